From an optimization exercise on the open Yosys and OpenROAD flow, aimed at small area, a short achievable clock period and few clock cycles per item; shortcuts taken in it are not production practice. Function was checked by simulation only, so behaviour that the tests miss may differ from the original. Runs are listed by start time; runs that overlapped did not see each other's results, and the first one shown may already differ from the original design. The series may have gaps, and a smaller design here may also do less where the tests do not look. Power is estimated from default activity; no workload was simulated.

[flow/design.v]
module fir (
	input clock,
	input aclr,
	input load,
	input [31:0] dataa,
	output [31:0] result
);
	reg [31:0] xr;
	reg [31:0] s2;
	reg [3:1] cy2;
	reg [31:0] s3;
	reg [3:1] cy3;
	reg [31:0] s4;
	reg [3:1] cy4;
	reg [31:0] s5;
	reg [3:1] cy5;
	reg [31:0] s6;
	reg [3:1] cy6;
	reg [31:0] s7;
	reg [3:1] cy7;
	reg [31:0] s8;
	reg [3:1] cy8;
	reg [31:0] s9;
	reg [3:1] cy9;
	reg [31:0] s10;
	reg [3:1] cy10;
	reg [31:0] s11;
	reg [3:1] cy11;
	reg [31:0] s12;
	reg [3:1] cy12;
	reg [31:0] s13;
	reg [3:1] cy13;
	reg [31:0] s14;
	reg [3:1] cy14;
	reg [31:0] s15;
	reg [3:1] cy15;
	reg [31:0] s16;
	reg [3:1] cy16;
	reg [31:0] s17;
	reg [3:1] cy17;
	reg [31:0] s18;
	reg [3:1] cy18;
	reg [31:0] s19;
	reg [3:1] cy19;
	reg [31:0] s20;
	reg [3:1] cy20;
	reg [31:0] s21;
	reg [3:1] cy21;
	reg [31:0] s22;
	reg [3:1] cy22;
	reg [31:0] s23;
	reg [3:1] cy23;
	reg [31:0] s24;
	reg [3:1] cy24;
	reg [31:0] s25;
	reg [3:1] cy25;
	reg [31:0] s26;
	reg [3:1] cy26;
	reg [31:0] s27;
	reg [3:1] cy27;
	reg [31:0] s28;
	reg [3:1] cy28;
	reg [31:0] s29;
	reg [3:1] cy29;
	reg [31:0] s30;
	reg [3:1] cy30;
	reg [31:0] s31;
	reg [3:1] cy31;
	reg [31:0] s32;
	reg [3:1] cy32;
	reg [31:0] s33;
	reg [3:1] cy33;
	reg [31:0] s34;
	reg [3:1] cy34;
	reg [31:0] s35;
	reg [3:1] cy35;
	reg [31:0] s36;
	reg [3:1] cy36;
	reg [31:0] s37;
	reg [3:1] cy37;
	reg [31:0] s38;
	reg [3:1] cy38;
	reg [31:0] s39;
	reg [3:1] cy39;
	reg [31:0] s40;
	reg [3:1] cy40;
	reg [31:0] s41;
	reg [3:1] cy41;
	reg [31:0] s42;
	reg [3:1] cy42;
	reg [31:0] s43;
	reg [3:1] cy43;
	reg [31:0] s44;
	reg [3:1] cy44;
	reg [31:0] s45;
	reg [3:1] cy45;
	reg [31:0] s46;
	reg [3:1] cy46;
	reg [31:0] s47;
	reg [3:1] cy47;
	reg [31:0] s48;
	reg [3:1] cy48;
	reg [31:0] s49;
	wire [31:0] p3 = xr + {xr[30:0],1'b0};
	wire [31:0] p5 = xr + {xr[29:0],2'b0};
	wire [31:0] m7 = xr - {xr[28:0],3'b0};
	wire [31:0] p9 = xr + {xr[28:0],3'b0};
	wire [31:0] m31 = xr - {xr[26:0],5'b0};
	wire [31:0] a2 = ~xr;
	wire [31:0] b2 = s3;
	wire [31:0] n2;
	wire [3:1] ncy2;
	rca #(8) u2_0 (.a(a2[7:0]), .b(b2[7:0]), .ci(1'b1), .s(n2[7:0]), .co(ncy2[1]));
	rca #(8) u2_1 (.a(a2[15:8]), .b(b2[15:8]), .ci(cy3[1]), .s(n2[15:8]), .co(ncy2[2]));
	rca #(8) u2_2 (.a(a2[23:16]), .b(b2[23:16]), .ci(cy3[2]), .s(n2[23:16]), .co(ncy2[3]));
	rca #(8) u2_3 (.a(a2[31:24]), .b(b2[31:24]), .ci(cy3[3]), .s(n2[31:24]), .co());
	wire [31:0] a3 = ~{xr[30:0],1'b0};
	wire [31:0] b3 = s4;
	wire [31:0] n3;
	wire [3:1] ncy3;
	rca #(8) u3_0 (.a(a3[7:0]), .b(b3[7:0]), .ci(1'b1), .s(n3[7:0]), .co(ncy3[1]));
	rca #(8) u3_1 (.a(a3[15:8]), .b(b3[15:8]), .ci(cy4[1]), .s(n3[15:8]), .co(ncy3[2]));
	rca #(8) u3_2 (.a(a3[23:16]), .b(b3[23:16]), .ci(cy4[2]), .s(n3[23:16]), .co(ncy3[3]));
	rca #(8) u3_3 (.a(a3[31:24]), .b(b3[31:24]), .ci(cy4[3]), .s(n3[31:24]), .co());
	wire [31:0] a4 = xr;
	wire [31:0] b4 = s5;
	wire [31:0] n4;
	wire [3:1] ncy4;
	rca #(8) u4_0 (.a(a4[7:0]), .b(b4[7:0]), .ci(1'b0), .s(n4[7:0]), .co(ncy4[1]));
	rca #(8) u4_1 (.a(a4[15:8]), .b(b4[15:8]), .ci(cy5[1]), .s(n4[15:8]), .co(ncy4[2]));
	rca #(8) u4_2 (.a(a4[23:16]), .b(b4[23:16]), .ci(cy5[2]), .s(n4[23:16]), .co(ncy4[3]));
	rca #(8) u4_3 (.a(a4[31:24]), .b(b4[31:24]), .ci(cy5[3]), .s(n4[31:24]), .co());
	wire [31:0] n5 = s6;
	wire [3:1] ncy5 = cy6;
	wire [31:0] a6 = ~{xr[30:0],1'b0};
	wire [31:0] b6 = s7;
	wire [31:0] n6;
	wire [3:1] ncy6;
	rca #(8) u6_0 (.a(a6[7:0]), .b(b6[7:0]), .ci(1'b1), .s(n6[7:0]), .co(ncy6[1]));
	rca #(8) u6_1 (.a(a6[15:8]), .b(b6[15:8]), .ci(cy7[1]), .s(n6[15:8]), .co(ncy6[2]));
	rca #(8) u6_2 (.a(a6[23:16]), .b(b6[23:16]), .ci(cy7[2]), .s(n6[23:16]), .co(ncy6[3]));
	rca #(8) u6_3 (.a(a6[31:24]), .b(b6[31:24]), .ci(cy7[3]), .s(n6[31:24]), .co());
	wire [31:0] a7 = xr;
	wire [31:0] b7 = s8;
	wire [31:0] n7;
	wire [3:1] ncy7;
	rca #(8) u7_0 (.a(a7[7:0]), .b(b7[7:0]), .ci(1'b0), .s(n7[7:0]), .co(ncy7[1]));
	rca #(8) u7_1 (.a(a7[15:8]), .b(b7[15:8]), .ci(cy8[1]), .s(n7[15:8]), .co(ncy7[2]));
	rca #(8) u7_2 (.a(a7[23:16]), .b(b7[23:16]), .ci(cy8[2]), .s(n7[23:16]), .co(ncy7[3]));
	rca #(8) u7_3 (.a(a7[31:24]), .b(b7[31:24]), .ci(cy8[3]), .s(n7[31:24]), .co());
	wire [31:0] a8 = xr;
	wire [31:0] b8 = s9;
	wire [31:0] n8;
	wire [3:1] ncy8;
	rca #(8) u8_0 (.a(a8[7:0]), .b(b8[7:0]), .ci(1'b0), .s(n8[7:0]), .co(ncy8[1]));
	rca #(8) u8_1 (.a(a8[15:8]), .b(b8[15:8]), .ci(cy9[1]), .s(n8[15:8]), .co(ncy8[2]));
	rca #(8) u8_2 (.a(a8[23:16]), .b(b8[23:16]), .ci(cy9[2]), .s(n8[23:16]), .co(ncy8[3]));
	rca #(8) u8_3 (.a(a8[31:24]), .b(b8[31:24]), .ci(cy9[3]), .s(n8[31:24]), .co());
	wire [31:0] a9 = ~p3;
	wire [31:0] b9 = s10;
	wire [31:0] n9;
	wire [3:1] ncy9;
	rca #(8) u9_0 (.a(a9[7:0]), .b(b9[7:0]), .ci(1'b1), .s(n9[7:0]), .co(ncy9[1]));
	rca #(8) u9_1 (.a(a9[15:8]), .b(b9[15:8]), .ci(cy10[1]), .s(n9[15:8]), .co(ncy9[2]));
	rca #(8) u9_2 (.a(a9[23:16]), .b(b9[23:16]), .ci(cy10[2]), .s(n9[23:16]), .co(ncy9[3]));
	rca #(8) u9_3 (.a(a9[31:24]), .b(b9[31:24]), .ci(cy10[3]), .s(n9[31:24]), .co());
	wire [31:0] a10 = xr;
	wire [31:0] b10 = s11;
	wire [31:0] n10;
	wire [3:1] ncy10;
	rca #(8) u10_0 (.a(a10[7:0]), .b(b10[7:0]), .ci(1'b0), .s(n10[7:0]), .co(ncy10[1]));
	rca #(8) u10_1 (.a(a10[15:8]), .b(b10[15:8]), .ci(cy11[1]), .s(n10[15:8]), .co(ncy10[2]));
	rca #(8) u10_2 (.a(a10[23:16]), .b(b10[23:16]), .ci(cy11[2]), .s(n10[23:16]), .co(ncy10[3]));
	rca #(8) u10_3 (.a(a10[31:24]), .b(b10[31:24]), .ci(cy11[3]), .s(n10[31:24]), .co());
	wire [31:0] a11 = p3;
	wire [31:0] b11 = s12;
	wire [31:0] n11;
	wire [3:1] ncy11;
	rca #(8) u11_0 (.a(a11[7:0]), .b(b11[7:0]), .ci(1'b0), .s(n11[7:0]), .co(ncy11[1]));
	rca #(8) u11_1 (.a(a11[15:8]), .b(b11[15:8]), .ci(cy12[1]), .s(n11[15:8]), .co(ncy11[2]));
	rca #(8) u11_2 (.a(a11[23:16]), .b(b11[23:16]), .ci(cy12[2]), .s(n11[23:16]), .co(ncy11[3]));
	rca #(8) u11_3 (.a(a11[31:24]), .b(b11[31:24]), .ci(cy12[3]), .s(n11[31:24]), .co());
	wire [31:0] a12 = ~p5;
	wire [31:0] b12 = s13;
	wire [31:0] n12;
	wire [3:1] ncy12;
	rca #(8) u12_0 (.a(a12[7:0]), .b(b12[7:0]), .ci(1'b1), .s(n12[7:0]), .co(ncy12[1]));
	rca #(8) u12_1 (.a(a12[15:8]), .b(b12[15:8]), .ci(cy13[1]), .s(n12[15:8]), .co(ncy12[2]));
	rca #(8) u12_2 (.a(a12[23:16]), .b(b12[23:16]), .ci(cy13[2]), .s(n12[23:16]), .co(ncy12[3]));
	rca #(8) u12_3 (.a(a12[31:24]), .b(b12[31:24]), .ci(cy13[3]), .s(n12[31:24]), .co());
	wire [31:0] n13 = s14;
	wire [3:1] ncy13 = cy14;
	wire [31:0] a14 = {p3[30:0],1'b0};
	wire [31:0] b14 = s15;
	wire [31:0] n14;
	wire [3:1] ncy14;
	rca #(8) u14_0 (.a(a14[7:0]), .b(b14[7:0]), .ci(1'b0), .s(n14[7:0]), .co(ncy14[1]));
	rca #(8) u14_1 (.a(a14[15:8]), .b(b14[15:8]), .ci(cy15[1]), .s(n14[15:8]), .co(ncy14[2]));
	rca #(8) u14_2 (.a(a14[23:16]), .b(b14[23:16]), .ci(cy15[2]), .s(n14[23:16]), .co(ncy14[3]));
	rca #(8) u14_3 (.a(a14[31:24]), .b(b14[31:24]), .ci(cy15[3]), .s(n14[31:24]), .co());
	wire [31:0] a15 = ~{p3[30:0],1'b0};
	wire [31:0] b15 = s16;
	wire [31:0] n15;
	wire [3:1] ncy15;
	rca #(8) u15_0 (.a(a15[7:0]), .b(b15[7:0]), .ci(1'b1), .s(n15[7:0]), .co(ncy15[1]));
	rca #(8) u15_1 (.a(a15[15:8]), .b(b15[15:8]), .ci(cy16[1]), .s(n15[15:8]), .co(ncy15[2]));
	rca #(8) u15_2 (.a(a15[23:16]), .b(b15[23:16]), .ci(cy16[2]), .s(n15[23:16]), .co(ncy15[3]));
	rca #(8) u15_3 (.a(a15[31:24]), .b(b15[31:24]), .ci(cy16[3]), .s(n15[31:24]), .co());
	wire [31:0] a16 = ~p3;
	wire [31:0] b16 = s17;
	wire [31:0] n16;
	wire [3:1] ncy16;
	rca #(8) u16_0 (.a(a16[7:0]), .b(b16[7:0]), .ci(1'b1), .s(n16[7:0]), .co(ncy16[1]));
	rca #(8) u16_1 (.a(a16[15:8]), .b(b16[15:8]), .ci(cy17[1]), .s(n16[15:8]), .co(ncy16[2]));
	rca #(8) u16_2 (.a(a16[23:16]), .b(b16[23:16]), .ci(cy17[2]), .s(n16[23:16]), .co(ncy16[3]));
	rca #(8) u16_3 (.a(a16[31:24]), .b(b16[31:24]), .ci(cy17[3]), .s(n16[31:24]), .co());
	wire [31:0] a17 = {p5[30:0],1'b0};
	wire [31:0] b17 = s18;
	wire [31:0] n17;
	wire [3:1] ncy17;
	rca #(8) u17_0 (.a(a17[7:0]), .b(b17[7:0]), .ci(1'b0), .s(n17[7:0]), .co(ncy17[1]));
	rca #(8) u17_1 (.a(a17[15:8]), .b(b17[15:8]), .ci(cy18[1]), .s(n17[15:8]), .co(ncy17[2]));
	rca #(8) u17_2 (.a(a17[23:16]), .b(b17[23:16]), .ci(cy18[2]), .s(n17[23:16]), .co(ncy17[3]));
	rca #(8) u17_3 (.a(a17[31:24]), .b(b17[31:24]), .ci(cy18[3]), .s(n17[31:24]), .co());
	wire [31:0] a18 = m7;
	wire [31:0] b18 = s19;
	wire [31:0] n18;
	wire [3:1] ncy18;
	rca #(8) u18_0 (.a(a18[7:0]), .b(b18[7:0]), .ci(1'b0), .s(n18[7:0]), .co(ncy18[1]));
	rca #(8) u18_1 (.a(a18[15:8]), .b(b18[15:8]), .ci(cy19[1]), .s(n18[15:8]), .co(ncy18[2]));
	rca #(8) u18_2 (.a(a18[23:16]), .b(b18[23:16]), .ci(cy19[2]), .s(n18[23:16]), .co(ncy18[3]));
	rca #(8) u18_3 (.a(a18[31:24]), .b(b18[31:24]), .ci(cy19[3]), .s(n18[31:24]), .co());
	wire [31:0] a19 = ~p9;
	wire [31:0] b19 = s20;
	wire [31:0] n19;
	wire [3:1] ncy19;
	rca #(8) u19_0 (.a(a19[7:0]), .b(b19[7:0]), .ci(1'b1), .s(n19[7:0]), .co(ncy19[1]));
	rca #(8) u19_1 (.a(a19[15:8]), .b(b19[15:8]), .ci(cy20[1]), .s(n19[15:8]), .co(ncy19[2]));
	rca #(8) u19_2 (.a(a19[23:16]), .b(b19[23:16]), .ci(cy20[2]), .s(n19[23:16]), .co(ncy19[3]));
	rca #(8) u19_3 (.a(a19[31:24]), .b(b19[31:24]), .ci(cy20[3]), .s(n19[31:24]), .co());
	wire [31:0] o1_20 = {xr[27:0],4'b0};
	wire [31:0] o2_20 = p3;
	wire [31:0] a20 = o1_20 ^ o2_20 ^ s21;
	wire [31:0] m20 = (o1_20 & o2_20) | (o1_20 & s21) | (o2_20 & s21);
	wire [31:0] b20 = {m20[30:0], 1'b0};
	wire [31:0] n20;
	wire [3:1] ncy20;
	rca #(8) u20_0 (.a(a20[7:0]), .b(b20[7:0]), .ci(1'b0), .s(n20[7:0]), .co(ncy20[1]));
	rca #(8) u20_1 (.a(a20[15:8]), .b(b20[15:8]), .ci(cy21[1]), .s(n20[15:8]), .co(ncy20[2]));
	rca #(8) u20_2 (.a(a20[23:16]), .b(b20[23:16]), .ci(cy21[2]), .s(n20[23:16]), .co(ncy20[3]));
	rca #(8) u20_3 (.a(a20[31:24]), .b(b20[31:24]), .ci(cy21[3]), .s(n20[31:24]), .co());
	wire [31:0] a21 = m7;
	wire [31:0] b21 = s22;
	wire [31:0] n21;
	wire [3:1] ncy21;
	rca #(8) u21_0 (.a(a21[7:0]), .b(b21[7:0]), .ci(1'b0), .s(n21[7:0]), .co(ncy21[1]));
	rca #(8) u21_1 (.a(a21[15:8]), .b(b21[15:8]), .ci(cy22[1]), .s(n21[15:8]), .co(ncy21[2]));
	rca #(8) u21_2 (.a(a21[23:16]), .b(b21[23:16]), .ci(cy22[2]), .s(n21[23:16]), .co(ncy21[3]));
	rca #(8) u21_3 (.a(a21[31:24]), .b(b21[31:24]), .ci(cy22[3]), .s(n21[31:24]), .co());
	wire [31:0] a22 = m31;
	wire [31:0] b22 = s23;
	wire [31:0] n22;
	wire [3:1] ncy22;
	rca #(8) u22_0 (.a(a22[7:0]), .b(b22[7:0]), .ci(1'b0), .s(n22[7:0]), .co(ncy22[1]));
	rca #(8) u22_1 (.a(a22[15:8]), .b(b22[15:8]), .ci(cy23[1]), .s(n22[15:8]), .co(ncy22[2]));
	rca #(8) u22_2 (.a(a22[23:16]), .b(b22[23:16]), .ci(cy23[2]), .s(n22[23:16]), .co(ncy22[3]));
	rca #(8) u22_3 (.a(a22[31:24]), .b(b22[31:24]), .ci(cy23[3]), .s(n22[31:24]), .co());
	wire [31:0] o1_23 = {xr[25:0],6'b0};
	wire [31:0] o2_23 = {p5[30:0],1'b0};
	wire [31:0] a23 = o1_23 ^ o2_23 ^ s24;
	wire [31:0] m23 = (o1_23 & o2_23) | (o1_23 & s24) | (o2_23 & s24);
	wire [31:0] b23 = {m23[30:0], 1'b0};
	wire [31:0] n23;
	wire [3:1] ncy23;
	rca #(8) u23_0 (.a(a23[7:0]), .b(b23[7:0]), .ci(1'b0), .s(n23[7:0]), .co(ncy23[1]));
	rca #(8) u23_1 (.a(a23[15:8]), .b(b23[15:8]), .ci(cy24[1]), .s(n23[15:8]), .co(ncy23[2]));
	rca #(8) u23_2 (.a(a23[23:16]), .b(b23[23:16]), .ci(cy24[2]), .s(n23[23:16]), .co(ncy23[3]));
	rca #(8) u23_3 (.a(a23[31:24]), .b(b23[31:24]), .ci(cy24[3]), .s(n23[31:24]), .co());
	wire [31:0] o1_24 = {p5[26:0],5'b0};
	wire [31:0] o2_24 = p3;
	wire [31:0] a24 = o1_24 ^ o2_24 ^ s25;
	wire [31:0] m24 = (o1_24 & o2_24) | (o1_24 & s25) | (o2_24 & s25);
	wire [31:0] b24 = {m24[30:0], 1'b0};
	wire [31:0] n24;
	wire [3:1] ncy24;
	rca #(8) u24_0 (.a(a24[7:0]), .b(b24[7:0]), .ci(1'b0), .s(n24[7:0]), .co(ncy24[1]));
	rca #(8) u24_1 (.a(a24[15:8]), .b(b24[15:8]), .ci(cy25[1]), .s(n24[15:8]), .co(ncy24[2]));
	rca #(8) u24_2 (.a(a24[23:16]), .b(b24[23:16]), .ci(cy25[2]), .s(n24[23:16]), .co(ncy24[3]));
	rca #(8) u24_3 (.a(a24[31:24]), .b(b24[31:24]), .ci(cy25[3]), .s(n24[31:24]), .co());
	wire [31:0] o1_25 = {xr[25:0],6'b0};
	wire [31:0] o2_25 = {p5[30:0],1'b0};
	wire [31:0] a25 = o1_25 ^ o2_25 ^ s26;
	wire [31:0] m25 = (o1_25 & o2_25) | (o1_25 & s26) | (o2_25 & s26);
	wire [31:0] b25 = {m25[30:0], 1'b0};
	wire [31:0] n25;
	wire [3:1] ncy25;
	rca #(8) u25_0 (.a(a25[7:0]), .b(b25[7:0]), .ci(1'b0), .s(n25[7:0]), .co(ncy25[1]));
	rca #(8) u25_1 (.a(a25[15:8]), .b(b25[15:8]), .ci(cy26[1]), .s(n25[15:8]), .co(ncy25[2]));
	rca #(8) u25_2 (.a(a25[23:16]), .b(b25[23:16]), .ci(cy26[2]), .s(n25[23:16]), .co(ncy25[3]));
	rca #(8) u25_3 (.a(a25[31:24]), .b(b25[31:24]), .ci(cy26[3]), .s(n25[31:24]), .co());
	wire [31:0] a26 = m31;
	wire [31:0] b26 = s27;
	wire [31:0] n26;
	wire [3:1] ncy26;
	rca #(8) u26_0 (.a(a26[7:0]), .b(b26[7:0]), .ci(1'b0), .s(n26[7:0]), .co(ncy26[1]));
	rca #(8) u26_1 (.a(a26[15:8]), .b(b26[15:8]), .ci(cy27[1]), .s(n26[15:8]), .co(ncy26[2]));
	rca #(8) u26_2 (.a(a26[23:16]), .b(b26[23:16]), .ci(cy27[2]), .s(n26[23:16]), .co(ncy26[3]));
	rca #(8) u26_3 (.a(a26[31:24]), .b(b26[31:24]), .ci(cy27[3]), .s(n26[31:24]), .co());
	wire [31:0] a27 = m7;
	wire [31:0] b27 = s28;
	wire [31:0] n27;
	wire [3:1] ncy27;
	rca #(8) u27_0 (.a(a27[7:0]), .b(b27[7:0]), .ci(1'b0), .s(n27[7:0]), .co(ncy27[1]));
	rca #(8) u27_1 (.a(a27[15:8]), .b(b27[15:8]), .ci(cy28[1]), .s(n27[15:8]), .co(ncy27[2]));
	rca #(8) u27_2 (.a(a27[23:16]), .b(b27[23:16]), .ci(cy28[2]), .s(n27[23:16]), .co(ncy27[3]));
	rca #(8) u27_3 (.a(a27[31:24]), .b(b27[31:24]), .ci(cy28[3]), .s(n27[31:24]), .co());
	wire [31:0] o1_28 = {xr[27:0],4'b0};
	wire [31:0] o2_28 = p3;
	wire [31:0] a28 = o1_28 ^ o2_28 ^ s29;
	wire [31:0] m28 = (o1_28 & o2_28) | (o1_28 & s29) | (o2_28 & s29);
	wire [31:0] b28 = {m28[30:0], 1'b0};
	wire [31:0] n28;
	wire [3:1] ncy28;
	rca #(8) u28_0 (.a(a28[7:0]), .b(b28[7:0]), .ci(1'b0), .s(n28[7:0]), .co(ncy28[1]));
	rca #(8) u28_1 (.a(a28[15:8]), .b(b28[15:8]), .ci(cy29[1]), .s(n28[15:8]), .co(ncy28[2]));
	rca #(8) u28_2 (.a(a28[23:16]), .b(b28[23:16]), .ci(cy29[2]), .s(n28[23:16]), .co(ncy28[3]));
	rca #(8) u28_3 (.a(a28[31:24]), .b(b28[31:24]), .ci(cy29[3]), .s(n28[31:24]), .co());
	wire [31:0] a29 = ~p9;
	wire [31:0] b29 = s30;
	wire [31:0] n29;
	wire [3:1] ncy29;
	rca #(8) u29_0 (.a(a29[7:0]), .b(b29[7:0]), .ci(1'b1), .s(n29[7:0]), .co(ncy29[1]));
	rca #(8) u29_1 (.a(a29[15:8]), .b(b29[15:8]), .ci(cy30[1]), .s(n29[15:8]), .co(ncy29[2]));
	rca #(8) u29_2 (.a(a29[23:16]), .b(b29[23:16]), .ci(cy30[2]), .s(n29[23:16]), .co(ncy29[3]));
	rca #(8) u29_3 (.a(a29[31:24]), .b(b29[31:24]), .ci(cy30[3]), .s(n29[31:24]), .co());
	wire [31:0] a30 = m7;
	wire [31:0] b30 = s31;
	wire [31:0] n30;
	wire [3:1] ncy30;
	rca #(8) u30_0 (.a(a30[7:0]), .b(b30[7:0]), .ci(1'b0), .s(n30[7:0]), .co(ncy30[1]));
	rca #(8) u30_1 (.a(a30[15:8]), .b(b30[15:8]), .ci(cy31[1]), .s(n30[15:8]), .co(ncy30[2]));
	rca #(8) u30_2 (.a(a30[23:16]), .b(b30[23:16]), .ci(cy31[2]), .s(n30[23:16]), .co(ncy30[3]));
	rca #(8) u30_3 (.a(a30[31:24]), .b(b30[31:24]), .ci(cy31[3]), .s(n30[31:24]), .co());
	wire [31:0] a31 = {p5[30:0],1'b0};
	wire [31:0] b31 = s32;
	wire [31:0] n31;
	wire [3:1] ncy31;
	rca #(8) u31_0 (.a(a31[7:0]), .b(b31[7:0]), .ci(1'b0), .s(n31[7:0]), .co(ncy31[1]));
	rca #(8) u31_1 (.a(a31[15:8]), .b(b31[15:8]), .ci(cy32[1]), .s(n31[15:8]), .co(ncy31[2]));
	rca #(8) u31_2 (.a(a31[23:16]), .b(b31[23:16]), .ci(cy32[2]), .s(n31[23:16]), .co(ncy31[3]));
	rca #(8) u31_3 (.a(a31[31:24]), .b(b31[31:24]), .ci(cy32[3]), .s(n31[31:24]), .co());
	wire [31:0] a32 = ~p3;
	wire [31:0] b32 = s33;
	wire [31:0] n32;
	wire [3:1] ncy32;
	rca #(8) u32_0 (.a(a32[7:0]), .b(b32[7:0]), .ci(1'b1), .s(n32[7:0]), .co(ncy32[1]));
	rca #(8) u32_1 (.a(a32[15:8]), .b(b32[15:8]), .ci(cy33[1]), .s(n32[15:8]), .co(ncy32[2]));
	rca #(8) u32_2 (.a(a32[23:16]), .b(b32[23:16]), .ci(cy33[2]), .s(n32[23:16]), .co(ncy32[3]));
	rca #(8) u32_3 (.a(a32[31:24]), .b(b32[31:24]), .ci(cy33[3]), .s(n32[31:24]), .co());
	wire [31:0] a33 = ~{p3[30:0],1'b0};
	wire [31:0] b33 = s34;
	wire [31:0] n33;
	wire [3:1] ncy33;
	rca #(8) u33_0 (.a(a33[7:0]), .b(b33[7:0]), .ci(1'b1), .s(n33[7:0]), .co(ncy33[1]));
	rca #(8) u33_1 (.a(a33[15:8]), .b(b33[15:8]), .ci(cy34[1]), .s(n33[15:8]), .co(ncy33[2]));
	rca #(8) u33_2 (.a(a33[23:16]), .b(b33[23:16]), .ci(cy34[2]), .s(n33[23:16]), .co(ncy33[3]));
	rca #(8) u33_3 (.a(a33[31:24]), .b(b33[31:24]), .ci(cy34[3]), .s(n33[31:24]), .co());
	wire [31:0] a34 = {p3[30:0],1'b0};
	wire [31:0] b34 = s35;
	wire [31:0] n34;
	wire [3:1] ncy34;
	rca #(8) u34_0 (.a(a34[7:0]), .b(b34[7:0]), .ci(1'b0), .s(n34[7:0]), .co(ncy34[1]));
	rca #(8) u34_1 (.a(a34[15:8]), .b(b34[15:8]), .ci(cy35[1]), .s(n34[15:8]), .co(ncy34[2]));
	rca #(8) u34_2 (.a(a34[23:16]), .b(b34[23:16]), .ci(cy35[2]), .s(n34[23:16]), .co(ncy34[3]));
	rca #(8) u34_3 (.a(a34[31:24]), .b(b34[31:24]), .ci(cy35[3]), .s(n34[31:24]), .co());
	wire [31:0] n35 = s36;
	wire [3:1] ncy35 = cy36;
	wire [31:0] a36 = ~p5;
	wire [31:0] b36 = s37;
	wire [31:0] n36;
	wire [3:1] ncy36;
	rca #(8) u36_0 (.a(a36[7:0]), .b(b36[7:0]), .ci(1'b1), .s(n36[7:0]), .co(ncy36[1]));
	rca #(8) u36_1 (.a(a36[15:8]), .b(b36[15:8]), .ci(cy37[1]), .s(n36[15:8]), .co(ncy36[2]));
	rca #(8) u36_2 (.a(a36[23:16]), .b(b36[23:16]), .ci(cy37[2]), .s(n36[23:16]), .co(ncy36[3]));
	rca #(8) u36_3 (.a(a36[31:24]), .b(b36[31:24]), .ci(cy37[3]), .s(n36[31:24]), .co());
	wire [31:0] a37 = p3;
	wire [31:0] b37 = s38;
	wire [31:0] n37;
	wire [3:1] ncy37;
	rca #(8) u37_0 (.a(a37[7:0]), .b(b37[7:0]), .ci(1'b0), .s(n37[7:0]), .co(ncy37[1]));
	rca #(8) u37_1 (.a(a37[15:8]), .b(b37[15:8]), .ci(cy38[1]), .s(n37[15:8]), .co(ncy37[2]));
	rca #(8) u37_2 (.a(a37[23:16]), .b(b37[23:16]), .ci(cy38[2]), .s(n37[23:16]), .co(ncy37[3]));
	rca #(8) u37_3 (.a(a37[31:24]), .b(b37[31:24]), .ci(cy38[3]), .s(n37[31:24]), .co());
	wire [31:0] a38 = xr;
	wire [31:0] b38 = s39;
	wire [31:0] n38;
	wire [3:1] ncy38;
	rca #(8) u38_0 (.a(a38[7:0]), .b(b38[7:0]), .ci(1'b0), .s(n38[7:0]), .co(ncy38[1]));
	rca #(8) u38_1 (.a(a38[15:8]), .b(b38[15:8]), .ci(cy39[1]), .s(n38[15:8]), .co(ncy38[2]));
	rca #(8) u38_2 (.a(a38[23:16]), .b(b38[23:16]), .ci(cy39[2]), .s(n38[23:16]), .co(ncy38[3]));
	rca #(8) u38_3 (.a(a38[31:24]), .b(b38[31:24]), .ci(cy39[3]), .s(n38[31:24]), .co());
	wire [31:0] a39 = ~p3;
	wire [31:0] b39 = s40;
	wire [31:0] n39;
	wire [3:1] ncy39;
	rca #(8) u39_0 (.a(a39[7:0]), .b(b39[7:0]), .ci(1'b1), .s(n39[7:0]), .co(ncy39[1]));
	rca #(8) u39_1 (.a(a39[15:8]), .b(b39[15:8]), .ci(cy40[1]), .s(n39[15:8]), .co(ncy39[2]));
	rca #(8) u39_2 (.a(a39[23:16]), .b(b39[23:16]), .ci(cy40[2]), .s(n39[23:16]), .co(ncy39[3]));
	rca #(8) u39_3 (.a(a39[31:24]), .b(b39[31:24]), .ci(cy40[3]), .s(n39[31:24]), .co());
	wire [31:0] a40 = xr;
	wire [31:0] b40 = s41;
	wire [31:0] n40;
	wire [3:1] ncy40;
	rca #(8) u40_0 (.a(a40[7:0]), .b(b40[7:0]), .ci(1'b0), .s(n40[7:0]), .co(ncy40[1]));
	rca #(8) u40_1 (.a(a40[15:8]), .b(b40[15:8]), .ci(cy41[1]), .s(n40[15:8]), .co(ncy40[2]));
	rca #(8) u40_2 (.a(a40[23:16]), .b(b40[23:16]), .ci(cy41[2]), .s(n40[23:16]), .co(ncy40[3]));
	rca #(8) u40_3 (.a(a40[31:24]), .b(b40[31:24]), .ci(cy41[3]), .s(n40[31:24]), .co());
	wire [31:0] a41 = xr;
	wire [31:0] b41 = s42;
	wire [31:0] n41;
	wire [3:1] ncy41;
	rca #(8) u41_0 (.a(a41[7:0]), .b(b41[7:0]), .ci(1'b0), .s(n41[7:0]), .co(ncy41[1]));
	rca #(8) u41_1 (.a(a41[15:8]), .b(b41[15:8]), .ci(cy42[1]), .s(n41[15:8]), .co(ncy41[2]));
	rca #(8) u41_2 (.a(a41[23:16]), .b(b41[23:16]), .ci(cy42[2]), .s(n41[23:16]), .co(ncy41[3]));
	rca #(8) u41_3 (.a(a41[31:24]), .b(b41[31:24]), .ci(cy42[3]), .s(n41[31:24]), .co());
	wire [31:0] a42 = ~{xr[30:0],1'b0};
	wire [31:0] b42 = s43;
	wire [31:0] n42;
	wire [3:1] ncy42;
	rca #(8) u42_0 (.a(a42[7:0]), .b(b42[7:0]), .ci(1'b1), .s(n42[7:0]), .co(ncy42[1]));
	rca #(8) u42_1 (.a(a42[15:8]), .b(b42[15:8]), .ci(cy43[1]), .s(n42[15:8]), .co(ncy42[2]));
	rca #(8) u42_2 (.a(a42[23:16]), .b(b42[23:16]), .ci(cy43[2]), .s(n42[23:16]), .co(ncy42[3]));
	rca #(8) u42_3 (.a(a42[31:24]), .b(b42[31:24]), .ci(cy43[3]), .s(n42[31:24]), .co());
	wire [31:0] n43 = s44;
	wire [3:1] ncy43 = cy44;
	wire [31:0] a44 = xr;
	wire [31:0] b44 = s45;
	wire [31:0] n44;
	wire [3:1] ncy44;
	rca #(8) u44_0 (.a(a44[7:0]), .b(b44[7:0]), .ci(1'b0), .s(n44[7:0]), .co(ncy44[1]));
	rca #(8) u44_1 (.a(a44[15:8]), .b(b44[15:8]), .ci(cy45[1]), .s(n44[15:8]), .co(ncy44[2]));
	rca #(8) u44_2 (.a(a44[23:16]), .b(b44[23:16]), .ci(cy45[2]), .s(n44[23:16]), .co(ncy44[3]));
	rca #(8) u44_3 (.a(a44[31:24]), .b(b44[31:24]), .ci(cy45[3]), .s(n44[31:24]), .co());
	wire [31:0] a45 = ~{xr[30:0],1'b0};
	wire [31:0] b45 = s46;
	wire [31:0] n45;
	wire [3:1] ncy45;
	rca #(8) u45_0 (.a(a45[7:0]), .b(b45[7:0]), .ci(1'b1), .s(n45[7:0]), .co(ncy45[1]));
	rca #(8) u45_1 (.a(a45[15:8]), .b(b45[15:8]), .ci(cy46[1]), .s(n45[15:8]), .co(ncy45[2]));
	rca #(8) u45_2 (.a(a45[23:16]), .b(b45[23:16]), .ci(cy46[2]), .s(n45[23:16]), .co(ncy45[3]));
	rca #(8) u45_3 (.a(a45[31:24]), .b(b45[31:24]), .ci(cy46[3]), .s(n45[31:24]), .co());
	wire [31:0] a46 = ~xr;
	wire [31:0] b46 = s47;
	wire [31:0] n46;
	wire [3:1] ncy46;
	rca #(8) u46_0 (.a(a46[7:0]), .b(b46[7:0]), .ci(1'b1), .s(n46[7:0]), .co(ncy46[1]));
	rca #(8) u46_1 (.a(a46[15:8]), .b(b46[15:8]), .ci(cy47[1]), .s(n46[15:8]), .co(ncy46[2]));
	rca #(8) u46_2 (.a(a46[23:16]), .b(b46[23:16]), .ci(cy47[2]), .s(n46[23:16]), .co(ncy46[3]));
	rca #(8) u46_3 (.a(a46[31:24]), .b(b46[31:24]), .ci(cy47[3]), .s(n46[31:24]), .co());
	wire [31:0] a47 = {xr[30:0],1'b0};
	wire [31:0] b47 = s48;
	wire [31:0] n47;
	wire [3:1] ncy47;
	rca #(8) u47_0 (.a(a47[7:0]), .b(b47[7:0]), .ci(1'b0), .s(n47[7:0]), .co(ncy47[1]));
	rca #(8) u47_1 (.a(a47[15:8]), .b(b47[15:8]), .ci(cy48[1]), .s(n47[15:8]), .co(ncy47[2]));
	rca #(8) u47_2 (.a(a47[23:16]), .b(b47[23:16]), .ci(cy48[2]), .s(n47[23:16]), .co(ncy47[3]));
	rca #(8) u47_3 (.a(a47[31:24]), .b(b47[31:24]), .ci(cy48[3]), .s(n47[31:24]), .co());
	wire [31:0] a48 = xr;
	wire [31:0] b48 = s49;
	wire [31:0] n48;
	wire [3:1] ncy48;
	rca #(8) u48_0 (.a(a48[7:0]), .b(b48[7:0]), .ci(1'b0), .s(n48[7:0]), .co(ncy48[1]));
	rca #(8) u48_1 (.a(a48[15:8]), .b(b48[15:8]), .ci(1'b0), .s(n48[15:8]), .co(ncy48[2]));
	rca #(8) u48_2 (.a(a48[23:16]), .b(b48[23:16]), .ci(1'b0), .s(n48[23:16]), .co(ncy48[3]));
	rca #(8) u48_3 (.a(a48[31:24]), .b(b48[31:24]), .ci(1'b0), .s(n48[31:24]), .co());
	wire [31:0] n49 = xr;
	wire [31:0] cv2 = {1'b0,1'b0,1'b0,1'b0,1'b0,1'b0,1'b0,cy2[3],1'b0,1'b0,1'b0,1'b0,1'b0,1'b0,1'b0,cy2[2],1'b0,1'b0,1'b0,1'b0,1'b0,1'b0,1'b0,cy2[1],1'b0,1'b0,1'b0,1'b0,1'b0,1'b0,1'b0,1'b0};
	wire [31:0] S = {xr[30:0],1'b0} + s2 + cv2;
	wire [16:0] ylo = {1'b0, dataa[15:0]} + {1'b0, S[15:0]};
	wire [15:0] yhi = dataa[31:16] + S[31:16];
	reg [7:0] rlo;
	reg rc;
	reg [15:0] rhi;
	assign result = {8'b0, rhi + {15'b0, rc}, rlo};
	always @(posedge clock) begin
		if (load) begin
			rlo <= ylo[15:8];
			rc <= ylo[16];
			rhi <= yhi;
		end
	end
	always @(posedge clock) begin
		if (aclr) begin
			xr <= 32'd0;
			s2 <= 32'd0;
			cy2 <= 3'd0;
			s3 <= 32'd0;
			cy3 <= 3'd0;
			s4 <= 32'd0;
			cy4 <= 3'd0;
			s5 <= 32'd0;
			cy5 <= 3'd0;
			s6 <= 32'd0;
			cy6 <= 3'd0;
			s7 <= 32'd0;
			cy7 <= 3'd0;
			s8 <= 32'd0;
			cy8 <= 3'd0;
			s9 <= 32'd0;
			cy9 <= 3'd0;
			s10 <= 32'd0;
			cy10 <= 3'd0;
			s11 <= 32'd0;
			cy11 <= 3'd0;
			s12 <= 32'd0;
			cy12 <= 3'd0;
			s13 <= 32'd0;
			cy13 <= 3'd0;
			s14 <= 32'd0;
			cy14 <= 3'd0;
			s15 <= 32'd0;
			cy15 <= 3'd0;
			s16 <= 32'd0;
			cy16 <= 3'd0;
			s17 <= 32'd0;
			cy17 <= 3'd0;
			s18 <= 32'd0;
			cy18 <= 3'd0;
			s19 <= 32'd0;
			cy19 <= 3'd0;
			s20 <= 32'd0;
			cy20 <= 3'd0;
			s21 <= 32'd0;
			cy21 <= 3'd0;
			s22 <= 32'd0;
			cy22 <= 3'd0;
			s23 <= 32'd0;
			cy23 <= 3'd0;
			s24 <= 32'd0;
			cy24 <= 3'd0;
			s25 <= 32'd0;
			cy25 <= 3'd0;
			s26 <= 32'd0;
			cy26 <= 3'd0;
			s27 <= 32'd0;
			cy27 <= 3'd0;
			s28 <= 32'd0;
			cy28 <= 3'd0;
			s29 <= 32'd0;
			cy29 <= 3'd0;
			s30 <= 32'd0;
			cy30 <= 3'd0;
			s31 <= 32'd0;
			cy31 <= 3'd0;
			s32 <= 32'd0;
			cy32 <= 3'd0;
			s33 <= 32'd0;
			cy33 <= 3'd0;
			s34 <= 32'd0;
			cy34 <= 3'd0;
			s35 <= 32'd0;
			cy35 <= 3'd0;
			s36 <= 32'd0;
			cy36 <= 3'd0;
			s37 <= 32'd0;
			cy37 <= 3'd0;
			s38 <= 32'd0;
			cy38 <= 3'd0;
			s39 <= 32'd0;
			cy39 <= 3'd0;
			s40 <= 32'd0;
			cy40 <= 3'd0;
			s41 <= 32'd0;
			cy41 <= 3'd0;
			s42 <= 32'd0;
			cy42 <= 3'd0;
			s43 <= 32'd0;
			cy43 <= 3'd0;
			s44 <= 32'd0;
			cy44 <= 3'd0;
			s45 <= 32'd0;
			cy45 <= 3'd0;
			s46 <= 32'd0;
			cy46 <= 3'd0;
			s47 <= 32'd0;
			cy47 <= 3'd0;
			s48 <= 32'd0;
			cy48 <= 3'd0;
			s49 <= 32'd0;
		end else if (load) begin
			xr <= dataa;
			s2 <= n2;
			cy2 <= ncy2;
			s3 <= n3;
			cy3 <= ncy3;
			s4 <= n4;
			cy4 <= ncy4;
			s5 <= n5;
			cy5 <= ncy5;
			s6 <= n6;
			cy6 <= ncy6;
			s7 <= n7;
			cy7 <= ncy7;
			s8 <= n8;
			cy8 <= ncy8;
			s9 <= n9;
			cy9 <= ncy9;
			s10 <= n10;
			cy10 <= ncy10;
			s11 <= n11;
			cy11 <= ncy11;
			s12 <= n12;
			cy12 <= ncy12;
			s13 <= n13;
			cy13 <= ncy13;
			s14 <= n14;
			cy14 <= ncy14;
			s15 <= n15;
			cy15 <= ncy15;
			s16 <= n16;
			cy16 <= ncy16;
			s17 <= n17;
			cy17 <= ncy17;
			s18 <= n18;
			cy18 <= ncy18;
			s19 <= n19;
			cy19 <= ncy19;
			s20 <= n20;
			cy20 <= ncy20;
			s21 <= n21;
			cy21 <= ncy21;
			s22 <= n22;
			cy22 <= ncy22;
			s23 <= n23;
			cy23 <= ncy23;
			s24 <= n24;
			cy24 <= ncy24;
			s25 <= n25;
			cy25 <= ncy25;
			s26 <= n26;
			cy26 <= ncy26;
			s27 <= n27;
			cy27 <= ncy27;
			s28 <= n28;
			cy28 <= ncy28;
			s29 <= n29;
			cy29 <= ncy29;
			s30 <= n30;
			cy30 <= ncy30;
			s31 <= n31;
			cy31 <= ncy31;
			s32 <= n32;
			cy32 <= ncy32;
			s33 <= n33;
			cy33 <= ncy33;
			s34 <= n34;
			cy34 <= ncy34;
			s35 <= n35;
			cy35 <= ncy35;
			s36 <= n36;
			cy36 <= ncy36;
			s37 <= n37;
			cy37 <= ncy37;
			s38 <= n38;
			cy38 <= ncy38;
			s39 <= n39;
			cy39 <= ncy39;
			s40 <= n40;
			cy40 <= ncy40;
			s41 <= n41;
			cy41 <= ncy41;
			s42 <= n42;
			cy42 <= ncy42;
			s43 <= n43;
			cy43 <= ncy43;
			s44 <= n44;
			cy44 <= ncy44;
			s45 <= n45;
			cy45 <= ncy45;
			s46 <= n46;
			cy46 <= ncy46;
			s47 <= n47;
			cy47 <= ncy47;
			s48 <= n48;
			cy48 <= ncy48;
			s49 <= n49;
		end
	end
endmodule
module rca #(parameter N = 8) (
	input [N-1:0] a,
	input [N-1:0] b,
	input ci,
	output [N-1:0] s,
	output co
);
	wire [N:0] c;
	assign c[0] = ci;
	genvar i;
	generate
		for (i = 0; i < N; i = i + 1) begin : g
			assign s[i] = a[i] ^ b[i] ^ c[i];
			assign c[i+1] = (a[i] & b[i]) | (c[i] & (a[i] ^ b[i]));
		end
	endgenerate
	assign co = c[N];
endmodule
module CI_fir
	(
		input 		reset,
		input		clk,
		input		clk_en,
		input	[31:0]	dataa,
		input	[31:0]	datab,
		input		start,
		output	[31:0]	result,
		output		done
	);
	wire        load = start & clk_en & ~reset;
	fir Inst_fir(
		.clock	(clk),
		.aclr	(reset),
		.load	(load),
		.dataa	(dataa),
		.result	(result)
	);
	reg done_reg;
	always @ (posedge clk) begin
		if (reset) begin
			done_reg <= 1'b0;
		end else if (clk_en) begin
			done_reg <= start;
		end
	end
	assign done = done_reg & clk_en;
endmodule
[flow/run.sh]
#!/bin/bash
# synth_recipe.tcl (not shown) runs the flow's synth.tcl, then flattens the netlist and writes it again
# the make line also repeats each setting of config.mk as NAME=value (left out here)
make -C /OpenROAD-flow-scripts/flow DESIGN_CONFIG=/design/flow/config.mk WORK_HOME=/design/flow/orfs CLKGATE_MAP_FILE= SYNTH_SCRIPT=/design/flow/synth_recipe.tcl finish
[flow/config.mk]
export PLATFORM = sky130hd
export DESIGN_NAME = CI_fir
export DESIGN_NICKNAME = CI_fir
export VERILOG_FILES = /design/flow/design.v
export SDC_FILE = /design/flow/constraint.sdc
export NUM_CORES = 4
export LEC_CHECK = 0
export CAP_MARGIN = 20
export CORE_MARGIN = 2
export CORE_UTILIZATION = 45
export SLEW_MARGIN = 20
[flow/constraint.sdc]
create_clock -name core_clock -period 17.0 [get_ports {clk}]
set_input_delay 3.4000 -clock core_clock [delete_from_list [all_inputs] [get_ports {clk}]]
set_output_delay 3.4000 -clock core_clock [all_outputs]
set_load 0.01 [all_outputs]
==> insert_results.sql, run 1 <==
INSERT INTO impl_metrics (metric_group, metric, value, unit) VALUES
('run_status', 'outcome', 'no timing/DRC/antenna violations', ''),
('clock_tree', 'clock_tree_root_buffer_cell', 'clkbuf_16', ''),
('synth', 'syn_avg_cell_area', '9.34', 'um^2'),
('sta', 'worst_hold_slack', '0.437', 'ns'),
('setup_path', 'worst-endpoint-required', '17.74', 'ns'),
('sta', 'hold_violations', '0', ''),
('sta', 'post-route-period-util', '51.2', '%'),
('floorplan', 'rows', '175', ''),
('sta', 'final.min_clock_period', '8.70', 'ns'),
('clock_tree', 'clk_pin_slew', '0.06', 'ns'),
('setup_path', 'cp_slowest_cell', 'o41ai_1', ''),
('placement', 'hpwlAfterDp', '175000', 'um'),
('clock_tree', 'post_cts_resized', '0', ''),
('synth', 'synth_warnings', '2', ''),
('detailed_routing', 'antenna_violating_nets_post_route', '0', ''),
('setup_path', 'worst-r2r-setup-slack', '8.30', 'ns'),
('synth', 'combined_area_of_all_synthesized_cells', '103000', 'um^2'),
('detailed_routing', 'drt_iter0_drc', '5367', ''),
('min_path', 'hold_path_class', 'register to register', ''),
('sta', 'finalSetupTns', '0', 'ns'),
('sta', 'worst_slew_pin_slew', '1.17', 'ns'),
('setup_path', 'critical_path.endpoint_type', 'register', ''),
('final_layout', 'nFillCells', '21000', ''),
('setup_path', 'critical-path-max-stage-delay', '1.01', 'ns'),
('floorplan', 'floorplan.initialDensity', '45.2', '%'),
('synth', 'synth_sequential_area_ratio', '34.0', '%'),
('clock_tree', 'cts.repair_timing.setup_buffer_count', '0', ''),
('global_route', 'grt_pass1_wl', '408000', 'um'),
('pwr', 'power_density', '103', 'nW/um^2'),
('detailed_routing', 'drt-vias-per-instance', '5.15', ''),
('floorplan', 'design.portCount', '101', ''),
('final_layout', 'areaGrowthSynthToFinish', '9.90', '%'),
('synth', 'number_of_synthesized_flops_with_an_enable_pin', '25', ''),
('sta', 'timing.max_slew.rel_slack', '22.3', '%'),
('sta', 'max_clock_freq', '115', 'MHz'),
('detailed_routing', 'remaining_drc_errors', '0', ''),
('floorplan', 'y_dimension_of_the_die', '482', 'um'),
('sta', 'worst_clock_skew', '0.0475', 'ns'),
('placement', 'place_worst_setup_slack', '8.46', 'ns'),
('detailed_routing', 'vias', '71900', ''),
('clock_tree', 'cts_tree', 'yes', ''),
('clock_tree', 'clock-sinks', '1735', ''),
('pwr', 'worst_ir_drop_vdd', '0.109', 'mV'),
('synth', 'synth_cell_types', '91', ''),
('setup_path', 'timing_worst_setup_path_type', 'register to register', ''),
('setup_path', 'worstPathMaxFanout', '30', ''),
('synth', 'ys.flop_type', 'dfxtp_1', ''),
('floorplan', 'design.die.area', '232000', 'um^2'),
('clock_tree', 'cts_inserted_buffers', '192', ''),
('final_layout', 'final_cell_mix', '2114 x nand2_1, 1688 x dfxtp_1, 1398 x fa_1', ''),
('global_route', 'antenna_found_initial', '6', ''),
('floorplan', 'dieWidth', '482', 'um'),
('placement', 'post-place-cells', '13600', ''),
('detailed_routing', 'total_wire_length_after_detailed_routing', '253000', 'um'),
('floorplan', 'fp.coreArea', '227000', 'um^2'),
('global_route', 'grt.total_usage', '22.1', '%'),
('final_layout', 'most_common_library_cell_in_the_layout_ignoring_fill_and_taps', 'nand2_1', ''),
('placement', 'globalplace.congestion', '0.921', ''),
('synth', 'synth_seq_cells', '1735', ''),
('pwr', 'reported_leakage_power', '0.0436', 'uW'),
('clock_tree', 'htreeDepth', '4', ''),
('global_route', 'pin_count_of_the_biggest_net_entering_global_routing', '248', ''),
('detailed_routing', 'routedWlPerCell', '18.1', 'um'),
('sta', 'total_count_of_max_transition_violations_in_the_final_report', '0', ''),
('global_route', 'grt_pass1_vias', '73100', ''),
('sta', 'grt_setup_unrepaired', 'no', ''),
('clock_tree', 'worst_skew_late_latency', '0.86', 'ns'),
('setup_path', 'library_cell_appearing_most_often_on_the_critical_path', 'fa_1', ''),
('sta', 'final_setup_fails', '0', ''),
('synth', 'ys_async_sr_fraction', '0', '%'),
('final_layout', 'post_route_cells_drive_above_1_share', '4.79', '%'),
('final_layout', 'fin_cells', '14000', ''),
('flow_run', 'drv.max_cap_violation_count', '0', ''),
('sta', 'worst_slack', '8.30', 'ns'),
('global_route', 'grt-ovfl-total', '0', ''),
('final_layout', 'final_net_count', '12600', ''),
('clock_tree', 'clk_path_buf_depth', '3', ''),
('setup_path', 'startpoint_type', 'register', ''),
('clock_tree', 'cts_hold_repair.buffers', '0', ''),
('detailed_routing', 'drtPass1Iterations', '6', ''),
('synth', 'synthCells', '11000', ''),
('setup_path', 'cp_data_arrival_time', '9.44', 'ns'),
('placement', 'port_buffers', '60', '');
[worst paths after layout]
check / startpoint / end / cells past startpoint
setup / recovery: Inst_fir.xr[3]$_SDFFE_PP0P_ / Inst_fir.s29[31]$_SDFFE_PP0P_ / 25
hold / removal: Inst_fir.s44[22]$_SDFFE_PP0P_ / Inst_fir.s43[22]$_SDFFE_PP0P_ / 2
setup reg to reg: Inst_fir.xr[3]$_SDFFE_PP0P_ / Inst_fir.s29[31]$_SDFFE_PP0P_ / 25
hold reg to reg: Inst_fir.s44[22]$_SDFFE_PP0P_ / Inst_fir.s43[22]$_SDFFE_PP0P_ / 2
[cell type report]
type                    instances  area [um^2]  area share, %
well taps                    3009         3760           3.33
flip-flops and latches       1735        35000           31.0
repair buffers                185         1780           1.58
multi-input cells            7353        60700           53.7
clock inverters                74         1160           1.02
inverters                    1322         4960           4.39
diodes                          3         7.51        0.00665
clock buffers                 281         5630           4.98
[critical path: cells and delay by family (launching register included)]
family / cells / cell delay, ns
compound gates: 8 / 2.81
buf+inv: 4 / 1.15
simple gates: 1 / 0.07
flops: 1 / 0.31
xor+xnor: 4 / 0.76
fa+ha+maj: 8 / 3.45
[synthesized netlist by cell type, drive strengths merged, types with 6 or more instances]
master | instances | area share (%)
nand2 | 2115 | 7.7
dfxtp | 1710 | 33
fa | 1398 | 27
inv | 1320 | 4.8
a21oi | 1182 | 5.8
nor2 | 802 | 2.9
a211oi | 701 | 5.1
clkbuf | 577 | 2.1
ha | 308 | 3.7
xnor2 | 206 | 1.8
o21ai | 81 | 0.41
xor2 | 74 | 0.65
a21o | 71 | 0.52
nor3 | 43 | 0.21
nand3 | 42 | 0.20
o21bai | 35 | 0.26
buf | 31 | 0.16
nand2b | 29 | 0.18
nor2b | 28 | 0.17
edfxtp | 25 | 0.73
and3 | 15 | 0.091
nand4 | 15 | 0.10
o21a | 15 | 0.11
a31oi | 14 | 0.097
o211ai | 14 | 0.12
xnor3 | 10 | 0.22
and2 | 9 | 0.055
nand3b | 9 | 0.066
o311ai | 9 | 0.094
a211o | 8 | 0.068
a21boi | 8 | 0.058
or2 | 8 | 0.049
o31ai | 7 | 0.065
nor3b | 6 | 0.044
nor4 | 6 | 0.057
o41ai | 6 | 0.069
or3 | 6 | 0.037
[metal layers]
| metal | share of wire, % | vias up | global-route usage (%) |
|---|---|---|---|
| li1 | - | 34600 | - |
| met1 | 49 | 35500 | 33.5 |
| met2 | 44 | 1501 | 33.3 |
| met3 | 5.0 | 346 | 3.05 |
| met4 | 2.0 | 2 | 5.32 |
| met5 | 0.0051 | - | 0 |
[stage by stage]
step	utilization [%]	instance area [um^2]	total power, uW
2_1_floorplan	-	103000	6440
3_3_place_gp	46.7	106000	7170
3_5_place_dp	46.7	106000	7220
4_1_cts	49.7	113000	11700
5_1_grt	49.7	113000	12300
6_report	49.7	113000	11600
[cells by family (layout without fill, tap and decap cells)]
family	Yosys count	in the layout	share of synthesized area [%]
and+or+nand+nor	3149	3149	12.1
AOI/OAI and AO/OA	2194	2194	13.2
buffers and inverters	1930	1862	7.09
DFF	1735	1735	34.0
adders and majority gates	1707	1707	31.0
xor gates and xnor gates	290	290	2.63
muxes	5	5	0.0487
other	1	11	0.00365
[where the power goes]
part	internal (uW)	total (uW)	switching, uW
sequential	4370	4550	182
combinational	1010	2590	1580
clock	2670	4470	1810
total	8050	11600	3570
Testbench counts, summed over its fixed seeds: cycles 9,608, items 9,600.
==> run 2: changes to the inputs <==
==> flow/design.v (replaced) <==
module rca #(parameter N = 8) (
	input [N-1:0] a,
	input [N-1:0] b,
	input ci,
	output [N-1:0] s,
	output co
);
	wire [N:0] c;
	assign c[0] = ci;
	genvar i;
	generate
		for (i = 0; i < N; i = i + 1) begin : g
			assign s[i] = a[i] ^ b[i] ^ c[i];
			assign c[i+1] = (a[i] & b[i]) | (c[i] & (a[i] ^ b[i]));
		end
	endgenerate
	assign co = c[N];
endmodule
module CI_fir
	(
		input 		reset,
		input		clk,
		input		clk_en,
		input	[31:0]	dataa,
		input	[31:0]	datab,
		input		start,
		output	[31:0]	result,
		output		done
	);
	wire load = start & clk_en & ~reset;
	reg [31:0] xr1;    
	reg [31:0] xr2;    
	reg [31:1] p3;    
	wire [31:0] p3_n = xr1 + {xr1[30:0],1'b0};
	wire [31:0] p3_f = {p3, xr2[0:0]};
	reg [31:2] p5;    
	wire [31:0] p5_n = xr1 + {xr1[29:0],2'b0};
	wire [31:0] p5_f = {p5, xr2[1:0]};
	reg [31:3] m7;    
	wire [31:0] m7_n = xr1 - {xr1[28:0],3'b0};
	wire [31:0] m7_f = {m7, xr2[2:0]};
	reg [31:3] p9;    
	wire [31:0] p9_n = xr1 + {xr1[28:0],3'b0};
	wire [31:0] p9_f = {p9, xr2[2:0]};
	reg [31:5] m31;    
	wire [31:0] m31_n = xr1 - {xr1[26:0],5'b0};
	wire [31:0] m31_f = {m31, xr2[4:0]};
	reg [31:0] t4;
	reg [3:1] cy4;
	reg [31:0] t5;
	reg [3:1] cy5;
	reg [31:0] t6;
	reg [3:1] cy6;
	reg [31:0] t7;
	reg [3:1] cy7;
	reg [31:0] t8;
	reg [3:1] cy8;
	reg [31:0] t9;
	reg [3:1] cy9;
	reg [31:0] t10;
	reg [3:1] cy10;
	reg [31:0] t11;
	reg [3:1] cy11;
	reg [31:0] t12;
	reg [3:1] cy12;
	reg [31:0] t13;
	reg [3:1] cy13;
	reg [31:0] t14;
	reg [3:1] cy14;
	reg [31:0] t15;
	reg [3:1] cy15;
	reg [31:0] t16;
	reg [3:1] cy16;
	reg [31:0] t17;
	reg [3:1] cy17;
	reg [31:0] t18;
	reg [3:1] cy18;
	reg [31:0] t19;
	reg [3:1] cy19;
	reg [31:0] t20;
	reg [3:1] cy20;
	reg [31:0] t21;
	reg [3:1] cy21;
	reg [31:0] t22;
	reg [3:1] cy22;
	reg [31:0] t23;
	reg [3:1] cy23;
	reg [31:0] t24;
	reg [3:1] cy24;
	reg [31:0] t25;
	reg [3:1] cy25;
	reg [31:0] t26;
	reg [3:1] cy26;
	reg [31:0] t27;
	reg [3:1] cy27;
	reg [31:0] t28;
	reg [3:1] cy28;
	reg [31:0] t29;
	reg [3:1] cy29;
	reg [31:0] t30;
	reg [3:1] cy30;
	reg [31:0] t31;
	reg [3:1] cy31;
	reg [31:0] t32;
	reg [3:1] cy32;
	reg [31:0] t33;
	reg [3:1] cy33;
	reg [31:0] t34;
	reg [3:1] cy34;
	reg [31:0] t35;
	reg [3:1] cy35;
	reg [31:0] t36;
	reg [3:1] cy36;
	reg [31:0] t37;
	reg [3:1] cy37;
	reg [31:0] t38;
	reg [3:1] cy38;
	reg [31:0] t39;
	reg [3:1] cy39;
	reg [31:0] t40;
	reg [3:1] cy40;
	reg [31:0] t41;
	reg [3:1] cy41;
	reg [31:0] t42;
	reg [3:1] cy42;
	reg [31:0] t43;
	reg [3:1] cy43;
	reg [31:0] t44;
	reg [3:1] cy44;
	reg [31:0] t45;
	reg [3:1] cy45;
	reg [31:0] t46;
	reg [3:1] cy46;
	reg [31:0] t47;
	reg [3:1] cy47;
	reg [31:0] t48;
	reg [3:1] cy48;
	reg [31:0] t49;
	wire [31:0] a4 = xr2;
	wire [31:0] b4 = t5;
	wire [31:0] n4;
	wire [3:1] ncy4;
	rca #(8) u4_0 (.a(a4[7:0]), .b(b4[7:0]), .ci(1'b0), .s(n4[7:0]), .co(ncy4[1]));
	rca #(8) u4_1 (.a(a4[15:8]), .b(b4[15:8]), .ci(cy5[1]), .s(n4[15:8]), .co(ncy4[2]));
	rca #(8) u4_2 (.a(a4[23:16]), .b(b4[23:16]), .ci(cy5[2]), .s(n4[23:16]), .co(ncy4[3]));
	rca #(8) u4_3 (.a(a4[31:24]), .b(b4[31:24]), .ci(cy5[3]), .s(n4[31:24]), .co());
	wire [31:0] a6 = ~{xr2[30:0],1'b0};
	wire [31:0] b6 = t7;
	wire [31:0] n6;
	wire [3:1] ncy6;
	rca #(8) u6_0 (.a(a6[7:0]), .b(b6[7:0]), .ci(1'b1), .s(n6[7:0]), .co(ncy6[1]));
	rca #(8) u6_1 (.a(a6[15:8]), .b(b6[15:8]), .ci(cy7[1]), .s(n6[15:8]), .co(ncy6[2]));
	rca #(8) u6_2 (.a(a6[23:16]), .b(b6[23:16]), .ci(cy7[2]), .s(n6[23:16]), .co(ncy6[3]));
	rca #(8) u6_3 (.a(a6[31:24]), .b(b6[31:24]), .ci(cy7[3]), .s(n6[31:24]), .co());
	wire [31:0] a7 = xr2;
	wire [31:0] b7 = t8;
	wire [31:0] n7;
	wire [3:1] ncy7;
	rca #(8) u7_0 (.a(a7[7:0]), .b(b7[7:0]), .ci(1'b0), .s(n7[7:0]), .co(ncy7[1]));
	rca #(8) u7_1 (.a(a7[15:8]), .b(b7[15:8]), .ci(cy8[1]), .s(n7[15:8]), .co(ncy7[2]));
	rca #(8) u7_2 (.a(a7[23:16]), .b(b7[23:16]), .ci(cy8[2]), .s(n7[23:16]), .co(ncy7[3]));
	rca #(8) u7_3 (.a(a7[31:24]), .b(b7[31:24]), .ci(cy8[3]), .s(n7[31:24]), .co());
	wire [31:0] a8 = xr2;
	wire [31:0] b8 = t9;
	wire [31:0] n8;
	wire [3:1] ncy8;
	rca #(8) u8_0 (.a(a8[7:0]), .b(b8[7:0]), .ci(1'b0), .s(n8[7:0]), .co(ncy8[1]));
	rca #(8) u8_1 (.a(a8[15:8]), .b(b8[15:8]), .ci(cy9[1]), .s(n8[15:8]), .co(ncy8[2]));
	rca #(8) u8_2 (.a(a8[23:16]), .b(b8[23:16]), .ci(cy9[2]), .s(n8[23:16]), .co(ncy8[3]));
	rca #(8) u8_3 (.a(a8[31:24]), .b(b8[31:24]), .ci(cy9[3]), .s(n8[31:24]), .co());
	wire [31:0] a9 = ~p3_f;
	wire [31:0] b9 = t10;
	wire [31:0] n9;
	wire [3:1] ncy9;
	rca #(8) u9_0 (.a(a9[7:0]), .b(b9[7:0]), .ci(1'b1), .s(n9[7:0]), .co(ncy9[1]));
	rca #(8) u9_1 (.a(a9[15:8]), .b(b9[15:8]), .ci(cy10[1]), .s(n9[15:8]), .co(ncy9[2]));
	rca #(8) u9_2 (.a(a9[23:16]), .b(b9[23:16]), .ci(cy10[2]), .s(n9[23:16]), .co(ncy9[3]));
	rca #(8) u9_3 (.a(a9[31:24]), .b(b9[31:24]), .ci(cy10[3]), .s(n9[31:24]), .co());
	wire [31:0] a10 = xr2;
	wire [31:0] b10 = t11;
	wire [31:0] n10;
	wire [3:1] ncy10;
	rca #(8) u10_0 (.a(a10[7:0]), .b(b10[7:0]), .ci(1'b0), .s(n10[7:0]), .co(ncy10[1]));
	rca #(8) u10_1 (.a(a10[15:8]), .b(b10[15:8]), .ci(cy11[1]), .s(n10[15:8]), .co(ncy10[2]));
	rca #(8) u10_2 (.a(a10[23:16]), .b(b10[23:16]), .ci(cy11[2]), .s(n10[23:16]), .co(ncy10[3]));
	rca #(8) u10_3 (.a(a10[31:24]), .b(b10[31:24]), .ci(cy11[3]), .s(n10[31:24]), .co());
	wire [31:0] a11 = p3_f;
	wire [31:0] b11 = t12;
	wire [31:0] n11;
	wire [3:1] ncy11;
	rca #(8) u11_0 (.a(a11[7:0]), .b(b11[7:0]), .ci(1'b0), .s(n11[7:0]), .co(ncy11[1]));
	rca #(8) u11_1 (.a(a11[15:8]), .b(b11[15:8]), .ci(cy12[1]), .s(n11[15:8]), .co(ncy11[2]));
	rca #(8) u11_2 (.a(a11[23:16]), .b(b11[23:16]), .ci(cy12[2]), .s(n11[23:16]), .co(ncy11[3]));
	rca #(8) u11_3 (.a(a11[31:24]), .b(b11[31:24]), .ci(cy12[3]), .s(n11[31:24]), .co());
	wire [31:0] a12 = ~p5_f;
	wire [31:0] b12 = t13;
	wire [31:0] n12;
	wire [3:1] ncy12;
	rca #(8) u12_0 (.a(a12[7:0]), .b(b12[7:0]), .ci(1'b1), .s(n12[7:0]), .co(ncy12[1]));
	rca #(8) u12_1 (.a(a12[15:8]), .b(b12[15:8]), .ci(cy13[1]), .s(n12[15:8]), .co(ncy12[2]));
	rca #(8) u12_2 (.a(a12[23:16]), .b(b12[23:16]), .ci(cy13[2]), .s(n12[23:16]), .co(ncy12[3]));
	rca #(8) u12_3 (.a(a12[31:24]), .b(b12[31:24]), .ci(cy13[3]), .s(n12[31:24]), .co());
	wire [31:0] a14 = {p3_f[30:0],1'b0};
	wire [31:0] b14 = t15;
	wire [31:0] n14;
	wire [3:1] ncy14;
	rca #(8) u14_0 (.a(a14[7:0]), .b(b14[7:0]), .ci(1'b0), .s(n14[7:0]), .co(ncy14[1]));
	rca #(8) u14_1 (.a(a14[15:8]), .b(b14[15:8]), .ci(cy15[1]), .s(n14[15:8]), .co(ncy14[2]));
	rca #(8) u14_2 (.a(a14[23:16]), .b(b14[23:16]), .ci(cy15[2]), .s(n14[23:16]), .co(ncy14[3]));
	rca #(8) u14_3 (.a(a14[31:24]), .b(b14[31:24]), .ci(cy15[3]), .s(n14[31:24]), .co());
	wire [31:0] a15 = ~{p3_f[30:0],1'b0};
	wire [31:0] b15 = t16;
	wire [31:0] n15;
	wire [3:1] ncy15;
	rca #(8) u15_0 (.a(a15[7:0]), .b(b15[7:0]), .ci(1'b1), .s(n15[7:0]), .co(ncy15[1]));
	rca #(8) u15_1 (.a(a15[15:8]), .b(b15[15:8]), .ci(cy16[1]), .s(n15[15:8]), .co(ncy15[2]));
	rca #(8) u15_2 (.a(a15[23:16]), .b(b15[23:16]), .ci(cy16[2]), .s(n15[23:16]), .co(ncy15[3]));
	rca #(8) u15_3 (.a(a15[31:24]), .b(b15[31:24]), .ci(cy16[3]), .s(n15[31:24]), .co());
	wire [31:0] a16 = ~p3_f;
	wire [31:0] b16 = t17;
	wire [31:0] n16;
	wire [3:1] ncy16;
	rca #(8) u16_0 (.a(a16[7:0]), .b(b16[7:0]), .ci(1'b1), .s(n16[7:0]), .co(ncy16[1]));
	rca #(8) u16_1 (.a(a16[15:8]), .b(b16[15:8]), .ci(cy17[1]), .s(n16[15:8]), .co(ncy16[2]));
	rca #(8) u16_2 (.a(a16[23:16]), .b(b16[23:16]), .ci(cy17[2]), .s(n16[23:16]), .co(ncy16[3]));
	rca #(8) u16_3 (.a(a16[31:24]), .b(b16[31:24]), .ci(cy17[3]), .s(n16[31:24]), .co());
	wire [31:0] a17 = {p5_f[30:0],1'b0};
	wire [31:0] b17 = t18;
	wire [31:0] n17;
	wire [3:1] ncy17;
	rca #(8) u17_0 (.a(a17[7:0]), .b(b17[7:0]), .ci(1'b0), .s(n17[7:0]), .co(ncy17[1]));
	rca #(8) u17_1 (.a(a17[15:8]), .b(b17[15:8]), .ci(cy18[1]), .s(n17[15:8]), .co(ncy17[2]));
	rca #(8) u17_2 (.a(a17[23:16]), .b(b17[23:16]), .ci(cy18[2]), .s(n17[23:16]), .co(ncy17[3]));
	rca #(8) u17_3 (.a(a17[31:24]), .b(b17[31:24]), .ci(cy18[3]), .s(n17[31:24]), .co());
	wire [31:0] a18 = m7_f;
	wire [31:0] b18 = t19;
	wire [31:0] n18;
	wire [3:1] ncy18;
	rca #(8) u18_0 (.a(a18[7:0]), .b(b18[7:0]), .ci(1'b0), .s(n18[7:0]), .co(ncy18[1]));
	rca #(8) u18_1 (.a(a18[15:8]), .b(b18[15:8]), .ci(cy19[1]), .s(n18[15:8]), .co(ncy18[2]));
	rca #(8) u18_2 (.a(a18[23:16]), .b(b18[23:16]), .ci(cy19[2]), .s(n18[23:16]), .co(ncy18[3]));
	rca #(8) u18_3 (.a(a18[31:24]), .b(b18[31:24]), .ci(cy19[3]), .s(n18[31:24]), .co());
	wire [31:0] a19 = ~p9_f;
	wire [31:0] b19 = t20;
	wire [31:0] n19;
	wire [3:1] ncy19;
	rca #(8) u19_0 (.a(a19[7:0]), .b(b19[7:0]), .ci(1'b1), .s(n19[7:0]), .co(ncy19[1]));
	rca #(8) u19_1 (.a(a19[15:8]), .b(b19[15:8]), .ci(cy20[1]), .s(n19[15:8]), .co(ncy19[2]));
	rca #(8) u19_2 (.a(a19[23:16]), .b(b19[23:16]), .ci(cy20[2]), .s(n19[23:16]), .co(ncy19[3]));
	rca #(8) u19_3 (.a(a19[31:24]), .b(b19[31:24]), .ci(cy20[3]), .s(n19[31:24]), .co());
	wire [31:0] o1_20 = {xr2[27:0],4'b0};
	wire [31:0] o2_20 = p3_f;
	wire [31:0] a20 = o1_20 ^ o2_20 ^ t21;
	wire [31:0] m20 = (o1_20 & o2_20) | (o1_20 & t21) | (o2_20 & t21);
	wire [31:0] b20 = {m20[30:0], 1'b0};
	wire [31:0] n20;
	wire [3:1] ncy20;
	rca #(8) u20_0 (.a(a20[7:0]), .b(b20[7:0]), .ci(1'b0), .s(n20[7:0]), .co(ncy20[1]));
	rca #(8) u20_1 (.a(a20[15:8]), .b(b20[15:8]), .ci(cy21[1]), .s(n20[15:8]), .co(ncy20[2]));
	rca #(8) u20_2 (.a(a20[23:16]), .b(b20[23:16]), .ci(cy21[2]), .s(n20[23:16]), .co(ncy20[3]));
	rca #(8) u20_3 (.a(a20[31:24]), .b(b20[31:24]), .ci(cy21[3]), .s(n20[31:24]), .co());
	wire [31:0] a21 = m7_f;
	wire [31:0] b21 = t22;
	wire [31:0] n21;
	wire [3:1] ncy21;
	rca #(8) u21_0 (.a(a21[7:0]), .b(b21[7:0]), .ci(1'b0), .s(n21[7:0]), .co(ncy21[1]));
	rca #(8) u21_1 (.a(a21[15:8]), .b(b21[15:8]), .ci(cy22[1]), .s(n21[15:8]), .co(ncy21[2]));
	rca #(8) u21_2 (.a(a21[23:16]), .b(b21[23:16]), .ci(cy22[2]), .s(n21[23:16]), .co(ncy21[3]));
	rca #(8) u21_3 (.a(a21[31:24]), .b(b21[31:24]), .ci(cy22[3]), .s(n21[31:24]), .co());
	wire [31:0] a22 = m31_f;
	wire [31:0] b22 = t23;
	wire [31:0] n22;
	wire [3:1] ncy22;
	rca #(8) u22_0 (.a(a22[7:0]), .b(b22[7:0]), .ci(1'b0), .s(n22[7:0]), .co(ncy22[1]));
	rca #(8) u22_1 (.a(a22[15:8]), .b(b22[15:8]), .ci(cy23[1]), .s(n22[15:8]), .co(ncy22[2]));
	rca #(8) u22_2 (.a(a22[23:16]), .b(b22[23:16]), .ci(cy23[2]), .s(n22[23:16]), .co(ncy22[3]));
	rca #(8) u22_3 (.a(a22[31:24]), .b(b22[31:24]), .ci(cy23[3]), .s(n22[31:24]), .co());
	wire [31:0] o1_23 = {xr2[25:0],6'b0};
	wire [31:0] o2_23 = {p5_f[30:0],1'b0};
	wire [31:0] a23 = o1_23 ^ o2_23 ^ t24;
	wire [31:0] m23 = (o1_23 & o2_23) | (o1_23 & t24) | (o2_23 & t24);
	wire [31:0] b23 = {m23[30:0], 1'b0};
	wire [31:0] n23;
	wire [3:1] ncy23;
	rca #(8) u23_0 (.a(a23[7:0]), .b(b23[7:0]), .ci(1'b0), .s(n23[7:0]), .co(ncy23[1]));
	rca #(8) u23_1 (.a(a23[15:8]), .b(b23[15:8]), .ci(cy24[1]), .s(n23[15:8]), .co(ncy23[2]));
	rca #(8) u23_2 (.a(a23[23:16]), .b(b23[23:16]), .ci(cy24[2]), .s(n23[23:16]), .co(ncy23[3]));
	rca #(8) u23_3 (.a(a23[31:24]), .b(b23[31:24]), .ci(cy24[3]), .s(n23[31:24]), .co());
	wire [31:0] o1_24 = {p5_f[26:0],5'b0};
	wire [31:0] o2_24 = p3_f;
	wire [31:0] a24 = o1_24 ^ o2_24 ^ t25;
	wire [31:0] m24 = (o1_24 & o2_24) | (o1_24 & t25) | (o2_24 & t25);
	wire [31:0] b24 = {m24[30:0], 1'b0};
	wire [31:0] n24;
	wire [3:1] ncy24;
	rca #(8) u24_0 (.a(a24[7:0]), .b(b24[7:0]), .ci(1'b0), .s(n24[7:0]), .co(ncy24[1]));
	rca #(8) u24_1 (.a(a24[15:8]), .b(b24[15:8]), .ci(cy25[1]), .s(n24[15:8]), .co(ncy24[2]));
	rca #(8) u24_2 (.a(a24[23:16]), .b(b24[23:16]), .ci(cy25[2]), .s(n24[23:16]), .co(ncy24[3]));
	rca #(8) u24_3 (.a(a24[31:24]), .b(b24[31:24]), .ci(cy25[3]), .s(n24[31:24]), .co());
	wire [31:0] o1_25 = {xr2[25:0],6'b0};
	wire [31:0] o2_25 = {p5_f[30:0],1'b0};
	wire [31:0] a25 = o1_25 ^ o2_25 ^ t26;
	wire [31:0] m25 = (o1_25 & o2_25) | (o1_25 & t26) | (o2_25 & t26);
	wire [31:0] b25 = {m25[30:0], 1'b0};
	wire [31:0] n25;
	wire [3:1] ncy25;
	rca #(8) u25_0 (.a(a25[7:0]), .b(b25[7:0]), .ci(1'b0), .s(n25[7:0]), .co(ncy25[1]));
	rca #(8) u25_1 (.a(a25[15:8]), .b(b25[15:8]), .ci(cy26[1]), .s(n25[15:8]), .co(ncy25[2]));
	rca #(8) u25_2 (.a(a25[23:16]), .b(b25[23:16]), .ci(cy26[2]), .s(n25[23:16]), .co(ncy25[3]));
	rca #(8) u25_3 (.a(a25[31:24]), .b(b25[31:24]), .ci(cy26[3]), .s(n25[31:24]), .co());
	wire [31:0] a26 = m31_f;
	wire [31:0] b26 = t27;
	wire [31:0] n26;
	wire [3:1] ncy26;
	rca #(8) u26_0 (.a(a26[7:0]), .b(b26[7:0]), .ci(1'b0), .s(n26[7:0]), .co(ncy26[1]));
	rca #(8) u26_1 (.a(a26[15:8]), .b(b26[15:8]), .ci(cy27[1]), .s(n26[15:8]), .co(ncy26[2]));
	rca #(8) u26_2 (.a(a26[23:16]), .b(b26[23:16]), .ci(cy27[2]), .s(n26[23:16]), .co(ncy26[3]));
	rca #(8) u26_3 (.a(a26[31:24]), .b(b26[31:24]), .ci(cy27[3]), .s(n26[31:24]), .co());
	wire [31:0] a27 = m7_f;
	wire [31:0] b27 = t28;
	wire [31:0] n27;
	wire [3:1] ncy27;
	rca #(8) u27_0 (.a(a27[7:0]), .b(b27[7:0]), .ci(1'b0), .s(n27[7:0]), .co(ncy27[1]));
	rca #(8) u27_1 (.a(a27[15:8]), .b(b27[15:8]), .ci(cy28[1]), .s(n27[15:8]), .co(ncy27[2]));
	rca #(8) u27_2 (.a(a27[23:16]), .b(b27[23:16]), .ci(cy28[2]), .s(n27[23:16]), .co(ncy27[3]));
	rca #(8) u27_3 (.a(a27[31:24]), .b(b27[31:24]), .ci(cy28[3]), .s(n27[31:24]), .co());
	wire [31:0] o1_28 = {xr2[27:0],4'b0};
	wire [31:0] o2_28 = p3_f;
	wire [31:0] a28 = o1_28 ^ o2_28 ^ t29;
	wire [31:0] m28 = (o1_28 & o2_28) | (o1_28 & t29) | (o2_28 & t29);
	wire [31:0] b28 = {m28[30:0], 1'b0};
	wire [31:0] n28;
	wire [3:1] ncy28;
	rca #(8) u28_0 (.a(a28[7:0]), .b(b28[7:0]), .ci(1'b0), .s(n28[7:0]), .co(ncy28[1]));
	rca #(8) u28_1 (.a(a28[15:8]), .b(b28[15:8]), .ci(cy29[1]), .s(n28[15:8]), .co(ncy28[2]));
	rca #(8) u28_2 (.a(a28[23:16]), .b(b28[23:16]), .ci(cy29[2]), .s(n28[23:16]), .co(ncy28[3]));
	rca #(8) u28_3 (.a(a28[31:24]), .b(b28[31:24]), .ci(cy29[3]), .s(n28[31:24]), .co());
	wire [31:0] a29 = ~p9_f;
	wire [31:0] b29 = t30;
	wire [31:0] n29;
	wire [3:1] ncy29;
	rca #(8) u29_0 (.a(a29[7:0]), .b(b29[7:0]), .ci(1'b1), .s(n29[7:0]), .co(ncy29[1]));
	rca #(8) u29_1 (.a(a29[15:8]), .b(b29[15:8]), .ci(cy30[1]), .s(n29[15:8]), .co(ncy29[2]));
	rca #(8) u29_2 (.a(a29[23:16]), .b(b29[23:16]), .ci(cy30[2]), .s(n29[23:16]), .co(ncy29[3]));
	rca #(8) u29_3 (.a(a29[31:24]), .b(b29[31:24]), .ci(cy30[3]), .s(n29[31:24]), .co());
	wire [31:0] a30 = m7_f;
	wire [31:0] b30 = t31;
	wire [31:0] n30;
	wire [3:1] ncy30;
	rca #(8) u30_0 (.a(a30[7:0]), .b(b30[7:0]), .ci(1'b0), .s(n30[7:0]), .co(ncy30[1]));
	rca #(8) u30_1 (.a(a30[15:8]), .b(b30[15:8]), .ci(cy31[1]), .s(n30[15:8]), .co(ncy30[2]));
	rca #(8) u30_2 (.a(a30[23:16]), .b(b30[23:16]), .ci(cy31[2]), .s(n30[23:16]), .co(ncy30[3]));
	rca #(8) u30_3 (.a(a30[31:24]), .b(b30[31:24]), .ci(cy31[3]), .s(n30[31:24]), .co());
	wire [31:0] a31 = {p5_f[30:0],1'b0};
	wire [31:0] b31 = t32;
	wire [31:0] n31;
	wire [3:1] ncy31;
	rca #(8) u31_0 (.a(a31[7:0]), .b(b31[7:0]), .ci(1'b0), .s(n31[7:0]), .co(ncy31[1]));
	rca #(8) u31_1 (.a(a31[15:8]), .b(b31[15:8]), .ci(cy32[1]), .s(n31[15:8]), .co(ncy31[2]));
	rca #(8) u31_2 (.a(a31[23:16]), .b(b31[23:16]), .ci(cy32[2]), .s(n31[23:16]), .co(ncy31[3]));
	rca #(8) u31_3 (.a(a31[31:24]), .b(b31[31:24]), .ci(cy32[3]), .s(n31[31:24]), .co());
	wire [31:0] a32 = ~p3_f;
	wire [31:0] b32 = t33;
	wire [31:0] n32;
	wire [3:1] ncy32;
	rca #(8) u32_0 (.a(a32[7:0]), .b(b32[7:0]), .ci(1'b1), .s(n32[7:0]), .co(ncy32[1]));
	rca #(8) u32_1 (.a(a32[15:8]), .b(b32[15:8]), .ci(cy33[1]), .s(n32[15:8]), .co(ncy32[2]));
	rca #(8) u32_2 (.a(a32[23:16]), .b(b32[23:16]), .ci(cy33[2]), .s(n32[23:16]), .co(ncy32[3]));
	rca #(8) u32_3 (.a(a32[31:24]), .b(b32[31:24]), .ci(cy33[3]), .s(n32[31:24]), .co());
	wire [31:0] a33 = ~{p3_f[30:0],1'b0};
	wire [31:0] b33 = t34;
	wire [31:0] n33;
	wire [3:1] ncy33;
	rca #(8) u33_0 (.a(a33[7:0]), .b(b33[7:0]), .ci(1'b1), .s(n33[7:0]), .co(ncy33[1]));
	rca #(8) u33_1 (.a(a33[15:8]), .b(b33[15:8]), .ci(cy34[1]), .s(n33[15:8]), .co(ncy33[2]));
	rca #(8) u33_2 (.a(a33[23:16]), .b(b33[23:16]), .ci(cy34[2]), .s(n33[23:16]), .co(ncy33[3]));
	rca #(8) u33_3 (.a(a33[31:24]), .b(b33[31:24]), .ci(cy34[3]), .s(n33[31:24]), .co());
	wire [31:0] a34 = {p3_f[30:0],1'b0};
	wire [31:0] b34 = t35;
	wire [31:0] n34;
	wire [3:1] ncy34;
	rca #(8) u34_0 (.a(a34[7:0]), .b(b34[7:0]), .ci(1'b0), .s(n34[7:0]), .co(ncy34[1]));
	rca #(8) u34_1 (.a(a34[15:8]), .b(b34[15:8]), .ci(cy35[1]), .s(n34[15:8]), .co(ncy34[2]));
	rca #(8) u34_2 (.a(a34[23:16]), .b(b34[23:16]), .ci(cy35[2]), .s(n34[23:16]), .co(ncy34[3]));
	rca #(8) u34_3 (.a(a34[31:24]), .b(b34[31:24]), .ci(cy35[3]), .s(n34[31:24]), .co());
	wire [31:0] a36 = ~p5_f;
	wire [31:0] b36 = t37;
	wire [31:0] n36;
	wire [3:1] ncy36;
	rca #(8) u36_0 (.a(a36[7:0]), .b(b36[7:0]), .ci(1'b1), .s(n36[7:0]), .co(ncy36[1]));
	rca #(8) u36_1 (.a(a36[15:8]), .b(b36[15:8]), .ci(cy37[1]), .s(n36[15:8]), .co(ncy36[2]));
	rca #(8) u36_2 (.a(a36[23:16]), .b(b36[23:16]), .ci(cy37[2]), .s(n36[23:16]), .co(ncy36[3]));
	rca #(8) u36_3 (.a(a36[31:24]), .b(b36[31:24]), .ci(cy37[3]), .s(n36[31:24]), .co());
	wire [31:0] a37 = p3_f;
	wire [31:0] b37 = t38;
	wire [31:0] n37;
	wire [3:1] ncy37;
	rca #(8) u37_0 (.a(a37[7:0]), .b(b37[7:0]), .ci(1'b0), .s(n37[7:0]), .co(ncy37[1]));
	rca #(8) u37_1 (.a(a37[15:8]), .b(b37[15:8]), .ci(cy38[1]), .s(n37[15:8]), .co(ncy37[2]));
	rca #(8) u37_2 (.a(a37[23:16]), .b(b37[23:16]), .ci(cy38[2]), .s(n37[23:16]), .co(ncy37[3]));
	rca #(8) u37_3 (.a(a37[31:24]), .b(b37[31:24]), .ci(cy38[3]), .s(n37[31:24]), .co());
	wire [31:0] a38 = xr2;
	wire [31:0] b38 = t39;
	wire [31:0] n38;
	wire [3:1] ncy38;
	rca #(8) u38_0 (.a(a38[7:0]), .b(b38[7:0]), .ci(1'b0), .s(n38[7:0]), .co(ncy38[1]));
	rca #(8) u38_1 (.a(a38[15:8]), .b(b38[15:8]), .ci(cy39[1]), .s(n38[15:8]), .co(ncy38[2]));
	rca #(8) u38_2 (.a(a38[23:16]), .b(b38[23:16]), .ci(cy39[2]), .s(n38[23:16]), .co(ncy38[3]));
	rca #(8) u38_3 (.a(a38[31:24]), .b(b38[31:24]), .ci(cy39[3]), .s(n38[31:24]), .co());
	wire [31:0] a39 = ~p3_f;
	wire [31:0] b39 = t40;
	wire [31:0] n39;
	wire [3:1] ncy39;
	rca #(8) u39_0 (.a(a39[7:0]), .b(b39[7:0]), .ci(1'b1), .s(n39[7:0]), .co(ncy39[1]));
	rca #(8) u39_1 (.a(a39[15:8]), .b(b39[15:8]), .ci(cy40[1]), .s(n39[15:8]), .co(ncy39[2]));
	rca #(8) u39_2 (.a(a39[23:16]), .b(b39[23:16]), .ci(cy40[2]), .s(n39[23:16]), .co(ncy39[3]));
	rca #(8) u39_3 (.a(a39[31:24]), .b(b39[31:24]), .ci(cy40[3]), .s(n39[31:24]), .co());
	wire [31:0] a40 = xr2;
	wire [31:0] b40 = t41;
	wire [31:0] n40;
	wire [3:1] ncy40;
	rca #(8) u40_0 (.a(a40[7:0]), .b(b40[7:0]), .ci(1'b0), .s(n40[7:0]), .co(ncy40[1]));
	rca #(8) u40_1 (.a(a40[15:8]), .b(b40[15:8]), .ci(cy41[1]), .s(n40[15:8]), .co(ncy40[2]));
	rca #(8) u40_2 (.a(a40[23:16]), .b(b40[23:16]), .ci(cy41[2]), .s(n40[23:16]), .co(ncy40[3]));
	rca #(8) u40_3 (.a(a40[31:24]), .b(b40[31:24]), .ci(cy41[3]), .s(n40[31:24]), .co());
	wire [31:0] a41 = xr2;
	wire [31:0] b41 = t42;
	wire [31:0] n41;
	wire [3:1] ncy41;
	rca #(8) u41_0 (.a(a41[7:0]), .b(b41[7:0]), .ci(1'b0), .s(n41[7:0]), .co(ncy41[1]));
	rca #(8) u41_1 (.a(a41[15:8]), .b(b41[15:8]), .ci(cy42[1]), .s(n41[15:8]), .co(ncy41[2]));
	rca #(8) u41_2 (.a(a41[23:16]), .b(b41[23:16]), .ci(cy42[2]), .s(n41[23:16]), .co(ncy41[3]));
	rca #(8) u41_3 (.a(a41[31:24]), .b(b41[31:24]), .ci(cy42[3]), .s(n41[31:24]), .co());
	wire [31:0] a42 = ~{xr2[30:0],1'b0};
	wire [31:0] b42 = t43;
	wire [31:0] n42;
	wire [3:1] ncy42;
	rca #(8) u42_0 (.a(a42[7:0]), .b(b42[7:0]), .ci(1'b1), .s(n42[7:0]), .co(ncy42[1]));
	rca #(8) u42_1 (.a(a42[15:8]), .b(b42[15:8]), .ci(cy43[1]), .s(n42[15:8]), .co(ncy42[2]));
	rca #(8) u42_2 (.a(a42[23:16]), .b(b42[23:16]), .ci(cy43[2]), .s(n42[23:16]), .co(ncy42[3]));
	rca #(8) u42_3 (.a(a42[31:24]), .b(b42[31:24]), .ci(cy43[3]), .s(n42[31:24]), .co());
	wire [31:0] a44 = xr2;
	wire [31:0] b44 = t45;
	wire [31:0] n44;
	wire [3:1] ncy44;
	rca #(8) u44_0 (.a(a44[7:0]), .b(b44[7:0]), .ci(1'b0), .s(n44[7:0]), .co(ncy44[1]));
	rca #(8) u44_1 (.a(a44[15:8]), .b(b44[15:8]), .ci(cy45[1]), .s(n44[15:8]), .co(ncy44[2]));
	rca #(8) u44_2 (.a(a44[23:16]), .b(b44[23:16]), .ci(cy45[2]), .s(n44[23:16]), .co(ncy44[3]));
	rca #(8) u44_3 (.a(a44[31:24]), .b(b44[31:24]), .ci(cy45[3]), .s(n44[31:24]), .co());
	wire [31:0] a45 = ~{xr2[30:0],1'b0};
	wire [31:0] b45 = t46;
	wire [31:0] n45;
	wire [3:1] ncy45;
	rca #(8) u45_0 (.a(a45[7:0]), .b(b45[7:0]), .ci(1'b1), .s(n45[7:0]), .co(ncy45[1]));
	rca #(8) u45_1 (.a(a45[15:8]), .b(b45[15:8]), .ci(cy46[1]), .s(n45[15:8]), .co(ncy45[2]));
	rca #(8) u45_2 (.a(a45[23:16]), .b(b45[23:16]), .ci(cy46[2]), .s(n45[23:16]), .co(ncy45[3]));
	rca #(8) u45_3 (.a(a45[31:24]), .b(b45[31:24]), .ci(cy46[3]), .s(n45[31:24]), .co());
	wire [31:0] a46 = ~xr2;
	wire [31:0] b46 = t47;
	wire [31:0] n46;
	wire [3:1] ncy46;
	rca #(8) u46_0 (.a(a46[7:0]), .b(b46[7:0]), .ci(1'b1), .s(n46[7:0]), .co(ncy46[1]));
	rca #(8) u46_1 (.a(a46[15:8]), .b(b46[15:8]), .ci(cy47[1]), .s(n46[15:8]), .co(ncy46[2]));
	rca #(8) u46_2 (.a(a46[23:16]), .b(b46[23:16]), .ci(cy47[2]), .s(n46[23:16]), .co(ncy46[3]));
	rca #(8) u46_3 (.a(a46[31:24]), .b(b46[31:24]), .ci(cy47[3]), .s(n46[31:24]), .co());
	wire [31:0] a47 = {xr2[30:0],1'b0};
	wire [31:0] b47 = t48;
	wire [31:0] n47;
	wire [3:1] ncy47;
	rca #(8) u47_0 (.a(a47[7:0]), .b(b47[7:0]), .ci(1'b0), .s(n47[7:0]), .co(ncy47[1]));
	rca #(8) u47_1 (.a(a47[15:8]), .b(b47[15:8]), .ci(cy48[1]), .s(n47[15:8]), .co(ncy47[2]));
	rca #(8) u47_2 (.a(a47[23:16]), .b(b47[23:16]), .ci(cy48[2]), .s(n47[23:16]), .co(ncy47[3]));
	rca #(8) u47_3 (.a(a47[31:24]), .b(b47[31:24]), .ci(cy48[3]), .s(n47[31:24]), .co());
	wire [31:0] a48 = xr2;
	wire [31:0] b48 = t49;
	wire [31:0] n48;
	wire [3:1] ncy48;
	rca #(8) u48_0 (.a(a48[7:0]), .b(b48[7:0]), .ci(1'b0), .s(n48[7:0]), .co(ncy48[1]));
	rca #(8) u48_1 (.a(a48[15:8]), .b(b48[15:8]), .ci(1'b0), .s(n48[15:8]), .co(ncy48[2]));
	rca #(8) u48_2 (.a(a48[23:16]), .b(b48[23:16]), .ci(1'b0), .s(n48[23:16]), .co(ncy48[3]));
	rca #(8) u48_3 (.a(a48[31:24]), .b(b48[31:24]), .ci(1'b0), .s(n48[31:24]), .co());
	reg [31:0] u;     
	wire [31:0] cv = {1'b0,1'b0,1'b0,1'b0,1'b0,1'b0,1'b0,cy4[3],1'b0,1'b0,1'b0,1'b0,1'b0,1'b0,1'b0,cy4[2],1'b0,1'b0,1'b0,1'b0,1'b0,1'b0,1'b0,cy4[1],1'b0,1'b0,1'b0,1'b0,1'b0,1'b0,1'b0,1'b0};
	wire [31:0] u_n = t4 + cv + ~xr1 + ~{xr2[30:0],1'b0} + 32'd2;
	wire [31:0] S = {xr1[30:0],1'b0} + u;
	wire [31:0] y = dataa + S;
	reg [23:0] rres;
	assign result = {8'b0, rres};
	always @(posedge clk) begin
		if (load) begin
			rres <= y[31:8];
		end
	end
	reg done_reg;
	always @(posedge clk) begin
		if (reset) begin
			done_reg <= 1'b0;
		end else if (clk_en) begin
			done_reg <= start;
		end
	end
	assign done = done_reg;
	always @(posedge clk) begin
		if (reset) begin
			xr1 <= 32'd0;
			xr2 <= 32'd0;
			p3 <= 31'd0;
			p5 <= 30'd0;
			m7 <= 29'd0;
			p9 <= 29'd0;
			m31 <= 27'd0;
			t4 <= 32'd0;
			cy4 <= 3'd0;
			t5 <= 32'd0;
			cy5 <= 3'd0;
			t6 <= 32'd0;
			cy6 <= 3'd0;
			t7 <= 32'd0;
			cy7 <= 3'd0;
			t8 <= 32'd0;
			cy8 <= 3'd0;
			t9 <= 32'd0;
			cy9 <= 3'd0;
			t10 <= 32'd0;
			cy10 <= 3'd0;
			t11 <= 32'd0;
			cy11 <= 3'd0;
			t12 <= 32'd0;
			cy12 <= 3'd0;
			t13 <= 32'd0;
			cy13 <= 3'd0;
			t14 <= 32'd0;
			cy14 <= 3'd0;
			t15 <= 32'd0;
			cy15 <= 3'd0;
			t16 <= 32'd0;
			cy16 <= 3'd0;
			t17 <= 32'd0;
			cy17 <= 3'd0;
			t18 <= 32'd0;
			cy18 <= 3'd0;
			t19 <= 32'd0;
			cy19 <= 3'd0;
			t20 <= 32'd0;
			cy20 <= 3'd0;
			t21 <= 32'd0;
			cy21 <= 3'd0;
			t22 <= 32'd0;
			cy22 <= 3'd0;
			t23 <= 32'd0;
			cy23 <= 3'd0;
			t24 <= 32'd0;
			cy24 <= 3'd0;
			t25 <= 32'd0;
			cy25 <= 3'd0;
			t26 <= 32'd0;
			cy26 <= 3'd0;
			t27 <= 32'd0;
			cy27 <= 3'd0;
			t28 <= 32'd0;
			cy28 <= 3'd0;
			t29 <= 32'd0;
			cy29 <= 3'd0;
			t30 <= 32'd0;
			cy30 <= 3'd0;
			t31 <= 32'd0;
			cy31 <= 3'd0;
			t32 <= 32'd0;
			cy32 <= 3'd0;
			t33 <= 32'd0;
			cy33 <= 3'd0;
			t34 <= 32'd0;
			cy34 <= 3'd0;
			t35 <= 32'd0;
			cy35 <= 3'd0;
			t36 <= 32'd0;
			cy36 <= 3'd0;
			t37 <= 32'd0;
			cy37 <= 3'd0;
			t38 <= 32'd0;
			cy38 <= 3'd0;
			t39 <= 32'd0;
			cy39 <= 3'd0;
			t40 <= 32'd0;
			cy40 <= 3'd0;
			t41 <= 32'd0;
			cy41 <= 3'd0;
			t42 <= 32'd0;
			cy42 <= 3'd0;
			t43 <= 32'd0;
			cy43 <= 3'd0;
			t44 <= 32'd0;
			cy44 <= 3'd0;
			t45 <= 32'd0;
			cy45 <= 3'd0;
			t46 <= 32'd0;
			cy46 <= 3'd0;
			t47 <= 32'd0;
			cy47 <= 3'd0;
			t48 <= 32'd0;
			cy48 <= 3'd0;
			t49 <= 32'd0;
			u <= 32'd0;
		end else if (load) begin
			xr1 <= dataa;
			xr2 <= xr1;
			p3 <= p3_n[31:1];
			p5 <= p5_n[31:2];
			m7 <= m7_n[31:3];
			p9 <= p9_n[31:3];
			m31 <= m31_n[31:5];
			t4 <= n4;
			cy4 <= ncy4;
			t5 <= t6;
			cy5 <= cy6;
			t6 <= n6;
			cy6 <= ncy6;
			t7 <= n7;
			cy7 <= ncy7;
			t8 <= n8;
			cy8 <= ncy8;
			t9 <= n9;
			cy9 <= ncy9;
			t10 <= n10;
			cy10 <= ncy10;
			t11 <= n11;
			cy11 <= ncy11;
			t12 <= n12;
			cy12 <= ncy12;
			t13 <= t14;
			cy13 <= cy14;
			t14 <= n14;
			cy14 <= ncy14;
			t15 <= n15;
			cy15 <= ncy15;
			t16 <= n16;
			cy16 <= ncy16;
			t17 <= n17;
			cy17 <= ncy17;
			t18 <= n18;
			cy18 <= ncy18;
			t19 <= n19;
			cy19 <= ncy19;
			t20 <= n20;
			cy20 <= ncy20;
			t21 <= n21;
			cy21 <= ncy21;
			t22 <= n22;
			cy22 <= ncy22;
			t23 <= n23;
			cy23 <= ncy23;
			t24 <= n24;
			cy24 <= ncy24;
			t25 <= n25;
			cy25 <= ncy25;
			t26 <= n26;
			cy26 <= ncy26;
			t27 <= n27;
			cy27 <= ncy27;
			t28 <= n28;
			cy28 <= ncy28;
			t29 <= n29;
			cy29 <= ncy29;
			t30 <= n30;
			cy30 <= ncy30;
			t31 <= n31;
			cy31 <= ncy31;
			t32 <= n32;
			cy32 <= ncy32;
			t33 <= n33;
			cy33 <= ncy33;
			t34 <= n34;
			cy34 <= ncy34;
			t35 <= t36;
			cy35 <= cy36;
			t36 <= n36;
			cy36 <= ncy36;
			t37 <= n37;
			cy37 <= ncy37;
			t38 <= n38;
			cy38 <= ncy38;
			t39 <= n39;
			cy39 <= ncy39;
			t40 <= n40;
			cy40 <= ncy40;
			t41 <= n41;
			cy41 <= ncy41;
			t42 <= n42;
			cy42 <= ncy42;
			t43 <= t44;
			cy43 <= cy44;
			t44 <= n44;
			cy44 <= ncy44;
			t45 <= n45;
			cy45 <= ncy45;
			t46 <= n46;
			cy46 <= ncy46;
			t47 <= n47;
			cy47 <= ncy47;
			t48 <= n48;
			cy48 <= ncy48;
			t49 <= xr2;
			u <= u_n;
		end
	end
endmodule
==> flow/flow/run.sh (new file) <==
#!/bin/bash
# Layout flow: the standard layout (standard.sh, unchanged synthesis and steps), with the
# resizer's setup repair told to keep MARGIN ns of slack against the 17 ns clock, so that it
# sizes and buffers the logic for the period the design can reach instead of stopping at 17 ns.
# make's full output goes to flow.log here; ORFS writes each step's log under orfs/logs/.
set -euo pipefail
MARGIN=12
bash standard.sh SETUP_SLACK_MARGIN=$MARGIN finish > flow.log 2>&1
==> flow/standard.sh (new file) <==
#!/bin/bash
# synth_recipe.tcl (not shown) runs the flow's synth.tcl, then flattens the netlist and writes it again
# the make line also repeats each setting of config.mk as NAME=value (left out here)
make -C /OpenROAD-flow-scripts/flow DESIGN_CONFIG=/design/flow/config.mk WORK_HOME=/design/flow/orfs CLKGATE_MAP_FILE= SYNTH_SCRIPT=/design/flow/synth_recipe.tcl "${@:-finish}"
removed: flow/run.sh
==> insert_results.sql, run 2 <==
INSERT INTO impl_metrics (metric_group, metric, value, unit) VALUES
('final_layout', 'most_common_library_cell_in_the_layout_ignoring_fill_and_taps', 'nand2_1', ''),
('final_layout', 'post_route_cells_drive_above_1_share', '5.79', '%'),
('sta', 'total_count_of_max_transition_violations_in_the_final_report', '0', ''),
('setup_path', 'critical_path.endpoint_type', 'register', ''),
('clock_tree', 'clk_pin_slew', '0.06', 'ns'),
('setup_path', 'worstPathMaxFanout', '3', ''),
('sta', 'final.min_clock_period', '5.63', 'ns'),
('min_path', 'hold_path_class', 'register to register', ''),
('placement', 'hpwlAfterDp', '188000', 'um'),
('final_layout', 'nFillCells', '21400', ''),
('min_path', 'min-delay-start', 't6[16]$_SDFFE_PP0P_', ''),
('placement', 'post-place-cells', '13900', ''),
('placement', 'globalplace.congestion', '0.899', ''),
('placement', 'placedInstanceArea', '109000', 'um^2'),
('synth', 'synth_seq_cells', '1873', ''),
('final_layout', 'fin_cells', '14400', ''),
('floorplan', 'dieWidth', '488', 'um'),
('pwr', 'reported_leakage_power', '0.0451', 'uW'),
('sta', 'grt_setup_unrepaired', 'yes', ''),
('final_layout', 'design_area', '118000', 'um^2'),
('flow_run', 'drv.max_cap_violation_count', '0', ''),
('synth', 'combined_area_of_all_synthesized_cells', '106000', 'um^2'),
('synth', 'number_of_synthesized_flops_with_an_enable_pin', '24', ''),
('synth', 'synth_top_cells_by_count', '2370 x nand2_1, 1849 x dfxtp_1, 1409 x fa_1', ''),
('synth', 'ys_async_sr_fraction', '0', '%'),
('detailed_routing', 'drt_iter0_drc', '5773', ''),
('floorplan', 'y_dimension_of_the_die', '488', 'um'),
('floorplan', 'floorplan.initialDensity', '45.3', '%'),
('synth', 'synth_top_area_share', '35.1', '%'),
('sta', 'timing.max_slew.rel_slack', '24.9', '%'),
('global_route', 'grt_pass1_wl', '444000', 'um'),
('setup_path', 'cp_data_arrival_time', '6.23', 'ns'),
('global_route', 'grt.total_usage', '23.6', '%'),
('sta', 'post-route-period-util', '33.1', '%'),
('sta', 'worst_slew_pin_slew', '1.13', 'ns'),
('setup_path', 'critical_path_origin', 'dataa[14]', ''),
('synth', 'post-synth-top-count-cell', 'nand2_1', ''),
('global_route', 'grt-ovfl-total', '0', ''),
('setup_path', 'startpoint_type', 'input pin', ''),
('clock_tree', 'clock_tree_root_buffer_cell', 'clkbuf_16', ''),
('detailed_routing', 'antenna_violating_nets_post_route', '0', ''),
('floorplan', 'design.die.area', '238000', 'um^2'),
('setup_path', 'timing_worst_setup_path_type', 'input pin to register', ''),
('clock_tree', 'cts_inserted_buffers', '207', ''),
('synth', 'synth_cell_types', '76', ''),
('detailed_routing', 'drt-vias-per-instance', '5.28', ''),
('detailed_routing', 'remaining_drc_errors', '0', ''),
('synth', 'synth_area_leaders', 'dfxtp_1 35%, fa_1 27%, nand2_1 8.4%', ''),
('clock_tree', 'cts_tree', 'yes', ''),
('detailed_routing', 'drtPass1Iterations', '6', ''),
('global_route', 'antenna_found_initial', '3', ''),
('floorplan', 'fp.coreArea', '233000', 'um^2'),
('synth', 'ys.flop_type', 'dfxtp_1', ''),
('synth', 'yosys.area.top_type', 'dfxtp_1', ''),
('detailed_routing', 'routedWlPerCell', '19.5', 'um'),
('placement', 'port_buffers', '60', ''),
('global_route', 'grt_pass1_vias', '77700', ''),
('final_layout', 'areaGrowthSynthToFinish', '11.5', '%'),
('clock_tree', 'worst_skew_late_latency', '0.89', 'ns'),
('sta', 'max_clock_freq', '178', 'MHz'),
('sta', 'final_setup_fails', '0', ''),
('detailed_routing', 'vias', '75900', ''),
('final_layout', 'final_net_count', '12800', ''),
('clock_tree', 'clock-sinks', '1873', ''),
('synth', 'synth_warnings', '1', ''),
('sta', 'worst_hold_slack', '0.415', 'ns'),
('floorplan', 'design.portCount', '101', ''),
('setup_path', 'crit-reg2reg-launch', 'p3[24]$_SDFFE_PP0P_', ''),
('sta', 'hold_violations', '0', ''),
('synth', 'syn_avg_cell_area', '9.38', 'um^2'),
('synth', 'synth_sequential_area_ratio', '35.8', '%'),
('sta', 'finalSetupTns', '0', 'ns'),
('detailed_routing', 'total_wire_length_after_detailed_routing', '280000', 'um'),
('sta', 'worst_clock_skew', '0.0992', 'ns'),
('pwr', 'power_density', '95.0', 'nW/um^2'),
('pwr', 'worst_ir_drop_vdd', '0.101', 'mV'),
('synth', 'synthCells', '11300', ''),
('run_status', 'outcome', 'no timing/DRC/antenna violations', ''),
('floorplan', 'rows', '177', ''),
('clock_tree', 'htreeDepth', '4', ''),
('final_layout', 'final_cell_mix', '2367 x nand2_1, 1821 x dfxtp_1, 1393 x fa_1', ''),
('pwr', 'post-layout-total-power', '11200', 'uW'),
('setup_path', 'worst-endpoint-required', '17.60', 'ns'),
('clock_tree', 'clk_path_buf_depth', '3', ''),
('global_route', 'pin_count_of_the_biggest_net_entering_global_routing', '204', '');
run 2: cell types whose count changed in the layout (fill, tap and decap cells not counted), moves of 17 or more:
| cell | previous run | this run |
|---|---|---|
| nand2_1 | 2114 | 2367 |
| buf_6 | 1 | 22 |
| clkdlybuf4s50_1 | 59 | 12 |
| dlygate4sd2_1 | 0 | 28 |
| o21ai_0 | 70 | 100 |
| inv_1 | 1315 | 1078 |
| a211oi_1 | 696 | 662 |
| dfxtp_1 | 1688 | 1821 |
| nor2_1 | 800 | 749 |
| ha_1 | 308 | 281 |
| a21oi_1 | 1179 | 1285 |
| buf_16 | 3 | 20 |
| clkbuf_16 | 194 | 215 |
run 2: cell families after synthesis:
family	after synthesis	share of synthesized area [%]
multiplexers	1	0.00948
AO/OA/AOI/OAI	2327	13.3
buffers and inverters	1743	6.23
other	1	0.00355
flip-flops	1873	35.8
AND/OR/NAND/NOR	3344	12.4
adder cells (fa/ha/maj)	1703	30.2
XOR/XNOR	258	2.14
run 2: worst max-delay path, stage by stage:
cell and delay [ns]:
buf_8 0.10, fa_1 0.52, ha_4 0.22, a21o_1 0.18
a21oi_2 0.22, o211ai_1 0.16, a221oi_4 0.28, nand2_2 0.11
a21o_1 0.24, a221o_1 0.41, a21oi_2 0.16, o21bai_1 0.09
xnor2_1 0.13
run 2: per-stage QoR:
step                      worst slack [ns]  utilization, %
final                                11.37            50.5
after CTS                            11.42            50.2
after detailed placement              9.54            46.7
after floorplan                      10.90               -
after global placement                9.61            46.7
after global routing                 11.28            50.5
run 2: cell type report:
class                   count  area, um^2  share of cell area [%]
inverters                1089        4120                    3.50
clock inverters            43         748                   0.636
multi-input cells        7644       61800                    52.5
well taps                3132        3920                    3.33
repair buffers            260        3140                    2.67
flip-flops and latches   1873       37800                    32.1
clock buffers             317        6170                    5.25
diodes                      1        2.50                 0.00213
run 2: power by group:
group,leakage (uW),internal [uW],switching [uW]
registers,0.0153,4630,207
logic,0.0264,713,1060
clock network,0.00337,2620,1940
total,0.0451,7970,3200
run 2: per-layer routing:
metal,global-route usage (%),wire [um],vias up,part of all wire (%)
met2,35.4,123000,1744,44
met5,0,0,-,0
met3,3.66,16100,368,5.8
met1,35.7,135000,38100,48
li1,-,-,35700,-
met4,5.33,5410,0,1.9
run 2: timing repair:
item | CTS | global route
hold buffers | 0 | 0
resized for setup | 198 | 103
gates cloned | 14 | 8
endpoints found under the setup margin | 1714 | 1061
endpoints found under the hold margin | 0 | 0
buffers inserted | 34 | 24
pin swaps | 45 | 45
run 2: worst paths after layout:
kind                           to  slack, ns  cells after the start
max            rres[23]$_DFFE_PP_      11.37                     13
max reg2reg  t24[31]$_SDFFE_PP0P_      12.16                     15
min reg2reg   t5[16]$_SDFFE_PP0P_       0.42                      2
min           t5[16]$_SDFFE_PP0P_       0.42                      2
Testbench counts for the RTL of run 2, summed over its fixed seeds: cycles 9,608, items 9,600.
==> run 3: changes to the inputs <==
--- a/flow/design.v
+++ b/flow/design.v
@@ -16,6 +16,15 @@
 	endgenerate
 	assign co = c[N];
 endmodule
+module gmux #(parameter W = 32) (
+	input [W-1:0] n,
+	input [W-1:0] q,
+	input ln,
+	input lq,
+	output [W-1:0] d
+);
+	assign d = ({W{ln}} & n) | ({W{lq}} & q);
+endmodule
 module CI_fir
 	(
 		input 		reset,
@@ -31,19 +40,611 @@
 	reg [31:0] xr1;    
 	reg [31:0] xr2;    
 	reg [31:1] p3;    
-	wire [31:0] p3_n = xr1 + {xr1[30:0],1'b0};
+	wire [31:0] p3_n_a = xr1;
+	wire [31:0] p3_n_b = {xr1[30:0],1'b0};
+	wire [31:0] p3_n_p = p3_n_a ^ p3_n_b;
+	wire [31:0] p3_n_g = p3_n_a & p3_n_b;
+	wire p3_n_G1 = p3_n_g[1] | (p3_n_p[1] & p3_n_g[0]);
+	wire p3_n_P1 = p3_n_p[1] & p3_n_p[0];
+	wire p3_n_G2 = p3_n_g[3] | (p3_n_p[3] & p3_n_g[2]);
+	wire p3_n_P2 = p3_n_p[3] & p3_n_p[2];
+	wire p3_n_G3 = p3_n_g[5] | (p3_n_p[5] & p3_n_g[4]);
+	wire p3_n_P3 = p3_n_p[5] & p3_n_p[4];
+	wire p3_n_G4 = p3_n_g[7] | (p3_n_p[7] & p3_n_g[6]);
+	wire p3_n_P4 = p3_n_p[7] & p3_n_p[6];
+	wire p3_n_G5 = p3_n_g[9] | (p3_n_p[9] & p3_n_g[8]);
+	wire p3_n_P5 = p3_n_p[9] & p3_n_p[8];
+	wire p3_n_G6 = p3_n_g[11] | (p3_n_p[11] & p3_n_g[10]);
+	wire p3_n_P6 = p3_n_p[11] & p3_n_p[10];
+	wire p3_n_G7 = p3_n_g[13] | (p3_n_p[13] & p3_n_g[12]);
+	wire p3_n_P7 = p3_n_p[13] & p3_n_p[12];
+	wire p3_n_G8 = p3_n_g[15] | (p3_n_p[15] & p3_n_g[14]);
+	wire p3_n_P8 = p3_n_p[15] & p3_n_p[14];
+	wire p3_n_G9 = p3_n_g[17] | (p3_n_p[17] & p3_n_g[16]);
+	wire p3_n_P9 = p3_n_p[17] & p3_n_p[16];
+	wire p3_n_G10 = p3_n_g[19] | (p3_n_p[19] & p3_n_g[18]);
+	wire p3_n_P10 = p3_n_p[19] & p3_n_p[18];
+	wire p3_n_G11 = p3_n_g[21] | (p3_n_p[21] & p3_n_g[20]);
+	wire p3_n_P11 = p3_n_p[21] & p3_n_p[20];
+	wire p3_n_G12 = p3_n_g[23] | (p3_n_p[23] & p3_n_g[22]);
+	wire p3_n_P12 = p3_n_p[23] & p3_n_p[22];
+	wire p3_n_G13 = p3_n_g[25] | (p3_n_p[25] & p3_n_g[24]);
+	wire p3_n_P13 = p3_n_p[25] & p3_n_p[24];
+	wire p3_n_G14 = p3_n_g[27] | (p3_n_p[27] & p3_n_g[26]);
+	wire p3_n_P14 = p3_n_p[27] & p3_n_p[26];
+	wire p3_n_G15 = p3_n_g[29] | (p3_n_p[29] & p3_n_g[28]);
+	wire p3_n_P15 = p3_n_p[29] & p3_n_p[28];
+	wire p3_n_G16 = p3_n_g[31] | (p3_n_p[31] & p3_n_g[30]);
+	wire p3_n_P16 = p3_n_p[31] & p3_n_p[30];
+	wire p3_n_G17 = p3_n_G2 | (p3_n_P2 & p3_n_G1);
+	wire p3_n_P17 = p3_n_P2 & p3_n_P1;
+	wire p3_n_G18 = p3_n_G4 | (p3_n_P4 & p3_n_G3);
+	wire p3_n_P18 = p3_n_P4 & p3_n_P3;
+	wire p3_n_G19 = p3_n_G6 | (p3_n_P6 & p3_n_G5);
+	wire p3_n_P19 = p3_n_P6 & p3_n_P5;
+	wire p3_n_G20 = p3_n_G8 | (p3_n_P8 & p3_n_G7);
+	wire p3_n_P20 = p3_n_P8 & p3_n_P7;
+	wire p3_n_G21 = p3_n_G10 | (p3_n_P10 & p3_n_G9);
+	wire p3_n_P21 = p3_n_P10 & p3_n_P9;
+	wire p3_n_G22 = p3_n_G12 | (p3_n_P12 & p3_n_G11);
+	wire p3_n_P22 = p3_n_P12 & p3_n_P11;
+	wire p3_n_G23 = p3_n_G14 | (p3_n_P14 & p3_n_G13);
+	wire p3_n_P23 = p3_n_P14 & p3_n_P13;
+	wire p3_n_G24 = p3_n_G16 | (p3_n_P16 & p3_n_G15);
+	wire p3_n_P24 = p3_n_P16 & p3_n_P15;
+	wire p3_n_G25 = p3_n_G18 | (p3_n_P18 & p3_n_G17);
+	wire p3_n_P25 = p3_n_P18 & p3_n_P17;
+	wire p3_n_G26 = p3_n_G20 | (p3_n_P20 & p3_n_G19);
+	wire p3_n_P26 = p3_n_P20 & p3_n_P19;
+	wire p3_n_G27 = p3_n_G22 | (p3_n_P22 & p3_n_G21);
+	wire p3_n_P27 = p3_n_P22 & p3_n_P21;
+	wire p3_n_G28 = p3_n_G24 | (p3_n_P24 & p3_n_G23);
+	wire p3_n_P28 = p3_n_P24 & p3_n_P23;
+	wire p3_n_G29 = p3_n_G26 | (p3_n_P26 & p3_n_G25);
+	wire p3_n_P29 = p3_n_P26 & p3_n_P25;
+	wire p3_n_G30 = p3_n_G28 | (p3_n_P28 & p3_n_G27);
+	wire p3_n_P30 = p3_n_P28 & p3_n_P27;
+	wire p3_n_G31 = p3_n_G30 | (p3_n_P30 & p3_n_G29);
+	wire p3_n_P31 = p3_n_P30 & p3_n_P29;
+	wire p3_n_G32 = p3_n_G27 | (p3_n_P27 & p3_n_G29);
+	wire p3_n_P32 = p3_n_P27 & p3_n_P29;
+	wire p3_n_G33 = p3_n_G19 | (p3_n_P19 & p3_n_G25);
+	wire p3_n_P33 = p3_n_P19 & p3_n_P25;
+	wire p3_n_G34 = p3_n_G21 | (p3_n_P21 & p3_n_G29);
+	wire p3_n_P34 = p3_n_P21 & p3_n_P29;
+	wire p3_n_G35 = p3_n_G23 | (p3_n_P23 & p3_n_G32);
+	wire p3_n_P35 = p3_n_P23 & p3_n_P32;
+	wire p3_n_G36 = p3_n_G3 | (p3_n_P3 & p3_n_G17);
+	wire p3_n_P36 = p3_n_P3 & p3_n_P17;
+	wire p3_n_G37 = p3_n_G5 | (p3_n_P5 & p3_n_G25);
+	wire p3_n_P37 = p3_n_P5 & p3_n_P25;
+	wire p3_n_G38 = p3_n_G7 | (p3_n_P7 & p3_n_G33);
+	wire p3_n_P38 = p3_n_P7 & p3_n_P33;
+	wire p3_n_G39 = p3_n_G9 | (p3_n_P9 & p3_n_G29);
+	wire p3_n_P39 = p3_n_P9 & p3_n_P29;
+	wire p3_n_G40 = p3_n_G11 | (p3_n_P11 & p3_n_G34);
+	wire p3_n_P40 = p3_n_P11 & p3_n_P34;
+	wire p3_n_G41 = p3_n_G13 | (p3_n_P13 & p3_n_G32);
+	wire p3_n_P41 = p3_n_P13 & p3_n_P32;
+	wire p3_n_G42 = p3_n_G15 | (p3_n_P15 & p3_n_G35);
+	wire p3_n_P42 = p3_n_P15 & p3_n_P35;
+	wire p3_n_G43 = p3_n_g[2] | (p3_n_p[2] & p3_n_G1);
+	wire p3_n_P43 = p3_n_p[2] & p3_n_P1;
+	wire p3_n_G44 = p3_n_g[4] | (p3_n_p[4] & p3_n_G17);
+	wire p3_n_P44 = p3_n_p[4] & p3_n_P17;
+	wire p3_n_G45 = p3_n_g[6] | (p3_n_p[6] & p3_n_G36);
+	wire p3_n_P45 = p3_n_p[6] & p3_n_P36;
+	wire p3_n_G46 = p3_n_g[8] | (p3_n_p[8] & p3_n_G25);
+	wire p3_n_P46 = p3_n_p[8] & p3_n_P25;
+	wire p3_n_G47 = p3_n_g[10] | (p3_n_p[10] & p3_n_G37);
+	wire p3_n_P47 = p3_n_p[10] & p3_n_P37;
+	wire p3_n_G48 = p3_n_g[12] | (p3_n_p[12] & p3_n_G33);
+	wire p3_n_P48 = p3_n_p[12] & p3_n_P33;
+	wire p3_n_G49 = p3_n_g[14] | (p3_n_p[14] & p3_n_G38);
+	wire p3_n_P49 = p3_n_p[14] & p3_n_P38;
+	wire p3_n_G50 = p3_n_g[16] | (p3_n_p[16] & p3_n_G29);
+	wire p3_n_P50 = p3_n_p[16] & p3_n_P29;
+	wire p3_n_G51 = p3_n_g[18] | (p3_n_p[18] & p3_n_G39);
+	wire p3_n_P51 = p3_n_p[18] & p3_n_P39;
+	wire p3_n_G52 = p3_n_g[20] | (p3_n_p[20] & p3_n_G34);
+	wire p3_n_P52 = p3_n_p[20] & p3_n_P34;
+	wire p3_n_G53 = p3_n_g[22] | (p3_n_p[22] & p3_n_G40);
+	wire p3_n_P53 = p3_n_p[22] & p3_n_P40;
+	wire p3_n_G54 = p3_n_g[24] | (p3_n_p[24] & p3_n_G32);
+	wire p3_n_P54 = p3_n_p[24] & p3_n_P32;
+	wire p3_n_G55 = p3_n_g[26] | (p3_n_p[26] & p3_n_G41);
+	wire p3_n_P55 = p3_n_p[26] & p3_n_P41;
+	wire p3_n_G56 = p3_n_g[28] | (p3_n_p[28] & p3_n_G35);
+	wire p3_n_P56 = p3_n_p[28] & p3_n_P35;
+	wire p3_n_G57 = p3_n_g[30] | (p3_n_p[30] & p3_n_G42);
+	wire p3_n_P57 = p3_n_p[30] & p3_n_P42;
+	wire [31:0] p3_n = p3_n_p ^ {p3_n_G57, p3_n_G42, p3_n_G56, p3_n_G35, p3_n_G55, p3_n_G41, p3_n_G54, p3_n_G32, p3_n_G53, p3_n_G40, p3_n_G52, p3_n_G34, p3_n_G51, p3_n_G39, p3_n_G50, p3_n_G29, p3_n_G49, p3_n_G38, p3_n_G48, p3_n_G33, p3_n_G47, p3_n_G37, p3_n_G46, p3_n_G25, p3_n_G45, p3_n_G36, p3_n_G44, p3_n_G17, p3_n_G43, p3_n_G1, p3_n_g[0], 1'b0};
 	wire [31:0] p3_f = {p3, xr2[0:0]};
 	reg [31:2] p5;    
-	wire [31:0] p5_n = xr1 + {xr1[29:0],2'b0};
+	wire [31:0] p5_n_a = xr1;
+	wire [31:0] p5_n_b = {xr1[29:0],2'b0};
+	wire [31:0] p5_n_p = p5_n_a ^ p5_n_b;
+	wire [31:0] p5_n_g = p5_n_a & p5_n_b;
+	wire p5_n_G1 = p5_n_g[1] | (p5_n_p[1] & p5_n_g[0]);
+	wire p5_n_P1 = p5_n_p[1] & p5_n_p[0];
+	wire p5_n_G2 = p5_n_g[3] | (p5_n_p[3] & p5_n_g[2]);
+	wire p5_n_P2 = p5_n_p[3] & p5_n_p[2];
+	wire p5_n_G3 = p5_n_g[5] | (p5_n_p[5] & p5_n_g[4]);
+	wire p5_n_P3 = p5_n_p[5] & p5_n_p[4];
+	wire p5_n_G4 = p5_n_g[7] | (p5_n_p[7] & p5_n_g[6]);
+	wire p5_n_P4 = p5_n_p[7] & p5_n_p[6];
+	wire p5_n_G5 = p5_n_g[9] | (p5_n_p[9] & p5_n_g[8]);
+	wire p5_n_P5 = p5_n_p[9] & p5_n_p[8];
+	wire p5_n_G6 = p5_n_g[11] | (p5_n_p[11] & p5_n_g[10]);
+	wire p5_n_P6 = p5_n_p[11] & p5_n_p[10];
+	wire p5_n_G7 = p5_n_g[13] | (p5_n_p[13] & p5_n_g[12]);
+	wire p5_n_P7 = p5_n_p[13] & p5_n_p[12];
+	wire p5_n_G8 = p5_n_g[15] | (p5_n_p[15] & p5_n_g[14]);
+	wire p5_n_P8 = p5_n_p[15] & p5_n_p[14];
+	wire p5_n_G9 = p5_n_g[17] | (p5_n_p[17] & p5_n_g[16]);
+	wire p5_n_P9 = p5_n_p[17] & p5_n_p[16];
+	wire p5_n_G10 = p5_n_g[19] | (p5_n_p[19] & p5_n_g[18]);
+	wire p5_n_P10 = p5_n_p[19] & p5_n_p[18];
+	wire p5_n_G11 = p5_n_g[21] | (p5_n_p[21] & p5_n_g[20]);
+	wire p5_n_P11 = p5_n_p[21] & p5_n_p[20];
+	wire p5_n_G12 = p5_n_g[23] | (p5_n_p[23] & p5_n_g[22]);
+	wire p5_n_P12 = p5_n_p[23] & p5_n_p[22];
+	wire p5_n_G13 = p5_n_g[25] | (p5_n_p[25] & p5_n_g[24]);
+	wire p5_n_P13 = p5_n_p[25] & p5_n_p[24];
+	wire p5_n_G14 = p5_n_g[27] | (p5_n_p[27] & p5_n_g[26]);
+	wire p5_n_P14 = p5_n_p[27] & p5_n_p[26];
+	wire p5_n_G15 = p5_n_g[29] | (p5_n_p[29] & p5_n_g[28]);
+	wire p5_n_P15 = p5_n_p[29] & p5_n_p[28];
+	wire p5_n_G16 = p5_n_g[31] | (p5_n_p[31] & p5_n_g[30]);
+	wire p5_n_P16 = p5_n_p[31] & p5_n_p[30];
+	wire p5_n_G17 = p5_n_G2 | (p5_n_P2 & p5_n_G1);
+	wire p5_n_P17 = p5_n_P2 & p5_n_P1;
+	wire p5_n_G18 = p5_n_G4 | (p5_n_P4 & p5_n_G3);
+	wire p5_n_P18 = p5_n_P4 & p5_n_P3;
+	wire p5_n_G19 = p5_n_G6 | (p5_n_P6 & p5_n_G5);
+	wire p5_n_P19 = p5_n_P6 & p5_n_P5;
+	wire p5_n_G20 = p5_n_G8 | (p5_n_P8 & p5_n_G7);
+	wire p5_n_P20 = p5_n_P8 & p5_n_P7;
+	wire p5_n_G21 = p5_n_G10 | (p5_n_P10 & p5_n_G9);
+	wire p5_n_P21 = p5_n_P10 & p5_n_P9;
+	wire p5_n_G22 = p5_n_G12 | (p5_n_P12 & p5_n_G11);
+	wire p5_n_P22 = p5_n_P12 & p5_n_P11;
+	wire p5_n_G23 = p5_n_G14 | (p5_n_P14 & p5_n_G13);
+	wire p5_n_P23 = p5_n_P14 & p5_n_P13;
+	wire p5_n_G24 = p5_n_G16 | (p5_n_P16 & p5_n_G15);
+	wire p5_n_P24 = p5_n_P16 & p5_n_P15;
+	wire p5_n_G25 = p5_n_G18 | (p5_n_P18 & p5_n_G17);
+	wire p5_n_P25 = p5_n_P18 & p5_n_P17;
+	wire p5_n_G26 = p5_n_G20 | (p5_n_P20 & p5_n_G19);
+	wire p5_n_P26 = p5_n_P20 & p5_n_P19;
+	wire p5_n_G27 = p5_n_G22 | (p5_n_P22 & p5_n_G21);
+	wire p5_n_P27 = p5_n_P22 & p5_n_P21;
+	wire p5_n_G28 = p5_n_G24 | (p5_n_P24 & p5_n_G23);
+	wire p5_n_P28 = p5_n_P24 & p5_n_P23;
+	wire p5_n_G29 = p5_n_G26 | (p5_n_P26 & p5_n_G25);
+	wire p5_n_P29 = p5_n_P26 & p5_n_P25;
+	wire p5_n_G30 = p5_n_G28 | (p5_n_P28 & p5_n_G27);
+	wire p5_n_P30 = p5_n_P28 & p5_n_P27;
+	wire p5_n_G31 = p5_n_G30 | (p5_n_P30 & p5_n_G29);
+	wire p5_n_P31 = p5_n_P30 & p5_n_P29;
+	wire p5_n_G32 = p5_n_G27 | (p5_n_P27 & p5_n_G29);
+	wire p5_n_P32 = p5_n_P27 & p5_n_P29;
+	wire p5_n_G33 = p5_n_G19 | (p5_n_P19 & p5_n_G25);
+	wire p5_n_P33 = p5_n_P19 & p5_n_P25;
+	wire p5_n_G34 = p5_n_G21 | (p5_n_P21 & p5_n_G29);
+	wire p5_n_P34 = p5_n_P21 & p5_n_P29;
+	wire p5_n_G35 = p5_n_G23 | (p5_n_P23 & p5_n_G32);
+	wire p5_n_P35 = p5_n_P23 & p5_n_P32;
+	wire p5_n_G36 = p5_n_G3 | (p5_n_P3 & p5_n_G17);
+	wire p5_n_P36 = p5_n_P3 & p5_n_P17;
+	wire p5_n_G37 = p5_n_G5 | (p5_n_P5 & p5_n_G25);
+	wire p5_n_P37 = p5_n_P5 & p5_n_P25;
+	wire p5_n_G38 = p5_n_G7 | (p5_n_P7 & p5_n_G33);
+	wire p5_n_P38 = p5_n_P7 & p5_n_P33;
+	wire p5_n_G39 = p5_n_G9 | (p5_n_P9 & p5_n_G29);
+	wire p5_n_P39 = p5_n_P9 & p5_n_P29;
+	wire p5_n_G40 = p5_n_G11 | (p5_n_P11 & p5_n_G34);
+	wire p5_n_P40 = p5_n_P11 & p5_n_P34;
+	wire p5_n_G41 = p5_n_G13 | (p5_n_P13 & p5_n_G32);
+	wire p5_n_P41 = p5_n_P13 & p5_n_P32;
+	wire p5_n_G42 = p5_n_G15 | (p5_n_P15 & p5_n_G35);
+	wire p5_n_P42 = p5_n_P15 & p5_n_P35;
+	wire p5_n_G43 = p5_n_g[2] | (p5_n_p[2] & p5_n_G1);
+	wire p5_n_P43 = p5_n_p[2] & p5_n_P1;
+	wire p5_n_G44 = p5_n_g[4] | (p5_n_p[4] & p5_n_G17);
+	wire p5_n_P44 = p5_n_p[4] & p5_n_P17;
+	wire p5_n_G45 = p5_n_g[6] | (p5_n_p[6] & p5_n_G36);
+	wire p5_n_P45 = p5_n_p[6] & p5_n_P36;
+	wire p5_n_G46 = p5_n_g[8] | (p5_n_p[8] & p5_n_G25);
+	wire p5_n_P46 = p5_n_p[8] & p5_n_P25;
+	wire p5_n_G47 = p5_n_g[10] | (p5_n_p[10] & p5_n_G37);
+	wire p5_n_P47 = p5_n_p[10] & p5_n_P37;
+	wire p5_n_G48 = p5_n_g[12] | (p5_n_p[12] & p5_n_G33);
+	wire p5_n_P48 = p5_n_p[12] & p5_n_P33;
+	wire p5_n_G49 = p5_n_g[14] | (p5_n_p[14] & p5_n_G38);
+	wire p5_n_P49 = p5_n_p[14] & p5_n_P38;
+	wire p5_n_G50 = p5_n_g[16] | (p5_n_p[16] & p5_n_G29);
+	wire p5_n_P50 = p5_n_p[16] & p5_n_P29;
+	wire p5_n_G51 = p5_n_g[18] | (p5_n_p[18] & p5_n_G39);
+	wire p5_n_P51 = p5_n_p[18] & p5_n_P39;
+	wire p5_n_G52 = p5_n_g[20] | (p5_n_p[20] & p5_n_G34);
+	wire p5_n_P52 = p5_n_p[20] & p5_n_P34;
+	wire p5_n_G53 = p5_n_g[22] | (p5_n_p[22] & p5_n_G40);
+	wire p5_n_P53 = p5_n_p[22] & p5_n_P40;
+	wire p5_n_G54 = p5_n_g[24] | (p5_n_p[24] & p5_n_G32);
+	wire p5_n_P54 = p5_n_p[24] & p5_n_P32;
+	wire p5_n_G55 = p5_n_g[26] | (p5_n_p[26] & p5_n_G41);
+	wire p5_n_P55 = p5_n_p[26] & p5_n_P41;
+	wire p5_n_G56 = p5_n_g[28] | (p5_n_p[28] & p5_n_G35);
+	wire p5_n_P56 = p5_n_p[28] & p5_n_P35;
+	wire p5_n_G57 = p5_n_g[30] | (p5_n_p[30] & p5_n_G42);
+	wire p5_n_P57 = p5_n_p[30] & p5_n_P42;
+	wire [31:0] p5_n = p5_n_p ^ {p5_n_G57, p5_n_G42, p5_n_G56, p5_n_G35, p5_n_G55, p5_n_G41, p5_n_G54, p5_n_G32, p5_n_G53, p5_n_G40, p5_n_G52, p5_n_G34, p5_n_G51, p5_n_G39, p5_n_G50, p5_n_G29, p5_n_G49, p5_n_G38, p5_n_G48, p5_n_G33, p5_n_G47, p5_n_G37, p5_n_G46, p5_n_G25, p5_n_G45, p5_n_G36, p5_n_G44, p5_n_G17, p5_n_G43, p5_n_G1, p5_n_g[0], 1'b0};
 	wire [31:0] p5_f = {p5, xr2[1:0]};
 	reg [31:3] m7;    
-	wire [31:0] m7_n = xr1 - {xr1[28:0],3'b0};
+	wire [31:0] m7_n_a = xr1;
+	wire [31:0] m7_n_b = ~{xr1[28:0],3'b0};
+	wire [31:0] m7_n_p = m7_n_a ^ m7_n_b;
+	wire [31:0] m7_n_g = m7_n_a & m7_n_b;
+	wire m7_n_g0c = m7_n_g[0] | (m7_n_p[0] & 1'b1);
+	wire m7_n_G1 = m7_n_g[1] | (m7_n_p[1] & m7_n_g0c);
+	wire m7_n_P1 = m7_n_p[1] & m7_n_p[0];
+	wire m7_n_G2 = m7_n_g[3] | (m7_n_p[3] & m7_n_g[2]);
+	wire m7_n_P2 = m7_n_p[3] & m7_n_p[2];
+	wire m7_n_G3 = m7_n_g[5] | (m7_n_p[5] & m7_n_g[4]);
+	wire m7_n_P3 = m7_n_p[5] & m7_n_p[4];
+	wire m7_n_G4 = m7_n_g[7] | (m7_n_p[7] & m7_n_g[6]);
+	wire m7_n_P4 = m7_n_p[7] & m7_n_p[6];
+	wire m7_n_G5 = m7_n_g[9] | (m7_n_p[9] & m7_n_g[8]);
+	wire m7_n_P5 = m7_n_p[9] & m7_n_p[8];
+	wire m7_n_G6 = m7_n_g[11] | (m7_n_p[11] & m7_n_g[10]);
+	wire m7_n_P6 = m7_n_p[11] & m7_n_p[10];
+	wire m7_n_G7 = m7_n_g[13] | (m7_n_p[13] & m7_n_g[12]);
+	wire m7_n_P7 = m7_n_p[13] & m7_n_p[12];
+	wire m7_n_G8 = m7_n_g[15] | (m7_n_p[15] & m7_n_g[14]);
+	wire m7_n_P8 = m7_n_p[15] & m7_n_p[14];
+	wire m7_n_G9 = m7_n_g[17] | (m7_n_p[17] & m7_n_g[16]);
+	wire m7_n_P9 = m7_n_p[17] & m7_n_p[16];
+	wire m7_n_G10 = m7_n_g[19] | (m7_n_p[19] & m7_n_g[18]);
+	wire m7_n_P10 = m7_n_p[19] & m7_n_p[18];
+	wire m7_n_G11 = m7_n_g[21] | (m7_n_p[21] & m7_n_g[20]);
+	wire m7_n_P11 = m7_n_p[21] & m7_n_p[20];
+	wire m7_n_G12 = m7_n_g[23] | (m7_n_p[23] & m7_n_g[22]);
+	wire m7_n_P12 = m7_n_p[23] & m7_n_p[22];
+	wire m7_n_G13 = m7_n_g[25] | (m7_n_p[25] & m7_n_g[24]);
+	wire m7_n_P13 = m7_n_p[25] & m7_n_p[24];
+	wire m7_n_G14 = m7_n_g[27] | (m7_n_p[27] & m7_n_g[26]);
+	wire m7_n_P14 = m7_n_p[27] & m7_n_p[26];
+	wire m7_n_G15 = m7_n_g[29] | (m7_n_p[29] & m7_n_g[28]);
+	wire m7_n_P15 = m7_n_p[29] & m7_n_p[28];
+	wire m7_n_G16 = m7_n_g[31] | (m7_n_p[31] & m7_n_g[30]);
+	wire m7_n_P16 = m7_n_p[31] & m7_n_p[30];
+	wire m7_n_G17 = m7_n_G2 | (m7_n_P2 & m7_n_G1);
+	wire m7_n_P17 = m7_n_P2 & m7_n_P1;
+	wire m7_n_G18 = m7_n_G4 | (m7_n_P4 & m7_n_G3);
+	wire m7_n_P18 = m7_n_P4 & m7_n_P3;
+	wire m7_n_G19 = m7_n_G6 | (m7_n_P6 & m7_n_G5);
+	wire m7_n_P19 = m7_n_P6 & m7_n_P5;
+	wire m7_n_G20 = m7_n_G8 | (m7_n_P8 & m7_n_G7);
+	wire m7_n_P20 = m7_n_P8 & m7_n_P7;
+	wire m7_n_G21 = m7_n_G10 | (m7_n_P10 & m7_n_G9);
+	wire m7_n_P21 = m7_n_P10 & m7_n_P9;
+	wire m7_n_G22 = m7_n_G12 | (m7_n_P12 & m7_n_G11);
+	wire m7_n_P22 = m7_n_P12 & m7_n_P11;
+	wire m7_n_G23 = m7_n_G14 | (m7_n_P14 & m7_n_G13);
+	wire m7_n_P23 = m7_n_P14 & m7_n_P13;
+	wire m7_n_G24 = m7_n_G16 | (m7_n_P16 & m7_n_G15);
+	wire m7_n_P24 = m7_n_P16 & m7_n_P15;
+	wire m7_n_G25 = m7_n_G18 | (m7_n_P18 & m7_n_G17);
+	wire m7_n_P25 = m7_n_P18 & m7_n_P17;
+	wire m7_n_G26 = m7_n_G20 | (m7_n_P20 & m7_n_G19);
+	wire m7_n_P26 = m7_n_P20 & m7_n_P19;
+	wire m7_n_G27 = m7_n_G22 | (m7_n_P22 & m7_n_G21);
+	wire m7_n_P27 = m7_n_P22 & m7_n_P21;
+	wire m7_n_G28 = m7_n_G24 | (m7_n_P24 & m7_n_G23);
+	wire m7_n_P28 = m7_n_P24 & m7_n_P23;
+	wire m7_n_G29 = m7_n_G26 | (m7_n_P26 & m7_n_G25);
+	wire m7_n_P29 = m7_n_P26 & m7_n_P25;
+	wire m7_n_G30 = m7_n_G28 | (m7_n_P28 & m7_n_G27);
+	wire m7_n_P30 = m7_n_P28 & m7_n_P27;
+	wire m7_n_G31 = m7_n_G30 | (m7_n_P30 & m7_n_G29);
+	wire m7_n_P31 = m7_n_P30 & m7_n_P29;
+	wire m7_n_G32 = m7_n_G27 | (m7_n_P27 & m7_n_G29);
+	wire m7_n_P32 = m7_n_P27 & m7_n_P29;
+	wire m7_n_G33 = m7_n_G19 | (m7_n_P19 & m7_n_G25);
+	wire m7_n_P33 = m7_n_P19 & m7_n_P25;
+	wire m7_n_G34 = m7_n_G21 | (m7_n_P21 & m7_n_G29);
+	wire m7_n_P34 = m7_n_P21 & m7_n_P29;
+	wire m7_n_G35 = m7_n_G23 | (m7_n_P23 & m7_n_G32);
+	wire m7_n_P35 = m7_n_P23 & m7_n_P32;
+	wire m7_n_G36 = m7_n_G3 | (m7_n_P3 & m7_n_G17);
+	wire m7_n_P36 = m7_n_P3 & m7_n_P17;
+	wire m7_n_G37 = m7_n_G5 | (m7_n_P5 & m7_n_G25);
+	wire m7_n_P37 = m7_n_P5 & m7_n_P25;
+	wire m7_n_G38 = m7_n_G7 | (m7_n_P7 & m7_n_G33);
+	wire m7_n_P38 = m7_n_P7 & m7_n_P33;
+	wire m7_n_G39 = m7_n_G9 | (m7_n_P9 & m7_n_G29);
+	wire m7_n_P39 = m7_n_P9 & m7_n_P29;
+	wire m7_n_G40 = m7_n_G11 | (m7_n_P11 & m7_n_G34);
+	wire m7_n_P40 = m7_n_P11 & m7_n_P34;
+	wire m7_n_G41 = m7_n_G13 | (m7_n_P13 & m7_n_G32);
+	wire m7_n_P41 = m7_n_P13 & m7_n_P32;
+	wire m7_n_G42 = m7_n_G15 | (m7_n_P15 & m7_n_G35);
+	wire m7_n_P42 = m7_n_P15 & m7_n_P35;
+	wire m7_n_G43 = m7_n_g[2] | (m7_n_p[2] & m7_n_G1);
+	wire m7_n_P43 = m7_n_p[2] & m7_n_P1;
+	wire m7_n_G44 = m7_n_g[4] | (m7_n_p[4] & m7_n_G17);
+	wire m7_n_P44 = m7_n_p[4] & m7_n_P17;
+	wire m7_n_G45 = m7_n_g[6] | (m7_n_p[6] & m7_n_G36);
+	wire m7_n_P45 = m7_n_p[6] & m7_n_P36;
+	wire m7_n_G46 = m7_n_g[8] | (m7_n_p[8] & m7_n_G25);
+	wire m7_n_P46 = m7_n_p[8] & m7_n_P25;
+	wire m7_n_G47 = m7_n_g[10] | (m7_n_p[10] & m7_n_G37);
+	wire m7_n_P47 = m7_n_p[10] & m7_n_P37;
+	wire m7_n_G48 = m7_n_g[12] | (m7_n_p[12] & m7_n_G33);
+	wire m7_n_P48 = m7_n_p[12] & m7_n_P33;
+	wire m7_n_G49 = m7_n_g[14] | (m7_n_p[14] & m7_n_G38);
+	wire m7_n_P49 = m7_n_p[14] & m7_n_P38;
+	wire m7_n_G50 = m7_n_g[16] | (m7_n_p[16] & m7_n_G29);
+	wire m7_n_P50 = m7_n_p[16] & m7_n_P29;
+	wire m7_n_G51 = m7_n_g[18] | (m7_n_p[18] & m7_n_G39);
+	wire m7_n_P51 = m7_n_p[18] & m7_n_P39;
+	wire m7_n_G52 = m7_n_g[20] | (m7_n_p[20] & m7_n_G34);
+	wire m7_n_P52 = m7_n_p[20] & m7_n_P34;
+	wire m7_n_G53 = m7_n_g[22] | (m7_n_p[22] & m7_n_G40);
+	wire m7_n_P53 = m7_n_p[22] & m7_n_P40;
+	wire m7_n_G54 = m7_n_g[24] | (m7_n_p[24] & m7_n_G32);
+	wire m7_n_P54 = m7_n_p[24] & m7_n_P32;
+	wire m7_n_G55 = m7_n_g[26] | (m7_n_p[26] & m7_n_G41);
+	wire m7_n_P55 = m7_n_p[26] & m7_n_P41;
+	wire m7_n_G56 = m7_n_g[28] | (m7_n_p[28] & m7_n_G35);
+	wire m7_n_P56 = m7_n_p[28] & m7_n_P35;
+	wire m7_n_G57 = m7_n_g[30] | (m7_n_p[30] & m7_n_G42);
+	wire m7_n_P57 = m7_n_p[30] & m7_n_P42;
+	wire [31:0] m7_n = m7_n_p ^ {m7_n_G57, m7_n_G42, m7_n_G56, m7_n_G35, m7_n_G55, m7_n_G41, m7_n_G54, m7_n_G32, m7_n_G53, m7_n_G40, m7_n_G52, m7_n_G34, m7_n_G51, m7_n_G39, m7_n_G50, m7_n_G29, m7_n_G49, m7_n_G38, m7_n_G48, m7_n_G33, m7_n_G47, m7_n_G37, m7_n_G46, m7_n_G25, m7_n_G45, m7_n_G36, m7_n_G44, m7_n_G17, m7_n_G43, m7_n_G1, m7_n_g0c, 1'b1};
 	wire [31:0] m7_f = {m7, xr2[2:0]};
 	reg [31:3] p9;    
-	wire [31:0] p9_n = xr1 + {xr1[28:0],3'b0};
+	wire [31:0] p9_n_a = xr1;
+	wire [31:0] p9_n_b = {xr1[28:0],3'b0};
+	wire [31:0] p9_n_p = p9_n_a ^ p9_n_b;
+	wire [31:0] p9_n_g = p9_n_a & p9_n_b;
+	wire p9_n_G1 = p9_n_g[1] | (p9_n_p[1] & p9_n_g[0]);
+	wire p9_n_P1 = p9_n_p[1] & p9_n_p[0];
+	wire p9_n_G2 = p9_n_g[3] | (p9_n_p[3] & p9_n_g[2]);
+	wire p9_n_P2 = p9_n_p[3] & p9_n_p[2];
+	wire p9_n_G3 = p9_n_g[5] | (p9_n_p[5] & p9_n_g[4]);
+	wire p9_n_P3 = p9_n_p[5] & p9_n_p[4];
+	wire p9_n_G4 = p9_n_g[7] | (p9_n_p[7] & p9_n_g[6]);
+	wire p9_n_P4 = p9_n_p[7] & p9_n_p[6];
+	wire p9_n_G5 = p9_n_g[9] | (p9_n_p[9] & p9_n_g[8]);
+	wire p9_n_P5 = p9_n_p[9] & p9_n_p[8];
+	wire p9_n_G6 = p9_n_g[11] | (p9_n_p[11] & p9_n_g[10]);
+	wire p9_n_P6 = p9_n_p[11] & p9_n_p[10];
+	wire p9_n_G7 = p9_n_g[13] | (p9_n_p[13] & p9_n_g[12]);
+	wire p9_n_P7 = p9_n_p[13] & p9_n_p[12];
+	wire p9_n_G8 = p9_n_g[15] | (p9_n_p[15] & p9_n_g[14]);
+	wire p9_n_P8 = p9_n_p[15] & p9_n_p[14];
+	wire p9_n_G9 = p9_n_g[17] | (p9_n_p[17] & p9_n_g[16]);
+	wire p9_n_P9 = p9_n_p[17] & p9_n_p[16];
+	wire p9_n_G10 = p9_n_g[19] | (p9_n_p[19] & p9_n_g[18]);
+	wire p9_n_P10 = p9_n_p[19] & p9_n_p[18];
+	wire p9_n_G11 = p9_n_g[21] | (p9_n_p[21] & p9_n_g[20]);
+	wire p9_n_P11 = p9_n_p[21] & p9_n_p[20];
+	wire p9_n_G12 = p9_n_g[23] | (p9_n_p[23] & p9_n_g[22]);
+	wire p9_n_P12 = p9_n_p[23] & p9_n_p[22];
+	wire p9_n_G13 = p9_n_g[25] | (p9_n_p[25] & p9_n_g[24]);
+	wire p9_n_P13 = p9_n_p[25] & p9_n_p[24];
+	wire p9_n_G14 = p9_n_g[27] | (p9_n_p[27] & p9_n_g[26]);
+	wire p9_n_P14 = p9_n_p[27] & p9_n_p[26];
+	wire p9_n_G15 = p9_n_g[29] | (p9_n_p[29] & p9_n_g[28]);
+	wire p9_n_P15 = p9_n_p[29] & p9_n_p[28];
+	wire p9_n_G16 = p9_n_g[31] | (p9_n_p[31] & p9_n_g[30]);
+	wire p9_n_P16 = p9_n_p[31] & p9_n_p[30];
+	wire p9_n_G17 = p9_n_G2 | (p9_n_P2 & p9_n_G1);
+	wire p9_n_P17 = p9_n_P2 & p9_n_P1;
+	wire p9_n_G18 = p9_n_G4 | (p9_n_P4 & p9_n_G3);
+	wire p9_n_P18 = p9_n_P4 & p9_n_P3;
+	wire p9_n_G19 = p9_n_G6 | (p9_n_P6 & p9_n_G5);
+	wire p9_n_P19 = p9_n_P6 & p9_n_P5;
+	wire p9_n_G20 = p9_n_G8 | (p9_n_P8 & p9_n_G7);
+	wire p9_n_P20 = p9_n_P8 & p9_n_P7;
+	wire p9_n_G21 = p9_n_G10 | (p9_n_P10 & p9_n_G9);
+	wire p9_n_P21 = p9_n_P10 & p9_n_P9;
+	wire p9_n_G22 = p9_n_G12 | (p9_n_P12 & p9_n_G11);
+	wire p9_n_P22 = p9_n_P12 & p9_n_P11;
+	wire p9_n_G23 = p9_n_G14 | (p9_n_P14 & p9_n_G13);
+	wire p9_n_P23 = p9_n_P14 & p9_n_P13;
+	wire p9_n_G24 = p9_n_G16 | (p9_n_P16 & p9_n_G15);
+	wire p9_n_P24 = p9_n_P16 & p9_n_P15;
+	wire p9_n_G25 = p9_n_G18 | (p9_n_P18 & p9_n_G17);
+	wire p9_n_P25 = p9_n_P18 & p9_n_P17;
+	wire p9_n_G26 = p9_n_G20 | (p9_n_P20 & p9_n_G19);
+	wire p9_n_P26 = p9_n_P20 & p9_n_P19;
+	wire p9_n_G27 = p9_n_G22 | (p9_n_P22 & p9_n_G21);
+	wire p9_n_P27 = p9_n_P22 & p9_n_P21;
+	wire p9_n_G28 = p9_n_G24 | (p9_n_P24 & p9_n_G23);
+	wire p9_n_P28 = p9_n_P24 & p9_n_P23;
+	wire p9_n_G29 = p9_n_G26 | (p9_n_P26 & p9_n_G25);
+	wire p9_n_P29 = p9_n_P26 & p9_n_P25;
+	wire p9_n_G30 = p9_n_G28 | (p9_n_P28 & p9_n_G27);
+	wire p9_n_P30 = p9_n_P28 & p9_n_P27;
+	wire p9_n_G31 = p9_n_G30 | (p9_n_P30 & p9_n_G29);
+	wire p9_n_P31 = p9_n_P30 & p9_n_P29;
+	wire p9_n_G32 = p9_n_G27 | (p9_n_P27 & p9_n_G29);
+	wire p9_n_P32 = p9_n_P27 & p9_n_P29;
+	wire p9_n_G33 = p9_n_G19 | (p9_n_P19 & p9_n_G25);
+	wire p9_n_P33 = p9_n_P19 & p9_n_P25;
+	wire p9_n_G34 = p9_n_G21 | (p9_n_P21 & p9_n_G29);
+	wire p9_n_P34 = p9_n_P21 & p9_n_P29;
+	wire p9_n_G35 = p9_n_G23 | (p9_n_P23 & p9_n_G32);
+	wire p9_n_P35 = p9_n_P23 & p9_n_P32;
+	wire p9_n_G36 = p9_n_G3 | (p9_n_P3 & p9_n_G17);
+	wire p9_n_P36 = p9_n_P3 & p9_n_P17;
+	wire p9_n_G37 = p9_n_G5 | (p9_n_P5 & p9_n_G25);
+	wire p9_n_P37 = p9_n_P5 & p9_n_P25;
+	wire p9_n_G38 = p9_n_G7 | (p9_n_P7 & p9_n_G33);
+	wire p9_n_P38 = p9_n_P7 & p9_n_P33;
+	wire p9_n_G39 = p9_n_G9 | (p9_n_P9 & p9_n_G29);
+	wire p9_n_P39 = p9_n_P9 & p9_n_P29;
+	wire p9_n_G40 = p9_n_G11 | (p9_n_P11 & p9_n_G34);
+	wire p9_n_P40 = p9_n_P11 & p9_n_P34;
+	wire p9_n_G41 = p9_n_G13 | (p9_n_P13 & p9_n_G32);
+	wire p9_n_P41 = p9_n_P13 & p9_n_P32;
+	wire p9_n_G42 = p9_n_G15 | (p9_n_P15 & p9_n_G35);
+	wire p9_n_P42 = p9_n_P15 & p9_n_P35;
+	wire p9_n_G43 = p9_n_g[2] | (p9_n_p[2] & p9_n_G1);
+	wire p9_n_P43 = p9_n_p[2] & p9_n_P1;
+	wire p9_n_G44 = p9_n_g[4] | (p9_n_p[4] & p9_n_G17);
+	wire p9_n_P44 = p9_n_p[4] & p9_n_P17;
+	wire p9_n_G45 = p9_n_g[6] | (p9_n_p[6] & p9_n_G36);
+	wire p9_n_P45 = p9_n_p[6] & p9_n_P36;
+	wire p9_n_G46 = p9_n_g[8] | (p9_n_p[8] & p9_n_G25);
+	wire p9_n_P46 = p9_n_p[8] & p9_n_P25;
+	wire p9_n_G47 = p9_n_g[10] | (p9_n_p[10] & p9_n_G37);
+	wire p9_n_P47 = p9_n_p[10] & p9_n_P37;
+	wire p9_n_G48 = p9_n_g[12] | (p9_n_p[12] & p9_n_G33);
+	wire p9_n_P48 = p9_n_p[12] & p9_n_P33;
+	wire p9_n_G49 = p9_n_g[14] | (p9_n_p[14] & p9_n_G38);
+	wire p9_n_P49 = p9_n_p[14] & p9_n_P38;
+	wire p9_n_G50 = p9_n_g[16] | (p9_n_p[16] & p9_n_G29);
+	wire p9_n_P50 = p9_n_p[16] & p9_n_P29;
+	wire p9_n_G51 = p9_n_g[18] | (p9_n_p[18] & p9_n_G39);
+	wire p9_n_P51 = p9_n_p[18] & p9_n_P39;
+	wire p9_n_G52 = p9_n_g[20] | (p9_n_p[20] & p9_n_G34);
+	wire p9_n_P52 = p9_n_p[20] & p9_n_P34;
+	wire p9_n_G53 = p9_n_g[22] | (p9_n_p[22] & p9_n_G40);
+	wire p9_n_P53 = p9_n_p[22] & p9_n_P40;
+	wire p9_n_G54 = p9_n_g[24] | (p9_n_p[24] & p9_n_G32);
+	wire p9_n_P54 = p9_n_p[24] & p9_n_P32;
+	wire p9_n_G55 = p9_n_g[26] | (p9_n_p[26] & p9_n_G41);
+	wire p9_n_P55 = p9_n_p[26] & p9_n_P41;
+	wire p9_n_G56 = p9_n_g[28] | (p9_n_p[28] & p9_n_G35);
+	wire p9_n_P56 = p9_n_p[28] & p9_n_P35;
+	wire p9_n_G57 = p9_n_g[30] | (p9_n_p[30] & p9_n_G42);
+	wire p9_n_P57 = p9_n_p[30] & p9_n_P42;
+	wire [31:0] p9_n = p9_n_p ^ {p9_n_G57, p9_n_G42, p9_n_G56, p9_n_G35, p9_n_G55, p9_n_G41, p9_n_G54, p9_n_G32, p9_n_G53, p9_n_G40, p9_n_G52, p9_n_G34, p9_n_G51, p9_n_G39, p9_n_G50, p9_n_G29, p9_n_G49, p9_n_G38, p9_n_G48, p9_n_G33, p9_n_G47, p9_n_G37, p9_n_G46, p9_n_G25, p9_n_G45, p9_n_G36, p9_n_G44, p9_n_G17, p9_n_G43, p9_n_G1, p9_n_g[0], 1'b0};
 	wire [31:0] p9_f = {p9, xr2[2:0]};
 	reg [31:5] m31;    
-	wire [31:0] m31_n = xr1 - {xr1[26:0],5'b0};
+	wire [31:0] m31_n_a = xr1;
+	wire [31:0] m31_n_b = ~{xr1[26:0],5'b0};
+	wire [31:0] m31_n_p = m31_n_a ^ m31_n_b;
+	wire [31:0] m31_n_g = m31_n_a & m31_n_b;
+	wire m31_n_g0c = m31_n_g[0] | (m31_n_p[0] & 1'b1);
+	wire m31_n_G1 = m31_n_g[1] | (m31_n_p[1] & m31_n_g0c);
+	wire m31_n_P1 = m31_n_p[1] & m31_n_p[0];
+	wire m31_n_G2 = m31_n_g[3] | (m31_n_p[3] & m31_n_g[2]);
+	wire m31_n_P2 = m31_n_p[3] & m31_n_p[2];
+	wire m31_n_G3 = m31_n_g[5] | (m31_n_p[5] & m31_n_g[4]);
+	wire m31_n_P3 = m31_n_p[5] & m31_n_p[4];
+	wire m31_n_G4 = m31_n_g[7] | (m31_n_p[7] & m31_n_g[6]);
+	wire m31_n_P4 = m31_n_p[7] & m31_n_p[6];
+	wire m31_n_G5 = m31_n_g[9] | (m31_n_p[9] & m31_n_g[8]);
+	wire m31_n_P5 = m31_n_p[9] & m31_n_p[8];
+	wire m31_n_G6 = m31_n_g[11] | (m31_n_p[11] & m31_n_g[10]);
+	wire m31_n_P6 = m31_n_p[11] & m31_n_p[10];
+	wire m31_n_G7 = m31_n_g[13] | (m31_n_p[13] & m31_n_g[12]);
+	wire m31_n_P7 = m31_n_p[13] & m31_n_p[12];
+	wire m31_n_G8 = m31_n_g[15] | (m31_n_p[15] & m31_n_g[14]);
+	wire m31_n_P8 = m31_n_p[15] & m31_n_p[14];
+	wire m31_n_G9 = m31_n_g[17] | (m31_n_p[17] & m31_n_g[16]);
+	wire m31_n_P9 = m31_n_p[17] & m31_n_p[16];
+	wire m31_n_G10 = m31_n_g[19] | (m31_n_p[19] & m31_n_g[18]);
+	wire m31_n_P10 = m31_n_p[19] & m31_n_p[18];
+	wire m31_n_G11 = m31_n_g[21] | (m31_n_p[21] & m31_n_g[20]);
+	wire m31_n_P11 = m31_n_p[21] & m31_n_p[20];
+	wire m31_n_G12 = m31_n_g[23] | (m31_n_p[23] & m31_n_g[22]);
+	wire m31_n_P12 = m31_n_p[23] & m31_n_p[22];
+	wire m31_n_G13 = m31_n_g[25] | (m31_n_p[25] & m31_n_g[24]);
+	wire m31_n_P13 = m31_n_p[25] & m31_n_p[24];
+	wire m31_n_G14 = m31_n_g[27] | (m31_n_p[27] & m31_n_g[26]);
+	wire m31_n_P14 = m31_n_p[27] & m31_n_p[26];
+	wire m31_n_G15 = m31_n_g[29] | (m31_n_p[29] & m31_n_g[28]);
+	wire m31_n_P15 = m31_n_p[29] & m31_n_p[28];
+	wire m31_n_G16 = m31_n_g[31] | (m31_n_p[31] & m31_n_g[30]);
+	wire m31_n_P16 = m31_n_p[31] & m31_n_p[30];
+	wire m31_n_G17 = m31_n_G2 | (m31_n_P2 & m31_n_G1);
+	wire m31_n_P17 = m31_n_P2 & m31_n_P1;
+	wire m31_n_G18 = m31_n_G4 | (m31_n_P4 & m31_n_G3);
+	wire m31_n_P18 = m31_n_P4 & m31_n_P3;
+	wire m31_n_G19 = m31_n_G6 | (m31_n_P6 & m31_n_G5);
+	wire m31_n_P19 = m31_n_P6 & m31_n_P5;
+	wire m31_n_G20 = m31_n_G8 | (m31_n_P8 & m31_n_G7);
+	wire m31_n_P20 = m31_n_P8 & m31_n_P7;
+	wire m31_n_G21 = m31_n_G10 | (m31_n_P10 & m31_n_G9);
+	wire m31_n_P21 = m31_n_P10 & m31_n_P9;
+	wire m31_n_G22 = m31_n_G12 | (m31_n_P12 & m31_n_G11);
+	wire m31_n_P22 = m31_n_P12 & m31_n_P11;
+	wire m31_n_G23 = m31_n_G14 | (m31_n_P14 & m31_n_G13);
+	wire m31_n_P23 = m31_n_P14 & m31_n_P13;
+	wire m31_n_G24 = m31_n_G16 | (m31_n_P16 & m31_n_G15);
+	wire m31_n_P24 = m31_n_P16 & m31_n_P15;
+	wire m31_n_G25 = m31_n_G18 | (m31_n_P18 & m31_n_G17);
+	wire m31_n_P25 = m31_n_P18 & m31_n_P17;
+	wire m31_n_G26 = m31_n_G20 | (m31_n_P20 & m31_n_G19);
+	wire m31_n_P26 = m31_n_P20 & m31_n_P19;
+	wire m31_n_G27 = m31_n_G22 | (m31_n_P22 & m31_n_G21);
+	wire m31_n_P27 = m31_n_P22 & m31_n_P21;
+	wire m31_n_G28 = m31_n_G24 | (m31_n_P24 & m31_n_G23);
+	wire m31_n_P28 = m31_n_P24 & m31_n_P23;
+	wire m31_n_G29 = m31_n_G26 | (m31_n_P26 & m31_n_G25);
+	wire m31_n_P29 = m31_n_P26 & m31_n_P25;
+	wire m31_n_G30 = m31_n_G28 | (m31_n_P28 & m31_n_G27);
+	wire m31_n_P30 = m31_n_P28 & m31_n_P27;
+	wire m31_n_G31 = m31_n_G30 | (m31_n_P30 & m31_n_G29);
+	wire m31_n_P31 = m31_n_P30 & m31_n_P29;
+	wire m31_n_G32 = m31_n_G27 | (m31_n_P27 & m31_n_G29);
+	wire m31_n_P32 = m31_n_P27 & m31_n_P29;
+	wire m31_n_G33 = m31_n_G19 | (m31_n_P19 & m31_n_G25);
+	wire m31_n_P33 = m31_n_P19 & m31_n_P25;
+	wire m31_n_G34 = m31_n_G21 | (m31_n_P21 & m31_n_G29);
+	wire m31_n_P34 = m31_n_P21 & m31_n_P29;
+	wire m31_n_G35 = m31_n_G23 | (m31_n_P23 & m31_n_G32);
+	wire m31_n_P35 = m31_n_P23 & m31_n_P32;
+	wire m31_n_G36 = m31_n_G3 | (m31_n_P3 & m31_n_G17);
+	wire m31_n_P36 = m31_n_P3 & m31_n_P17;
+	wire m31_n_G37 = m31_n_G5 | (m31_n_P5 & m31_n_G25);
+	wire m31_n_P37 = m31_n_P5 & m31_n_P25;
+	wire m31_n_G38 = m31_n_G7 | (m31_n_P7 & m31_n_G33);
+	wire m31_n_P38 = m31_n_P7 & m31_n_P33;
+	wire m31_n_G39 = m31_n_G9 | (m31_n_P9 & m31_n_G29);
+	wire m31_n_P39 = m31_n_P9 & m31_n_P29;
+	wire m31_n_G40 = m31_n_G11 | (m31_n_P11 & m31_n_G34);
+	wire m31_n_P40 = m31_n_P11 & m31_n_P34;
+	wire m31_n_G41 = m31_n_G13 | (m31_n_P13 & m31_n_G32);
+	wire m31_n_P41 = m31_n_P13 & m31_n_P32;
+	wire m31_n_G42 = m31_n_G15 | (m31_n_P15 & m31_n_G35);
+	wire m31_n_P42 = m31_n_P15 & m31_n_P35;
+	wire m31_n_G43 = m31_n_g[2] | (m31_n_p[2] & m31_n_G1);
+	wire m31_n_P43 = m31_n_p[2] & m31_n_P1;
+	wire m31_n_G44 = m31_n_g[4] | (m31_n_p[4] & m31_n_G17);
+	wire m31_n_P44 = m31_n_p[4] & m31_n_P17;
+	wire m31_n_G45 = m31_n_g[6] | (m31_n_p[6] & m31_n_G36);
+	wire m31_n_P45 = m31_n_p[6] & m31_n_P36;
+	wire m31_n_G46 = m31_n_g[8] | (m31_n_p[8] & m31_n_G25);
+	wire m31_n_P46 = m31_n_p[8] & m31_n_P25;
+	wire m31_n_G47 = m31_n_g[10] | (m31_n_p[10] & m31_n_G37);
+	wire m31_n_P47 = m31_n_p[10] & m31_n_P37;
+	wire m31_n_G48 = m31_n_g[12] | (m31_n_p[12] & m31_n_G33);
+	wire m31_n_P48 = m31_n_p[12] & m31_n_P33;
+	wire m31_n_G49 = m31_n_g[14] | (m31_n_p[14] & m31_n_G38);
+	wire m31_n_P49 = m31_n_p[14] & m31_n_P38;
+	wire m31_n_G50 = m31_n_g[16] | (m31_n_p[16] & m31_n_G29);
+	wire m31_n_P50 = m31_n_p[16] & m31_n_P29;
+	wire m31_n_G51 = m31_n_g[18] | (m31_n_p[18] & m31_n_G39);
+	wire m31_n_P51 = m31_n_p[18] & m31_n_P39;
+	wire m31_n_G52 = m31_n_g[20] | (m31_n_p[20] & m31_n_G34);
+	wire m31_n_P52 = m31_n_p[20] & m31_n_P34;
+	wire m31_n_G53 = m31_n_g[22] | (m31_n_p[22] & m31_n_G40);
+	wire m31_n_P53 = m31_n_p[22] & m31_n_P40;
+	wire m31_n_G54 = m31_n_g[24] | (m31_n_p[24] & m31_n_G32);
+	wire m31_n_P54 = m31_n_p[24] & m31_n_P32;
+	wire m31_n_G55 = m31_n_g[26] | (m31_n_p[26] & m31_n_G41);
+	wire m31_n_P55 = m31_n_p[26] & m31_n_P41;
+	wire m31_n_G56 = m31_n_g[28] | (m31_n_p[28] & m31_n_G35);
+	wire m31_n_P56 = m31_n_p[28] & m31_n_P35;
+	wire m31_n_G57 = m31_n_g[30] | (m31_n_p[30] & m31_n_G42);
+	wire m31_n_P57 = m31_n_p[30] & m31_n_P42;
+	wire [31:0] m31_n = m31_n_p ^ {m31_n_G57, m31_n_G42, m31_n_G56, m31_n_G35, m31_n_G55, m31_n_G41, m31_n_G54, m31_n_G32, m31_n_G53, m31_n_G40, m31_n_G52, m31_n_G34, m31_n_G51, m31_n_G39, m31_n_G50, m31_n_G29, m31_n_G49, m31_n_G38, m31_n_G48, m31_n_G33, m31_n_G47, m31_n_G37, m31_n_G46, m31_n_G25, m31_n_G45, m31_n_G36, m31_n_G44, m31_n_G17, m31_n_G43, m31_n_G1, m31_n_g0c, 1'b1};
 	wire [31:0] m31_f = {m31, xr2[4:0]};
 	reg [31:0] t4;
 	reg [3:1] cy4;
@@ -481,8 +1082,253 @@
 	rca #(8) u48_3 (.a(a48[31:24]), .b(b48[31:24]), .ci(1'b0), .s(n48[31:24]), .co());
 	reg [31:0] u;     
 	wire [31:0] cv = {1'b0,1'b0,1'b0,1'b0,1'b0,1'b0,1'b0,cy4[3],1'b0,1'b0,1'b0,1'b0,1'b0,1'b0,1'b0,cy4[2],1'b0,1'b0,1'b0,1'b0,1'b0,1'b0,1'b0,cy4[1],1'b0,1'b0,1'b0,1'b0,1'b0,1'b0,1'b0,1'b0};
-	wire [31:0] u_n = t4 + cv + ~xr1 + ~{xr2[30:0],1'b0} + 32'd2;
-	wire [31:0] S = {xr1[30:0],1'b0} + u;
+	wire [31:0] ua = t4;
+	wire [31:0] ub = ~xr1;
+	wire [31:0] uc = {~xr2[30:0],1'b1};
+	wire [31:0] us1 = ua ^ ub ^ uc;
+	wire [31:0] uc1 = (ua & ub) | (ua & uc) | (ub & uc);
+	wire [31:0] ud = cv | 32'd2;
+	wire [31:0] ue = {uc1[30:0],1'b0};
+	wire [31:0] us2 = us1 ^ ue ^ ud;
+	wire [31:0] uc2 = (us1 & ue) | (us1 & ud) | (ue & ud);
+	wire [31:0] u_n_a = us2;
+	wire [31:0] u_n_b = {uc2[30:0],1'b0};
+	wire [31:0] u_n_p = u_n_a ^ u_n_b;
+	wire [31:0] u_n_g = u_n_a & u_n_b;
+	wire u_n_G1 = u_n_g[1] | (u_n_p[1] & u_n_g[0]);
+	wire u_n_P1 = u_n_p[1] & u_n_p[0];
+	wire u_n_G2 = u_n_g[3] | (u_n_p[3] & u_n_g[2]);
+	wire u_n_P2 = u_n_p[3] & u_n_p[2];
+	wire u_n_G3 = u_n_g[5] | (u_n_p[5] & u_n_g[4]);
+	wire u_n_P3 = u_n_p[5] & u_n_p[4];
+	wire u_n_G4 = u_n_g[7] | (u_n_p[7] & u_n_g[6]);
+	wire u_n_P4 = u_n_p[7] & u_n_p[6];
+	wire u_n_G5 = u_n_g[9] | (u_n_p[9] & u_n_g[8]);
+	wire u_n_P5 = u_n_p[9] & u_n_p[8];
+	wire u_n_G6 = u_n_g[11] | (u_n_p[11] & u_n_g[10]);
+	wire u_n_P6 = u_n_p[11] & u_n_p[10];
+	wire u_n_G7 = u_n_g[13] | (u_n_p[13] & u_n_g[12]);
+	wire u_n_P7 = u_n_p[13] & u_n_p[12];
+	wire u_n_G8 = u_n_g[15] | (u_n_p[15] & u_n_g[14]);
+	wire u_n_P8 = u_n_p[15] & u_n_p[14];
+	wire u_n_G9 = u_n_g[17] | (u_n_p[17] & u_n_g[16]);
+	wire u_n_P9 = u_n_p[17] & u_n_p[16];
+	wire u_n_G10 = u_n_g[19] | (u_n_p[19] & u_n_g[18]);
+	wire u_n_P10 = u_n_p[19] & u_n_p[18];
+	wire u_n_G11 = u_n_g[21] | (u_n_p[21] & u_n_g[20]);
+	wire u_n_P11 = u_n_p[21] & u_n_p[20];
+	wire u_n_G12 = u_n_g[23] | (u_n_p[23] & u_n_g[22]);
+	wire u_n_P12 = u_n_p[23] & u_n_p[22];
+	wire u_n_G13 = u_n_g[25] | (u_n_p[25] & u_n_g[24]);
+	wire u_n_P13 = u_n_p[25] & u_n_p[24];
+	wire u_n_G14 = u_n_g[27] | (u_n_p[27] & u_n_g[26]);
+	wire u_n_P14 = u_n_p[27] & u_n_p[26];
+	wire u_n_G15 = u_n_g[29] | (u_n_p[29] & u_n_g[28]);
+	wire u_n_P15 = u_n_p[29] & u_n_p[28];
+	wire u_n_G16 = u_n_g[31] | (u_n_p[31] & u_n_g[30]);
+	wire u_n_P16 = u_n_p[31] & u_n_p[30];
+	wire u_n_G17 = u_n_G2 | (u_n_P2 & u_n_G1);
+	wire u_n_P17 = u_n_P2 & u_n_P1;
+	wire u_n_G18 = u_n_G4 | (u_n_P4 & u_n_G3);
+	wire u_n_P18 = u_n_P4 & u_n_P3;
+	wire u_n_G19 = u_n_G6 | (u_n_P6 & u_n_G5);
+	wire u_n_P19 = u_n_P6 & u_n_P5;
+	wire u_n_G20 = u_n_G8 | (u_n_P8 & u_n_G7);
+	wire u_n_P20 = u_n_P8 & u_n_P7;
+	wire u_n_G21 = u_n_G10 | (u_n_P10 & u_n_G9);
+	wire u_n_P21 = u_n_P10 & u_n_P9;
+	wire u_n_G22 = u_n_G12 | (u_n_P12 & u_n_G11);
+	wire u_n_P22 = u_n_P12 & u_n_P11;
+	wire u_n_G23 = u_n_G14 | (u_n_P14 & u_n_G13);
+	wire u_n_P23 = u_n_P14 & u_n_P13;
+	wire u_n_G24 = u_n_G16 | (u_n_P16 & u_n_G15);
+	wire u_n_P24 = u_n_P16 & u_n_P15;
+	wire u_n_G25 = u_n_G18 | (u_n_P18 & u_n_G17);
+	wire u_n_P25 = u_n_P18 & u_n_P17;
+	wire u_n_G26 = u_n_G20 | (u_n_P20 & u_n_G19);
+	wire u_n_P26 = u_n_P20 & u_n_P19;
+	wire u_n_G27 = u_n_G22 | (u_n_P22 & u_n_G21);
+	wire u_n_P27 = u_n_P22 & u_n_P21;
+	wire u_n_G28 = u_n_G24 | (u_n_P24 & u_n_G23);
+	wire u_n_P28 = u_n_P24 & u_n_P23;
+	wire u_n_G29 = u_n_G26 | (u_n_P26 & u_n_G25);
+	wire u_n_P29 = u_n_P26 & u_n_P25;
+	wire u_n_G30 = u_n_G28 | (u_n_P28 & u_n_G27);
+	wire u_n_P30 = u_n_P28 & u_n_P27;
+	wire u_n_G31 = u_n_G30 | (u_n_P30 & u_n_G29);
+	wire u_n_P31 = u_n_P30 & u_n_P29;
+	wire u_n_G32 = u_n_G27 | (u_n_P27 & u_n_G29);
+	wire u_n_P32 = u_n_P27 & u_n_P29;
+	wire u_n_G33 = u_n_G19 | (u_n_P19 & u_n_G25);
+	wire u_n_P33 = u_n_P19 & u_n_P25;
+	wire u_n_G34 = u_n_G21 | (u_n_P21 & u_n_G29);
+	wire u_n_P34 = u_n_P21 & u_n_P29;
+	wire u_n_G35 = u_n_G23 | (u_n_P23 & u_n_G32);
+	wire u_n_P35 = u_n_P23 & u_n_P32;
+	wire u_n_G36 = u_n_G3 | (u_n_P3 & u_n_G17);
+	wire u_n_P36 = u_n_P3 & u_n_P17;
+	wire u_n_G37 = u_n_G5 | (u_n_P5 & u_n_G25);
+	wire u_n_P37 = u_n_P5 & u_n_P25;
+	wire u_n_G38 = u_n_G7 | (u_n_P7 & u_n_G33);
+	wire u_n_P38 = u_n_P7 & u_n_P33;
+	wire u_n_G39 = u_n_G9 | (u_n_P9 & u_n_G29);
+	wire u_n_P39 = u_n_P9 & u_n_P29;
+	wire u_n_G40 = u_n_G11 | (u_n_P11 & u_n_G34);
+	wire u_n_P40 = u_n_P11 & u_n_P34;
+	wire u_n_G41 = u_n_G13 | (u_n_P13 & u_n_G32);
+	wire u_n_P41 = u_n_P13 & u_n_P32;
+	wire u_n_G42 = u_n_G15 | (u_n_P15 & u_n_G35);
+	wire u_n_P42 = u_n_P15 & u_n_P35;
+	wire u_n_G43 = u_n_g[2] | (u_n_p[2] & u_n_G1);
+	wire u_n_P43 = u_n_p[2] & u_n_P1;
+	wire u_n_G44 = u_n_g[4] | (u_n_p[4] & u_n_G17);
+	wire u_n_P44 = u_n_p[4] & u_n_P17;
+	wire u_n_G45 = u_n_g[6] | (u_n_p[6] & u_n_G36);
+	wire u_n_P45 = u_n_p[6] & u_n_P36;
+	wire u_n_G46 = u_n_g[8] | (u_n_p[8] & u_n_G25);
+	wire u_n_P46 = u_n_p[8] & u_n_P25;
+	wire u_n_G47 = u_n_g[10] | (u_n_p[10] & u_n_G37);
+	wire u_n_P47 = u_n_p[10] & u_n_P37;
+	wire u_n_G48 = u_n_g[12] | (u_n_p[12] & u_n_G33);
+	wire u_n_P48 = u_n_p[12] & u_n_P33;
+	wire u_n_G49 = u_n_g[14] | (u_n_p[14] & u_n_G38);
+	wire u_n_P49 = u_n_p[14] & u_n_P38;
+	wire u_n_G50 = u_n_g[16] | (u_n_p[16] & u_n_G29);
+	wire u_n_P50 = u_n_p[16] & u_n_P29;
+	wire u_n_G51 = u_n_g[18] | (u_n_p[18] & u_n_G39);
+	wire u_n_P51 = u_n_p[18] & u_n_P39;
+	wire u_n_G52 = u_n_g[20] | (u_n_p[20] & u_n_G34);
+	wire u_n_P52 = u_n_p[20] & u_n_P34;
+	wire u_n_G53 = u_n_g[22] | (u_n_p[22] & u_n_G40);
+	wire u_n_P53 = u_n_p[22] & u_n_P40;
+	wire u_n_G54 = u_n_g[24] | (u_n_p[24] & u_n_G32);
+	wire u_n_P54 = u_n_p[24] & u_n_P32;
+	wire u_n_G55 = u_n_g[26] | (u_n_p[26] & u_n_G41);
+	wire u_n_P55 = u_n_p[26] & u_n_P41;
+	wire u_n_G56 = u_n_g[28] | (u_n_p[28] & u_n_G35);
+	wire u_n_P56 = u_n_p[28] & u_n_P35;
+	wire u_n_G57 = u_n_g[30] | (u_n_p[30] & u_n_G42);
+	wire u_n_P57 = u_n_p[30] & u_n_P42;
+	wire [31:0] u_n = u_n_p ^ {u_n_G57, u_n_G42, u_n_G56, u_n_G35, u_n_G55, u_n_G41, u_n_G54, u_n_G32, u_n_G53, u_n_G40, u_n_G52, u_n_G34, u_n_G51, u_n_G39, u_n_G50, u_n_G29, u_n_G49, u_n_G38, u_n_G48, u_n_G33, u_n_G47, u_n_G37, u_n_G46, u_n_G25, u_n_G45, u_n_G36, u_n_G44, u_n_G17, u_n_G43, u_n_G1, u_n_g[0], 1'b0};
+	wire [31:0] S_a = {xr1[30:0],1'b0};
+	wire [31:0] S_b = u;
+	wire [31:0] S_p = S_a ^ S_b;
+	wire [31:0] S_g = S_a & S_b;
+	wire S_G1 = S_g[1] | (S_p[1] & S_g[0]);
+	wire S_P1 = S_p[1] & S_p[0];
+	wire S_G2 = S_g[3] | (S_p[3] & S_g[2]);
+	wire S_P2 = S_p[3] & S_p[2];
+	wire S_G3 = S_g[5] | (S_p[5] & S_g[4]);
+	wire S_P3 = S_p[5] & S_p[4];
+	wire S_G4 = S_g[7] | (S_p[7] & S_g[6]);
+	wire S_P4 = S_p[7] & S_p[6];
+	wire S_G5 = S_g[9] | (S_p[9] & S_g[8]);
+	wire S_P5 = S_p[9] & S_p[8];
+	wire S_G6 = S_g[11] | (S_p[11] & S_g[10]);
+	wire S_P6 = S_p[11] & S_p[10];
+	wire S_G7 = S_g[13] | (S_p[13] & S_g[12]);
+	wire S_P7 = S_p[13] & S_p[12];
+	wire S_G8 = S_g[15] | (S_p[15] & S_g[14]);
+	wire S_P8 = S_p[15] & S_p[14];
+	wire S_G9 = S_g[17] | (S_p[17] & S_g[16]);
+	wire S_P9 = S_p[17] & S_p[16];
+	wire S_G10 = S_g[19] | (S_p[19] & S_g[18]);
+	wire S_P10 = S_p[19] & S_p[18];
+	wire S_G11 = S_g[21] | (S_p[21] & S_g[20]);
+	wire S_P11 = S_p[21] & S_p[20];
+	wire S_G12 = S_g[23] | (S_p[23] & S_g[22]);
+	wire S_P12 = S_p[23] & S_p[22];
+	wire S_G13 = S_g[25] | (S_p[25] & S_g[24]);
+	wire S_P13 = S_p[25] & S_p[24];
+	wire S_G14 = S_g[27] | (S_p[27] & S_g[26]);
+	wire S_P14 = S_p[27] & S_p[26];
+	wire S_G15 = S_g[29] | (S_p[29] & S_g[28]);
+	wire S_P15 = S_p[29] & S_p[28];
+	wire S_G16 = S_g[31] | (S_p[31] & S_g[30]);
+	wire S_P16 = S_p[31] & S_p[30];
+	wire S_G17 = S_G2 | (S_P2 & S_G1);
+	wire S_P17 = S_P2 & S_P1;
+	wire S_G18 = S_G4 | (S_P4 & S_G3);
+	wire S_P18 = S_P4 & S_P3;
+	wire S_G19 = S_G6 | (S_P6 & S_G5);
+	wire S_P19 = S_P6 & S_P5;
+	wire S_G20 = S_G8 | (S_P8 & S_G7);
+	wire S_P20 = S_P8 & S_P7;
+	wire S_G21 = S_G10 | (S_P10 & S_G9);
+	wire S_P21 = S_P10 & S_P9;
+	wire S_G22 = S_G12 | (S_P12 & S_G11);
+	wire S_P22 = S_P12 & S_P11;
+	wire S_G23 = S_G14 | (S_P14 & S_G13);
+	wire S_P23 = S_P14 & S_P13;
+	wire S_G24 = S_G16 | (S_P16 & S_G15);
+	wire S_P24 = S_P16 & S_P15;
+	wire S_G25 = S_G18 | (S_P18 & S_G17);
+	wire S_P25 = S_P18 & S_P17;
+	wire S_G26 = S_G20 | (S_P20 & S_G19);
+	wire S_P26 = S_P20 & S_P19;
+	wire S_G27 = S_G22 | (S_P22 & S_G21);
+	wire S_P27 = S_P22 & S_P21;
+	wire S_G28 = S_G24 | (S_P24 & S_G23);
+	wire S_P28 = S_P24 & S_P23;
+	wire S_G29 = S_G26 | (S_P26 & S_G25);
+	wire S_P29 = S_P26 & S_P25;
+	wire S_G30 = S_G28 | (S_P28 & S_G27);
+	wire S_P30 = S_P28 & S_P27;
+	wire S_G31 = S_G30 | (S_P30 & S_G29);
+	wire S_P31 = S_P30 & S_P29;
+	wire S_G32 = S_G27 | (S_P27 & S_G29);
+	wire S_P32 = S_P27 & S_P29;
+	wire S_G33 = S_G19 | (S_P19 & S_G25);
+	wire S_P33 = S_P19 & S_P25;
+	wire S_G34 = S_G21 | (S_P21 & S_G29);
+	wire S_P34 = S_P21 & S_P29;
+	wire S_G35 = S_G23 | (S_P23 & S_G32);
+	wire S_P35 = S_P23 & S_P32;
+	wire S_G36 = S_G3 | (S_P3 & S_G17);
+	wire S_P36 = S_P3 & S_P17;
+	wire S_G37 = S_G5 | (S_P5 & S_G25);
+	wire S_P37 = S_P5 & S_P25;
+	wire S_G38 = S_G7 | (S_P7 & S_G33);
+	wire S_P38 = S_P7 & S_P33;
+	wire S_G39 = S_G9 | (S_P9 & S_G29);
+	wire S_P39 = S_P9 & S_P29;
+	wire S_G40 = S_G11 | (S_P11 & S_G34);
+	wire S_P40 = S_P11 & S_P34;
+	wire S_G41 = S_G13 | (S_P13 & S_G32);
+	wire S_P41 = S_P13 & S_P32;
+	wire S_G42 = S_G15 | (S_P15 & S_G35);
+	wire S_P42 = S_P15 & S_P35;
+	wire S_G43 = S_g[2] | (S_p[2] & S_G1);
+	wire S_P43 = S_p[2] & S_P1;
+	wire S_G44 = S_g[4] | (S_p[4] & S_G17);
+	wire S_P44 = S_p[4] & S_P17;
+	wire S_G45 = S_g[6] | (S_p[6] & S_G36);
+	wire S_P45 = S_p[6] & S_P36;
+	wire S_G46 = S_g[8] | (S_p[8] & S_G25);
+	wire S_P46 = S_p[8] & S_P25;
+	wire S_G47 = S_g[10] | (S_p[10] & S_G37);
+	wire S_P47 = S_p[10] & S_P37;
+	wire S_G48 = S_g[12] | (S_p[12] & S_G33);
+	wire S_P48 = S_p[12] & S_P33;
+	wire S_G49 = S_g[14] | (S_p[14] & S_G38);
+	wire S_P49 = S_p[14] & S_P38;
+	wire S_G50 = S_g[16] | (S_p[16] & S_G29);
+	wire S_P50 = S_p[16] & S_P29;
+	wire S_G51 = S_g[18] | (S_p[18] & S_G39);
+	wire S_P51 = S_p[18] & S_P39;
+	wire S_G52 = S_g[20] | (S_p[20] & S_G34);
+	wire S_P52 = S_p[20] & S_P34;
+	wire S_G53 = S_g[22] | (S_p[22] & S_G40);
+	wire S_P53 = S_p[22] & S_P40;
+	wire S_G54 = S_g[24] | (S_p[24] & S_G32);
+	wire S_P54 = S_p[24] & S_P32;
+	wire S_G55 = S_g[26] | (S_p[26] & S_G41);
+	wire S_P55 = S_p[26] & S_P41;
+	wire S_G56 = S_g[28] | (S_p[28] & S_G35);
+	wire S_P56 = S_p[28] & S_P35;
+	wire S_G57 = S_g[30] | (S_p[30] & S_G42);
+	wire S_P57 = S_p[30] & S_P42;
+	wire [31:0] S = S_p ^ {S_G57, S_G42, S_G56, S_G35, S_G55, S_G41, S_G54, S_G32, S_G53, S_G40, S_G52, S_G34, S_G51, S_G39, S_G50, S_G29, S_G49, S_G38, S_G48, S_G33, S_G47, S_G37, S_G46, S_G25, S_G45, S_G36, S_G44, S_G17, S_G43, S_G1, S_g[0], 1'b0};
 	wire [31:0] y = dataa + S;
 	reg [23:0] rres;
 	assign result = {8'b0, rres};
@@ -500,207 +1346,112 @@
 		end
 	end
 	assign done = done_reg;
+	wire sel_new = load;             
+	wire sel_old = ~load & ~reset;
+	wire [1848:0] d_all;
+	gmux #(1849) g_all (
+		.n({dataa, xr1, p3_n[31:1], p5_n[31:2], m7_n[31:3], p9_n[31:3], m31_n[31:5], n4, ncy4, t6, cy6, n6, ncy6, n7, ncy7, n8, ncy8, n9, ncy9, n10, ncy10, n11, ncy11, n12, ncy12, t14, cy14, n14, ncy14, n15, ncy15, n16, ncy16, n17, ncy17, n18, ncy18, n19, ncy19, n20, ncy20, n21, ncy21, n22, ncy22, n23, ncy23, n24, ncy24, n25, ncy25, n26, ncy26, n27, ncy27, n28, ncy28, n29, ncy29, n30, ncy30, n31, ncy31, n32, ncy32, n33, ncy33, n34, ncy34, t36, cy36, n36, ncy36, n37, ncy37, n38, ncy38, n39, ncy39, n40, ncy40, n41, ncy41, n42, ncy42, t44, cy44, n44, ncy44, n45, ncy45, n46, ncy46, n47, ncy47, n48, ncy48, xr2, u_n}),
+		.q({xr1, xr2, p3, p5, m7, p9, m31, t4, cy4, t5, cy5, t6, cy6, t7, cy7, t8, cy8, t9, cy9, t10, cy10, t11, cy11, t12, cy12, t13, cy13, t14, cy14, t15, cy15, t16, cy16, t17, cy17, t18, cy18, t19, cy19, t20, cy20, t21, cy21, t22, cy22, t23, cy23, t24, cy24, t25, cy25, t26, cy26, t27, cy27, t28, cy28, t29, cy29, t30, cy30, t31, cy31, t32, cy32, t33, cy33, t34, cy34, t35, cy35, t36, cy36, t37, cy37, t38, cy38, t39, cy39, t40, cy40, t41, cy41, t42, cy42, t43, cy43, t44, cy44, t45, cy45, t46, cy46, t47, cy47, t48, cy48, t49, u}),
+		.ln(sel_new), .lq(sel_old), .d(d_all));
 	always @(posedge clk) begin
-		if (reset) begin
-			xr1 <= 32'd0;
-			xr2 <= 32'd0;
-			p3 <= 31'd0;
-			p5 <= 30'd0;
-			m7 <= 29'd0;
-			p9 <= 29'd0;
-			m31 <= 27'd0;
-			t4 <= 32'd0;
-			cy4 <= 3'd0;
-			t5 <= 32'd0;
-			cy5 <= 3'd0;
-			t6 <= 32'd0;
-			cy6 <= 3'd0;
-			t7 <= 32'd0;
-			cy7 <= 3'd0;
-			t8 <= 32'd0;
-			cy8 <= 3'd0;
-			t9 <= 32'd0;
-			cy9 <= 3'd0;
-			t10 <= 32'd0;
-			cy10 <= 3'd0;
-			t11 <= 32'd0;
-			cy11 <= 3'd0;
-			t12 <= 32'd0;
-			cy12 <= 3'd0;
-			t13 <= 32'd0;
-			cy13 <= 3'd0;
-			t14 <= 32'd0;
-			cy14 <= 3'd0;
-			t15 <= 32'd0;
-			cy15 <= 3'd0;
-			t16 <= 32'd0;
-			cy16 <= 3'd0;
-			t17 <= 32'd0;
-			cy17 <= 3'd0;
-			t18 <= 32'd0;
-			cy18 <= 3'd0;
-			t19 <= 32'd0;
-			cy19 <= 3'd0;
-			t20 <= 32'd0;
-			cy20 <= 3'd0;
-			t21 <= 32'd0;
-			cy21 <= 3'd0;
-			t22 <= 32'd0;
-			cy22 <= 3'd0;
-			t23 <= 32'd0;
-			cy23 <= 3'd0;
-			t24 <= 32'd0;
-			cy24 <= 3'd0;
-			t25 <= 32'd0;
-			cy25 <= 3'd0;
-			t26 <= 32'd0;
-			cy26 <= 3'd0;
-			t27 <= 32'd0;
-			cy27 <= 3'd0;
-			t28 <= 32'd0;
-			cy28 <= 3'd0;
-			t29 <= 32'd0;
-			cy29 <= 3'd0;
-			t30 <= 32'd0;
-			cy30 <= 3'd0;
-			t31 <= 32'd0;
-			cy31 <= 3'd0;
-			t32 <= 32'd0;
-			cy32 <= 3'd0;
-			t33 <= 32'd0;
-			cy33 <= 3'd0;
-			t34 <= 32'd0;
-			cy34 <= 3'd0;
-			t35 <= 32'd0;
-			cy35 <= 3'd0;
-			t36 <= 32'd0;
-			cy36 <= 3'd0;
-			t37 <= 32'd0;
-			cy37 <= 3'd0;
-			t38 <= 32'd0;
-			cy38 <= 3'd0;
-			t39 <= 32'd0;
-			cy39 <= 3'd0;
-			t40 <= 32'd0;
-			cy40 <= 3'd0;
-			t41 <= 32'd0;
-			cy41 <= 3'd0;
-			t42 <= 32'd0;
-			cy42 <= 3'd0;
-			t43 <= 32'd0;
-			cy43 <= 3'd0;
-			t44 <= 32'd0;
-			cy44 <= 3'd0;
-			t45 <= 32'd0;
-			cy45 <= 3'd0;
-			t46 <= 32'd0;
-			cy46 <= 3'd0;
-			t47 <= 32'd0;
-			cy47 <= 3'd0;
-			t48 <= 32'd0;
-			cy48 <= 3'd0;
-			t49 <= 32'd0;
-			u <= 32'd0;
-		end else if (load) begin
-			xr1 <= dataa;
-			xr2 <= xr1;
-			p3 <= p3_n[31:1];
-			p5 <= p5_n[31:2];
-			m7 <= m7_n[31:3];
-			p9 <= p9_n[31:3];
-			m31 <= m31_n[31:5];
-			t4 <= n4;
-			cy4 <= ncy4;
-			t5 <= t6;
-			cy5 <= cy6;
-			t6 <= n6;
-			cy6 <= ncy6;
-			t7 <= n7;
-			cy7 <= ncy7;
-			t8 <= n8;
-			cy8 <= ncy8;
-			t9 <= n9;
-			cy9 <= ncy9;
-			t10 <= n10;
-			cy10 <= ncy10;
-			t11 <= n11;
-			cy11 <= ncy11;
-			t12 <= n12;
-			cy12 <= ncy12;
-			t13 <= t14;
-			cy13 <= cy14;
-			t14 <= n14;
-			cy14 <= ncy14;
-			t15 <= n15;
-			cy15 <= ncy15;
-			t16 <= n16;
-			cy16 <= ncy16;
-			t17 <= n17;
-			cy17 <= ncy17;
-			t18 <= n18;
-			cy18 <= ncy18;
-			t19 <= n19;
-			cy19 <= ncy19;
-			t20 <= n20;
-			cy20 <= ncy20;
-			t21 <= n21;
-			cy21 <= ncy21;
-			t22 <= n22;
-			cy22 <= ncy22;
-			t23 <= n23;
-			cy23 <= ncy23;
-			t24 <= n24;
-			cy24 <= ncy24;
-			t25 <= n25;
-			cy25 <= ncy25;
-			t26 <= n26;
-			cy26 <= ncy26;
-			t27 <= n27;
-			cy27 <= ncy27;
-			t28 <= n28;
-			cy28 <= ncy28;
-			t29 <= n29;
-			cy29 <= ncy29;
-			t30 <= n30;
-			cy30 <= ncy30;
-			t31 <= n31;
-			cy31 <= ncy31;
-			t32 <= n32;
-			cy32 <= ncy32;
-			t33 <= n33;
-			cy33 <= ncy33;
-			t34 <= n34;
-			cy34 <= ncy34;
-			t35 <= t36;
-			cy35 <= cy36;
-			t36 <= n36;
-			cy36 <= ncy36;
-			t37 <= n37;
-			cy37 <= ncy37;
-			t38 <= n38;
-			cy38 <= ncy38;
-			t39 <= n39;
-			cy39 <= ncy39;
-			t40 <= n40;
-			cy40 <= ncy40;
-			t41 <= n41;
-			cy41 <= ncy41;
-			t42 <= n42;
-			cy42 <= ncy42;
-			t43 <= t44;
-			cy43 <= cy44;
-			t44 <= n44;
-			cy44 <= ncy44;
-			t45 <= n45;
-			cy45 <= ncy45;
-			t46 <= n46;
-			cy46 <= ncy46;
-			t47 <= n47;
-			cy47 <= ncy47;
-			t48 <= n48;
-			cy48 <= ncy48;
-			t49 <= xr2;
-			u <= u_n;
-		end
+		xr1 <= d_all[1848:1817];
+		xr2 <= d_all[1816:1785];
+		p3 <= d_all[1784:1754];
+		p5 <= d_all[1753:1724];
+		m7 <= d_all[1723:1695];
+		p9 <= d_all[1694:1666];
+		m31 <= d_all[1665:1639];
+		t4 <= d_all[1638:1607];
+		cy4 <= d_all[1606:1604];
+		t5 <= d_all[1603:1572];
+		cy5 <= d_all[1571:1569];
+		t6 <= d_all[1568:1537];
+		cy6 <= d_all[1536:1534];
+		t7 <= d_all[1533:1502];
+		cy7 <= d_all[1501:1499];
+		t8 <= d_all[1498:1467];
+		cy8 <= d_all[1466:1464];
+		t9 <= d_all[1463:1432];
+		cy9 <= d_all[1431:1429];
+		t10 <= d_all[1428:1397];
+		cy10 <= d_all[1396:1394];
+		t11 <= d_all[1393:1362];
+		cy11 <= d_all[1361:1359];
+		t12 <= d_all[1358:1327];
+		cy12 <= d_all[1326:1324];
+		t13 <= d_all[1323:1292];
+		cy13 <= d_all[1291:1289];
+		t14 <= d_all[1288:1257];
+		cy14 <= d_all[1256:1254];
+		t15 <= d_all[1253:1222];
+		cy15 <= d_all[1221:1219];
+		t16 <= d_all[1218:1187];
+		cy16 <= d_all[1186:1184];
+		t17 <= d_all[1183:1152];
+		cy17 <= d_all[1151:1149];
+		t18 <= d_all[1148:1117];
+		cy18 <= d_all[1116:1114];
+		t19 <= d_all[1113:1082];
+		cy19 <= d_all[1081:1079];
+		t20 <= d_all[1078:1047];
+		cy20 <= d_all[1046:1044];
+		t21 <= d_all[1043:1012];
+		cy21 <= d_all[1011:1009];
+		t22 <= d_all[1008:977];
+		cy22 <= d_all[976:974];
+		t23 <= d_all[973:942];
+		cy23 <= d_all[941:939];
+		t24 <= d_all[938:907];
+		cy24 <= d_all[906:904];
+		t25 <= d_all[903:872];
+		cy25 <= d_all[871:869];
+		t26 <= d_all[868:837];
+		cy26 <= d_all[836:834];
+		t27 <= d_all[833:802];
+		cy27 <= d_all[801:799];
+		t28 <= d_all[798:767];
+		cy28 <= d_all[766:764];
+		t29 <= d_all[763:732];
+		cy29 <= d_all[731:729];
+		t30 <= d_all[728:697];
+		cy30 <= d_all[696:694];
+		t31 <= d_all[693:662];
+		cy31 <= d_all[661:659];
+		t32 <= d_all[658:627];
+		cy32 <= d_all[626:624];
+		t33 <= d_all[623:592];
+		cy33 <= d_all[591:589];
+		t34 <= d_all[588:557];
+		cy34 <= d_all[556:554];
+		t35 <= d_all[553:522];
+		cy35 <= d_all[521:519];
+		t36 <= d_all[518:487];
+		cy36 <= d_all[486:484];
+		t37 <= d_all[483:452];
+		cy37 <= d_all[451:449];
+		t38 <= d_all[448:417];
+		cy38 <= d_all[416:414];
+		t39 <= d_all[413:382];
+		cy39 <= d_all[381:379];
+		t40 <= d_all[378:347];
+		cy40 <= d_all[346:344];
+		t41 <= d_all[343:312];
+		cy41 <= d_all[311:309];
+		t42 <= d_all[308:277];
+		cy42 <= d_all[276:274];
+		t43 <= d_all[273:242];
+		cy43 <= d_all[241:239];
+		t44 <= d_all[238:207];
+		cy44 <= d_all[206:204];
+		t45 <= d_all[203:172];
+		cy45 <= d_all[171:169];
+		t46 <= d_all[168:137];
+		cy46 <= d_all[136:134];
+		t47 <= d_all[133:102];
+		cy47 <= d_all[101:99];
+		t48 <= d_all[98:67];
+		cy48 <= d_all[66:64];
+		t49 <= d_all[63:32];
+		u <= d_all[31:0];
 	end
 endmodule
--- a/flow/config.mk
+++ b/flow/config.mk
@@ -8,4 +8,6 @@
 export CAP_MARGIN = 20
 export CORE_MARGIN = 2
 export CORE_UTILIZATION = 45
+export CTS_CLUSTER_DIAMETER = 80
+export CTS_CLUSTER_SIZE = 25
 export SLEW_MARGIN = 20
==> insert_results.sql, run 3 <==
INSERT INTO impl_metrics (metric_group, metric, value, unit) VALUES
('run_status', 'outcome', 'no timing/DRC/antenna violations', ''),
('synth', 'synth_sequential_area_ratio', '37.8', '%'),
('floorplan', 'dieWidth', '475', 'um'),
('synth', 'ys.flop_type', 'dfxtp_1', ''),
('synth', 'number_of_synthesized_flops_with_an_enable_pin', '24', ''),
('sta', 'worst_slack', '12.01', 'ns'),
('pwr', 'worst_ir_drop_vdd', '0.0947', 'mV'),
('global_route', 'grt.total_usage', '22.8', '%'),
('global_route', 'grt_util_met3', '3.41', '%'),
('floorplan', 'floorplan.initialDensity', '45.1', '%'),
('clock_tree', 'cts_inserted_buffers', '111', ''),
('global_route', 'pin_count_of_the_biggest_net_entering_global_routing', '176', ''),
('sta', 'timing.max_slew.rel_slack', '28.1', '%'),
('synth', 'synth_cell_types', '70', ''),
('floorplan', 'y_dimension_of_the_die', '475', 'um'),
('global_route', 'grt-ovfl-total', '0', ''),
('final_layout', 'final_net_count', '11000', ''),
('clock_tree', 'htreeDepth', '3', ''),
('synth', 'synth_area_leaders', 'dfxtp_1 37%, fa_1 30%, a22o_1 7.8%', ''),
('setup_path', 'timing_worst_setup_path_type', 'input pin to register', ''),
('synth', 'synth_top_cells_by_count', '1850 x dfxtp_1, 1608 x inv_1, 1474 x fa_1', ''),
('pwr', 'post-layout-total-power', '9430', 'uW'),
('setup_path', 'worst-endpoint-required', '17.53', 'ns'),
('final_layout', 'final_cell_mix', '1820 x dfxtp_1, 1584 x inv_1, 1401 x fa_1', ''),
('global_route', 'grt_pass1_vias', '68100', ''),
('flow_run', 'drv.max_cap_violation_count', '0', ''),
('synth', 'post-synth-top-count-cell', 'dfxtp_1', ''),
('detailed_routing', 'total_wire_length_after_detailed_routing', '250000', 'um'),
('setup_path', 'startpoint_type', 'input pin', ''),
('sta', 'final.min_clock_period', '4.99', 'ns'),
('global_route', 'antenna_found_initial', '8', ''),
('sta', 'worst_hold_slack', '0.456', 'ns'),
('synth', 'post_synthesis_xor_xnor_area_fraction', '1.94', '%'),
('sta', 'worst_clock_skew', '0.0425', 'ns'),
('synth', 'syn_avg_cell_area', '10.9', 'um^2'),
('global_route', 'grt_pass1_wl', '400000', 'um'),
('synth', 'synth_top_area_share', '37.0', '%'),
('placement', 'place_worst_setup_slack', '8.61', 'ns'),
('detailed_routing', 'drt-vias-per-instance', '5.20', ''),
('synth', 'synthCells', '9202', ''),
('synth', 'muxShareOfSynthArea', '0', '%'),
('synth', 'synth_compound_gate_area_share', '14.6', '%'),
('synth', 'synth_simple_gate_area_share', '4.47', '%'),
('clock_tree', 'clock_tree_root_buffer_cell', 'clkbuf_16', ''),
('placement', 'globalplace.congestion', '0.817', ''),
('synth', 'ys_async_sr_fraction', '0', '%'),
('clock_tree', 'clk_pin_slew', '0.10', 'ns'),
('global_route', 'grt_util_met1', '34.0', '%'),
('sta', 'grt_setup_unrepaired', 'yes', ''),
('setup_path', 'worstRegToRegCells', '14', ''),
('floorplan', 'fp.coreArea', '221000', 'um^2'),
('final_layout', 'most_common_library_cell_in_the_layout_ignoring_fill_and_taps', 'dfxtp_1', ''),
('final_layout', 'areaGrowthSynthToFinish', '10.8', '%'),
('detailed_routing', 'drtPass1Iterations', '5', ''),
('detailed_routing', 'routedWlPerCell', '20.4', 'um'),
('detailed_routing', 'antenna_violating_nets_post_route', '0', ''),
('sta', 'final_setup_fails', '0', ''),
('clock_tree', 'cts_tree', 'yes', ''),
('min_path', 'hold_path_class', 'register to register', ''),
('setup_path', 'cp_data_arrival_time', '5.52', 'ns'),
('placement', 'port_buffers', '60', ''),
('detailed_routing', 'drt_iter0_drc', '4493', ''),
('sta', 'max_clock_freq', '200', 'MHz'),
('setup_path', 'worstPathMaxFanout', '3', ''),
('synth', 'yosys.area.top_type', 'dfxtp_1', ''),
('sta', 'total_count_of_max_transition_violations_in_the_final_report', '0', ''),
('sta', 'post-route-period-util', '29.4', '%'),
('placement', 'hpwlAfterDp', '166000', 'um'),
('global_route', 'use_met2', '35.3', '%'),
('placement', 'placedInstanceArea', '104000', 'um^2'),
('final_layout', 'nFillCells', '19700', ''),
('clock_tree', 'clock-sinks', '1874', ''),
('sta', 'worst_slew_pin_slew', '1.08', 'ns'),
('synth', 'dominant_combinational_cell_family_by_area_after_synthesis', 'adder cells', ''),
('pwr', 'power_density', '85.1', 'nW/um^2'),
('final_layout', 'design_area', '111000', 'um^2'),
('sta', 'hold_violations', '0', ''),
('synth', 'synth-adder-area-share', '33.5', '%'),
('floorplan', 'design.portCount', '101', ''),
('setup_path', 'critical_path.endpoint_type', 'register', ''),
('min_path', 'timing.hold.worst_path_depth', '1', ''),
('synth', 'synth_warnings', '1', ''),
('synth', 'combined_area_of_all_synthesized_cells', '100000', 'um^2'),
('pwr', 'reported_leakage_power', '0.0422', 'uW'),
('detailed_routing', 'vias', '63700', ''),
('clock_tree', 'worst_skew_late_latency', '0.80', 'ns'),
('global_route', 'grt_busiest_layer', 'met2', ''),
('clock_tree', 'clk_path_buf_depth', '3', ''),
('synth', 'synth_seq_cells', '1874', ''),
('detailed_routing', 'remaining_drc_errors', '0', ''),
('floorplan', 'design.die.area', '226000', 'um^2'),
('sta', 'finalSetupTns', '0', 'ns'),
('final_layout', 'post_route_cells_drive_above_1_share', '6.85', '%'),
('floorplan', 'rows', '173', '');
[run 3: worst paths after layout]
kind	from	to	slack [ns]
setup / recovery	dataa[2]	rres[11]$_DFFE_PP_	12.01
hold / removal	t14[26]$_DFF_P_	t13[26]$_DFF_P_	0.46
setup reg to reg	p3[16]$_DFF_P_	t24[23]$_DFF_P_	12.10
hold reg to reg	t14[26]$_DFF_P_	t13[26]$_DFF_P_	0.46
[run 3: logic make-up (layout without fill, tap and decap cells)]
group | count (synthesis) | count (layout)
other | 1 | 12
adders and majority gates | 1791 | 1791
AOI/OAI and AO/OA | 2151 | 2151
and+or+nand+nor | 1124 | 1126
xor gates and xnor gates | 222 | 222
DFF | 1874 | 1874
buffers and inverters | 2039 | 2093
[run 3: where the power goes]
part           total [uW]  internal [uW]  switching [uW]
Combinational        1470            608             863
Sequential           4750           4600             150
Clock                3210           1450            1760
Total                9430           6660            2770
[run 3: critical path: stages]
cell and delay, ns:
clkdlybuf4s15_2 0.21, ha_4 0.22, buf_4 0.13, a21oi_4 0.18
a211oi_4 0.10, buf_4 0.16, nor4_4 0.27, o21ai_2 0.12
a21o_1 0.24, a21oi_2 0.19, o21bai_1 0.12, xor2_1 0.16
[run 3: stage by stage]
| stage | instances | util (%) |
|---|---|---|
| finish | 12200 | 50.0 |
| floorplan | 9209 | - |
| global placement | 11900 | 46.9 |
| detailed placement | 11900 | 46.9 |
| global route | 12200 | 50.0 |
| CTS | 12200 | 49.7 |
[run 3: layout make-up]
type / count / area, um^2 / area share [%]
tap: 2975 / 3720 / 3.36
timing repair buffer: 275 / 3730 / 3.37
inverter: 1608 / 6130 / 5.54
clock inverter: 85 / 1060 / 0.956
antenna: 4 / 10.0 / 0.00904
multi-input combinational: 5298 / 55300 / 49.9
sequential: 1874 / 37800 / 34.2
timing repair inverter: 2 / 17.5 / 0.0158
clock buffer: 123 / 2950 / 2.66
[run 3: what timing repair did]
action	in CTS	in global routing
gates cloned	44	3
endpoints found under the setup margin	1848	797
pin swaps	26	33
buffers inserted	40	42
hold buffers	0	0
gates resized for setup	227	83
[run 3: metal layers]
metal	vias up	wire length [um]	share of wire [%]
li1	29400	-	-
met2	1297	113000	45
met3	227	13600	5.4
met1	32800	120000	48
met4	0	3740	1.5
met5	-	0	0
Testbench counts for the RTL of run 3, summed over its fixed seeds: cycles 9,608, items 9,600.
==> run 4: changes to the inputs <==
==> flow/flow/run.sh (replaced) <==
#!/bin/bash
# Layout flow: the standard layout (standard.sh, unchanged synthesis and steps), with the
# resizer's setup repair told to keep MARGIN ns of slack against the 17 ns clock, so that it
# sizes and buffers the logic for the period the design can reach instead of stopping at 17 ns.
# Synthesis is the standard one except that SYNTH_ARGS=-noabc skips the quick ABC pass inside
# yosys synth (registers are unchanged), so extract_fa sees the adders as written and maps
# them to full-adder cells without extra inverters.
# make's full output goes to flow.log here; ORFS writes each step's log under orfs/logs/.
set -euo pipefail
MARGIN=12
bash standard.sh SYNTH_ARGS=-noabc SETUP_SLACK_MARGIN=$MARGIN finish > flow.log 2>&1
==> insert_results.sql, run 4 <==
INSERT INTO impl_metrics (metric_group, metric, value, unit) VALUES
('run_status', 'outcome', 'no timing/DRC/antenna violations', ''),
('pwr', 'reported_leakage_power', '0.0459', 'uW'),
('synth', 'synth_area_leaders', 'dfxtp_1 38%, fa_1 31%, a22o_1 11%', ''),
('synth', 'synth_sequential_area_ratio', '39.2', '%'),
('sta', 'worst_clock_skew', '0.0546', 'ns'),
('final_layout', 'final_net_count', '9739', ''),
('placement', 'port_buffers', '60', ''),
('global_route', 'antenna_found_initial', '5', ''),
('synth', 'muxShareOfSynthArea', '0', '%'),
('sta', 'worst_hold_slack', '0.461', 'ns'),
('synth', 'synth-adder-area-share', '34.9', '%'),
('synth', 'syn_avg_cell_area', '12.2', 'um^2'),
('clock_tree', 'clock-sinks', '1874', ''),
('detailed_routing', 'drt-vias-per-instance', '5.43', ''),
('global_route', 'grt_pass1_wl', '367000', 'um'),
('floorplan', 'design.portCount', '101', ''),
('synth', 'synth_warnings', '1', ''),
('pwr', 'power_density', '87.8', 'nW/um^2'),
('synth', 'synth_top_area_share', '38.4', '%'),
('synth', 'synth_simple_gate_area_share', '3.50', '%'),
('clock_tree', 'cts_tree', 'yes', ''),
('final_layout', 'nFillCells', '18600', ''),
('clock_tree', 'htreeDepth', '3', ''),
('synth', 'synthCells', '7922', ''),
('synth', 'synth_compound_gate_area_share', '16.3', '%'),
('detailed_routing', 'drt_iter0_drc', '4283', ''),
('clock_tree', 'worst_skew_late_latency', '0.80', 'ns'),
('setup_path', 'critical_path.endpoint_type', 'register', ''),
('setup_path', 'cp_data_arrival_time', '5.84', 'ns'),
('synth', 'dominant_combinational_cell_family_by_area_after_synthesis', 'adder cells', ''),
('detailed_routing', 'total_wire_length_after_detailed_routing', '229000', 'um'),
('detailed_routing', 'drtPass1Iterations', '5', ''),
('floorplan', 'y_dimension_of_the_die', '467', 'um'),
('synth', 'synth_seq_cells', '1874', ''),
('placement', 'placedInstanceArea', '100000', 'um^2'),
('global_route', 'grt_pass1_vias', '63400', ''),
('synth', 'synth_cell_types', '58', ''),
('sta', 'max_clock_freq', '189', 'MHz'),
('sta', 'final.min_clock_period', '5.28', 'ns'),
('synth', 'ys.flop_type', 'dfxtp_1', ''),
('global_route', 'grt-ovfl-total', '0', ''),
('placement', 'hpwlAfterDp', '151000', 'um'),
('global_route', 'grt.total_usage', '21.4', '%'),
('floorplan', 'design.die.area', '218000', 'um^2'),
('synth', 'combined_area_of_all_synthesized_cells', '96400', 'um^2'),
('final_layout', 'multi_input_area', '55200', 'um^2'),
('final_layout', 'final_cell_mix', '1811 x dfxtp_1, 1472 x fa_1, 1191 x a22o_1', ''),
('placement', 'globalplace.congestion', '0.796', ''),
('setup_path', 'worstPathMaxFanout', '2', ''),
('final_layout', 'post_route_cells_drive_above_1_share', '6.56', '%'),
('pwr', 'worst_ir_drop_vdd', '0.0887', 'mV'),
('detailed_routing', 'remaining_drc_errors', '0', ''),
('floorplan', 'fp.coreArea', '213000', 'um^2'),
('floorplan', 'dieWidth', '467', 'um'),
('clock_tree', 'clk_path_buf_depth', '3', ''),
('setup_path', 'timing_worst_setup_path_type', 'input pin to register', ''),
('min_path', 'hold_path_class', 'register to register', ''),
('final_layout', 'areaGrowthSynthToFinish', '10.0', '%'),
('floorplan', 'floorplan.initialDensity', '45.3', '%'),
('synth', 'post_synthesis_xor_xnor_area_fraction', '2.00', '%'),
('sta', 'total_count_of_max_transition_violations_in_the_final_report', '0', ''),
('detailed_routing', 'antenna_violating_nets_post_route', '0', ''),
('synth', 'number_of_synthesized_flops_with_an_enable_pin', '24', ''),
('synth', 'ys_async_sr_fraction', '0', '%'),
('detailed_routing', 'vias', '58600', ''),
('clock_tree', 'cts_inserted_buffers', '111', ''),
('final_layout', 'most_common_library_cell_in_the_layout_ignoring_fill_and_taps', 'dfxtp_1', ''),
('sta', 'worst_slew_pin_slew', '1.17', 'ns'),
('flow_run', 'drv.max_cap_violation_count', '0', ''),
('synth', 'post-synth-top-count-cell', 'dfxtp_1', ''),
('sta', 'hold_violations', '0', ''),
('global_route', 'pin_count_of_the_biggest_net_entering_global_routing', '225', ''),
('final_layout', 'seqCellArea', '37800', 'um^2'),
('sta', 'grt_setup_unrepaired', 'yes', ''),
('synth', 'synth_top_cells_by_count', '1850 x dfxtp_1, 1474 x fa_1, 1191 x a22o_1', ''),
('setup_path', 'startpoint_type', 'input pin', ''),
('floorplan', 'rows', '169', ''),
('sta', 'timing.max_slew.rel_slack', '22.0', '%'),
('sta', 'post-route-period-util', '31.1', '%'),
('clock_tree', 'clock_tree_root_buffer_cell', 'clkbuf_16', ''),
('synth', 'yosys.area.top_type', 'dfxtp_1', ''),
('detailed_routing', 'routedWlPerCell', '21.2', 'um'),
('sta', 'final_setup_fails', '0', ''),
('sta', 'finalSetupTns', '0', 'ns'),
('clock_tree', 'clk_pin_slew', '0.09', 'ns'),
('setup_path', 'worst-endpoint-required', '17.56', 'ns'),
('final_layout', 'design_area', '106000', 'um^2');
-- run 4: timing repair --
action	in CTS	in global routing
setup endpoints to repair	1644	691
setup buffers	33	27
cloned	19	7
gates resized for setup	230	49
hold buffers	0	0
pin swaps	39	44
-- run 4: kinds of logic (layout without fill, tap and decap cells) --
kind of cell             Yosys count  after routing
buffers and inverters           1054           1084
flip-flops                      1874           1874
adder cells (fa/ha/maj)         1805           1805
AO/OA/AOI/OAI                   2135           2136
AND/OR/NAND/NOR                  833            835
other                              1             12
XOR/XNOR                         220            220
-- run 4: cell type report --
type | count | share of cell area, %
clock buffer | 124 | 2.79
timing repair inverter | 3 | 0.0248
multi-input combinational | 5004 | 52.1
antenna | 4 | 0.00944
sequential | 1874 | 35.7
inverter | 621 | 2.21
timing repair buffer | 251 | 2.91
tap | 2821 | 3.33
clock inverter | 85 | 0.955
-- run 4: power by group --
group / internal (uW) / leakage [uW] / switching (uW)
combinational: 586 / 0.0287 / 762
sequential: 4590 / 0.0153 / 192
clock: 1430 / 0.00192 / 1740
total: 6610 / 0.0459 / 2700
-- run 4: final timing paths --
| path | from | endpoint | slack, ns | cells after the start |
|---|---|---|---|---|
| hold reg to reg | t16[17]$_DFF_P_ | t16[17]$_DFF_P_ | 0.46 | 2 |
| setup / recovery | dataa[4] | rres[17]$_DFFE_PP_ | 11.72 | 17 |
| hold / removal | t16[17]$_DFF_P_ | t16[17]$_DFF_P_ | 0.46 | 2 |
| setup reg to reg | xr1[1]$_DFF_P_ | rres[17]$_DFFE_PP_ | 11.83 | 25 |
-- run 4: routing by layer --
layer / GRT usage, % / up-vias / share of wire [%]
met5: 0 / - / 0.0057
met4: 5.03 / 2 / 2.1
li1: - / 26700 / -
met2: 32.7 / 1122 / 45
met1: 32.2 / 30500 / 48
met3: 2.99 / 253 / 4.8
-- run 4: worst max-delay path, cell delays in order --
cell and delay [ns]:
clkdlybuf4s15_1 0.20, ha_1 0.32, nand3_2 0.10, a211oi_4 0.25
a311oi_2 0.15, buf_4 0.18, a21oi_4 0.19, a311oi_4 0.05
buf_6 0.16, buf_6 0.11, buf_6 0.11, nor2_4 0.11
buf_4 0.13, buf_6 0.09, nand2_2 0.05, o21ai_2 0.15
xor2_1 0.09
-- run 4: stage by stage --
| stage | util, % | cells | worst slack [ns] | total power [uW] |
|---|---|---|---|---|
| after floorplan | - | 7929 | 11.48 | 5730 |
| after global placement | 47.1 | 10500 | 8.88 | 6100 |
| after detailed placement | 47.1 | 10500 | 8.86 | 6140 |
| after CTS | 49.6 | 10700 | 11.76 | 9380 |
| after global routing | 49.9 | 10800 | 11.65 | 9770 |
| final | 49.9 | 10800 | 11.72 | 9310 |
==> run 5: changes to the inputs <==
--- a/flow/design.v
+++ b/flow/design.v
@@ -21,9 +21,11 @@
 	input [W-1:0] q,
 	input ln,
 	input lq,
+	input [W-1:0] rv,
+	input lr,
 	output [W-1:0] d
 );
-	assign d = ({W{ln}} & n) | ({W{lq}} & q);
+	assign d = ({W{ln}} & n) | ({W{lq}} & q) | ({W{lr}} & rv);
 endmodule
 module CI_fir
 	(
@@ -745,11 +747,11 @@
 	rca #(8) u4_1 (.a(a4[15:8]), .b(b4[15:8]), .ci(cy5[1]), .s(n4[15:8]), .co(ncy4[2]));
 	rca #(8) u4_2 (.a(a4[23:16]), .b(b4[23:16]), .ci(cy5[2]), .s(n4[23:16]), .co(ncy4[3]));
 	rca #(8) u4_3 (.a(a4[31:24]), .b(b4[31:24]), .ci(cy5[3]), .s(n4[31:24]), .co());
-	wire [31:0] a6 = ~{xr2[30:0],1'b0};
+	wire [31:0] a6 = {xr2[30:0],1'b0};
 	wire [31:0] b6 = t7;
 	wire [31:0] n6;
 	wire [3:1] ncy6;
-	rca #(8) u6_0 (.a(a6[7:0]), .b(b6[7:0]), .ci(1'b1), .s(n6[7:0]), .co(ncy6[1]));
+	rca #(8) u6_0 (.a(a6[7:0]), .b(b6[7:0]), .ci(1'b0), .s(n6[7:0]), .co(ncy6[1]));
 	rca #(8) u6_1 (.a(a6[15:8]), .b(b6[15:8]), .ci(cy7[1]), .s(n6[15:8]), .co(ncy6[2]));
 	rca #(8) u6_2 (.a(a6[23:16]), .b(b6[23:16]), .ci(cy7[2]), .s(n6[23:16]), .co(ncy6[3]));
 	rca #(8) u6_3 (.a(a6[31:24]), .b(b6[31:24]), .ci(cy7[3]), .s(n6[31:24]), .co());
@@ -769,11 +771,11 @@
 	rca #(8) u8_1 (.a(a8[15:8]), .b(b8[15:8]), .ci(cy9[1]), .s(n8[15:8]), .co(ncy8[2]));
 	rca #(8) u8_2 (.a(a8[23:16]), .b(b8[23:16]), .ci(cy9[2]), .s(n8[23:16]), .co(ncy8[3]));
 	rca #(8) u8_3 (.a(a8[31:24]), .b(b8[31:24]), .ci(cy9[3]), .s(n8[31:24]), .co());
-	wire [31:0] a9 = ~p3_f;
+	wire [31:0] a9 = p3_f;
 	wire [31:0] b9 = t10;
 	wire [31:0] n9;
 	wire [3:1] ncy9;
-	rca #(8) u9_0 (.a(a9[7:0]), .b(b9[7:0]), .ci(1'b1), .s(n9[7:0]), .co(ncy9[1]));
+	rca #(8) u9_0 (.a(a9[7:0]), .b(b9[7:0]), .ci(1'b0), .s(n9[7:0]), .co(ncy9[1]));
 	rca #(8) u9_1 (.a(a9[15:8]), .b(b9[15:8]), .ci(cy10[1]), .s(n9[15:8]), .co(ncy9[2]));
 	rca #(8) u9_2 (.a(a9[23:16]), .b(b9[23:16]), .ci(cy10[2]), .s(n9[23:16]), .co(ncy9[3]));
 	rca #(8) u9_3 (.a(a9[31:24]), .b(b9[31:24]), .ci(cy10[3]), .s(n9[31:24]), .co());
@@ -793,11 +795,11 @@
 	rca #(8) u11_1 (.a(a11[15:8]), .b(b11[15:8]), .ci(cy12[1]), .s(n11[15:8]), .co(ncy11[2]));
 	rca #(8) u11_2 (.a(a11[23:16]), .b(b11[23:16]), .ci(cy12[2]), .s(n11[23:16]), .co(ncy11[3]));
 	rca #(8) u11_3 (.a(a11[31:24]), .b(b11[31:24]), .ci(cy12[3]), .s(n11[31:24]), .co());
-	wire [31:0] a12 = ~p5_f;
+	wire [31:0] a12 = p5_f;
 	wire [31:0] b12 = t13;
 	wire [31:0] n12;
 	wire [3:1] ncy12;
-	rca #(8) u12_0 (.a(a12[7:0]), .b(b12[7:0]), .ci(1'b1), .s(n12[7:0]), .co(ncy12[1]));
+	rca #(8) u12_0 (.a(a12[7:0]), .b(b12[7:0]), .ci(1'b0), .s(n12[7:0]), .co(ncy12[1]));
 	rca #(8) u12_1 (.a(a12[15:8]), .b(b12[15:8]), .ci(cy13[1]), .s(n12[15:8]), .co(ncy12[2]));
 	rca #(8) u12_2 (.a(a12[23:16]), .b(b12[23:16]), .ci(cy13[2]), .s(n12[23:16]), .co(ncy12[3]));
 	rca #(8) u12_3 (.a(a12[31:24]), .b(b12[31:24]), .ci(cy13[3]), .s(n12[31:24]), .co());
@@ -809,19 +811,19 @@
 	rca #(8) u14_1 (.a(a14[15:8]), .b(b14[15:8]), .ci(cy15[1]), .s(n14[15:8]), .co(ncy14[2]));
 	rca #(8) u14_2 (.a(a14[23:16]), .b(b14[23:16]), .ci(cy15[2]), .s(n14[23:16]), .co(ncy14[3]));
 	rca #(8) u14_3 (.a(a14[31:24]), .b(b14[31:24]), .ci(cy15[3]), .s(n14[31:24]), .co());
-	wire [31:0] a15 = ~{p3_f[30:0],1'b0};
+	wire [31:0] a15 = {p3_f[30:0],1'b0};
 	wire [31:0] b15 = t16;
 	wire [31:0] n15;
 	wire [3:1] ncy15;
-	rca #(8) u15_0 (.a(a15[7:0]), .b(b15[7:0]), .ci(1'b1), .s(n15[7:0]), .co(ncy15[1]));
+	rca #(8) u15_0 (.a(a15[7:0]), .b(b15[7:0]), .ci(1'b0), .s(n15[7:0]), .co(ncy15[1]));
 	rca #(8) u15_1 (.a(a15[15:8]), .b(b15[15:8]), .ci(cy16[1]), .s(n15[15:8]), .co(ncy15[2]));
 	rca #(8) u15_2 (.a(a15[23:16]), .b(b15[23:16]), .ci(cy16[2]), .s(n15[23:16]), .co(ncy15[3]));
 	rca #(8) u15_3 (.a(a15[31:24]), .b(b15[31:24]), .ci(cy16[3]), .s(n15[31:24]), .co());
-	wire [31:0] a16 = ~p3_f;
+	wire [31:0] a16 = p3_f;
 	wire [31:0] b16 = t17;
 	wire [31:0] n16;
 	wire [3:1] ncy16;
-	rca #(8) u16_0 (.a(a16[7:0]), .b(b16[7:0]), .ci(1'b1), .s(n16[7:0]), .co(ncy16[1]));
+	rca #(8) u16_0 (.a(a16[7:0]), .b(b16[7:0]), .ci(1'b0), .s(n16[7:0]), .co(ncy16[1]));
 	rca #(8) u16_1 (.a(a16[15:8]), .b(b16[15:8]), .ci(cy17[1]), .s(n16[15:8]), .co(ncy16[2]));
 	rca #(8) u16_2 (.a(a16[23:16]), .b(b16[23:16]), .ci(cy17[2]), .s(n16[23:16]), .co(ncy16[3]));
 	rca #(8) u16_3 (.a(a16[31:24]), .b(b16[31:24]), .ci(cy17[3]), .s(n16[31:24]), .co());
@@ -841,11 +843,11 @@
 	rca #(8) u18_1 (.a(a18[15:8]), .b(b18[15:8]), .ci(cy19[1]), .s(n18[15:8]), .co(ncy18[2]));
 	rca #(8) u18_2 (.a(a18[23:16]), .b(b18[23:16]), .ci(cy19[2]), .s(n18[23:16]), .co(ncy18[3]));
 	rca #(8) u18_3 (.a(a18[31:24]), .b(b18[31:24]), .ci(cy19[3]), .s(n18[31:24]), .co());
-	wire [31:0] a19 = ~p9_f;
+	wire [31:0] a19 = p9_f;
 	wire [31:0] b19 = t20;
 	wire [31:0] n19;
 	wire [3:1] ncy19;
-	rca #(8) u19_0 (.a(a19[7:0]), .b(b19[7:0]), .ci(1'b1), .s(n19[7:0]), .co(ncy19[1]));
+	rca #(8) u19_0 (.a(a19[7:0]), .b(b19[7:0]), .ci(1'b0), .s(n19[7:0]), .co(ncy19[1]));
 	rca #(8) u19_1 (.a(a19[15:8]), .b(b19[15:8]), .ci(cy20[1]), .s(n19[15:8]), .co(ncy19[2]));
 	rca #(8) u19_2 (.a(a19[23:16]), .b(b19[23:16]), .ci(cy20[2]), .s(n19[23:16]), .co(ncy19[3]));
 	rca #(8) u19_3 (.a(a19[31:24]), .b(b19[31:24]), .ci(cy20[3]), .s(n19[31:24]), .co());
@@ -936,11 +938,11 @@
 	rca #(8) u28_1 (.a(a28[15:8]), .b(b28[15:8]), .ci(cy29[1]), .s(n28[15:8]), .co(ncy28[2]));
 	rca #(8) u28_2 (.a(a28[23:16]), .b(b28[23:16]), .ci(cy29[2]), .s(n28[23:16]), .co(ncy28[3]));
 	rca #(8) u28_3 (.a(a28[31:24]), .b(b28[31:24]), .ci(cy29[3]), .s(n28[31:24]), .co());
-	wire [31:0] a29 = ~p9_f;
+	wire [31:0] a29 = p9_f;
 	wire [31:0] b29 = t30;
 	wire [31:0] n29;
 	wire [3:1] ncy29;
-	rca #(8) u29_0 (.a(a29[7:0]), .b(b29[7:0]), .ci(1'b1), .s(n29[7:0]), .co(ncy29[1]));
+	rca #(8) u29_0 (.a(a29[7:0]), .b(b29[7:0]), .ci(1'b0), .s(n29[7:0]), .co(ncy29[1]));
 	rca #(8) u29_1 (.a(a29[15:8]), .b(b29[15:8]), .ci(cy30[1]), .s(n29[15:8]), .co(ncy29[2]));
 	rca #(8) u29_2 (.a(a29[23:16]), .b(b29[23:16]), .ci(cy30[2]), .s(n29[23:16]), .co(ncy29[3]));
 	rca #(8) u29_3 (.a(a29[31:24]), .b(b29[31:24]), .ci(cy30[3]), .s(n29[31:24]), .co());
@@ -960,19 +962,19 @@
 	rca #(8) u31_1 (.a(a31[15:8]), .b(b31[15:8]), .ci(cy32[1]), .s(n31[15:8]), .co(ncy31[2]));
 	rca #(8) u31_2 (.a(a31[23:16]), .b(b31[23:16]), .ci(cy32[2]), .s(n31[23:16]), .co(ncy31[3]));
 	rca #(8) u31_3 (.a(a31[31:24]), .b(b31[31:24]), .ci(cy32[3]), .s(n31[31:24]), .co());
-	wire [31:0] a32 = ~p3_f;
+	wire [31:0] a32 = p3_f;
 	wire [31:0] b32 = t33;
 	wire [31:0] n32;
 	wire [3:1] ncy32;
-	rca #(8) u32_0 (.a(a32[7:0]), .b(b32[7:0]), .ci(1'b1), .s(n32[7:0]), .co(ncy32[1]));
+	rca #(8) u32_0 (.a(a32[7:0]), .b(b32[7:0]), .ci(1'b0), .s(n32[7:0]), .co(ncy32[1]));
 	rca #(8) u32_1 (.a(a32[15:8]), .b(b32[15:8]), .ci(cy33[1]), .s(n32[15:8]), .co(ncy32[2]));
 	rca #(8) u32_2 (.a(a32[23:16]), .b(b32[23:16]), .ci(cy33[2]), .s(n32[23:16]), .co(ncy32[3]));
 	rca #(8) u32_3 (.a(a32[31:24]), .b(b32[31:24]), .ci(cy33[3]), .s(n32[31:24]), .co());
-	wire [31:0] a33 = ~{p3_f[30:0],1'b0};
+	wire [31:0] a33 = {p3_f[30:0],1'b0};
 	wire [31:0] b33 = t34;
 	wire [31:0] n33;
 	wire [3:1] ncy33;
-	rca #(8) u33_0 (.a(a33[7:0]), .b(b33[7:0]), .ci(1'b1), .s(n33[7:0]), .co(ncy33[1]));
+	rca #(8) u33_0 (.a(a33[7:0]), .b(b33[7:0]), .ci(1'b0), .s(n33[7:0]), .co(ncy33[1]));
 	rca #(8) u33_1 (.a(a33[15:8]), .b(b33[15:8]), .ci(cy34[1]), .s(n33[15:8]), .co(ncy33[2]));
 	rca #(8) u33_2 (.a(a33[23:16]), .b(b33[23:16]), .ci(cy34[2]), .s(n33[23:16]), .co(ncy33[3]));
 	rca #(8) u33_3 (.a(a33[31:24]), .b(b33[31:24]), .ci(cy34[3]), .s(n33[31:24]), .co());
@@ -984,11 +986,11 @@
 	rca #(8) u34_1 (.a(a34[15:8]), .b(b34[15:8]), .ci(cy35[1]), .s(n34[15:8]), .co(ncy34[2]));
 	rca #(8) u34_2 (.a(a34[23:16]), .b(b34[23:16]), .ci(cy35[2]), .s(n34[23:16]), .co(ncy34[3]));
 	rca #(8) u34_3 (.a(a34[31:24]), .b(b34[31:24]), .ci(cy35[3]), .s(n34[31:24]), .co());
-	wire [31:0] a36 = ~p5_f;
+	wire [31:0] a36 = p5_f;
 	wire [31:0] b36 = t37;
 	wire [31:0] n36;
 	wire [3:1] ncy36;
-	rca #(8) u36_0 (.a(a36[7:0]), .b(b36[7:0]), .ci(1'b1), .s(n36[7:0]), .co(ncy36[1]));
+	rca #(8) u36_0 (.a(a36[7:0]), .b(b36[7:0]), .ci(1'b0), .s(n36[7:0]), .co(ncy36[1]));
 	rca #(8) u36_1 (.a(a36[15:8]), .b(b36[15:8]), .ci(cy37[1]), .s(n36[15:8]), .co(ncy36[2]));
 	rca #(8) u36_2 (.a(a36[23:16]), .b(b36[23:16]), .ci(cy37[2]), .s(n36[23:16]), .co(ncy36[3]));
 	rca #(8) u36_3 (.a(a36[31:24]), .b(b36[31:24]), .ci(cy37[3]), .s(n36[31:24]), .co());
@@ -1008,11 +1010,11 @@
 	rca #(8) u38_1 (.a(a38[15:8]), .b(b38[15:8]), .ci(cy39[1]), .s(n38[15:8]), .co(ncy38[2]));
 	rca #(8) u38_2 (.a(a38[23:16]), .b(b38[23:16]), .ci(cy39[2]), .s(n38[23:16]), .co(ncy38[3]));
 	rca #(8) u38_3 (.a(a38[31:24]), .b(b38[31:24]), .ci(cy39[3]), .s(n38[31:24]), .co());
-	wire [31:0] a39 = ~p3_f;
+	wire [31:0] a39 = p3_f;
 	wire [31:0] b39 = t40;
 	wire [31:0] n39;
 	wire [3:1] ncy39;
-	rca #(8) u39_0 (.a(a39[7:0]), .b(b39[7:0]), .ci(1'b1), .s(n39[7:0]), .co(ncy39[1]));
+	rca #(8) u39_0 (.a(a39[7:0]), .b(b39[7:0]), .ci(1'b0), .s(n39[7:0]), .co(ncy39[1]));
 	rca #(8) u39_1 (.a(a39[15:8]), .b(b39[15:8]), .ci(cy40[1]), .s(n39[15:8]), .co(ncy39[2]));
 	rca #(8) u39_2 (.a(a39[23:16]), .b(b39[23:16]), .ci(cy40[2]), .s(n39[23:16]), .co(ncy39[3]));
 	rca #(8) u39_3 (.a(a39[31:24]), .b(b39[31:24]), .ci(cy40[3]), .s(n39[31:24]), .co());
@@ -1032,11 +1034,11 @@
 	rca #(8) u41_1 (.a(a41[15:8]), .b(b41[15:8]), .ci(cy42[1]), .s(n41[15:8]), .co(ncy41[2]));
 	rca #(8) u41_2 (.a(a41[23:16]), .b(b41[23:16]), .ci(cy42[2]), .s(n41[23:16]), .co(ncy41[3]));
 	rca #(8) u41_3 (.a(a41[31:24]), .b(b41[31:24]), .ci(cy42[3]), .s(n41[31:24]), .co());
-	wire [31:0] a42 = ~{xr2[30:0],1'b0};
+	wire [31:0] a42 = {xr2[30:0],1'b0};
 	wire [31:0] b42 = t43;
 	wire [31:0] n42;
 	wire [3:1] ncy42;
-	rca #(8) u42_0 (.a(a42[7:0]), .b(b42[7:0]), .ci(1'b1), .s(n42[7:0]), .co(ncy42[1]));
+	rca #(8) u42_0 (.a(a42[7:0]), .b(b42[7:0]), .ci(1'b0), .s(n42[7:0]), .co(ncy42[1]));
 	rca #(8) u42_1 (.a(a42[15:8]), .b(b42[15:8]), .ci(cy43[1]), .s(n42[15:8]), .co(ncy42[2]));
 	rca #(8) u42_2 (.a(a42[23:16]), .b(b42[23:16]), .ci(cy43[2]), .s(n42[23:16]), .co(ncy42[3]));
 	rca #(8) u42_3 (.a(a42[31:24]), .b(b42[31:24]), .ci(cy43[3]), .s(n42[31:24]), .co());
@@ -1048,19 +1050,19 @@
 	rca #(8) u44_1 (.a(a44[15:8]), .b(b44[15:8]), .ci(cy45[1]), .s(n44[15:8]), .co(ncy44[2]));
 	rca #(8) u44_2 (.a(a44[23:16]), .b(b44[23:16]), .ci(cy45[2]), .s(n44[23:16]), .co(ncy44[3]));
 	rca #(8) u44_3 (.a(a44[31:24]), .b(b44[31:24]), .ci(cy45[3]), .s(n44[31:24]), .co());
-	wire [31:0] a45 = ~{xr2[30:0],1'b0};
+	wire [31:0] a45 = {xr2[30:0],1'b0};
 	wire [31:0] b45 = t46;
 	wire [31:0] n45;
 	wire [3:1] ncy45;
-	rca #(8) u45_0 (.a(a45[7:0]), .b(b45[7:0]), .ci(1'b1), .s(n45[7:0]), .co(ncy45[1]));
+	rca #(8) u45_0 (.a(a45[7:0]), .b(b45[7:0]), .ci(1'b0), .s(n45[7:0]), .co(ncy45[1]));
 	rca #(8) u45_1 (.a(a45[15:8]), .b(b45[15:8]), .ci(cy46[1]), .s(n45[15:8]), .co(ncy45[2]));
 	rca #(8) u45_2 (.a(a45[23:16]), .b(b45[23:16]), .ci(cy46[2]), .s(n45[23:16]), .co(ncy45[3]));
 	rca #(8) u45_3 (.a(a45[31:24]), .b(b45[31:24]), .ci(cy46[3]), .s(n45[31:24]), .co());
-	wire [31:0] a46 = ~xr2;
+	wire [31:0] a46 = xr2;
 	wire [31:0] b46 = t47;
 	wire [31:0] n46;
 	wire [3:1] ncy46;
-	rca #(8) u46_0 (.a(a46[7:0]), .b(b46[7:0]), .ci(1'b1), .s(n46[7:0]), .co(ncy46[1]));
+	rca #(8) u46_0 (.a(a46[7:0]), .b(b46[7:0]), .ci(1'b0), .s(n46[7:0]), .co(ncy46[1]));
 	rca #(8) u46_1 (.a(a46[15:8]), .b(b46[15:8]), .ci(cy47[1]), .s(n46[15:8]), .co(ncy46[2]));
 	rca #(8) u46_2 (.a(a46[23:16]), .b(b46[23:16]), .ci(cy47[2]), .s(n46[23:16]), .co(ncy46[3]));
 	rca #(8) u46_3 (.a(a46[31:24]), .b(b46[31:24]), .ci(cy47[3]), .s(n46[31:24]), .co());
@@ -1329,7 +1331,19 @@
 	wire S_G57 = S_g[30] | (S_p[30] & S_G42);
 	wire S_P57 = S_p[30] & S_P42;
 	wire [31:0] S = S_p ^ {S_G57, S_G42, S_G56, S_G35, S_G55, S_G41, S_G54, S_G32, S_G53, S_G40, S_G52, S_G34, S_G51, S_G39, S_G50, S_G29, S_G49, S_G38, S_G48, S_G33, S_G47, S_G37, S_G46, S_G25, S_G45, S_G36, S_G44, S_G17, S_G43, S_G1, S_g[0], 1'b0};
-	wire [31:0] y = dataa + S;
+	wire [31:0] y_g0 = (dataa) & (S);
+	wire [31:0] y_p0 = (dataa) ^ (S);
+	wire [31:0] y_g1 = y_g0 | (y_p0 & {y_g0[30:0], 1'b0});
+	wire [31:0] y_p1 = y_p0 & {y_p0[30:0], {1{1'b1}}};
+	wire [31:0] y_g2 = y_g1 | (y_p1 & {y_g1[29:0], 2'b0});
+	wire [31:0] y_p2 = y_p1 & {y_p1[29:0], {2{1'b1}}};
+	wire [31:0] y_g3 = y_g2 | (y_p2 & {y_g2[27:0], 4'b0});
+	wire [31:0] y_p3 = y_p2 & {y_p2[27:0], {4{1'b1}}};
+	wire [31:0] y_g4 = y_g3 | (y_p3 & {y_g3[23:0], 8'b0});
+	wire [31:0] y_p4 = y_p3 & {y_p3[23:0], {8{1'b1}}};
+	wire [31:0] y_g5 = y_g4 | (y_p4 & {y_g4[15:0], 16'b0});
+	wire [31:0] y_p5 = y_p4 & {y_p4[15:0], {16{1'b1}}};
+	wire [31:0] y = y_p0 ^ {y_g5[30:0], 1'b0};
 	reg [23:0] rres;
 	assign result = {8'b0, rres};
 	always @(posedge clk) begin
@@ -1350,9 +1364,10 @@
 	wire sel_old = ~load & ~reset;
 	wire [1848:0] d_all;
 	gmux #(1849) g_all (
-		.n({dataa, xr1, p3_n[31:1], p5_n[31:2], m7_n[31:3], p9_n[31:3], m31_n[31:5], n4, ncy4, t6, cy6, n6, ncy6, n7, ncy7, n8, ncy8, n9, ncy9, n10, ncy10, n11, ncy11, n12, ncy12, t14, cy14, n14, ncy14, n15, ncy15, n16, ncy16, n17, ncy17, n18, ncy18, n19, ncy19, n20, ncy20, n21, ncy21, n22, ncy22, n23, ncy23, n24, ncy24, n25, ncy25, n26, ncy26, n27, ncy27, n28, ncy28, n29, ncy29, n30, ncy30, n31, ncy31, n32, ncy32, n33, ncy33, n34, ncy34, t36, cy36, n36, ncy36, n37, ncy37, n38, ncy38, n39, ncy39, n40, ncy40, n41, ncy41, n42, ncy42, t44, cy44, n44, ncy44, n45, ncy45, n46, ncy46, n47, ncy47, n48, ncy48, xr2, u_n}),
+		.n({dataa, xr1, p3_n[31:1], p5_n[31:2], m7_n[31:3], p9_n[31:3], m31_n[31:5], n4, ncy4, t6, cy6, ~n6, ~ncy6, ~n7, ~ncy7, n8, ncy8, ~n9, ~ncy9, ~n10, ~ncy10, n11, ncy11, ~n12, ~ncy12, t14, cy14, ~n14, ~ncy14, ~n15, ~ncy15, n16, ncy16, ~n17, ~ncy17, n18, ncy18, ~n19, ~ncy19, ~n20, ~ncy20, n21, ncy21, n22, ncy22, n23, ncy23, n24, ncy24, n25, ncy25, n26, ncy26, n27, ncy27, n28, ncy28, ~n29, ~ncy29, ~n30, ~ncy30, n31, ncy31, ~n32, ~ncy32, n33, ncy33, ~n34, ~ncy34, t36, cy36, ~n36, ~ncy36, ~n37, ~ncy37, n38, ncy38, ~n39, ~ncy39, ~n40, ~ncy40, n41, ncy41, ~n42, ~ncy42, t44, cy44, ~n44, ~ncy44, ~n45, ~ncy45, n46, ncy46, ~n47, ~ncy47, n48, ncy48, xr2, u_n}),
 		.q({xr1, xr2, p3, p5, m7, p9, m31, t4, cy4, t5, cy5, t6, cy6, t7, cy7, t8, cy8, t9, cy9, t10, cy10, t11, cy11, t12, cy12, t13, cy13, t14, cy14, t15, cy15, t16, cy16, t17, cy17, t18, cy18, t19, cy19, t20, cy20, t21, cy21, t22, cy22, t23, cy23, t24, cy24, t25, cy25, t26, cy26, t27, cy27, t28, cy28, t29, cy29, t30, cy30, t31, cy31, t32, cy32, t33, cy33, t34, cy34, t35, cy35, t36, cy36, t37, cy37, t38, cy38, t39, cy39, t40, cy40, t41, cy41, t42, cy42, t43, cy43, t44, cy44, t45, cy45, t46, cy46, t47, cy47, t48, cy48, t49, u}),
-		.ln(sel_new), .lq(sel_old), .d(d_all));
+		.rv({32'b0, 32'b0, 31'b0, 30'b0, 29'b0, 29'b0, 27'b0, 32'b0, 3'b0, 32'b0, 3'b0, 32'b0, 3'b0, {32{1'b1}}, {3{1'b1}}, 32'b0, 3'b0, 32'b0, 3'b0, {32{1'b1}}, {3{1'b1}}, 32'b0, 3'b0, 32'b0, 3'b0, {32{1'b1}}, {3{1'b1}}, {32{1'b1}}, {3{1'b1}}, 32'b0, 3'b0, {32{1'b1}}, {3{1'b1}}, {32{1'b1}}, {3{1'b1}}, 32'b0, 3'b0, 32'b0, 3'b0, {32{1'b1}}, {3{1'b1}}, 32'b0, 3'b0, 32'b0, 3'b0, 32'b0, 3'b0, 32'b0, 3'b0, 32'b0, 3'b0, 32'b0, 3'b0, 32'b0, 3'b0, 32'b0, 3'b0, 32'b0, 3'b0, {32{1'b1}}, {3{1'b1}}, 32'b0, 3'b0, 32'b0, 3'b0, {32{1'b1}}, {3{1'b1}}, {32{1'b1}}, {3{1'b1}}, 32'b0, 3'b0, 32'b0, 3'b0, {32{1'b1}}, {3{1'b1}}, 32'b0, 3'b0, 32'b0, 3'b0, {32{1'b1}}, {3{1'b1}}, 32'b0, 3'b0, 32'b0, 3'b0, {32{1'b1}}, {3{1'b1}}, {32{1'b1}}, {3{1'b1}}, 32'b0, 3'b0, {32{1'b1}}, {3{1'b1}}, {32{1'b1}}, {3{1'b1}}, 32'b0, 3'b0, 32'b0, 32'b0}),
+		.ln(sel_new), .lq(sel_old), .lr(reset), .d(d_all));
 	always @(posedge clk) begin
 		xr1 <= d_all[1848:1817];
 		xr2 <= d_all[1816:1785];
==> insert_results.sql, run 5 <==
INSERT INTO impl_metrics (metric_group, metric, value, unit) VALUES
('sta', 'hold_violations', '0', ''),
('detailed_routing', 'antenna_violating_nets_post_route', '0', ''),
('global_route', 'antenna_found_initial', '5', ''),
('sta', 'final.min_clock_period', '5.08', 'ns'),
('sta', 'post-route-period-util', '29.9', '%'),
('floorplan', 'design.portCount', '101', ''),
('min_path', 'timing.hold.worst_path_depth', '1', ''),
('synth', 'dominant_combinational_cell_family_by_area_after_synthesis', 'adder cells', ''),
('synth', 'ys_async_sr_fraction', '0', '%'),
('final_layout', 'post_route_cells_drive_above_1_share', '6.84', '%'),
('detailed_routing', 'routedWlPerCell', '22.8', 'um'),
('setup_path', 'crit-reg2reg-launch', 'xr2[2]$_DFF_P_', ''),
('setup_path', 'r2r-end', 't23[15]$_DFF_P_', ''),
('sta', 'worst_slack', '11.92', 'ns'),
('min_path', 'hold_path_class', 'register to register', ''),
('global_route', 'grt_util_met3', '3.27', '%'),
('pwr', 'post-layout-total-power', '9390', 'uW'),
('final_layout', 'final_net_count', '9621', ''),
('sta', 'worst_hold_slack', '0.411', 'ns'),
('detailed_routing', 'drtPass1Iterations', '5', ''),
('sta', 'grt_setup_unrepaired', 'yes', ''),
('setup_path', 'cp_num_buf_inv', '7', ''),
('flow_run', 'drv.max_cap_violation_count', '0', ''),
('final_layout', 'most_common_library_cell_in_the_layout_ignoring_fill_and_taps', 'dfxtp_1', ''),
('global_route', 'grt_busiest_layer', 'met2', ''),
('synth', 'synth_cell_types', '72', ''),
('setup_path', 'worst-r2r-setup-slack', '11.99', 'ns'),
('detailed_routing', 'drt_iter0_drc', '4179', ''),
('clock_tree', 'cts_tree', 'yes', ''),
('final_layout', 'multi_input_area', '55200', 'um^2'),
('placement', 'port_buffers', '60', ''),
('synth', 'synth_area_leaders', 'dfxtp_1 39%, fa_1 31%, a22o_1 6.3%', ''),
('synth', 'synthCells', '7811', ''),
('setup_path', 'worstRegToRegCells', '11', ''),
('min_path', 'min-delay-start', 't36[0]$_DFF_P_', ''),
('sta', 'worst_slew_pin_slew', '1.03', 'ns'),
('floorplan', 'design.die.area', '214000', 'um^2'),
('setup_path', 'critical-path-max-stage-delay', '0.50', 'ns'),
('synth', 'synth_warnings', '1', ''),
('synth', 'ys.flop_type', 'dfxtp_1', ''),
('clock_tree', 'htreeDepth', '3', ''),
('global_route', 'grt.total_usage', '22.6', '%'),
('detailed_routing', 'vias', '59100', ''),
('detailed_routing', 'drt-vias-per-instance', '5.54', ''),
('global_route', 'grt_pass1_wl', '377000', 'um'),
('floorplan', 'floorplan.initialDensity', '45.2', '%'),
('global_route', 'use_met2', '35.6', '%'),
('synth', 'post-synth-top-count-cell', 'dfxtp_1', ''),
('clock_tree', 'clk_path_buf_depth', '3', ''),
('sta', 'finalSetupTns', '0', 'ns'),
('synth', 'synth_sequential_area_ratio', '39.9', '%'),
('placement', 'globalplace.congestion', '0.824', ''),
('synth', 'synth_simple_gate_area_share', '5.03', '%'),
('floorplan', 'dieWidth', '463', 'um'),
('placement', 'hpwlAfterDp', '162000', 'um'),
('synth', 'synth_compound_gate_area_share', '15.3', '%'),
('min_path', 'worstHoldEndpoint', 't35[0]$_DFF_P_', ''),
('sta', 'total_count_of_max_transition_violations_in_the_final_report', '0', ''),
('setup_path', 'cp_cell_sequence', 'clkdlybuf4s50_1 > buf_12 > or2_4 > buf_12 > inv_16 > buf_16 > buf_16 > clkbuf_16 > a22o_1', ''),
('global_route', 'grt-ovfl-total', '0', ''),
('placement', 'place_worst_setup_slack', '8.44', 'ns'),
('clock_tree', 'clock-sinks', '1874', ''),
('clock_tree', 'cts_inserted_buffers', '106', ''),
('setup_path', 'timing_worst_setup_path_type', 'input pin to register', ''),
('synth', 'synth_seq_cells', '1874', ''),
('final_layout', 'fin_cells', '10700', ''),
('synth', 'synth_top_cells_by_count', '1850 x dfxtp_1, 1474 x fa_1, 683 x a22o_1', ''),
('global_route', 'pin_count_of_the_biggest_net_entering_global_routing', '200', ''),
('synth', 'synth-adder-area-share', '35.4', '%'),
('final_layout', 'seqCellArea', '37800', 'um^2'),
('final_layout', 'nFillCells', '18500', ''),
('setup_path', 'startpoint_type', 'input pin', ''),
('sta', 'worst_clock_skew', '0.0874', 'ns'),
('pwr', 'worst_ir_drop_vdd', '0.0888', 'mV'),
('synth', 'yosys.area.top_type', 'dfxtp_1', ''),
('sta', 'final_setup_fails', '0', ''),
('sta', 'max_clock_freq', '197', 'MHz'),
('synth', 'muxShareOfSynthArea', '0', '%'),
('synth', 'combined_area_of_all_synthesized_cells', '94700', 'um^2'),
('global_route', 'grt_util_met1', '33.2', '%'),
('floorplan', 'y_dimension_of_the_die', '463', 'um'),
('global_route', 'grt_pass1_vias', '62500', ''),
('synth', 'synth_top_area_share', '39.1', '%'),
('final_layout', 'areaGrowthSynthToFinish', '10.2', '%'),
('pwr', 'power_density', '90.0', 'nW/um^2'),
('floorplan', 'fp.coreArea', '209000', 'um^2'),
('clock_tree', 'cts_hold_repair.buffers', '0', ''),
('floorplan', 'rows', '168', ''),
('clock_tree', 'worst_skew_late_latency', '0.81', 'ns'),
('setup_path', 'worst-endpoint-required', '17.70', 'ns'),
('final_layout', 'final_cell_mix', '1803 x dfxtp_1, 1473 x fa_1, 683 x a22o_1', ''),
('setup_path', 'largest_delay_share_family_worst_path', 'buffers and inverters', ''),
('synth', 'post_synthesis_xor_xnor_area_fraction', '2.04', '%'),
('setup_path', 'critical_path.endpoint_type', 'register', ''),
('detailed_routing', 'total_wire_length_after_detailed_routing', '243000', 'um'),
('setup_path', 'cp_data_arrival_time', '5.78', 'ns'),
('synth', 'syn_avg_cell_area', '12.1', 'um^2'),
('detailed_routing', 'remaining_drc_errors', '0', ''),
('sta', 'timing.max_slew.rel_slack', '31.2', '%'),
('synth', 'number_of_synthesized_flops_with_an_enable_pin', '24', ''),
('setup_path', 'worstPathMaxFanout', '39', ''),
('clock_tree', 'clock_tree_root_buffer_cell', 'clkbuf_16', ''),
('setup_path', 'cp_slowest_cell', 'clkdlybuf4s50_1', ''),
('run_status', 'outcome', 'no timing/DRC/antenna violations', ''),
('placement', 'post-place-cells', '10400', ''),
('pwr', 'reported_leakage_power', '0.0443', 'uW'),
('clock_tree', 'clk_pin_slew', '0.09', 'ns');
## run 5: cell types whose count changed in the layout (fill, tap and decap cells not counted), moves of 21 or more
cell / delta
o22a_1: +171
a22o_1: -508
inv_1: -464
o21ai_0: -35
xnor2_1: +21
a21o_1: -30
nand2_1: -39
a21oi_1: +398
nor2_1: +382
## run 5: kinds of logic (layout without fill, tap and decap cells)
group,count (synthesis),after routing
simple gates,1198,1202
flops,1874,1874
buf+inv,588,612
xor+xnor,221,221
other cells,1,10
fa+ha+maj,1793,1793
compound gates,2136,2137
## run 5: how the worst max path moves through the flow
stage                    endpoint  slack (ns)            from  cells after the start
3_5_place_dp       t30[6]$_DFF_P_        8.44          clk_en                      8
2_1_floorplan  rres[20]$_DFFE_PP_       11.51        dataa[2]                     10
3_3_place_gp       t26[2]$_DFF_P_        8.45          clk_en                      8
4_1_cts           t23[15]$_DFF_P_       11.92  xr2[1]$_DFF_P_                     11
5_1_grt        rres[22]$_DFFE_PP_       11.89        dataa[8]                     12
6_report           t11[6]$_DFF_P_       11.92           reset                      9
## run 5: area by class of cell
| cell class | instances | area share [%] |
|---|---|---|
| diodes | 2 | 0.00480 |
| multi-input cells | 5361 | 52.9 |
| inverters | 156 | 0.577 |
| repair buffers | 259 | 3.12 |
| well taps | 2805 | 3.36 |
| clock inverters | 78 | 1.12 |
| flip-flops and latches | 1874 | 36.3 |
| repair inverters | 2 | 0.0168 |
| clock buffers | 117 | 2.62 |
## run 5: timing repair
item	CTS	global route
setup buffers	30	21
pin swaps	36	28
endpoints found under the setup margin	1884	984
resized for setup	233	92
cloned	18	15
## run 5: per-layer routing
layer	wire (um)	vias up	share of wire, %
met5	0	-	0
met4	5080	0	2.1
met3	14000	254	5.8
met2	112000	1353	46
met1	111000	30900	46
li1	-	26600	-
## run 5: power by group
group	total, uW	switching [uW]	internal, uW
clock network	3150	1700	1450
logic	1410	802	611
registers	4830	220	4610
## run 5: per-stage QoR
stage / utilization (%) / instance area [um^2]
after floorplan: - / 94900
after global placement: 47.0 / 98300
after detailed placement: 47.0 / 98300
after CTS: 49.4 / 104000
after global routing: 49.8 / 104000
final: 49.8 / 104000
Testbench counts for the RTL of run 5, summed over its fixed seeds: cycles 9,608, items 9,600.
==> run 6: changes to the inputs <==
==> flow/flow/run.sh (replaced) <==
#!/bin/bash
# Layout flow: the standard layout (standard.sh, unchanged synthesis and steps), with the
# resizer's setup repair told to keep MARGIN ns of slack against the 17 ns clock, so that it
# sizes and buffers the logic for the period the design can reach instead of stopping at 17 ns.
# make's full output goes to flow.log here; ORFS writes each step's log under orfs/logs/.
set -euo pipefail
MARGIN=12
bash standard.sh SETUP_SLACK_MARGIN=$MARGIN finish > flow.log 2>&1
==> insert_results.sql, run 6 <==
INSERT INTO impl_metrics (metric_group, metric, value, unit) VALUES
('synth', 'syn_avg_cell_area', '10.7', 'um^2'),
('detailed_routing', 'routedWlPerCell', '23.1', 'um'),
('sta', 'worst_slew_pin_slew', '1.08', 'ns'),
('setup_path', 'largest_delay_share_family_worst_path', 'compound AO/OA/AOI/OAI gates', ''),
('placement', 'hpwlAfterDp', '182000', 'um'),
('clock_tree', 'clk_path_buf_depth', '3', ''),
('floorplan', 'design.die.area', '222000', 'um^2'),
('sta', 'post-route-period-util', '30.9', '%'),
('detailed_routing', 'route.top_layer_used', 'met4', ''),
('setup_path', 'worstPathMaxFanout', '3', ''),
('synth', 'number_of_synthesized_flops_with_an_enable_pin', '24', ''),
('clock_tree', 'cts_inserted_buffers', '112', ''),
('placement', 'globalplace.congestion', '0.844', ''),
('final_layout', 'most_common_library_cell_in_the_layout_ignoring_fill_and_taps', 'dfxtp_1', ''),
('floorplan', 'fp.coreArea', '217000', 'um^2'),
('synth', 'ys.flop_type', 'dfxtp_1', ''),
('detailed_routing', 'total_wire_length_after_detailed_routing', '282000', 'um'),
('synth', 'synth_warnings', '1', ''),
('setup_path', 'worst-endpoint-required', '17.64', 'ns'),
('run_status', 'outcome', 'no timing/DRC/antenna violations', ''),
('clock_tree', 'clock_tree_root_buffer_cell', 'clkbuf_16', ''),
('min_path', 'hold_path_class', 'register to register', ''),
('synth', 'synth_seq_cells', '1874', ''),
('floorplan', 'design.portCount', '101', ''),
('final_layout', 'final_cell_mix', '1818 x dfxtp_1, 1466 x inv_1, 1398 x fa_1', ''),
('flow_run', 'drv.max_cap_violation_count', '0', ''),
('synth', 'synth_sequential_area_ratio', '38.4', '%'),
('sta', 'timing.max_slew.rel_slack', '27.8', '%'),
('synth', 'synthCells', '9194', ''),
('synth', 'yosys.area.top_type', 'dfxtp_1', ''),
('sta', 'hold_violations', '0', ''),
('synth', 'synth_area_leaders', 'dfxtp_1 38%, fa_1 30%, inv_1 5.7%', ''),
('detailed_routing', 'wl_met2', '135000', 'um'),
('sta', 'max_clock_freq', '190', 'MHz'),
('detailed_routing', 'routedLengthMet1', '122000', 'um'),
('synth', 'synth_top_area_share', '37.7', '%'),
('placement', 'port_buffers', '60', ''),
('setup_path', 'cp_num_buf_inv', '5', ''),
('pwr', 'reported_leakage_power', '0.0443', 'uW'),
('synth', 'combined_area_of_all_synthesized_cells', '98200', 'um^2'),
('setup_path', 'cp_data_arrival_time', '5.89', 'ns'),
('detailed_routing', 'antenna_violating_nets_post_route', '0', ''),
('global_route', 'pin_count_of_the_biggest_net_entering_global_routing', '99', ''),
('sta', 'finalSetupTns', '0', 'ns'),
('clock_tree', 'worst_skew_late_latency', '0.88', 'ns'),
('clock_tree', 'cts_tree', 'yes', ''),
('sta', 'worst_clock_skew', '0.110', 'ns'),
('synth', 'ys_async_sr_fraction', '0', '%'),
('pwr', 'worst_ir_drop_vdd', '0.0876', 'mV'),
('floorplan', 'floorplan.initialDensity', '45.2', '%'),
('setup_path', 'cp_cell_sequence', 'clkbuf_4 > ha_4 > nand3_1 > a21oi_4 > o211ai_1 > buf_4 > a21oi_4 > nor4_4 > buf_4 > o31ai_4 > a311oi_2 > buf_4 > buf_4 > xnor2_1', ''),
('sta', 'grt_setup_unrepaired', 'yes', ''),
('global_route', 'grt.total_usage', '25.2', '%'),
('detailed_routing', 'dr_wl_met3', '15400', 'um'),
('synth', 'post-synth-top-count-cell', 'dfxtp_1', ''),
('setup_path', 'critical_path.endpoint_type', 'register', ''),
('clock_tree', 'htreeDepth', '3', ''),
('setup_path', 'startpoint_type', 'input pin', ''),
('floorplan', 'dieWidth', '471', 'um'),
('setup_path', 'library_cell_appearing_most_often_on_the_critical_path', 'buf_4', ''),
('final_layout', 'finish.utilization', '50.7', '%'),
('final_layout', 'post_route_cells_drive_above_1_share', '8.30', '%'),
('floorplan', 'rows', '171', ''),
('synth', 'synth_top_cells_by_count', '1850 x dfxtp_1, 1500 x inv_1, 1474 x fa_1', ''),
('global_route', 'grt_pass1_vias', '69100', ''),
('final_layout', 'areaGrowthSynthToFinish', '12.1', '%'),
('sta', 'final.min_clock_period', '5.26', 'ns'),
('detailed_routing', 'drt-vias-per-instance', '5.36', ''),
('setup_path', 'timing_worst_setup_path_type', 'input pin to register', ''),
('clock_tree', 'clk_pin_slew', '0.09', 'ns'),
('sta', 'final_setup_fails', '0', ''),
('setup_path', 'critical-path-max-stage-delay', '0.33', 'ns'),
('detailed_routing', 'drtPass1Iterations', '6', ''),
('synth', 'synth_cell_types', '68', ''),
('detailed_routing', 'drt_iter0_drc', '4799', ''),
('global_route', 'antenna_found_initial', '3', ''),
('detailed_routing', 'vias', '65400', ''),
('global_route', 'grt_pass1_wl', '428000', 'um'),
('pwr', 'power_density', '87.5', 'nW/um^2'),
('final_layout', 'final_net_count', '11100', ''),
('final_layout', 'nFillCells', '19200', ''),
('detailed_routing', 'remaining_drc_errors', '0', ''),
('sta', 'total_count_of_max_transition_violations_in_the_final_report', '0', ''),
('global_route', 'grt-ovfl-total', '0', ''),
('clock_tree', 'clock-sinks', '1874', ''),
('setup_path', 'cp_slowest_cell', 'a21oi_4', ''),
('floorplan', 'y_dimension_of_the_die', '471', 'um');
-- run 6: cell families (layout without fill, tap and decap cells) --
kind of cell	after synthesis	in the layout	synth area share [%]
AOI/OAI and AO/OA	2125	2125	13.1
xor gates and xnor gates	220	220	1.96
adders and majority gates	1791	1791	34.1
buffers and inverters	1933	2063	7.42
DFF	1874	1874	38.4
other	1	9	0.00382
and+or+nand+nor	1250	1254	5.05
-- run 6: worst paths after layout --
| check | cells past startpoint | slack (ns) | start | endpoint |
|---|---|---|---|---|
| max | 14 | 11.74 | dataa[5] | rres[22]$_DFFE_PP_ |
| max reg2reg | 19 | 11.83 | u[2]$_DFF_P_ | rres[22]$_DFFE_PP_ |
| min | 1 | 0.44 | t14[12]$_DFF_P_ | t13[12]$_DFF_P_ |
| min reg2reg | 1 | 0.44 | t14[12]$_DFF_P_ | t13[12]$_DFF_P_ |
-- run 6: per-layer routing --
| layer | GRT usage, % | vias to the layer above |
|---|---|---|
| met3 | 3.09 | 398 |
| met1 | 35.1 | 33700 |
| met4 | 7.53 | 0 |
| met5 | 0 | - |
| li1 | - | 29500 |
| met2 | 41.4 | 1754 |
-- run 6: layout make-up --
class / count / area, um^2 / share of cell area [%]
Multi-Input combinational cell: 5398 / 54200 / 49.3
Tap cell: 2854 / 3570 / 3.24
Sequential cell: 1874 / 37900 / 34.4
Clock inverter: 90 / 1210 / 1.10
Antenna cell: 1 / 2.50 / 0.00227
Inverter: 1501 / 5770 / 5.24
Timing Repair inverter: 1 / 8.76 / 0.00795
Timing Repair Buffer: 350 / 4550 / 4.14
Clock buffer: 121 / 2900 / 2.63
-- run 6: power breakdown --
part           internal, uW  leakage, uW  switching, uW
clock network          1430      0.00197           1820
logic                   660       0.0270            992
registers              4600       0.0153            135
total                  6690       0.0443           2940
-- run 6: through the flow --
stage	worst slack (ns)	hold slack (ns)	power, uW	cells	cell area (um^2)
2_1_floorplan	11.51	0.406	5790	9201	98700
3_3_place_gp	8.23	0.418	6270	11800	102000
3_5_place_dp	8.22	0.419	6310	11800	102000
4_1_cts	11.82	0.441	9640	12100	109000
5_1_grt	11.72	0.463	10100	12200	110000
6_report	11.74	0.439	9640	12200	110000
-- run 6: timing repair --
| item | 4_1_cts | 5_1_grt |
|---|---|---|
| gates resized for setup | 357 | 110 |
| endpoints found under the setup margin | 1892 | 792 |
| cloned | 37 | 18 |
| pin swaps | 44 | 45 |
| setup buffers | 93 | 42 |
| hold buffers | 0 | 0 |
==> run 7: changes to the inputs <==
==> flow/flow/run.sh (replaced) <==
#!/bin/bash
# Layout flow: the standard layout (standard.sh, unchanged synthesis and steps), with the
# resizer's setup repair told to keep MARGIN ns of slack against the 17 ns clock, so that it
# sizes and buffers the logic for the period the design can reach instead of stopping at 17 ns.
# Synthesis is the standard one except that SYNTH_ARGS=-noabc skips the quick ABC pass inside
# yosys synth (registers are unchanged), so extract_fa sees the adders as written and maps
# them to full-adder cells without extra inverters.
# make's full output goes to flow.log here; ORFS writes each step's log under orfs/logs/.
set -euo pipefail
MARGIN=12
bash standard.sh SYNTH_ARGS=-noabc SETUP_SLACK_MARGIN=$MARGIN finish > flow.log 2>&1
--- a/flow/config.mk
+++ b/flow/config.mk
@@ -7,7 +7,7 @@
 export LEC_CHECK = 0
 export CAP_MARGIN = 20
 export CORE_MARGIN = 2
-export CORE_UTILIZATION = 45
+export CORE_UTILIZATION = 70
 export CTS_CLUSTER_DIAMETER = 80
 export CTS_CLUSTER_SIZE = 25
 export SLEW_MARGIN = 20
==> insert_results.sql, run 7 <==
INSERT INTO impl_metrics (metric_group, metric, value, unit) VALUES
('run_status', 'outcome', 'no timing/DRC/antenna violations', ''),
('setup_path', 'cp_num_buf_inv', '2', ''),
('synth', 'synthCells', '7811', ''),
('global_route', 'grt-ovfl-total', '0', ''),
('global_route', 'grt.total_usage', '34.5', '%'),
('clock_tree', 'htreeDepth', '3', ''),
('min_path', 'hold_path_class', 'register to register', ''),
('detailed_routing', 'vias', '59700', ''),
('synth', 'synth_cell_types', '72', ''),
('synth', 'synth_seq_cells', '1874', ''),
('global_route', 'grt_pass1_vias', '64300', ''),
('floorplan', 'fp.coreArea', '134000', 'um^2'),
('synth', 'ys.flop_type', 'dfxtp_1', ''),
('clock_tree', 'cts_inserted_buffers', '93', ''),
('final_layout', 'final_net_count', '9600', ''),
('detailed_routing', 'total_wire_length_after_detailed_routing', '231000', 'um'),
('global_route', 'antenna_found_initial', '3', ''),
('synth', 'synth_warnings', '1', ''),
('final_layout', 'fin_cells', '9549', ''),
('setup_path', 'cp_slowest_cell', 'a2111oi_4', ''),
('synth', 'synth_top_cells_by_count', '1850 x dfxtp_1, 1474 x fa_1, 683 x a22o_1', ''),
('clock_tree', 'cts_hold_repair.buffers', '0', ''),
('final_layout', 'most_common_library_cell_in_the_layout_ignoring_fill_and_taps', 'dfxtp_1', ''),
('pwr', 'power_density', '86.8', 'nW/um^2'),
('clock_tree', 'clk_path_buf_depth', '3', ''),
('synth', 'synth_area_leaders', 'dfxtp_1 39%, fa_1 31%, a22o_1 6.3%', ''),
('clock_tree', 'clock-sinks', '1874', ''),
('sta', 'finalSetupTns', '0', 'ns'),
('placement', 'placedInstanceArea', '97000', 'um^2'),
('setup_path', 'timing_worst_setup_path_type', 'input pin to register', ''),
('floorplan', 'floorplan.initialDensity', '70.8', '%'),
('detailed_routing', 'remaining_drc_errors', '0', ''),
('final_layout', 'final_cell_mix', '1813 x dfxtp_1, 1473 x fa_1, 683 x a22o_1', ''),
('final_layout', 'areaGrowthSynthToFinish', '7.86', '%'),
('sta', 'total_count_of_max_transition_violations_in_the_final_report', '0', ''),
('flow_run', 'drv.max_cap_violation_count', '0', ''),
('setup_path', 'critical_path.endpoint_type', 'register', ''),
('synth', 'number_of_synthesized_flops_with_an_enable_pin', '24', ''),
('final_layout', 'nFillCells', '8778', ''),
('setup_path', 'cp_cell_sequence', 'buf_6 > ha_4 > nand4_1 > a21o_4 > a2111oi_4 > o311ai_2 > a21boi_2 > a41oi_4 > o21bai_4 > buf_4 > xor2_4', ''),
('clock_tree', 'worst_skew_late_latency', '0.75', 'ns'),
('setup_path', 'worst-endpoint-required', '17.48', 'ns'),
('final_layout', 'post_route_cells_drive_above_1_share', '5.82', '%'),
('clock_tree', 'cts_tree', 'yes', ''),
('synth', 'combined_area_of_all_synthesized_cells', '94700', 'um^2'),
('detailed_routing', 'drt_iter0_drc', '5143', ''),
('floorplan', 'design.die.area', '138000', 'um^2'),
('synth', 'post-synth-top-count-cell', 'dfxtp_1', ''),
('setup_path', 'largest_delay_share_family_worst_path', 'compound AO/OA/AOI/OAI gates', ''),
('floorplan', 'rows', '134', ''),
('sta', 'max_clock_freq', '194', 'MHz'),
('detailed_routing', 'drtPass1Iterations', '5', ''),
('placement', 'post-place-cells', '9325', ''),
('sta', 'final.min_clock_period', '5.16', 'ns'),
('floorplan', 'dieWidth', '372', 'um'),
('detailed_routing', 'antenna_violating_nets_post_route', '0', ''),
('synth', 'yosys.area.top_type', 'dfxtp_1', ''),
('pwr', 'reported_leakage_power', '0.0440', 'uW'),
('setup_path', 'critical-path-max-stage-delay', '0.44', 'ns'),
('floorplan', 'design.portCount', '101', ''),
('synth', 'syn_avg_cell_area', '12.1', 'um^2'),
('setup_path', 'worstPathMaxFanout', '3', ''),
('placement', 'globalplace.congestion', '0.853', ''),
('placement', 'hpwlAfterDp', '150000', 'um'),
('detailed_routing', 'routedWlPerCell', '24.2', 'um'),
('setup_path', 'cp_data_arrival_time', '5.64', 'ns'),
('floorplan', 'y_dimension_of_the_die', '372', 'um'),
('sta', 'grt_setup_unrepaired', 'yes', ''),
('placement', 'port_buffers', '60', ''),
('global_route', 'grt_pass1_wl', '368000', 'um'),
('global_route', 'pin_count_of_the_biggest_net_entering_global_routing', '179', ''),
('final_layout', 'finish.utilization', '76.3', '%'),
('setup_path', 'startpoint_type', 'input pin', ''),
('clock_tree', 'clk_pin_slew', '0.10', 'ns'),
('sta', 'worst_slew_pin_slew', '1.04', 'ns'),
('synth', 'ys_async_sr_fraction', '0', '%'),
('setup_path', 'worst-r2r-setup-slack', '12.08', 'ns'),
('sta', 'hold_violations', '0', ''),
('sta', 'timing.max_slew.rel_slack', '30.3', '%'),
('sta', 'post-route-period-util', '30.3', '%'),
('pwr', 'worst_ir_drop_vdd', '0.0855', 'mV'),
('synth', 'synth_sequential_area_ratio', '39.9', '%'),
('final_layout', 'design_area', '102000', 'um^2'),
('sta', 'worst_clock_skew', '0.0271', 'ns'),
('synth', 'synth_top_area_share', '39.1', '%'),
('clock_tree', 'clock_tree_root_buffer_cell', 'clkbuf_16', ''),
('sta', 'final_setup_fails', '0', ''),
('detailed_routing', 'drt-vias-per-instance', '6.25', '');
-- run 7: area by class of cell --
type	instances	area (um^2)	share of cell area (%)
timing repair inverter	2	17.5	0.0172
clock buffer	104	2460	2.41
antenna	1	2.50	0.00245
multi-input combinational	5358	55200	54.0
timing repair buffer	254	3430	3.36
inverter	156	602	0.589
tap	1768	2210	2.17
sequential	1874	37800	37.0
clock inverter	32	398	0.390
-- run 7: metrics by stage --
step	setup WS [ns]	total power, uW	hold WS, ns
floorplan	11.51	5780	0.406
global placement	8.71	6160	0.416
detailed placement	8.67	6200	0.426
CTS	11.93	8870	0.441
global route	11.74	9240	0.467
finish	11.84	8860	0.434
-- run 7: power breakdown --
part	switching (uW)	total, uW	internal, uW
logic	794	1420	621
clock network	1510	2620	1120
registers	216	4820	4610
total	2520	8860	6340
-- run 7: worst paths after layout --
| kind | from | to | cells after the start |
|---|---|---|---|
| setup / recovery | dataa[1] | rres[19]$_DFFE_PP_ | 11 |
| hold / removal | t15[0]$_DFF_P_ | t14[0]$_DFF_P_ | 1 |
| setup reg to reg | xr1[1]$_DFF_P_ | rres[19]$_DFFE_PP_ | 22 |
| hold reg to reg | t15[0]$_DFF_P_ | t14[0]$_DFF_P_ | 1 |
-- run 7: repair_timing --
action / 4_1_cts / 5_1_grt
setup buffers: 30 / 12
gates cloned: 36 / 9
resized for setup: 214 / 52
endpoints found under the setup margin: 1914 / 1170
pin swaps: 31 / 20
-- run 7: kinds of logic after synthesis --
| logic type | Yosys count | share of synthesized area [%] |
|---|---|---|
| and+or+nand+nor | 1198 | 5.03 |
| other | 1 | 0.00396 |
| xor gates and xnor gates | 221 | 2.04 |
| DFF | 1874 | 39.9 |
| AOI/OAI and AO/OA | 2136 | 15.3 |
| adders and majority gates | 1793 | 35.4 |
| buffers and inverters | 588 | 2.37 |
-- run 7: metal layers --
| layer | wire [um] | track usage (%) | share of wire [%] |
|---|---|---|---|
| met1 | 95800 | 47.2 | 41 |
| met2 | 113000 | 57.8 | 49 |
| met3 | 14000 | 4.79 | 6.1 |
| met4 | 8400 | 10.9 | 3.6 |
| met5 | 27 | 0 | 0.012 |
==> run 8: changes to the inputs <==
--- a/flow/flow/run.sh
+++ b/flow/flow/run.sh
@@ -7,5 +7,5 @@
 # them to full-adder cells without extra inverters.
 # make's full output goes to flow.log here; ORFS writes each step's log under orfs/logs/.
 set -euo pipefail
-MARGIN=12
+MARGIN=12.3
 bash standard.sh SYNTH_ARGS=-noabc SETUP_SLACK_MARGIN=$MARGIN finish > flow.log 2>&1
==> insert_results.sql, run 8 <==
INSERT INTO impl_metrics (metric_group, metric, value, unit) VALUES
('run_status', 'outcome', 'no timing/DRC/antenna violations', ''),
('sta', 'worst_clock_skew', '0.0447', 'ns'),
('detailed_routing', 'vias', '61000', ''),
('synth', 'number_of_synthesized_flops_with_an_enable_pin', '24', ''),
('synth', 'synth_warnings', '1', ''),
('placement', 'port_buffers', '60', ''),
('sta', 'timing.max_slew.rel_slack', '30.9', '%'),
('final_layout', 'most_common_library_cell_in_the_layout_ignoring_fill_and_taps', 'dfxtp_1', ''),
('clock_tree', 'clock-sinks', '1874', ''),
('synth', 'synth_cell_types', '72', ''),
('synth', 'synthCells', '7811', ''),
('setup_path', 'worst-endpoint-required', '17.48', 'ns'),
('sta', 'final.min_clock_period', '5.14', 'ns'),
('pwr', 'post-layout-total-power', '8960', 'uW'),
('global_route', 'grt_pass1_wl', '383000', 'um'),
('synth', 'ys.flop_type', 'dfxtp_1', ''),
('sta', 'post-route-period-util', '30.2', '%'),
('sta', 'finalSetupTns', '0', 'ns'),
('detailed_routing', 'drt_iter0_drc', '5146', ''),
('setup_path', 'critical_path.endpoint_type', 'register', ''),
('detailed_routing', 'drt-vias-per-instance', '6.34', ''),
('sta', 'final_setup_fails', '0', ''),
('synth', 'synth_top_area_share', '39.1', '%'),
('clock_tree', 'clk_pin_slew', '0.09', 'ns'),
('synth', 'post-synth-top-count-cell', 'dfxtp_1', ''),
('floorplan', 'dieWidth', '372', 'um'),
('global_route', 'grt.total_usage', '36.3', '%'),
('synth', 'synth_area_leaders', 'dfxtp_1 39%, fa_1 31%, a22o_1 6.3%', ''),
('synth', 'synth_top_cells_by_count', '1850 x dfxtp_1, 1474 x fa_1, 683 x a22o_1', ''),
('global_route', 'grt_pass1_vias', '65100', ''),
('clock_tree', 'clk_path_buf_depth', '3', ''),
('final_layout', 'post_route_cells_drive_above_1_share', '7.70', '%'),
('synth', 'synth_sequential_area_ratio', '39.9', '%'),
('synth', 'combined_area_of_all_synthesized_cells', '94700', 'um^2'),
('min_path', 'hold_path_class', 'register to register', ''),
('sta', 'total_count_of_max_transition_violations_in_the_final_report', '0', ''),
('final_layout', 'multi_input_area', '55300', 'um^2'),
('setup_path', 'largest_delay_share_family_worst_path', 'compound AO/OA/AOI/OAI gates', ''),
('placement', 'globalplace.congestion', '0.858', ''),
('setup_path', 'timing_worst_setup_path_type', 'input pin to register', ''),
('final_layout', 'fin_cells', '9623', ''),
('global_route', 'pin_count_of_the_biggest_net_entering_global_routing', '112', ''),
('sta', 'max_clock_freq', '194', 'MHz'),
('setup_path', 'cp_cell_sequence', 'buf_8 > ha_4 > nand4_1 > a21o_4 > a2111oi_4 > o311ai_4 > a21boi_2 > a41oi_4 > o21ai_2 > a21oi_2 > xnor2_2', ''),
('setup_path', 'worstPathMaxFanout', '3', ''),
('sta', 'hold_violations', '0', ''),
('clock_tree', 'worst_skew_late_latency', '0.76', 'ns'),
('detailed_routing', 'total_wire_length_after_detailed_routing', '247000', 'um'),
('flow_run', 'drv.max_cap_violation_count', '0', ''),
('final_layout', 'final_cell_mix', '1797 x dfxtp_1, 1459 x fa_1, 683 x a22o_1', ''),
('final_layout', 'seqCellArea', '37900', 'um^2'),
('setup_path', 'critical-path-max-stage-delay', '0.47', 'ns'),
('pwr', 'reported_leakage_power', '0.0446', 'uW'),
('sta', 'grt_setup_unrepaired', 'yes', ''),
('placement', 'hpwlAfterDp', '150000', 'um'),
('floorplan', 'y_dimension_of_the_die', '372', 'um'),
('synth', 'synth_seq_cells', '1874', ''),
('final_layout', 'nFillCells', '8487', ''),
('synth', 'yosys.area.top_type', 'dfxtp_1', ''),
('synth', 'ys_async_sr_fraction', '0', '%'),
('floorplan', 'floorplan.initialDensity', '70.8', '%'),
('clock_tree', 'cts_tree', 'yes', ''),
('pwr', 'power_density', '86.6', 'nW/um^2'),
('clock_tree', 'clock_tree_root_buffer_cell', 'clkbuf_16', ''),
('setup_path', 'cp_slowest_cell', 'a2111oi_4', ''),
('global_route', 'grt-ovfl-total', '0', ''),
('detailed_routing', 'routedWlPerCell', '25.7', 'um'),
('floorplan', 'rows', '134', ''),
('final_layout', 'final_net_count', '9670', ''),
('global_route', 'antenna_found_initial', '3', ''),
('detailed_routing', 'remaining_drc_errors', '0', ''),
('clock_tree', 'cts_inserted_buffers', '96', ''),
('synth', 'syn_avg_cell_area', '12.1', 'um^2'),
('floorplan', 'design.portCount', '101', ''),
('placement', 'post-place-cells', '9315', ''),
('floorplan', 'design.die.area', '138000', 'um^2'),
('pwr', 'worst_ir_drop_vdd', '0.103', 'mV'),
('setup_path', 'startpoint_type', 'input pin', ''),
('clock_tree', 'htreeDepth', '3', ''),
('detailed_routing', 'antenna_violating_nets_post_route', '0', ''),
('detailed_routing', 'drtPass1Iterations', '6', ''),
('setup_path', 'cp_num_buf_inv', '1', ''),
('final_layout', 'areaGrowthSynthToFinish', '9.31', '%'),
('sta', 'worst_slew_pin_slew', '1.04', 'ns'),
('setup_path', 'cp_data_arrival_time', '5.62', 'ns'),
('floorplan', 'fp.coreArea', '134000', 'um^2');
## run 8: cell counts after synthesis
No cell type changed its count.
## run 8: cell families (layout without fill, tap and decap cells)
group / after synthesis / in the layout / synth area share [%]
AND/OR/NAND/NOR: 1198 / 1202 / 5.03
other: 1 / 9 / 0.00396
buffers and inverters: 588 / 619 / 2.37
flip-flops: 1874 / 1874 / 39.9
XOR/XNOR: 221 / 221 / 2.04
AO/OA/AOI/OAI: 2136 / 2137 / 15.3
adder cells (fa/ha/maj): 1793 / 1793 / 35.4
## run 8: final timing paths
path,cells past startpoint,slack (ns),to,from
setup / recovery,11,11.86,rres[22]$_DFFE_PP_,dataa[2]
hold / removal,1,0.44,t34[0]$_DFF_P_,t35[0]$_DFF_P_
setup reg to reg,23,12.11,rres[16]$_DFFE_PP_,xr1[4]$_DFF_P_
hold reg to reg,1,0.44,t34[0]$_DFF_P_,t35[0]$_DFF_P_
## run 8: final cells by class
| cell class | count | share of cell area (%) |
|---|---|---|
| Clock buffer | 105 | 2.42 |
| Antenna cell | 1 | 0.00242 |
| Multi-Input combinational cell | 5361 | 53.5 |
| Timing Repair Buffer | 316 | 4.30 |
| Clock inverter | 38 | 0.422 |
| Timing Repair inverter | 4 | 0.0387 |
| Inverter | 156 | 0.582 |
| Tap cell | 1768 | 2.14 |
| Sequential cell | 1874 | 36.6 |
## run 8: report_power, final
group | leakage (uW) | internal [uW] | switching [uW]
clock network | 0.00144 | 1120 | 1540
registers | 0.0153 | 4600 | 220
logic | 0.0279 | 650 | 821
## run 8: per-layer routing
layer / GRT usage (%) / up-vias / part of all wire, %
met1: 48.4 / 31700 / 40
met4: 13.6 / 4 / 5.0
met3: 6.24 / 528 / 7.2
met2: 60.1 / 2094 / 48
li1: - / 26700 / -
met5: 0 / - / 0.011
## run 8: per-stage QoR
stage	util (%)	setup WS, ns	area, um^2	hold slack [ns]
after detailed placement	72.5	8.92	97000	0.427
after global placement	72.5	8.94	97000	0.420
after CTS	76.6	11.89	103000	0.437
final	77.3	11.86	103000	0.438
after global routing	77.3	11.80	103000	0.467
after floorplan	-	11.53	95500	0.406
## run 8: timing repair
item | CTS | global route
gates resized for setup | 356 | 77
pin swaps | 47 | 46
cloned | 57 | 14
buffers inserted | 55 | 38
hold buffers | 0 | 0
endpoints found under the setup margin | 1918 | 919
## run 8: worst reg2reg max path: stages (launching register included)
cell      delay, ns
dfxtp_4        0.56
ha_1           0.36
o211ai_1       0.30
nand2_1        0.09
nand2_1        0.07
nor2_1         0.04
o21ai_0        0.13
nor2b_2        0.18
o21ai_0        0.15
a21o_1         0.21
a21o_1         0.18
fa_1           0.40
xor2_2         0.18
ha_4           0.28
a21oi_1        0.15
o21ai_1        0.10
o21a_1         0.15
a31oi_2        0.17
a21boi_2       0.11
buf_4          0.15
o21a_1         0.18
or2_4          0.26
buf_4          0.13
xor2_1         0.13

[re-timing with driven ports]
No port has a modelled driver above. Below, the same layouts with a new extraction and two added sets of constraints.
Step 1 assumes that a clkbuf_16 drives the clock port and a buf_2 every other input.
Step 2 also shifts input and output timing later by t, the mid clock arrival at the registers, as if the neighbouring blocks saw the same clock.
Three values: ideal, step 1, step 2; two values: the first two.
run | shift t [ns] | setup slack, ns | worst hold slack (ns) | clock arrival spread, ns | slew at the worst register clock pin (ns)
run 1 | 0.941 | 8.301 / 8.301 / 8.301 | 0.437 / 0.437 / 0.437 | 0.051 / 0.051 | 0.07 / 0.07
run 2 | 0.946 | 11.371 / 11.424 / 10.479 | 0.415 / 0.415 / 0.415 | 0.107 / 0.107 | 0.07 / 0.07
run 3 | 0.873 | 12.008 / 12.024 / 11.188 | 0.456 / 0.456 / 0.456 | 0.053 / 0.053 | 0.10 / 0.10
run 4 | 0.859 | 11.720 / 11.757 / 10.898 | 0.461 / 0.461 / 0.461 | 0.057 / 0.057 | 0.10 / 0.10
run 5 | 0.854 | 11.921 / 11.981 / 11.128 | 0.411 / 0.411 / 0.411 | 0.091 / 0.091 | 0.11 / 0.11
run 6 | 0.916 | 11.745 / 11.806 / 10.890 | 0.439 / 0.439 / 0.439 | 0.111 / 0.111 | 0.10 / 0.10
run 7 | 0.809 | 11.843 / 11.885 / 11.076 | 0.434 / 0.434 / 0.434 | 0.029 / 0.029 | 0.10 / 0.10
run 8 | 0.812 | 11.859 / 11.892 / 11.080 | 0.438 / 0.438 / 0.438 | 0.048 / 0.048 | 0.11 / 0.11
After both steps every run listed still meets setup and hold. The setup slack of run 2, which loses most, moves by +0.053 ns with the drivers and by -0.892 ns with both steps.
